This is an optimization exercise on Yosys and OpenROAD, whose aim is a short achievable clock period and few clock cycles, not a production implementation. RTL that was checked went through simulation tests only; none was proved equivalent to the original. Order is by start time. A run may have started before the one above it ended, and the first run may already hold edits. Not every run is shown, and edits may drop behaviour that the tests do not exercise. The RTL of run 3 was laid out without a check of its function. No activity file was given, so power comes from the tool's default toggle rates.

--- run.sh ---
#!/bin/bash
# synth_recipe.tcl (not shown) runs the flow's synth.tcl, then flattens the netlist and writes it again
# the make line also repeats each setting of config.mk as NAME=value (left out here)
make -C /OpenROAD-flow-scripts/flow DESIGN_CONFIG=/design/flow/config.mk WORK_HOME=/design/flow/orfs CLKGATE_MAP_FILE= SYNTH_SCRIPT=/design/flow/synth_recipe.tcl finish
--- config.mk ---
export PLATFORM = sky130hd
export DESIGN_NAME = pipelined_processor
export DESIGN_NICKNAME = pipelined_processor
export VERILOG_FILES = /design/flow/design.v
export SDC_FILE = /design/flow/constraint.sdc
export NUM_CORES = 8
export LEC_CHECK = 0
export CAP_MARGIN = 20
export CORE_MARGIN = 2
export CORE_UTILIZATION = 40
export PLACE_DENSITY = 0.6
export SLEW_MARGIN = 20
--- constraint.sdc ---
create_clock -name core_clock -period 8.5 [get_ports {clk}]
set_input_delay 1.7000 -clock core_clock [delete_from_list [all_inputs] [get_ports {clk}]]
set_output_delay 1.7000 -clock core_clock [all_outputs]
set_load 0.01 [all_outputs]
--- design.v ---
module Adder(
	input [63:0] a,b, 
	output wire [63:0] out
);
	assign out = a + b;
endmodule
module mux(
  input sel,
  input [63:0] a,  
  input [63:0] b,
  output reg [63:0] data_out
);
always @ (sel or a or b)
begin
  if (sel) 
    data_out = a;
  else
    data_out = b;
end
endmodule
module InstructionParser (
  input [31:0] instruction,
  output reg [6:0] opcode,
  output reg [4:0] rd,
  output reg [2:0] funct3,
  output reg [4:0] rs1,
  output reg [4:0] rs2,
  output reg [6:0] funct7
);
  always @ (instruction)
  begin 
    opcode = instruction[6:0];
    rd = instruction[11:7];
    funct3 = instruction[14:12];
    rs1 = instruction[19:15];
    rs2 = instruction[24:20];
    funct7 = instruction[31:25];
  end
endmodule
module ImmDataExtractor(
  input [31:0] instruction,
  output reg [63:0] imm_data
  );
always@(instruction)
	begin
	case(instruction[6]) 
		1'b0:  
			case(instruction[5]) 
				1'b0:  
					imm_data = {{52{instruction[31]}}, instruction[31:20]};
				1'b1:  
					imm_data = {{52{instruction[31]}}, instruction[31:25], instruction[11:7]};
			endcase
		1'b1:  
			imm_data = {{52{instruction[31]}}, instruction[31], instruction[7], instruction[30:25], instruction[11:8]};
	endcase
end
endmodule
module Control_Unit(
	input [6:0] opcode,
	output reg Branch, MemRead, MemToReg, MemWrite, ALUSrc, RegWrite,
	output reg [1:0] ALUOp
);
always @ (*)
begin
	case (opcode)
		7'b0110011:  
			{ALUSrc, MemToReg, RegWrite, MemRead, MemWrite, Branch, ALUOp} = 8'b00100010;
		7'b0000011:  
			{ALUSrc, MemToReg, RegWrite, MemRead, MemWrite, Branch, ALUOp} = 8'b11110000;
		7'b0100011:  
			{ALUSrc, MemToReg, RegWrite, MemRead, MemWrite, Branch, ALUOp} = 8'b10001000;
		7'b1100011:  
			{ALUSrc, MemToReg, RegWrite, MemRead, MemWrite, Branch, ALUOp} = 8'b00000101;
		7'b0010011:  
			{ALUSrc, MemToReg, RegWrite, MemRead, MemWrite, Branch, ALUOp} = 8'b10100010;
		default:     
			{ALUSrc, MemToReg, RegWrite, MemRead, MemWrite, Branch, ALUOp} = 8'b00000000;
	endcase
end
endmodule
module hazard_mux(
  input sel,
  input Branch, MemRead, MemToReg, MemWrite, ALUSrc, RegWrite,
  input [1:0] ALUOp,
  output reg [7:0] out
);
always @ (*)
begin
  if (sel) 
    out = {ALUSrc, MemToReg, RegWrite, MemRead, MemWrite, Branch, ALUOp};
  else
    out = 8'b00000000;
end
endmodule
module Hazard_Detection
(
	input id_ex_memread,
	input[4:0] id_ex_rd, if_id_rs1, if_id_rs2,
	output reg PCWrite, if_id_write, control_mux_sel
);
	always @ (*)
	begin
		if ((id_ex_memread) && ((id_ex_rd == if_id_rs1) ||  (id_ex_rd == if_id_rs2)))
		begin
			PCWrite = 1'b0;
			if_id_write = 1'b0;
			control_mux_sel = 1'b0;
		end
	    else
		begin
			PCWrite = 1'b1;
			if_id_write = 1'b1;
			control_mux_sel = 1'b1;
		end
	end
endmodule
module registerFile(
	input [63:0] WriteData,
	input [4:0] rs1,
	input [4:0] rs2,
	input [4:0] rd,
	output reg [63:0] readData1,
	output reg [63:0] readData2,
	input clk, reset, RegWrite
);
reg [63:0] Registers [31:1];
always @ (posedge clk)
begin
	if (RegWrite && (rd != 5'd0))
		Registers[rd] <= WriteData;
end
always @ (*)
begin
	if (rs1 == 5'd0)
		readData1 = 64'd0;
	else if (RegWrite && (rd == rs1))
		readData1 = WriteData;
	else
		readData1 = Registers[rs1];
	if (rs2 == 5'd0)
		readData2 = 64'd0;
	else if (RegWrite && (rd == rs2))
		readData2 = WriteData;
	else
		readData2 = Registers[rs2];
end
endmodule
module Program_Counter
(
	input clk, reset,
	input [63:0] PC_In,
	input PCWrite,
	output reg [63:0] PC_Out
);
always @ (posedge clk)
begin
	if (reset == 1)
		PC_Out <= 64'd0;
	else if (PCWrite == 1)
		PC_Out <= PC_In;
end
endmodule
module IF_ID(
  input clk,
  input reset,
  input flush,
  input if_id_write,
  input [31:0] Instruction,
  input [63:0] Inst_Addr,
  output reg [31:0] Instruction_Out,
  output reg [63:0] Inst_Addr_Out
);
always @ (posedge clk)
begin
if ((if_id_write == 1) && (flush == 0))
begin
  Instruction_Out <= Instruction;
  Inst_Addr_Out <= Inst_Addr;
end
if (flush == 1)
begin
    Instruction_Out <= 32'h00000000;
    Inst_Addr_Out <=  64'h0000000000000000;
end
if (reset == 1)
    Instruction_Out <= 32'h00000000;
end
endmodule
module ID_EX(
  input clk,
  input reset,
  input flush,
  input [63:0] Inst_Addr,
  output reg [63:0] Inst_Addr_Out,
  input [4:0] rs1,
  output reg [4:0] rs1_Out,
  input [4:0] rs2,
  output reg [4:0] rs2_Out,
  input [4:0] rd,
  output reg [4:0] rd_Out,
  input [63:0] ReadData1, 
  output reg [63:0] ReadData1_Out,
  input [63:0] ReadData2,
  output reg [63:0] ReadData2_Out,
  input [63:0] ImmediateData,
  output reg [63:0] ImmediateData_Out,
  input [3:0] Funct_Instruction,  
  output reg [3:0] Funct_Out,  
  input [1:0] WB,
  output reg [1:0] WB_Out,
  input [2:0] M,
  output reg [2:0] M_Out,
  input [2:0] EX,
  output reg [1:0] ALUOp,
  output reg ALUSrc
);
always @ (posedge clk)
begin
  if ((flush == 1) || (reset == 1))
   begin
  Inst_Addr_Out <= 64'h0000000000000000;
  rs1_Out <= 5'b00000;
  rs2_Out <= 5'b00000;
  rd_Out <= 5'b00000;
  ReadData1_Out <= 64'h0000000000000000;
  ReadData2_Out <= 64'h0000000000000000;
  ImmediateData_Out <= 64'h0000000000000000;
  Funct_Out <= 4'b0000;
  WB_Out <= 2'b00;
  M_Out <= 3'b000;
  ALUOp <= 2'b00;
  ALUSrc <= 1'b0;
 end
 else
 begin
  Inst_Addr_Out <= Inst_Addr;
  rs1_Out <= rs1;
  rs2_Out <= rs2;
  rd_Out <= rd;
  ReadData1_Out <= ReadData1;
  ReadData2_Out <= ReadData2;
  ImmediateData_Out <= ImmediateData;
  Funct_Out <= Funct_Instruction;
  WB_Out <= WB;
  M_Out <= M;
  ALUOp <= EX[1:0];
  ALUSrc <= EX[2];
  end
end
endmodule
module MEM_WB(
  input clk,
  input reset,
  input flush,
  input [1:0] WB,
  output reg [1:0] WB_Out,
  input [2:0] M,
  output reg Branch, MemWrite, MemRead,
  input [63:0] Adder_Result,
  output reg [63:0] Adder_Result_Out,
  input comp,
  output reg comp_Out,
  input [63:0] ALU_Result,
  output reg [63:0] ALU_Result_Out,
  input [63:0] Forward_B_Mux_Result,
  output reg [63:0] Forward_B_Mux_Result_Out,
  input [4:0] rd,
  output reg [4:0] rd_out
);
always @ (posedge clk)
begin
if ((flush == 0) && (reset == 0))
begin
  WB_Out <= WB;
  {Branch, MemWrite, MemRead} <= M;
  Adder_Result_Out <= Adder_Result;
  comp_Out <= comp;
  ALU_Result_Out <= ALU_Result;
  Forward_B_Mux_Result_Out <= Forward_B_Mux_Result;
  rd_out <= rd;
end
else
begin
  WB_Out <= 2'b00;
  {Branch, MemWrite, MemRead} <= 3'b000;
  Adder_Result_Out <= 64'h0000000000000000;
  comp_Out <= 1'b0;
  ALU_Result_Out <= 64'h0000000000000000;
  Forward_B_Mux_Result_Out <= 64'h0000000000000000;
  rd_out <= 5'b00000;
end
end
endmodule
module EX_MEM
(
    input clk,
    input reset,
    input [1:0] WB,
    output reg Mem_to_Reg, Reg_Write,
    input [63:0] Read_Data,
    output reg [63:0] Read_Data_out,
    input [4:0] rd,
    output reg [4:0] rd_out,
    input [63:0] Mem_Address,
    output reg [63:0] Mem_Address_out
);
    always@(posedge clk)
    begin
      Mem_to_Reg <= WB[0];
      Reg_Write <= reset ? 1'b0 : WB[1];
      Read_Data_out <= Read_Data;
      rd_out <= rd;
      Mem_Address_out <= Mem_Address;
    end
endmodule
module ALU_Control(
	input [1:0] ALUOp,
	input [3:0] Funct,
	output reg [3:0] Operation
);
always @ (ALUOp or Funct)
begin
	case (ALUOp)
		2'b00:
			Operation = 4'b0010;
		2'b01:
			Operation = 4'b0110;
		2'b10:
			case (Funct)
				4'b0000:
					Operation = 4'b0010;
				4'b1000:
					Operation = 4'b0110;
				4'b0111:
					Operation = 4'b0000;
				4'b0110:
					Operation = 4'b0001;
				default:
					Operation = 4'b0010;
			endcase
		default:
			Operation = 4'b0010;
	endcase
end
endmodule
module alu_64(
	input [63:0] a,b,
	input [3:0] ALUOp,
	output reg [63:0] Result,
	output reg CarryOut,
	output reg less  
);
always @ (a or b or ALUOp)
begin
	case(ALUOp)
	4'b0000:
		Result = a & b;
	4'b0010:
		Result = a + b;
	4'b0001:
		Result = a | b;
	4'b0110:
		Result = a - b;
	4'b1100:
		Result = ~a & ~b;
	default:
		Result = a + b;
	endcase
	if (Result == 0)            
		CarryOut = 1;
	else
		CarryOut = 0;
	if (a[63] != b[63])         
		less = a[63];
	else if (Result[63] == 1)
		less = 1;
	else
		less = 0;
end
endmodule
module branch_control(
	input [3:0] Funct,
	input less,
	input  CarryOut,
	output reg comp
);
always @ (*)
begin
	if ((Funct[2:0] == 3'b000) && ( CarryOut == 1'b1))
		comp = 1'b1;   
	else if ((Funct[2:0] == 3'b100) && ( less == 1'b1))
		comp = 1'b1;  
	else
		comp = 1'b0;
end
endmodule
module forward_A_mux (
	input [1:0] ForwardA,
	input[63:0] id_ex_input,
	input[63:0] mem_wb_input,
	input[63:0] ex_mem_input,
	output reg [63:0] a
);
	always @ (*)
	begin
		case (ForwardA)
			2'b01 : a = mem_wb_input;
			2'b10 : a = ex_mem_input;
			default : a = id_ex_input;
		endcase
	end
endmodule
module forward_B_mux (
	input [1:0] ForwardB,
	input[63:0] id_ex_input,
	input[63:0] mem_wb_input,
	input[63:0] ex_mem_input,
	output reg [63:0] b
);
	always @ (*)
	begin
		case (ForwardB)
			2'b01 : b = mem_wb_input;
			2'b10 : b = ex_mem_input;
			default : b = id_ex_input;
		endcase
	end
endmodule
module forwarding_unit 
(
	input [4:0] id_ex_rs1,
	input [4:0] id_ex_rs2,
	input ex_mem_RegWrite, 
	input [4:0] ex_mem_rd,
	input mem_wb_RegWrite,
	input [4:0] mem_wb_rd,
	output reg [1:0] ForwardA,
	output reg [1:0] ForwardB
);
	always @ (*)
	begin
		ForwardA = 2'b00;
		ForwardB = 2'b00;
		if(ex_mem_RegWrite == 1'b1) begin
			if(ex_mem_rd != 5'b0) begin
				if(ex_mem_rd == id_ex_rs1) begin
					ForwardA = 2'b10;
				end
			end
		end
		if(mem_wb_RegWrite == 1'b1) 
		begin
			if(mem_wb_rd != 5'b0) 
			begin
				if(mem_wb_rd == id_ex_rs1) 
				begin
					if(ex_mem_RegWrite != 1'b1)
						ForwardA = 2'b01;
					if(ex_mem_rd == 5'b0)
						ForwardA = 2'b01;
					if(ex_mem_rd != id_ex_rs1)
						ForwardA = 2'b01;					
				end
			end
		end
		if(ex_mem_RegWrite == 1'b1) begin
			if(ex_mem_rd != 5'b0) begin
				if(ex_mem_rd == id_ex_rs2) begin
					ForwardB = 2'b10;
				end
			end
		end
		if(mem_wb_RegWrite == 1'b1) begin
			if(mem_wb_rd != 5'b0) begin
				if(mem_wb_rd == id_ex_rs2) begin
					if(ex_mem_RegWrite != 1'b1)
						ForwardB = 2'b01;
					if(ex_mem_rd == 5'b0)
						ForwardB = 2'b01;
					if(ex_mem_rd != id_ex_rs2)
						ForwardB = 2'b01;					
				end
			end
		end
	end
endmodule
module pipelined_processor (
	input clk,     
	input reset,   
	output [63:0] imem_addr,
	input  [31:0] imem_rdata,
	output [63:0] dmem_addr,
	output [63:0] dmem_wdata,
	output        dmem_we,
	input  [63:0] dmem_rdata
);
	wire pc_select;  
	wire [63:0] pc_default_out;  
	wire [63:0] mem_branch_out;  
	wire [63:0] pc_mux_out;  
	wire [63:0] PC_Out;
	wire [31:0] instruction;
	wire [31:0] id_Instruction_Out;
	wire [63:0] if_id_Inst_Addr_Out;
	wire [6:0] opcode;
	wire [4:0] id_rs1;
	wire [4:0] id_rs2;
	wire [4:0] id_rd;
	wire [2:0] funct3; 
	wire [6:0] funct7; 
	wire [3:0] Funct;
	wire [63:0] readData1;
	wire [63:0] readData2;
	wire [63:0] imm_data;
	wire Branch, RegWrite, MemRead, MemToReg, MemWrite, ALUSrc;
	wire [1:0] ALUOp;
	wire [63:0] id_ex_Inst_Addr_Out;
	wire [4:0] ex_rs1;
	wire [4:0] ex_rs2;
	wire [4:0] ex_rd;
	wire [63:0] ex_readData1;
	wire [63:0] ex_readData2;
	wire [63:0] ex_imm_data;
	wire [3:0] ex_Funct;
	wire [1:0] ex_WB_out;
	wire [2:0] ex_M_out;
	wire ex_ALUSrc;
	wire [1:0] ex_ALUOp;
	wire [63:0] forward_mux_a_out;
	wire [63:0] forward_mux_b_out;
	wire [63:0] register_file_mux_out;
	wire [1:0] ForwardA;
	wire [1:0] ForwardB;
	wire [63:0] branch_adder_out;
	wire [3:0] alu_c_aluop;
	wire [63:0] alu_result;
	wire Zero, less, comp;
	wire [1:0] mem_WB_out;
	wire mem_Branch, mem_MemWrite, mem_MemRead, mem_comp;
	wire [63:0] mem_alu_result, mem_WriteData;
	wire [4:0] mem_rd;
	wire [63:0] data_memory_readData, wb_readData;
	wire wb_MemToReg, wb_RegWrite;
	wire [4:0] wb_rd;
	wire [63:0] wb_alu_result, WriteData;
	wire if_id_write, PCWrite, hm_sel;	
	wire [7:0] hm_id_ex;
	wire flush;
	assign Funct = {id_Instruction_Out[30] & opcode[5], id_Instruction_Out[14:12]};
	assign pc_select = mem_Branch & mem_comp;
	assign flush = pc_select;
	Hazard_Detection hd(
		.id_ex_memread(ex_M_out[0]),
		.id_ex_rd(ex_rd), 
		.if_id_rs1(id_rs1), 
		.if_id_rs2(id_rs2),
		.PCWrite(PCWrite), 
		.if_id_write(if_id_write), 
		.control_mux_sel(hm_sel)
	);
	hazard_mux hm(
		.sel(hm_sel),
                  	.Branch(Branch), 
	  	.MemRead(MemRead),
	  	.MemToReg(MemToReg),
	  	.MemWrite(MemWrite), 
	  	.ALUSrc(ALUSrc), 
	  	.RegWrite(RegWrite),
  	  	.ALUOp(ALUOp),
  	  	.out(hm_id_ex)
	);
	mux pc_mux(
		.sel(pc_select), 
		.a(mem_branch_out), 
		.b(pc_default_out),
		.data_out(pc_mux_out)
	);
	Program_Counter pc0(
		.PC_In(pc_mux_out),
		.PC_Out(PC_Out),
		.clk(clk),
		.reset(reset),
		.PCWrite(PCWrite | pc_select)
	);
	Adder pc_default_adder(
		.a(PC_Out),
		.b(64'd4),
		.out(pc_default_out)
	);
	assign imem_addr = PC_Out;
	assign instruction = imem_rdata;
	IF_ID if_id
	(
		.clk(clk),
		.reset(reset),
		.flush(flush),
		.Instruction(instruction),
		.Inst_Addr(PC_Out),
		.Instruction_Out(id_Instruction_Out),
		.Inst_Addr_Out(if_id_Inst_Addr_Out),
		.if_id_write(if_id_write)
	);
	InstructionParser ip0 (
		.opcode(opcode),
		.instruction(id_Instruction_Out),
		.rs1(id_rs1),
		.rs2(id_rs2),
		.rd(id_rd),
		.funct3(funct3),
		.funct7(funct7)
	);
	registerFile rf(
		.WriteData(WriteData), 
		.rs1(id_rs1),
		.rs2(id_rs2),
		.rd(wb_rd),
		.readData1(readData1),
		.readData2(readData2),
		.RegWrite(wb_RegWrite),
		.clk(clk),
		.reset(reset)
	);
	ImmDataExtractor ide0(
		.instruction(id_Instruction_Out),
		.imm_data(imm_data)
	);
	Control_Unit cu(
		.opcode(opcode),
		.Branch(Branch),
		.ALUOp(ALUOp),
		.RegWrite(RegWrite),
		.MemRead(MemRead),
		.MemToReg(MemToReg),
		.MemWrite(MemWrite),
		.ALUSrc(ALUSrc)
	);
	ID_EX id_ex
	(
		.flush(flush),
		.reset(reset),
		.clk(clk),
		.Inst_Addr(if_id_Inst_Addr_Out),
		.Inst_Addr_Out(id_ex_Inst_Addr_Out),
		.rs1(id_rs1),
		.rs1_Out(ex_rs1),
		.rs2(id_rs2),
		.rs2_Out(ex_rs2),
		.rd(id_rd),
		.rd_Out(ex_rd),
		.ReadData1(readData1),
		.ReadData1_Out(ex_readData1),
		.ReadData2(readData2),
		.ReadData2_Out(ex_readData2),
		.ImmediateData(imm_data),
		.ImmediateData_Out(ex_imm_data),
		.Funct_Instruction(Funct),
		.Funct_Out(ex_Funct),
		.WB({hm_id_ex[5], hm_id_ex[6]}),
		.WB_Out(ex_WB_out),
		.M({hm_id_ex[2], hm_id_ex[3], hm_id_ex[4]}),
		.M_Out(ex_M_out),
		.EX({hm_id_ex[7], hm_id_ex[1:0]}),
		.ALUOp(ex_ALUOp),
		.ALUSrc(ex_ALUSrc)
	);
	forward_A_mux fam0(
		.ForwardA(ForwardA),
		.id_ex_input(ex_readData1),
		.mem_wb_input(WriteData),
		.ex_mem_input(mem_alu_result),
		.a(forward_mux_a_out)
	);
	forward_B_mux fbm0(
		.ForwardB(ForwardB),
		.id_ex_input(ex_readData2),
		.mem_wb_input(WriteData),
		.ex_mem_input(mem_alu_result),
		.b(forward_mux_b_out)
	);
	Adder pc_branch_adder(
		.a(id_ex_Inst_Addr_Out),
		.b(ex_imm_data << 1),  
		.out(branch_adder_out) 
	);
	mux register_file_mux(
		.sel(ex_ALUSrc),
		.a(ex_imm_data),
		.b(forward_mux_b_out),
		.data_out(register_file_mux_out)
	);
	ALU_Control alu_c(
		.ALUOp(ex_ALUOp),
		.Funct(ex_Funct),
		.Operation(alu_c_aluop)
	);
	alu_64 a(
		.a(forward_mux_a_out),
		.b(register_file_mux_out),
		.ALUOp(alu_c_aluop),
		.Result(alu_result),
		.CarryOut(Zero),
		.less(less)
	);
	forwarding_unit fu0(
		.id_ex_rs1(ex_rs1),
		.id_ex_rs2(ex_rs2),
		.ex_mem_RegWrite(mem_WB_out[1]),
		.ex_mem_rd(mem_rd),
		.mem_wb_RegWrite(wb_RegWrite),
		.mem_wb_rd(wb_rd),
		.ForwardA(ForwardA),
		.ForwardB(ForwardB)
	);
	branch_control bc0
	(
		.Funct(ex_Funct),
		.less(less),
		.CarryOut(Zero),
		.comp(comp)
	);
	MEM_WB mem_wb
	(
		.clk(clk),
		.reset(reset),
		.flush(flush),
		.WB(ex_WB_out),
		.WB_Out(mem_WB_out),
		.M(ex_M_out),
		.Branch(mem_Branch),
		.MemWrite(mem_MemWrite),
		.MemRead(mem_MemRead),
		.Adder_Result(branch_adder_out),
		.Adder_Result_Out(mem_branch_out),
		.comp(comp),
		.comp_Out(mem_comp),
		.ALU_Result(alu_result),
		.ALU_Result_Out(mem_alu_result),
		.Forward_B_Mux_Result(forward_mux_b_out),
		.Forward_B_Mux_Result_Out(mem_WriteData),
		.rd(ex_rd),
		.rd_out(mem_rd)
	);
	assign dmem_addr = mem_alu_result;
	assign dmem_wdata = mem_WriteData;
	assign dmem_we = mem_MemWrite;
	assign data_memory_readData = dmem_rdata;
	EX_MEM ex_mem
	(
		.clk(clk),
		.reset(reset),
		.WB(mem_WB_out),
		.Mem_to_Reg(wb_MemToReg),
		.Reg_Write(wb_RegWrite),
		.Read_Data(data_memory_readData),
		.Read_Data_out(wb_readData),
		.rd(mem_rd),
		.rd_out(wb_rd),
		.Mem_Address(mem_alu_result),
		.Mem_Address_out(wb_alu_result)
	);
	mux data_memory_mux(
		.sel(wb_MemToReg),
		.a(wb_readData),
		.b(wb_alu_result),
		.data_out(WriteData)
	);
endmodule
==> impl_metrics.ini, run 1 <==
[route]
first_iter_violations = 11700
vias = 87300
drc = 0
vias_per_cell = 6.44
routed_wl_um = 463000
wl_per_cell_um = 34.2
dr.pass1.iters = 8
antenna_left = 0

[sta]
fmax_ghz = 0.123
finalCritPeriodShare = 0.960
skew_ps = 62.5
slew_viol_final = 0
hold_viol = 0
tightest_slew_ps = 1280
fin_setup_tns_ps = 0
whs_ps = 337
setup_viol = 0
fin_crit_ps = 8160
slew_headroom = 0.137
grt_setup_unrepaired = false

[clocking]
cts_max_level = 5
cts_made_buffers = 293
cts.sink_count = 2710
cts_max_path_buffers = 4
clkLatencyLatePin_ps = 880
cts_tree = built
cts_root_buffer = clkbuf_16
path_clk_slew_ps = 60
cts_hold_buffers = 0

[setup_path]
cp_common_cell = buf_4
rr_startpoint = mem_wb.rd_out[4]$_SDFF_PN0_
endpoint = mem_wb.comp_Out$_SDFF_PN0_
cpPeakStageDelay_ps = 610
r2r_cells = 31
critPathTopFamily = simple AND/OR/NAND/NOR gates
critical_path_class = register to register
cp_num_buf_inv = 5
worst-path-max-fanout = 14
crit_cells = 31
timing.rr.end = mem_wb.comp_Out$_SDFF_PN0_
reg2reg_slack_ps = 340
slowest_stage = o31ai_2
critPathLaunchType = register
startpoint = mem_wb.rd_out[4]$_SDFF_PN0_
worstSetupEndpointType = register
cp_data_arrival_time_ps = 8920
required_ps = 9260

[layout]
fillers = 27300
final_nets = 9388
fin_util = 0.463
drive_gt1_frac = 0.224
area_growth_pct = 14.9

[logic_synthesis]
synth.distinct_cells = 103
synthArstFlopShare = 0
synth_top_family_by_area = multiplexers
synthMuxAreaShare = 0.203
synth-simple-area-share = 0.0658
synth-xor-area-share = 0.0168
yosysMostFrequentCell = edfxtp_1
synth_compound_area_frac = 0.0918
synth_edf_count = 1984
yosysSeqAreaShare = 0.584
synthAdderAreaFrac = 0.0161
yosys-top-cells-area = edfxtp_1 (47%), mux4_2 (16%), dfxtp_1 (11%)
synth_top_cell_by_area = edfxtp_1
synthFlopType = edfxtp_1
yosys_warnings = 18
synth_top_area_share = 0.470
yosys-top-cells-count = edfxtp_1 (1984), mux4_2 (876), dfxtp_1 (726)
netlist_instances = 8834
synth-seq-cells = 2710
synthesis.area_mm2 = 0.127
synth_area_per_cell_um2 = 14.4

[power_and_ir_drop]
p_int_uw = 23600
ir_drop_uv = 164
p_sw_frac = 0.261
p_seq_frac = 0.473
netSwitchingPower_uw = 8330
leakagePower_uw = 0.0483
clock_power_share = 0.403
power_density_mw_per_mm2 = 219
power_frac_comb = 0.124

[place]
dp_hpwl_um = 288000
place_congestion = 0.981
port_buffers = 290

[grt]
grt_pass1_vias = 85700
antenna_found_initial = 37
grt_pass1_wl_um = 648000
grt_max_degree = 125
grt_util_all_layers = 0.280
grt-ovfl-total = 0

[floorplanning]
coreArea_mm2 = 0.315
io_pins = 291
die_area_mm2 = 0.322
fp.dieH_um = 567
start_util = 0.402
num_rows = 206
die_x_um = 567

[status]
status = no timing/DRC/antenna violations

[min_path]
hp-class = register to register

[flow_run]
cap_viol_max_count = 0
==> cells by family (layout without fill, tap and decap cells) <==
| group | count (synthesis) | count (layout) |
|---|---|---|
| compound gates | 1773 | 1773 |
| xor+xnor | 243 | 243 |
| fa+ha+maj | 166 | 166 |
| buf+inv | 716 | 1257 |
| flops | 2710 | 2710 |
| mux | 1444 | 1444 |
| other cells | 0 | 24 |
| simple gates | 1782 | 1782 |
==> worst min-delay path by stage <==
stage / endpoint / cells past startpoint / start / slack (ps)
5_1_grt: ex_mem.Mem_to_Reg$_DFF_P_ / 0 / mem_wb.WB_Out[0]$_SDFF_PN0_ / 340
4_1_cts: ex_mem.Mem_to_Reg$_DFF_P_ / 0 / mem_wb.WB_Out[0]$_SDFF_PN0_ / 340
6_report: ex_mem.Mem_to_Reg$_DFF_P_ / 0 / mem_wb.WB_Out[0]$_SDFF_PN0_ / 340
3_3_place_gp: ex_mem.Mem_to_Reg$_DFF_P_ / 0 / mem_wb.WB_Out[0]$_SDFF_PN0_ / 320
2_1_floorplan: ex_mem.Mem_to_Reg$_DFF_P_ / 0 / mem_wb.WB_Out[0]$_SDFF_PN0_ / 310
3_5_place_dp: ex_mem.Mem_to_Reg$_DFF_P_ / 0 / mem_wb.WB_Out[0]$_SDFF_PN0_ / 330
==> registers in the layout, indices dropped and copies added, names as in the netlist, 12 cells and up <==
name,cells
mem_wb.Forward_B_Mux_Result_Out,64
mem_wb.ALU_Result_Out,64
if_id.Instruction_Out,32
mem_wb.Adder_Result_Out,64
if_id.Inst_Addr_Out,64
id_ex.Inst_Addr_Out,64
id_ex.ReadData1_Out,64
pc0.PC_Out,64
rf.Registers,1984
ex_mem.Read_Data_out,64
ex_mem.Mem_Address_out,64
id_ex.ReadData2_Out,64
id_ex.ImmediateData_Out,12
==> worst reg2reg max path: cells and delay by family (launching register included) <==
| kind | cells | cell delay, ps |
|---|---|---|
| simple gates | 14 | 3470 |
| xor+xnor | 1 | 100 |
| compound gates | 9 | 2460 |
| buf+inv | 5 | 990 |
| flops | 1 | 350 |
| fa+ha+maj | 2 | 700 |
==> metal layers <==
metal	routed length (um)	part of all wire	vias up	global-route usage
met4	19200	0.041	12	0.105
met3	48400	0.10	885	0.0653
met2	209000	0.45	5133	0.433
li1	-	-	35800	-
met1	187000	0.40	45500	0.384
met5	57	0.00012	-	0
==> cell usage in the layout (no fill, tap or decap), types with 24 or more instances in the layout <==
| cell | netlist | routed |
|---|---|---|
| nand2b_1 | 30 | 29 |
| mux2i_1 | 302 | 302 |
| clkinv_2 | 0 | 60 |
| a221oi_1 | 227 | 225 |
| and3_1 | 43 | 43 |
| clkbuf_16 | 0 | 303 |
| nand2_1 | 490 | 486 |
| diode_2 | 0 | 24 |
| a221o_1 | 53 | 53 |
| bufinv_16 | 0 | 26 |
| o221ai_1 | 77 | 77 |
| a211oi_1 | 71 | 70 |
| nor2_1 | 566 | 532 |
| xor2_1 | 113 | 113 |
| clkinv_1 | 0 | 46 |
| nor2b_1 | 80 | 76 |
| nand3_1 | 78 | 78 |
| dfxtp_1 | 726 | 713 |
| inv_1 | 55 | 55 |
| edfxtp_1 | 1984 | 1984 |
| clkbuf_1 | 467 | 41 |
| xnor2_1 | 130 | 130 |
| a21oi_1 | 580 | 579 |
| mux2_2 | 255 | 255 |
| nand4_1 | 49 | 49 |
| and2_1 | 137 | 135 |
| o21a_1 | 32 | 32 |
| nor2_4 | 0 | 32 |
| nor3_1 | 186 | 180 |
| buf_12 | 0 | 27 |
| clkdlybuf4s50_1 | 0 | 289 |
| a31oi_1 | 37 | 36 |
| a22oi_1 | 72 | 72 |
| or3_1 | 34 | 31 |
| a21o_1 | 62 | 61 |
| ha_1 | 142 | 138 |
| mux4_2 | 876 | 876 |
| o21ai_0 | 361 | 361 |
| buf_4 | 5 | 355 |
==> power by group through the flow <==
stage | combinational (uW) | sequential (uW) | clock [uW]
5_1_grt | 4160 | 15100 | 13500
4_1_cts | 3890 | 15100 | 13000
2_1_floorplan | 2150 | 15200 | 0
3_3_place_gp | 3850 | 15400 | 0
3_5_place_dp | 3870 | 15400 | 0
6_report | 3970 | 15100 | 12900
==> final cells by class <==
class / instances / area [um^2] / area share
clock buffer: 359 / 7930 / 0.0544
clock inverter: 165 / 1600 / 0.0110
multi-input combinational: 5408 / 50500 / 0.346
tap: 4160 / 5200 / 0.0357
sequential: 2710 / 74200 / 0.509
inverter: 57 / 214 / 0.00147
timing repair buffer: 676 / 6180 / 0.0424
antenna: 24 / 60.1 / 0.000412
==> through the flow <==
stage | power (uW) | setup slack, ps | instance area (um^2) | cells
floorplan | 17300 | 825 | 127000 | 8834
global placement | 19200 | 35.5 | 136000 | 13000
detailed placement | 19200 | 199 | 136000 | 13000
CTS | 32000 | 134 | 146000 | 13500
global route | 32800 | 11.1 | 146000 | 13500
finish | 31900 | 338 | 146000 | 13600
==> repair_timing <==
action | 4_1_cts | 5_1_grt
setup endpoints to repair | 0 | 1
resized for setup | 0 | 9
buffers inserted | 0 | 2
Testbench counts, summed over its fixed seeds: cycles 43,592.
==> run 2: changes to the inputs <==
==> design.v (replaced) <==
module pipelined_processor (
	input clk,     
	input reset,   
	output [63:0] imem_addr,
	input  [31:0] imem_rdata,
	output [63:0] dmem_addr,
	output [63:0] dmem_wdata,
	output        dmem_we,
	input  [63:0] dmem_rdata
);
	localparam OP_R  = 7'b0110011;
	localparam OP_I  = 7'b0010011;
	localparam OP_LD = 7'b0000011;
	localparam OP_ST = 7'b0100011;
	localparam OP_BR = 7'b1100011;
	reg  [63:0] pc;
	reg         d_valid;
	reg  [31:0] d_inst;
	reg  [63:0] d_alt;       
	reg         d_pred;
	reg  [3:0]  d_pidx;
	reg         e_valid;
	reg  [63:0] e_a, e_b, e_c;    
	reg         e_fa, e_fb, e_fc;  
	reg         e_la, e_lb, e_lc;  
	reg         e_sub, e_and, e_or;
	reg         e_ld, e_st, e_br, e_wen;
	reg  [4:0]  e_rd;
	reg         e_beq, e_blt;
	reg         e_pred;
	reg  [63:0] e_alt;
	reg  [3:0]  e_pidx;
	reg  [63:0] m_res;       
	reg  [63:0] m_addr;      
	reg  [63:0] m_wdata;
	reg         m_we;
	reg         m_ld, m_wen;
	reg  [4:0]  m_rd;
	reg         m_br;        
	reg  [63:0] m_ba, m_bb;
	reg         m_beq, m_blt;
	reg         m_pred;
	reg  [63:0] m_alt;
	reg  [3:0]  m_pidx;
	reg  [63:0] rf [1:31];
	reg  [1:0]  bp [0:15];
	assign dmem_addr  = m_addr;
	assign dmem_wdata = m_wdata;
	assign dmem_we    = m_we;
	wire [63:0] m_wbdata = m_ld ? dmem_rdata : m_res;
	wire m_eq = (m_ba == m_bb);
	wire m_lt = (m_ba[63] != m_bb[63]) ? m_ba[63] : (m_ba[62:0] < m_bb[62:0]);
	wire m_taken = (m_beq & m_eq) | (m_blt & m_lt);
	wire m_redir = m_br & (m_taken != m_pred);
	wire [63:0] ea = e_fa ? m_res : e_a;
	wire [63:0] eb = e_fb ? m_res : e_b;
	wire [63:0] ec = e_lc ? dmem_rdata : (e_fc ? m_res : e_c);
	wire [63:0] e_sum = ea + (e_sub ? ~eb : eb) + {63'd0, e_sub};
	wire [63:0] e_res = e_and ? (ea & eb) : e_or ? (ea | eb) : e_sum;
	wire e_late = e_la | e_lb;
	wire e_eq = (ea == eb);
	wire e_lt = (ea[63] != eb[63]) ? ea[63] : (ea[62:0] < eb[62:0]);
	wire e_taken = (e_beq & e_eq) | (e_blt & e_lt);
	wire e_bres = e_valid & e_br & ~e_late;            
	wire e_redir = e_bres & (e_taken != e_pred) & ~m_redir;
	wire e_go = e_valid & ~m_redir;                   
	wire [6:0] d_op  = d_inst[6:0];
	wire [4:0] d_rd  = d_inst[11:7];
	wire [2:0] d_f3  = d_inst[14:12];
	wire [4:0] d_rs1 = d_inst[19:15];
	wire [4:0] d_rs2 = d_inst[24:20];
	wire d_isR  = (d_op == OP_R);
	wire d_isI  = (d_op == OP_I);
	wire d_isLd = (d_op == OP_LD);
	wire d_isSt = (d_op == OP_ST);
	wire d_isBr = (d_op == OP_BR);
	wire d_wen  = (d_isR | d_isI | d_isLd) & (d_rd != 5'd0);
	wire d_use1 = d_isR | d_isI | d_isLd | d_isSt | d_isBr;
	wire d_use2 = d_isR | d_isSt | d_isBr;
	wire [63:0] d_immI = {{52{d_inst[31]}}, d_inst[31:20]};
	wire [63:0] d_immS = {{52{d_inst[31]}}, d_inst[31:25], d_inst[11:7]};
	wire [63:0] d_r1 = (d_rs1 == 5'd0) ? 64'd0 :
	                   (m_wen && m_rd == d_rs1) ? m_wbdata : rf[d_rs1];
	wire [63:0] d_r2 = (d_rs2 == 5'd0) ? 64'd0 :
	                   (m_wen && m_rd == d_rs2) ? m_wbdata : rf[d_rs2];
	wire d_hit1 = e_valid & e_wen & (e_rd == d_rs1);
	wire d_hit2 = e_valid & e_wen & (e_rd == d_rs2);
	wire d_stall = d_valid & e_valid & e_ld &
	               ((d_hit1 & (d_isR | d_isI | d_isLd | d_isSt)) | (d_hit2 & d_isR));
	assign imem_addr = pc;
	wire [31:0] f_inst = imem_rdata;
	wire        f_isBr = (f_inst[6:0] == OP_BR);
	wire        f_same = (f_inst[19:15] == f_inst[24:20]);
	wire        f_beq  = (f_inst[14:12] == 3'b000);
	wire        f_blt  = (f_inst[14:12] == 3'b100);
	wire [3:0]  f_pidx = pc[5:2];
	wire        f_pred = f_isBr & ((f_beq & f_same) | (~(f_blt & f_same) & bp[f_pidx][1]));
	wire [12:0] f_imm = {f_inst[31], f_inst[7], f_inst[30:25], f_inst[11:8], 1'b0};
	wire [13:0] f_lo  = {1'b0, pc[12:0]} + {1'b0, f_imm};
	wire [50:0] pc_hi     = pc[63:13];
	wire [50:0] pc_hi_inc = pc_hi + 51'd1;
	wire [50:0] pc_hi_dec = pc_hi - 51'd1;
	wire [50:0] f_hi = (f_lo[13] == f_imm[12]) ? pc_hi :
	                   f_lo[13] ? pc_hi_inc : pc_hi_dec;
	wire [63:0] f_target = {f_hi, f_lo[12:0]};
	wire [63:0] f_next   = {pc[63:2] + 62'd1, pc[1:0]};
	integer i;
	always @(posedge clk) begin
		if (reset)
			pc <= 64'd0;
		else if (m_redir)
			pc <= m_alt;
		else if (e_redir)
			pc <= e_alt;
		else if (!d_stall)
			pc <= f_pred ? f_target : f_next;
		if (reset || m_redir || e_redir)
			d_valid <= 1'b0;
		else if (!d_stall)
			d_valid <= 1'b1;
		if (!d_stall) begin
			d_inst <= f_inst;
			d_alt  <= f_pred ? f_next : f_target;
			d_pred <= f_pred;
			d_pidx <= f_pidx;
		end
		if (reset || m_redir || e_redir || d_stall)
			e_valid <= 1'b0;
		else
			e_valid <= d_valid;
		e_a  <= d_r1;
		e_b  <= (d_isI | d_isLd) ? d_immI : d_isSt ? d_immS : d_r2;
		e_c  <= d_r2;
		e_fa <= d_hit1 & ~e_ld;
		e_fb <= d_hit2 & ~e_ld & (d_isR | d_isBr);
		e_fc <= d_hit2 & ~e_ld;
		e_la <= d_hit1 & e_ld;
		e_lb <= d_hit2 & e_ld & d_isBr;
		e_lc <= d_hit2 & e_ld;
		e_sub <= d_isBr | (d_isR & d_inst[30] & (d_f3 == 3'b000));
		e_and <= (d_isR | d_isI) & (d_f3 == 3'b111);
		e_or  <= (d_isR | d_isI) & (d_f3 == 3'b110);
		e_ld  <= d_isLd;
		e_st  <= d_isSt;
		e_br  <= d_isBr;
		e_wen <= d_wen;
		e_rd  <= d_rd;
		e_beq <= d_f3 == 3'b000;
		e_blt <= d_f3 == 3'b100;
		e_pred <= d_pred;
		e_alt  <= d_alt;
		e_pidx <= d_pidx;
		m_res <= e_res;
		if (e_ld | e_st)
			m_addr <= e_sum;
		if (e_st)
			m_wdata <= ec;
		if (reset) begin
			m_we  <= 1'b0;
			m_wen <= 1'b0;
			m_br  <= 1'b0;
		end else begin
			m_we  <= e_go & e_st;
			m_wen <= e_go & e_wen;
			m_br  <= e_go & e_br & e_late;
		end
		m_ld  <= e_ld;
		m_rd  <= e_rd;
		m_ba  <= e_la ? dmem_rdata : ea;
		m_bb  <= e_lb ? dmem_rdata : eb;
		m_beq <= e_beq;
		m_blt <= e_blt;
		m_pred <= e_pred;
		m_alt  <= e_alt;
		m_pidx <= e_pidx;
		if (m_wen)
			rf[m_rd] <= m_wbdata;
		if (reset) begin
			for (i = 0; i < 16; i = i + 1)
				bp[i] <= 2'b10;
		end else begin
			if (m_br) begin
				if (m_taken && bp[m_pidx] != 2'b11)
					bp[m_pidx] <= bp[m_pidx] + 2'b01;
				else if (!m_taken && bp[m_pidx] != 2'b00)
					bp[m_pidx] <= bp[m_pidx] - 2'b01;
			end
			if (e_bres && !m_redir) begin
				if (e_taken && bp[e_pidx] != 2'b11)
					bp[e_pidx] <= bp[e_pidx] + 2'b01;
				else if (!e_taken && bp[e_pidx] != 2'b00)
					bp[e_pidx] <= bp[e_pidx] - 2'b01;
			end
		end
	end
endmodule
==> run 2 against run 1 <==
Non-clock buffer count decreased by 189. Register-to-register slack gained 1600 ps. Still clean. Critical path depth shrank 12. Count of clock-buffer cells in the layout increased by 47. Die area grew 11%. Worst setup slack improved by 1300 ps. Sequential cell count up 163. Synthesized cell count increased by 7.7%. Via count up 6.0%. Total power up 16%. Highest routed layer unchanged. Final cell count rose by 6.9%. Clock power is 5% higher.
==> impl_metrics.ini, run 2 <==
[place]
port_buffers = 290
place_congestion = 0.941
place_area_mm2 = 0.149
dp_hpwl_um = 296000

[sta]
hold_viol = 0
fin_crit_ps = 6910
setup_viol = 0
tightest_slew_ps = 1230
fin_setup_tns_ps = 0
finalCritPeriodShare = 0.812
grt_setup_unrepaired = false
whs_ps = 314
skew_ps = 61.1
fmax_ghz = 0.145
slew_headroom = 0.172
slew_viol_final = 0

[clocking]
cts_hold_buffers = 0
cts_tree = built
cts_setup_buffers = 0
cts_root_buffer = clkbuf_16
cts_resized = 0
clkLatencyLatePin_ps = 910
path_clk_slew_ps = 70
cts.sink_count = 2873
cts_made_buffers = 311
cts_max_path_buffers = 4
cts_max_level = 5

[setup_path]
path_cells = clkdlybuf4s50_1 -> ha_1 -> fa_1 -> a211o_1 -> o211ai_1 -> a211o_1 -> nand3_1 -> nand2_2 -> buf_4 -> ha_1 -> a21oi_1 -> o211ai_1 -> a211oi_1 -> a211oi_1 -> o21ai_0 -> o21ai_0 -> a311oi_1 -> xor2_1 -> a21oi_1
worstSetupEndpointType = register
reg2reg_slack_ps = 1920
required_ps = 9100
critPathLaunchType = input port
cpPeakStageDelay_ps = 620
startpoint = imem_rdata[8]
slowest_stage = a311oi_1
worst-path-max-fanout = 22
cp_data_arrival_time_ps = 7510
rr_startpoint = e_fb$_DFF_P_
critical_path_class = input port to register

[layout]
design_area_mm2 = 0.159
top_register = rf
fin_util = 0.454
largest_reg_flops = 1984
final_common_cell = edfxtp_1
layout_common_cells = edfxtp_1 (2245), mux4_2 (1019), dfxtp_1 (613)
area_growth_pct = 12.9
drive_gt1_frac = 0.219
final_nets = 10100

[logic_synthesis]
synth_top_cell_by_area = edfxtp_1
synth-seq-cells = 2873
yosys-top-cells-area = edfxtp_1 (48%), mux4_2 (16%), dfxtp_1 (8.9%)
synth_edf_count = 2245
synth_top_area_share = 0.480
synthesis.area_mm2 = 0.141
synthFlopType = edfxtp_1
synthArstFlopShare = 0
yosys_warnings = 1
synth.distinct_cells = 92
yosys-top-cells-count = edfxtp_1 (2245), mux4_2 (1019), dfxtp_1 (628)
yosysSeqAreaShare = 0.569
netlist_instances = 9517
yosysMostFrequentCell = edfxtp_1
synth_area_per_cell_um2 = 14.8

[min_path]
hp-class = register to register
hp-start = e_alt[20]$_DFF_P_

[flow_run]
cap_viol_max_count = 0

[floorplanning]
num_rows = 217
coreArea_mm2 = 0.350
fp.dieH_um = 597
start_util = 0.402
die_area_mm2 = 0.356
die_x_um = 597
io_pins = 291

[route]
vias = 92500
antenna_left = 0
vias_per_cell = 6.38
wl_per_cell_um = 33.3
dr.pass1.iters = 6
drc = 0
first_iter_violations = 11400
routed_wl_um = 484000

[power_and_ir_drop]
ir_drop_uv = 162
power_density_mw_per_mm2 = 233
leakagePower_uw = 0.0542

[grt]
grt_pass1_vias = 91600
antenna_found_initial = 31
grt_max_degree = 132
grt-ovfl-total = 0
grt_util_all_layers = 0.265
grt_pass1_wl_um = 682000

[status]
status = no timing/DRC/antenna violations
==> run 2: cell count changes in the layout (fill, tap and decap cells not counted), sizes merged, moves of 143 or more <==
cell,before,now
edfxtp,1984,2245
inv,68,309
ha,142,378
buf,387,198
mux2i,302,469
mux4,876,1019
==> run 2: area by class of cell <==
class / instances / area (um^2)
diodes: 9 / 22.5
clock buffers: 406 / 8540
clock inverters: 153 / 1440
fillers: 30400 / 191000
inverters: 300 / 1130
multi-input cells: 5673 / 57200
flip-flops and latches: 2873 / 80000
well taps: 4599 / 5750
repair buffers: 487 / 4650
==> run 2: metal layers <==
metal  vias to the layer above  global-route usage  part of all wire
met4                        10               0.105             0.044
met1                     48200               0.352              0.39
met2                      5219               0.426              0.47
li1                      38100                   -                 -
met3                      1026              0.0561              0.10
met5                         -                   0           0.00014
==> run 2: where the power goes <==
part           internal (uW)  switching, uW  leakage [uW]  total [uW]
clock network           7790           5780       0.00486       13600
logic                   1780           4090        0.0237        5870
registers              17100            354        0.0256       17500
==> run 2: path summary, 6_finish.rpt <==
| check | to | cells past startpoint |
|---|---|---|
| min | m_alt[20]$_DFF_P_ | 0 |
| max reg2reg | pc[5]$_SDFFE_PP0N_ | 14 |
| min reg2reg | m_alt[20]$_DFF_P_ | 0 |
| max | d_alt[60]$_DFFE_PN_ | 19 |
==> run 2: cell families (layout without fill, tap and decap cells) <==
kind of cell               count (synthesis)  after routing  share of synthesized area
muxes                                   1861           1861                      0.227
buffers and inverters                    971           1346                     0.0272
and+or+nand+nor                         1484           1484                     0.0508
AOI/OAI and AO/OA                       1714           1714                     0.0777
other                                      0              9                          0
DFF                                     2873           2873                      0.569
adders and majority gates                381            381                     0.0341
xor gates and xnor gates                 233            233                     0.0145
==> run 2: through the flow <==
step           instances  setup slack (ps)  power, uW
3_5_place_dp       13900               761      23500
5_1_grt            14500              1190      38100
4_1_cts            14500              1670      37000
3_3_place_gp       13900               457      23400
6_report           14500              1590      36900
2_1_floorplan       9517              1750      21200
==> run 2: worst max-delay path: cells and delay by family <==
kind,cells,cell delay [ps]
and+or+nand+nor,2,630
AOI/OAI and AO/OA,11,3250
xor gates and xnor gates,1,200
buffers and inverters,2,720
adders and majority gates,3,960
Testbench counts for the RTL of run 2, summed over its fixed seeds: cycles 27,357.
==> run 3: changes to the inputs <==
==> design.v (replaced) <==
module pipelined_processor (
	input clk,     
	input reset,   
	output [63:0] imem_addr,
	input  [31:0] imem_rdata,
	output [63:0] dmem_addr,
	output [63:0] dmem_wdata,
	output        dmem_we,
	input  [63:0] dmem_rdata
);
	localparam OP_R  = 7'b0110011;
	localparam OP_I  = 7'b0010011;
	localparam OP_LD = 7'b0000011;
	localparam OP_ST = 7'b0100011;
	localparam OP_BR = 7'b1100011;
	localparam K_NONE = 2'd0;    
	localparam K_OWN  = 2'd1;    
	localparam K_FOLD = 2'd2;    
	reg  [61:0] pc;          
	reg         f_sq;        
	reg         f_recov;     
	reg         d_valid;
	reg  [31:0] d_inst;
	reg  [61:0] d_pc;
	reg         d_sq;
	reg  [1:0]  d_kind;
	reg  [4:0]  d_frs;       
	reg         d_fsw, d_fpz;    
	reg         d_fbeq, d_fblt;
	reg         d_pred;      
	reg  [61:0] d_alt;       
	reg  [1:0]  d_pidx;
	reg  [4:0]  d_ghr;
	reg         e_valid;
	reg  [63:0] e_a, e_b, e_c;     
	reg         e_fa, e_fb, e_fc;  
	reg         e_la, e_lb, e_lc;  
	reg         e_sub, e_and, e_or;
	reg         e_ld, e_st, e_wen;
	reg  [4:0]  e_rd;
	reg         e_car;             
	reg         e_br;              
	reg         e_beq, e_blt;
	reg         e_fold;            
	reg  [63:0] e_x;               
	reg         e_xf, e_xl, e_fsw, e_fpz;
	reg         e_fbeq, e_fblt;
	reg         e_pred;
	reg  [1:0]  e_pidx;
	reg  [4:0]  e_ghr;
	reg  [61:0] e_ra;              
	reg         e_sok;             
	reg  [2:0]  e_sidx;
	reg  [63:0] m_res;       
	reg  [63:0] m_addr;      
	reg  [63:0] m_wdata;
	reg         m_we;
	reg         m_ld, m_wen;
	reg  [4:0]  m_rd;
	reg         m_fold;
	reg  [63:0] m_x;
	reg         m_fsw, m_fpz;
	reg         m_beq, m_blt;
	reg         m_pred;
	reg  [1:0]  m_pidx;
	reg  [4:0]  m_ghr;
	reg  [61:0] m_ra;
	reg         m_sok;
	reg  [2:0]  m_sidx;
	reg  [63:0] rf [1:31];
	reg  [1:0]  bp [0:127];
	reg  [4:0]  ghr;
	reg         u_v, u_taken, w_v, w_taken;
	reg  [6:0]  u_idx, w_idx;
	reg  [1:0]  u_old, w_old;
	reg  [47:0] rg;
	reg         bv   [0:15];
	reg  [9:0]  btag [0:15];
	reg  [13:0] btgt [0:15];
	reg         bunc [0:15];
	reg         bnev [0:15];
	reg         bcar [0:15];
	reg         bbeq [0:15];
	reg         bblt [0:15];
	reg  [4:0]  brs  [0:15];
	reg         bsw  [0:15];
	reg         bpz  [0:15];
	reg         l_v, l_ok, l_unc, l_nev, l_car, l_beq, l_blt;
	reg  [47:0] l_rg;
	reg  [3:0]  l_idx;
	reg  [9:0]  l_tag;
	reg  [13:0] l_tgt;
	reg  [4:0]  l_rs;
	wire        l_new = (l_rg != rg);    
	reg         l_sw, l_pz;
	reg         sv    [0:7];
	reg  [10:0] stag  [0:7];
	reg  [31:0] sword [0:7];
	assign dmem_addr  = m_addr;
	assign dmem_wdata = m_wdata;
	assign dmem_we    = m_we;
	wire [63:0] m_wbdata = m_ld ? dmem_rdata : m_res;
	wire [63:0] mo = m_fpz ? 64'd0 : m_res;
	wire [63:0] mx = m_fsw ? mo : m_x;
	wire [63:0] my = m_fsw ? m_x : mo;
	wire m_eq = (mx == my);
	wire m_lt = (mx[63] != my[63]) ? mx[63] : (mx[62:0] < my[62:0]);
	wire m_taken = (m_beq & m_eq) | (m_blt & m_lt);
	wire m_redir = m_fold & (m_taken != m_pred);
	wire m_rsh   = m_redir & m_sok;
	wire m_rpc   = m_redir & ~m_sok;
	wire [63:0] ea = e_fa ? m_res : e_a;
	wire [63:0] eb = e_fb ? m_res : e_b;
	wire [63:0] ec = e_lc ? dmem_rdata : (e_fc ? m_res : e_c);
	wire [63:0] e_sum = ea + (e_sub ? ~eb : eb) + {63'd0, e_sub};
	wire [63:0] e_res = e_and ? (ea & eb) : e_or ? (ea | eb) : e_sum;
	wire [63:0] ca = e_la ? dmem_rdata : ea;
	wire [63:0] cb = e_lb ? dmem_rdata : eb;
	wire e_eq = (ca == cb);
	wire e_lt = (ca[63] != cb[63]) ? ca[63] : (ca[62:0] < cb[62:0]);
	wire e_taken = (e_beq & e_eq) | (e_blt & e_lt);
	wire e_redir = e_br & (e_taken != e_pred);     
	wire e_rsh   = e_redir & e_sok;
	wire e_rpc   = e_redir & ~e_sok;
	wire [63:0] ex = e_xl ? dmem_rdata : e_xf ? m_res : e_x;
	wire [6:0] d_op  = d_inst[6:0];
	wire [4:0] d_rd  = d_inst[11:7];
	wire [2:0] d_f3  = d_inst[14:12];
	wire [4:0] d_rs1 = d_inst[19:15];
	wire [4:0] d_rs2 = d_inst[24:20];
	wire d_isR  = (d_op == OP_R);
	wire d_isI  = (d_op == OP_I);
	wire d_isLd = (d_op == OP_LD);
	wire d_isSt = (d_op == OP_ST);
	wire d_isBr = (d_op == OP_BR);
	wire d_own  = (d_kind == K_OWN);
	wire d_wen  = (d_isR | d_isI | d_isLd) & (d_rd != 5'd0);
	wire [63:0] d_immI = {{52{d_inst[31]}}, d_inst[31:20]};
	wire [63:0] d_immS = {{52{d_inst[31]}}, d_inst[31:25], d_inst[11:7]};
	wire [61:0] d_tgt  = d_pc + {{52{d_inst[31]}}, d_inst[7], d_inst[30:25], d_inst[11:9]};
	wire        d_same = (d_rs1 == d_rs2);
	wire        d_z1 = (d_rs1 == 5'd0), d_z2 = (d_rs2 == 5'd0);
	wire        d_q1 = e_wen & (e_rd == d_rs1), d_q2 = e_wen & (e_rd == d_rs2);
	wire        d_sa = (d_z1 | d_q1) & ~d_q2;      
	wire        d_sb = (d_z2 | d_q2) & ~d_q1;      
	wire        d_car  = d_sq & e_valid & e_car & (d_sa | d_sb);
	wire        d_learn = d_valid & d_isBr & (~d_own | d_car);
	wire [14:0] d_tlo  = {1'b0, d_pc[13:0]} + {{4{d_inst[31]}}, d_inst[31], d_inst[7], d_inst[30:25], d_inst[11:9]};
	wire        d_bpred = d_own & d_pred;
	wire [61:0] d_balt  = d_own ? d_alt : d_tgt;
	wire [2:0] d_sidx = d_alt[2:0];
	wire       d_sok  = (d_own | (d_kind == K_FOLD)) & (d_alt[61:14] == rg) &
	                    sv[d_sidx] & (stag[d_sidx] == d_alt[13:3]) &
	                    (sword[d_sidx][6:0] != OP_BR);
	function [63:0] rd_reg(input [4:0] r);
		rd_reg = (r == 5'd0) ? 64'd0 : (m_wen && m_rd == r) ? m_wbdata : rf[r];
	endfunction
	wire [63:0] d_r1 = rd_reg(d_rs1);
	wire [63:0] d_r2 = rd_reg(d_rs2);
	wire [63:0] d_x  = rd_reg(d_frs);
	wire d_hit1 = e_valid & e_wen & (e_rd == d_rs1);
	wire d_hit2 = e_valid & e_wen & (e_rd == d_rs2);
	wire d_hitx = e_valid & e_wen & (e_rd == d_frs);
	wire d_stall = d_valid & e_valid & e_ld &
	               ((d_hit1 & (d_isR | d_isI | d_isLd | d_isSt)) | (d_hit2 & d_isR));
	assign imem_addr = {pc, 2'b00};
	wire [61:0] pc1 = pc + 62'd1;
	wire [61:0] pc2 = pc + 62'd2;
	wire        f_inrg  = (pc[61:14] == rg);
	wire        f_inrg1 = f_inrg & ~(&pc[13:0]);
	wire [3:0]  i0 = pc[3:0];
	wire [3:0]  i1 = pc[3:0] + 4'd1;
	wire        h0 = f_inrg  & bv[i0] & (btag[i0] == pc[13:4]);
	wire        h1 = f_inrg1 & bv[i1] & (btag[i1] == pc1[13:4]);
	wire [61:0] t0 = {pc[61:14], btgt[i0]};
	wire [61:0] t1 = {pc[61:14], btgt[i1]};
	wire        p0 = bunc[i0] | (~bnev[i0] & bp[{i0[1:0], ghr}][1]);
	wire        p1 = bunc[i1] | (~bnev[i1] & bp[{i1[1:0], ghr}][1]);
	wire        j1 = h1 & bunc[i1];              
	wire        c1 = h1 & ~bunc[i1] & bcar[i1];  
	wire [61:0] f_ft   = j1 ? t1 : pc1;
	wire [61:0] f_go   = h0 ? (p0 ? t0 : f_ft) : j1 ? t1 : c1 ? (p1 ? t1 : pc2) : pc1;
	wire [61:0] f_alt  = h0 ? (p0 ? f_ft : t0) : (p1 ? pc2 : t1);
	wire        f_seqn = h0 ? (~p0 & ~j1) : (~j1 & ~c1);   
	wire [1:0]  f_kind = h0 ? K_OWN : c1 ? K_FOLD : K_NONE;
	wire        f_bpred = h0 ? p0 : p1;
	wire        f_push = (h0 & ~bunc[i0]) | c1;
	wire [61:0] re_1 = e_ra + 62'd1, re_2 = e_ra + 62'd2;
	wire [3:0]  re_i = re_1[3:0];
	wire        re_h = (re_1[61:14] == rg) & bv[re_i] & (btag[re_i] == re_1[13:4]);
	wire [4:0]  re_ghr = {e_ghr[3:0], ~e_pred};
	wire        re_p = bunc[re_i] | (~bnev[re_i] & bp[{re_i[1:0], re_ghr}][1]);
	wire        re_j = re_h & bunc[re_i];
	wire        re_c = re_h & ~bunc[re_i] & bcar[re_i];
	wire [61:0] re_t = {re_1[61:14], btgt[re_i]};
	wire [61:0] re_alt = re_p ? re_2 : re_t;
	wire        re_sq = ~re_j & ~re_c;
	wire [61:0] re_pc = ~e_sok ? e_ra : re_j ? re_t : re_c ? (re_p ? re_t : re_2) : re_1;
	wire [61:0] rm_1 = m_ra + 62'd1, rm_2 = m_ra + 62'd2;
	wire [3:0]  rm_i = rm_1[3:0];
	wire        rm_h = (rm_1[61:14] == rg) & bv[rm_i] & (btag[rm_i] == rm_1[13:4]);
	wire [4:0]  rm_ghr = {m_ghr[3:0], ~m_pred};
	wire        rm_p = bunc[rm_i] | (~bnev[rm_i] & bp[{rm_i[1:0], rm_ghr}][1]);
	wire        rm_j = rm_h & bunc[rm_i];
	wire        rm_c = rm_h & ~bunc[rm_i] & bcar[rm_i];
	wire [61:0] rm_t = {rm_1[61:14], btgt[rm_i]};
	wire [61:0] rm_alt = rm_p ? rm_2 : rm_t;
	wire        rm_sq = ~rm_j & ~rm_c;
	wire [61:0] rm_pc = ~m_sok ? m_ra : rm_j ? rm_t : rm_c ? (rm_p ? rm_t : rm_2) : rm_1;
	wire [61:0] pc_keep = d_stall ? pc : f_go;
	wire [61:0] pc_e    = e_redir ? re_pc : pc_keep;
	wire [61:0] pc_nxt  = m_redir ? rm_pc : pc_e;
	integer i;
	always @(posedge clk) begin
		if (reset)
			pc <= 62'd0;
		else
			pc <= pc_nxt;
		if (reset || m_rpc || (e_rpc && !m_redir))
			f_sq <= 1'b0;
		else if (m_rsh)
			f_sq <= rm_sq;
		else if (e_rsh)
			f_sq <= re_sq;
		else if (!d_stall)
			f_sq <= f_seqn;
		if (reset || m_rpc || (e_rpc && !m_redir))
			d_valid <= 1'b0;
		else if (!d_stall)
			d_valid <= 1'b1;
		if (m_rsh) begin
			d_inst <= sword[m_sidx];
			d_kind <= rm_c ? K_FOLD : K_NONE;
			d_sq   <= 1'b0;
			d_pred <= rm_p;
			d_alt  <= rm_alt;
			d_pidx <= rm_i[1:0];
			d_ghr  <= rm_ghr;
			d_frs  <= brs[rm_i];
			d_fsw  <= bsw[rm_i];
			d_fpz  <= bpz[rm_i];
			d_fbeq <= bbeq[rm_i];
			d_fblt <= bblt[rm_i];
		end else if (e_rsh) begin
			d_inst <= sword[e_sidx];
			d_kind <= re_c ? K_FOLD : K_NONE;
			d_sq   <= 1'b0;
			d_pred <= re_p;
			d_alt  <= re_alt;
			d_pidx <= re_i[1:0];
			d_ghr  <= re_ghr;
			d_frs  <= brs[re_i];
			d_fsw  <= bsw[re_i];
			d_fpz  <= bpz[re_i];
			d_fbeq <= bbeq[re_i];
			d_fblt <= bblt[re_i];
		end else if (!d_stall) begin
			d_inst <= imem_rdata;
			d_kind <= f_kind;
			d_sq   <= f_sq;
			d_pc   <= pc;
			d_pred <= f_bpred;
			d_alt  <= f_alt;
			d_pidx <= h0 ? i0[1:0] : i1[1:0];
			d_ghr  <= ghr;
			d_frs  <= brs[i1];
			d_fsw  <= bsw[i1];
			d_fpz  <= bpz[i1];
			d_fbeq <= bbeq[i1];
			d_fblt <= bblt[i1];
		end
		if (reset)
			f_recov <= 1'b0;
		else
			f_recov <= m_rpc | (e_rpc & ~m_redir);
		if (reset || (l_v && l_new)) begin
			for (i = 0; i < 8; i = i + 1)
				sv[i] <= 1'b0;
		end else if (f_recov && f_inrg) begin
			sv[pc[2:0]]    <= 1'b1;
			stag[pc[2:0]]  <= pc[13:3];
			sword[pc[2:0]] <= imem_rdata;
		end
		if (reset)
			l_v <= 1'b0;
		else
			l_v <= d_learn;
		l_ok   <= ~d_tlo[14];
		l_rg   <= d_pc[61:14];
		l_idx  <= d_pc[3:0];
		l_tag  <= d_pc[13:4];
		l_tgt  <= d_tlo[13:0];
		l_unc  <= (d_f3 == 3'b000) & d_same;
		l_nev  <= (d_f3 == 3'b100) & d_same;
		l_car  <= d_car;
		l_beq  <= (d_f3 == 3'b000);
		l_blt  <= (d_f3 == 3'b100);
		l_rs   <= d_sa ? d_rs2 : d_rs1;
		l_sw   <= d_sa;
		l_pz   <= d_sa ? d_z1 : d_z2;
		if (reset) begin
			for (i = 0; i < 16; i = i + 1)
				bv[i] <= 1'b0;
		end else if (l_v) begin
			if (l_new) begin
				rg <= l_rg;
				for (i = 0; i < 16; i = i + 1)
					bv[i] <= 1'b0;
			end
			if (l_ok) begin
				bv[l_idx]   <= 1'b1;
				btag[l_idx] <= l_tag;
				btgt[l_idx] <= l_tgt;
				bunc[l_idx] <= l_unc;
				bnev[l_idx] <= l_nev;
				bcar[l_idx] <= l_car;
				bbeq[l_idx] <= l_beq;
				bblt[l_idx] <= l_blt;
				brs[l_idx]  <= l_rs;
				bsw[l_idx]  <= l_sw;
				bpz[l_idx]  <= l_pz;
			end
		end
		if (reset)
			ghr <= 5'd0;
		else if (m_redir)
			ghr <= (m_sok & rm_c) ? {rm_ghr[3:0], rm_p} : rm_ghr;
		else if (e_redir)
			ghr <= (e_sok & re_c) ? {re_ghr[3:0], re_p} : re_ghr;
		else if (!d_stall && f_push)
			ghr <= {ghr[3:0], f_bpred};
		if (reset || m_redir || e_redir || d_stall) begin
			e_valid <= 1'b0;
			e_br    <= 1'b0;
			e_fold  <= 1'b0;
		end else begin
			e_valid <= d_valid;
			e_br    <= d_valid & d_isBr;
			e_fold  <= d_valid & (d_kind == K_FOLD);
		end
		e_a  <= d_r1;
		e_b  <= (d_isI | d_isLd) ? d_immI : d_isSt ? d_immS : d_r2;
		e_c  <= d_r2;
		e_fa <= d_hit1 & ~e_ld;
		e_fb <= d_hit2 & ~e_ld & (d_isR | d_isBr);
		e_fc <= d_hit2 & ~e_ld;
		e_la <= d_hit1 & e_ld;
		e_lb <= d_hit2 & e_ld & d_isBr;
		e_lc <= d_hit2 & e_ld;
		e_sub <= d_isR & d_inst[30] & (d_f3 == 3'b000);
		e_and <= (d_isR | d_isI) & (d_f3 == 3'b111);
		e_or  <= (d_isR | d_isI) & (d_f3 == 3'b110);
		e_ld  <= d_isLd;
		e_st  <= d_isSt;
		e_wen <= d_wen;
		e_rd  <= d_rd;
		e_car <= ~d_isBr & ~d_isLd & (d_kind != K_FOLD);
		e_beq <= d_f3 == 3'b000;
		e_blt <= d_f3 == 3'b100;
		e_x  <= d_x;
		e_xf <= d_hitx & ~e_ld;
		e_xl <= d_hitx & e_ld;
		e_fsw <= d_fsw;
		e_fpz <= d_fpz;
		e_fbeq <= d_fbeq;
		e_fblt <= d_fblt;
		e_pred <= d_isBr ? d_bpred : d_pred;
		e_pidx <= d_isBr ? d_pc[1:0] : d_pidx;
		e_ghr  <= d_ghr;
		e_sok  <= d_sok;
		e_sidx <= d_sidx;
		e_ra   <= d_isBr ? d_balt : d_alt;
		m_res <= e_res;
		if (e_ld | e_st)
			m_addr <= e_sum;
		if (e_st)
			m_wdata <= ec;
		if (reset) begin
			m_we   <= 1'b0;
			m_wen  <= 1'b0;
			m_fold <= 1'b0;
		end else begin
			m_we   <= e_valid & e_st & ~m_redir;
			m_wen  <= e_valid & e_wen & ~m_redir;
			m_fold <= e_fold & ~m_redir;
		end
		m_ld  <= e_ld;
		m_rd  <= e_rd;
		m_x   <= ex;
		m_fsw <= e_fsw;
		m_fpz <= e_fpz;
		m_beq <= e_fbeq;
		m_blt <= e_fblt;
		m_pred <= e_pred;
		m_pidx <= e_pidx;
		m_ghr  <= e_ghr;
		m_ra   <= e_ra;
		m_sok  <= e_sok;
		m_sidx <= e_sidx;
		if (m_wen)
			rf[m_rd] <= m_wbdata;
		if (reset) begin
			u_v <= 1'b0;
			w_v <= 1'b0;
		end else begin
			u_v <= e_br & ~m_redir;
			w_v <= m_fold;
		end
		u_taken <= e_taken;
		u_idx   <= {e_pidx, e_ghr};
		u_old   <= bp[{e_pidx, e_ghr}];
		w_taken <= m_taken;
		w_idx   <= {m_pidx, m_ghr};
		w_old   <= bp[{m_pidx, m_ghr}];
		if (reset) begin
			for (i = 0; i < 128; i = i + 1)
				bp[i] <= 2'b10;
		end else begin
			if (w_v)
				bp[w_idx] <= w_taken ? (w_old == 2'b11 ? 2'b11 : w_old + 2'b01)
				                     : (w_old == 2'b00 ? 2'b00 : w_old - 2'b01);
			if (u_v)
				bp[u_idx] <= u_taken ? (u_old == 2'b11 ? 2'b11 : u_old + 2'b01)
				                     : (u_old == 2'b00 ? 2'b00 : u_old - 2'b01);
		end
	end
endmodule
==> flow/run.sh (new file) <==
#!/bin/bash
# Layout flow: the standard flow step by step, except that the ports are
# buffered with plain buffers (sky130_fd_sc_hd__buf_4) instead of the delay
# cell buffer_ports picks by default. Each step's output goes to its own log.
set -euo pipefail
export BUFFER_PORTS_ARGS="-buffer_cell sky130_fd_sc_hd__buf_4"
for step in synth floorplan place cts route finish; do
  bash standard.sh "$step" > "log_$step.txt" 2>&1
done
==> standard.sh (new file) <==
#!/bin/bash
# synth_recipe.tcl (not shown) runs the flow's synth.tcl, then flattens the netlist and writes it again
# the make line also repeats each setting of config.mk as NAME=value (left out here)
make -C /OpenROAD-flow-scripts/flow DESIGN_CONFIG=/design/flow/config.mk WORK_HOME=/design/flow/orfs CLKGATE_MAP_FILE= SYNTH_SCRIPT=/design/flow/synth_recipe.tcl "${@:-finish}"
--- a/config.mk
+++ b/config.mk
@@ -10,3 +10,5 @@
 export CORE_UTILIZATION = 40
 export PLACE_DENSITY = 0.6
+export SETUP_SLACK_MARGIN = 5
 export SLEW_MARGIN = 20
+export TNS_END_PERCENT = 30
removed: run.sh
==> run 3 against run 2 <==
Worst setup slack better by 1600 ps. First-iteration DRC count grew to 2.9 times the previous value. Synthesized cell count is 94% higher. Largest cell class is now multi-input combinational cells. Critical endpoint is now pc[44]$_SDFFE_PP0P_.
==> impl_metrics.ini, run 3 <==
[layout]
layout_common_cells = edfxtp_1 (3511), mux4_2 (2541), buf_4 (1282)
largest_reg_flops = 1984
drive_gt1_frac = 0.353
fillers = 53200
area_growth_pct = 21.3
top_register = rf
final_common_cell = edfxtp_1
final_nets = 19700

[clocking]
clkLatencyLatePin_ps = 1140
cts_root_buffer = clkbuf_16
cts_hold_buffers = 0
cts_max_level = 5
cts.sink_count = 4295
cts_made_buffers = 471
cts_tree = built
path_clk_slew_ps = 70
cts_max_path_buffers = 4

[setup_path]
slowest_stage = or4_4
worstSetupEndpointType = register
critical_path_class = register to register
worst-path-max-fanout = 8
required_ps = 9560
rr_startpoint = m_ra[2]$_DFF_P_
startpoint = m_ra[2]$_DFF_P_
cp_data_arrival_time_ps = 6400
path_cells = ha_4 -> nand3_2 -> nor2_1 -> nand4_1 -> or4_1 -> o21ai_0 -> nand3_1 -> buf_4 -> nand3b_1 -> or4_4 -> mux2_4 -> nand3b_1 -> xnor2_2 -> buf_6 -> a22oi_2 -> a31oi_1
cp_common_cell = nand3b_1
cp_num_buf_inv = 2
critPathLaunchType = register
critPathTopFamily = simple AND/OR/NAND/NOR gates
cpPeakStageDelay_ps = 750

[logic_synthesis]
yosys-top-cells-count = edfxtp_1 (3511), mux4_2 (2541), nand2_1 (1337)
yosys-top-cells-area = edfxtp_1 (42%), mux4_2 (23%), dfxtp_1 (6.3%)
synthesis.area_mm2 = 0.249
synthFlopType = edfxtp_1
synth_top_cell_by_area = edfxtp_1
synthArstFlopShare = 0
synth_area_per_cell_um2 = 13.5
synth_edf_count = 3511
synth.distinct_cells = 116
yosysMostFrequentCell = edfxtp_1
netlist_instances = 18400
synth-seq-cells = 4295
yosys_warnings = 1
synth_top_area_share = 0.423
yosysSeqAreaShare = 0.486

[sta]
fin_crit_ps = 5330
tightest_slew_ps = 1300
fmax_ghz = 0.187
slew_viol_final = 0
skew_ps = 109
slew_headroom = 0.123
grt_setup_unrepaired = true
finalCritPeriodShare = 0.628
hold_viol = 0
setup_viol = 0
fin_setup_tns_ps = 0

[grt]
antenna_found_initial = 91
grt_pass1_wl_um = 1550000
grt_max_degree = 118
grt_util_all_layers = 0.351
grt_pass1_vias = 183000
grt-ovfl-total = 0

[route]
antenna_left = 0
dr.pass1.iters = 7
wl_met2_um = 501000
vias_per_cell = 6.95
first_iter_violations = 32800
vias = 196000
wl_per_cell_um = 41.4
wl_met1_um = 414000
highest_layer = met5
drc = 0
wl_met3_um = 148000
routed_wl_um = 1160000

[floorplanning]
die_area_mm2 = 0.630
num_rows = 290
fp.dieH_um = 794
start_util = 0.401
die_x_um = 794
coreArea_mm2 = 0.623
io_pins = 291

[flow_run]
cap_viol_max_count = 0

[place]
dp_hpwl_um = 735000
port_buffers = 288
place_congestion = 1.05

[min_path]
hp-class = register to register
hp-start = d_fblt$_DFFE_PN_

[power_and_ir_drop]
power.total_uw = 65000
leakagePower_uw = 0.101
power_density_mw_per_mm2 = 215
ir_drop_uv = 213

[status]
status = no timing/DRC/antenna violations
run 3: what timing repair did:
action                                   CTS  global route
gates cloned                              93            48
setup buffers                            596           271
gates resized for setup                 1445           925
pin swaps                                312           313
endpoints found under the setup margin  1671          1926
run 3: area by class of cell:
cell class	instances	area, um^2	area share
tap	8322	10400	0.0344
sequential	4295	121000	0.401
timing repair inverter	2	17.5	0.0000579
multi-input combinational	12300	131000	0.433
antenna	53	133	0.000438
clock buffer	634	13000	0.0429
timing repair buffer	1984	22600	0.0748
inverter	241	986	0.00326
clock inverter	261	3030	0.0100
run 3: worst paths after layout:
kind	end	slack, ps	cells after the start
worst min register to register	e_fblt$_DFF_P_	330	0
worst max-delay path	pc[44]$_SDFFE_PP0P_	3170	16
worst min-delay path	e_fblt$_DFF_P_	330	0
worst max register to register	pc[44]$_SDFFE_PP0P_	3170	16
run 3: per-layer routing:
layer	vias up	GRT usage
li1	76000	-
met1	100000	0.451
met2	15500	0.516
met3	3569	0.0989
met4	42	0.240
met5	-	0.000454
run 3: worst register-to-register path, cell delays in order, from the launching register on:
cell	delay, ps
dfxtp_2	460
ha_4	250
nand3_2	280
nor2_1	620
nand4_1	330
or4_1	490
o21ai_0	190
nand3_1	100
buf_4	190
nand3b_1	290
or4_4	750
mux2_4	370
nand3b_1	200
xnor2_2	320
buf_6	230
a22oi_2	70
a31oi_1	150
run 3: cells by family after synthesis:
family	share of synthesized area
AO/OA/AOI/OAI	0.0821
XOR/XNOR	0.0296
adder cells (fa/ha/maj)	0.0132
buffers and inverters	0.0286
flip-flops	0.486
multiplexers	0.279
other	0.0000150
AND/OR/NAND/NOR	0.0818
run 3: through the flow:
step / instance area, um^2 / util / hold WS [ps] / setup WS (ps) / std cells
floorplan: 251000 / - / 310 / 2370 / 18400
global placement: 263000 / 0.423 / 311 / 1170 / 26200
detailed placement: 263000 / 0.423 / 312 / 1110 / 26200
CTS: 294000 / 0.473 / 328 / 3320 / 27700
global route: 302000 / 0.486 / 344 / 3190 / 28100
finish: 303000 / 0.486 / 326 / 3170 / 28100
run 3: report_power, final:
part	switching, uW	internal, uW	leakage [uW]
Clock	9190	12300	0.00782
Sequential	1140	25000	0.0385
Combinational	10500	6840	0.0550
Total	20800	44200	0.101
==> run 4: changes to the inputs <==
==> design.v (replaced) <==
module pipelined_processor (
	input clk,     
	input reset,   
	output [63:0] imem_addr,
	input  [31:0] imem_rdata,
	output [63:0] dmem_addr,
	output [63:0] dmem_wdata,
	output        dmem_we,
	input  [63:0] dmem_rdata
);
	localparam OP_R  = 7'b0110011;
	localparam OP_I  = 7'b0010011;
	localparam OP_LD = 7'b0000011;
	localparam OP_ST = 7'b0100011;
	localparam OP_BR = 7'b1100011;
	localparam K_NONE = 2'd0;    
	localparam K_OWN  = 2'd1;    
	localparam K_FOLD = 2'd2;    
	reg  [61:0] pc;          
	reg  [61:0] pc_o;        
	reg         f_first;     
	reg         f_sq;        
	reg         f_recov;     
	reg         d_valid;
	reg  [31:0] d_inst;
	reg  [61:0] d_pc;
	reg         d_sq;
	reg  [1:0]  d_kind;
	reg  [4:0]  d_frs;           
	reg         d_fsw, d_fpz;    
	reg         d_fbeq, d_fblt;
	reg         d_pred;      
	reg  [61:0] d_alt;       
	reg  [1:0]  d_pidx;
	reg  [4:0]  d_ghr;
	reg         d_rec;       
	reg         e_valid;
	reg  [63:0] e_a, e_b, e_c;     
	reg         e_la, e_lb, e_lc;  
	reg         e_sub, e_and, e_lg;
	reg         e_ld, e_st, e_wen;
	reg  [4:0]  e_rd;
	reg         e_car;             
	reg         e_br;              
	reg         e_beq, e_blt;
	reg         e_fold;            
	reg         e_fsw, e_fpz;
	reg         e_fbeq, e_fblt;
	reg         e_pred;
	reg  [1:0]  e_pidx;
	reg  [4:0]  e_ghr;
	reg  [61:0] e_ra;              
	reg         e_fp, e_flip;      
	reg         e_sok;             
	reg  [2:0]  e_sidx;
	reg  [63:0] m_res;       
	reg  [63:0] m_addr;      
	reg  [63:0] m_wdata;
	reg         m_we;
	reg         m_ld, m_wen;
	reg  [4:0]  m_rd;
	reg         m_fold;
	reg  [63:0] m_x;
	reg         m_fsw, m_fpz;
	reg         m_beq, m_blt;
	reg         m_pred;
	reg  [1:0]  m_pidx;
	reg  [4:0]  m_ghr;
	reg  [61:0] m_ra;
	reg         m_fp, m_flip;
	reg         m_sok;
	reg  [2:0]  m_sidx;
	reg         x_v, y_v;
	reg  [61:0] x_pc, y_pc;
	reg         x_sok, y_sok;
	reg  [2:0]  x_sidx, y_sidx;
	reg  [4:0]  x_ghr, y_ghr;
	reg         x_fp, y_fp;        
	reg         x_flip, y_flip;    
	reg         x_inrg, y_inrg;    
	reg  [63:0] rf [1:31];
	reg  [1:0]  bp [0:127];
	reg  [4:0]  ghr;
	reg         u_v, u_taken, w_v, w_taken;
	reg  [6:0]  u_idx, w_idx;
	reg  [1:0]  u_old, w_old;
	reg  [47:0] rg;
	reg         in_rg;
	reg         bv   [0:15];
	reg  [9:0]  btag [0:15];
	reg  [13:0] btgt [0:15];
	reg         bunc [0:15];
	reg         bnev [0:15];
	reg         bcar [0:15];
	reg         bbeq [0:15];
	reg         bblt [0:15];
	reg  [4:0]  brs  [0:15];
	reg         bsw  [0:15];
	reg         bpz  [0:15];
	reg         l_v, l_ok, l_unc, l_nev, l_car, l_beq, l_blt;
	reg  [47:0] l_rg;
	reg  [3:0]  l_idx;
	reg  [9:0]  l_tag;
	reg  [13:0] l_tgt;
	reg  [4:0]  l_rs;
	reg         l_sw, l_pz;
	wire        l_new = (l_rg != rg);    
	reg         sv    [0:7];
	reg  [10:0] stag  [0:7];
	reg  [31:0] sword [0:7];
	reg         sfold [0:7];
	reg  [4:0]  sfrs  [0:7];
	reg         sfsw  [0:7];
	reg         sfpz  [0:7];
	reg         sfbeq [0:7];
	reg         sfblt [0:7];
	reg         spred [0:7];
	reg  [13:0] snext [0:7];
	reg  [13:0] salt  [0:7];
	reg         sseq  [0:7];
	function [1:0] cmp64(input [63:0] a, input [63:0] b);
		reg [63:0] l, e;
		integer k, w;
		begin
			l = ~a & b;
			e = ~(a ^ b);
			l[63] = a[63] & ~b[63];
			for (w = 1; w < 64; w = w * 2)
				for (k = 0; k < 64; k = k + 2 * w) begin
					l[k] = l[k + w] | (e[k + w] & l[k]);
					e[k] = e[k + w] & e[k];
				end
			cmp64 = {l[0], e[0]};
		end
	endfunction
	wire redir = x_v | y_v;      
	assign dmem_addr  = m_addr;
	assign dmem_wdata = m_wdata;
	assign dmem_we    = m_we;
	wire [63:0] m_wbdata = m_ld ? dmem_rdata : m_res;
	wire [1:0] m_cmp = cmp64(m_res, m_x);
	wire       m_xz  = (m_x == 64'd0);
	wire m_eq = m_fpz ? m_xz : m_cmp[0];
	wire m_lt = m_fpz ? (m_fsw ? (~m_x[63] & ~m_xz) : m_x[63])
	                  : (m_fsw ? m_cmp[1] : (~m_cmp[1] & ~m_cmp[0]));
	wire m_taken = (m_beq & m_eq) | (m_blt & m_lt);
	wire m_mis   = m_fold & (m_taken != m_pred);
	wire [63:0] ec = e_lc ? dmem_rdata : e_c;
	wire [63:0] e_sum = e_a + e_b + {63'd0, e_sub};
	wire [63:0] e_log = e_and ? (e_a & e_b) : (e_a | e_b);
	wire [63:0] e_res = e_lg ? e_log : e_sum;
	wire [1:0] e_cmp0 = cmp64(e_a, e_b);
	wire [1:0] e_cmpa = cmp64(dmem_rdata, e_b);
	wire [1:0] e_cmpb = cmp64(e_a, dmem_rdata);
	wire e_eq = e_la ? (e_lb | e_cmpa[0]) : e_lb ? e_cmpb[0] : e_cmp0[0];
	wire e_lt = e_la ? (~e_lb & e_cmpa[1]) : e_lb ? e_cmpb[1] : e_cmp0[1];
	wire e_taken = (e_beq & e_eq) | (e_blt & e_lt);
	wire e_ok    = ~redir & ~m_mis;                   
	wire e_mis   = e_br & e_ok & (e_taken != e_pred);
	wire [6:0] d_op  = d_inst[6:0];
	wire [4:0] d_rd  = d_inst[11:7];
	wire [2:0] d_f3  = d_inst[14:12];
	wire [4:0] d_rs1 = d_inst[19:15];
	wire [4:0] d_rs2 = d_inst[24:20];
	wire d_isR  = (d_op == OP_R);
	wire d_isI  = (d_op == OP_I);
	wire d_isLd = (d_op == OP_LD);
	wire d_isSt = (d_op == OP_ST);
	wire d_isBr = (d_op == OP_BR);
	wire d_own  = (d_kind == K_OWN);
	wire d_wen  = (d_isR | d_isI | d_isLd) & (d_rd != 5'd0);
	wire [63:0] d_immI = {{52{d_inst[31]}}, d_inst[31:20]};
	wire [63:0] d_immS = {{52{d_inst[31]}}, d_inst[31:25], d_inst[11:7]};
	wire        d_same = (d_rs1 == d_rs2);
	wire        d_z1 = (d_rs1 == 5'd0), d_z2 = (d_rs2 == 5'd0);
	wire        d_q1 = e_wen & (e_rd == d_rs1), d_q2 = e_wen & (e_rd == d_rs2);
	wire        d_sa = (d_z1 | d_q1) & ~d_q2;      
	wire        d_sb = (d_z2 | d_q2) & ~d_q1;      
	wire        d_car  = d_sq & e_valid & e_car & (d_sa | d_sb);
	wire        d_learn = d_valid & d_isBr & (~d_own | d_car);
	wire [14:0] d_tlo  = {1'b0, d_pc[13:0]} + {{4{d_inst[31]}}, d_inst[31], d_inst[7], d_inst[30:25], d_inst[11:9]};
	wire [47:0] d_hi   = d_pc[61:14];
	wire [47:0] d_hi_i = d_hi + 48'd1;
	wire [47:0] d_hi_d = d_hi - 48'd1;
	wire        d_up   = d_tlo[14] & ~d_inst[31];
	wire        d_dn   = d_tlo[14] & d_inst[31];
	wire [61:0] d_tgt  = {({48{d_up}} & d_hi_i) | ({48{d_dn}} & d_hi_d) | ({48{~d_tlo[14]}} & d_hi),
	                      d_tlo[13:0]};
	wire        d_bpred = d_own & d_pred;
	wire [61:0] d_balt  = d_own ? d_alt : d_tgt;
	wire [2:0] d_sidx = d_alt[2:0];
	wire       d_sok  = (d_own | (d_kind == K_FOLD)) & (d_alt[61:14] == rg) &
	                    sv[d_sidx] & (stag[d_sidx] == d_alt[13:3]) &
	                    (sword[d_sidx][6:0] != OP_BR);
	wire       d_fp   = bp[{d_sidx[1:0] + 2'd1, d_ghr[3:0], ~d_pred}][1];
	wire       d_flip = sfold[d_sidx] & (d_fp != spred[d_sidx]);
	wire [2:0] d_widx = d_pc[2:0];
	wire       d_wok  = ~(d_valid & d_sok & (d_sidx == d_widx)) &
	                    ~(e_sok & (e_br | e_fold) & (e_sidx == d_widx)) &
	                    ~(m_sok & m_fold & (m_sidx == d_widx));
	wire       rg_busy = (d_valid & d_sok) | e_br | e_fold | m_fold | x_v | y_v;
	wire       rg_chg  = l_v & l_new & ~rg_busy;
	function [63:0] rd_reg(input [4:0] r);
		rd_reg = (r == 5'd0) ? 64'd0 : (m_wen && m_rd == r) ? m_wbdata : rf[r];
	endfunction
	wire [63:0] d_r1 = rd_reg(d_rs1);
	wire [4:0]  d_rs2p = (d_kind == K_FOLD) ? d_frs : d_rs2;
	wire [63:0] d_r2 = rd_reg(d_rs2p);
	wire d_hit1 = e_valid & e_wen & (e_rd == d_rs1);
	wire d_hit2 = e_valid & e_wen & (e_rd == d_rs2p);
	wire        d_f1 = d_hit1 & ~e_ld, d_f2 = d_hit2 & ~e_ld;
	wire [63:0] d_a = ({64{d_f1 & ~e_lg}} & e_sum) | ({64{d_f1 & e_lg}} & e_log) | ({64{~d_f1}} & d_r1);
	wire [63:0] d_c = ({64{d_f2 & ~e_lg}} & e_sum) | ({64{d_f2 & e_lg}} & e_log) | ({64{~d_f2}} & d_r2);
	wire        d_sub = d_isR & d_inst[30] & (d_f3 == 3'b000);
	wire [63:0] d_b = (d_isI | d_isLd) ? d_immI : d_isSt ? d_immS : d_c;
	wire d_stall = d_valid & e_valid & e_ld &
	               ((d_hit1 & (d_isR | d_isI | d_isLd | d_isSt)) | (d_hit2 & d_isR));
	assign imem_addr = {pc_o, 2'b00};
	wire [61:0] pc1 = pc + 62'd1;
	wire [61:0] pc2 = pc + 62'd2;
	wire        f_inrg  = in_rg;
	wire        f_inrg1 = f_inrg & ~(&pc[13:0]);
	wire [3:0]  i0 = pc[3:0];
	wire [3:0]  i1 = pc[3:0] + 4'd1;
	reg  [15:0] f_bm;
	integer     k;
	always @(*)
		for (k = 0; k < 16; k = k + 1)
			f_bm[k] = bv[k] & (btag[k] == pc[13:4]);
	wire        f_bm0n = bv[0] & (btag[0] == pc[13:4] + 10'd1);
	wire        h0 = f_inrg  & f_bm[i0];
	wire        h1 = f_inrg1 & ((i0 == 4'hf) ? f_bm0n : f_bm[i1]);
	wire [61:0] t0 = {pc[61:14], btgt[i0]};
	wire [61:0] t1 = {pc[61:14], btgt[i1]};
	wire        p0 = bunc[i0] | (~bnev[i0] & bp[{i0[1:0], ghr}][1]);
	wire        p1 = bunc[i1] | (~bnev[i1] & bp[{i1[1:0], ghr}][1]);
	wire        j1 = h1 & bunc[i1];              
	wire        c1 = h1 & ~bunc[i1] & bcar[i1];  
	wire        f_on  = ~redir & ~d_stall & ~f_first;
	wire        s_t0  = f_on & h0 & p0;
	wire        s_t1  = f_on & (h0 ? (~p0 & j1) : (j1 | (c1 & p1)));
	wire        s_pc2 = f_on & ~h0 & ~j1 & c1 & ~p1;
	wire        s_pc1 = f_on & (h0 ? (~p0 & ~j1) : (~j1 & ~c1));
	wire        s_hld = ~redir & (d_stall | f_first);
	wire        s_x   = x_v & ~y_v;
	wire [61:0] f_ft   = j1 ? t1 : pc1;
	wire [61:0] f_alt  = ({62{h0 & ~p0}} & t0) | ({62{(h0 & p0 & j1) | (~h0 & ~p1)}} & t1) |
	                     ({62{h0 & p0 & ~j1}} & pc1) | ({62{~h0 & p1}} & pc2);
	wire        f_seqn = h0 ? (~p0 & ~j1) : (~j1 & ~c1);   
	wire [1:0]  f_kind = h0 ? K_OWN : c1 ? K_FOLD : K_NONE;
	wire        f_bpred = h0 ? p0 : p1;
	wire        f_push = (h0 & ~bunc[i0]) | c1;
	wire        f_rec = (f_recov | (sv[pc[2:0]] & (stag[pc[2:0]] == pc[13:3]))) &
	                    f_inrg & (pc[13:1] != 13'h1fff);
	wire        rsok  = y_v ? y_sok : x_sok;
	wire        rfp   = y_v ? y_fp : x_fp;
	wire        rflip = y_v ? y_flip : x_flip;
	wire [2:0]  rsidx = y_v ? y_sidx : x_sidx;
	wire [4:0]  rghr  = y_v ? y_ghr : x_ghr;
	wire        rsh   = redir & rsok;
	wire [61:0] pc_nxt  = ({62{y_v}} & y_pc) | ({62{s_x}} & x_pc) | ({62{s_hld}} & pc) |
	                      ({62{s_t0}} & t0) | ({62{s_t1}} & t1) |
	                      ({62{s_pc1}} & pc1) | ({62{s_pc2}} & pc2);
	integer i;
	always @(posedge clk) begin
		if (reset) begin
			x_v <= 1'b0;
			y_v <= 1'b0;
		end else begin
			x_v <= e_mis;
			y_v <= m_mis;
		end
		x_pc   <= e_sok ? {rg, e_flip ? salt[e_sidx] : snext[e_sidx]} : e_ra;
		x_sok  <= e_sok;
		x_sidx <= e_sidx;
		x_ghr  <= {e_ghr[3:0], ~e_pred};
		x_fp   <= e_fp;
		x_flip <= e_flip;
		x_inrg <= e_sok | (e_ra[61:14] == rg);
		y_pc   <= m_sok ? {rg, m_flip ? salt[m_sidx] : snext[m_sidx]} : m_ra;
		y_sok  <= m_sok;
		y_sidx <= m_sidx;
		y_ghr  <= {m_ghr[3:0], ~m_pred};
		y_fp   <= m_fp;
		y_flip <= m_flip;
		y_inrg <= m_sok | (m_ra[61:14] == rg);
		if (reset)
			pc <= 62'd0;
		else
			pc <= pc_nxt;
		pc_o    <= pc_nxt;
		f_first <= reset;
		if (reset)
			in_rg <= 1'b1;
		else if (rg_chg)
			in_rg <= 1'b0;
		else if (y_v)
			in_rg <= y_inrg;
		else if (x_v)
			in_rg <= x_inrg;
		else if (s_pc1)
			in_rg <= in_rg & ~(&pc[13:0]);
		else if (s_pc2)
			in_rg <= in_rg & (pc[13:1] != 13'h1fff);
		if (reset || (redir && !rsok))
			f_sq <= 1'b0;
		else if (redir)
			f_sq <= sseq[rsidx];
		else if (f_on)
			f_sq <= f_seqn;
		if (reset || (redir && !rsok) || f_first)
			d_valid <= 1'b0;
		else if (!d_stall || redir)
			d_valid <= 1'b1;
		if (rsh) begin
			d_inst <= sword[rsidx];
			d_kind <= sfold[rsidx] ? K_FOLD : K_NONE;
			d_sq   <= 1'b0;
			d_rec  <= 1'b0;
			d_pred <= rfp;
			d_alt  <= {rg, rflip ? snext[rsidx] : salt[rsidx]};
			d_pidx <= rsidx[1:0] + 2'd1;
			d_ghr  <= rghr;
			d_frs  <= sfrs[rsidx];
			d_fsw  <= sfsw[rsidx];
			d_fpz  <= sfpz[rsidx];
			d_fbeq <= sfbeq[rsidx];
			d_fblt <= sfblt[rsidx];
		end else if (!d_stall) begin
			d_inst <= imem_rdata;
			d_kind <= f_kind;
			d_sq   <= f_sq;
			d_rec  <= f_rec;
			d_pc   <= pc;
			d_pred <= f_bpred;
			d_alt  <= f_alt;
			d_pidx <= h0 ? i0[1:0] : i1[1:0];
			d_ghr  <= ghr;
			d_frs  <= brs[i1];
			d_fsw  <= bsw[i1];
			d_fpz  <= bpz[i1];
			d_fbeq <= bbeq[i1];
			d_fblt <= bblt[i1];
		end
		if (reset)
			f_recov <= 1'b0;
		else
			f_recov <= redir & ~rsok;
		if (reset || rg_chg) begin
			for (i = 0; i < 8; i = i + 1)
				sv[i] <= 1'b0;
		end else if (l_v && l_ok) begin
			sv[l_idx[2:0] - 1'b1] <= 1'b0;
		end else if (d_valid && d_rec && !redir && d_wok) begin
			sv[d_pc[2:0]]    <= 1'b1;
			stag[d_pc[2:0]]  <= d_pc[13:3];
			sword[d_pc[2:0]] <= d_inst;
			sfold[d_pc[2:0]] <= d_kind == K_FOLD;
			sfrs[d_pc[2:0]]  <= d_frs;
			sfsw[d_pc[2:0]]  <= d_fsw;
			sfpz[d_pc[2:0]]  <= d_fpz;
			sfbeq[d_pc[2:0]] <= d_fbeq;
			sfblt[d_pc[2:0]] <= d_fblt;
			spred[d_pc[2:0]] <= d_pred;
			snext[d_pc[2:0]] <= pc[13:0];
			salt[d_pc[2:0]]  <= d_alt[13:0];
			sseq[d_pc[2:0]]  <= f_sq;
		end
		if (reset)
			l_v <= 1'b0;
		else
			l_v <= d_learn;
		l_ok   <= ~d_tlo[14];
		l_rg   <= d_pc[61:14];
		l_idx  <= d_pc[3:0];
		l_tag  <= d_pc[13:4];
		l_tgt  <= d_tlo[13:0];
		l_unc  <= (d_f3 == 3'b000) & d_same;
		l_nev  <= (d_f3 == 3'b100) & d_same;
		l_car  <= d_car;
		l_beq  <= (d_f3 == 3'b000);
		l_blt  <= (d_f3 == 3'b100);
		l_rs   <= d_sa ? d_rs2 : d_rs1;
		l_sw   <= d_sa;
		l_pz   <= d_sa ? d_z1 : d_z2;
		if (reset) begin
			rg <= 48'd0;
			for (i = 0; i < 16; i = i + 1)
				bv[i] <= 1'b0;
		end else if (l_v && (!l_new || rg_chg)) begin
			if (l_new) begin
				rg <= l_rg;
				for (i = 0; i < 16; i = i + 1)
					bv[i] <= 1'b0;
			end
			if (l_ok) begin
				bv[l_idx]   <= 1'b1;
				btag[l_idx] <= l_tag;
				btgt[l_idx] <= l_tgt;
				bunc[l_idx] <= l_unc;
				bnev[l_idx] <= l_nev;
				bcar[l_idx] <= l_car;
				bbeq[l_idx] <= l_beq;
				bblt[l_idx] <= l_blt;
				brs[l_idx]  <= l_rs;
				bsw[l_idx]  <= l_sw;
				bpz[l_idx]  <= l_pz;
			end
		end
		if (reset)
			ghr <= 5'd0;
		else if (redir)
			ghr <= (rsok & sfold[rsidx]) ? {rghr[3:0], rfp} : rghr;
		else if (f_on && f_push)
			ghr <= {ghr[3:0], f_bpred};
		if (reset || redir || d_stall) begin
			e_valid <= 1'b0;
			e_br    <= 1'b0;
			e_fold  <= 1'b0;
		end else begin
			e_valid <= d_valid;
			e_br    <= d_valid & d_isBr;
			e_fold  <= d_valid & (d_kind == K_FOLD);
		end
		e_a  <= d_a;
		e_b  <= d_sub ? ~d_b : d_b;
		e_c  <= d_c;
		e_la <= d_hit1 & e_ld;
		e_lb <= d_hit2 & e_ld & d_isBr;
		e_lc <= d_hit2 & e_ld;
		e_sub <= d_sub;
		e_and <= (d_isR | d_isI) & (d_f3 == 3'b111);
		e_lg  <= (d_isR | d_isI) & ((d_f3 == 3'b111) | (d_f3 == 3'b110));
		e_ld  <= d_isLd;
		e_st  <= d_isSt;
		e_wen <= d_wen;
		e_rd  <= d_rd;
		e_car <= ~d_isBr & ~d_isLd & ~d_isR & ~d_isSt & (d_kind != K_FOLD);
		e_beq <= d_f3 == 3'b000;
		e_blt <= d_f3 == 3'b100;
		e_fsw <= d_fsw;
		e_fpz <= d_fpz;
		e_fbeq <= d_fbeq;
		e_fblt <= d_fblt;
		e_pred <= d_isBr ? d_bpred : d_pred;
		e_pidx <= d_isBr ? d_pc[1:0] : d_pidx;
		e_ghr  <= d_ghr;
		e_sok  <= d_sok;
		e_fp   <= d_fp;
		e_flip <= d_flip;
		e_sidx <= d_sidx;
		e_ra   <= d_isBr ? d_balt : d_alt;
		m_res <= e_res;
		m_addr  <= e_sum;
		m_wdata <= ec;
		if (reset) begin
			m_we   <= 1'b0;
			m_wen  <= 1'b0;
			m_fold <= 1'b0;
		end else begin
			m_we   <= e_valid & e_ok & e_st;
			m_wen  <= e_valid & e_ok & e_wen;
			m_fold <= e_fold & e_ok;
		end
		m_ld  <= e_ld;
		m_rd  <= e_rd;
		if (e_fold)
			m_x <= ec;
		m_fsw <= e_fsw;
		m_fpz <= e_fpz;
		m_beq <= e_fbeq;
		m_blt <= e_fblt;
		m_pred <= e_pred;
		m_pidx <= e_pidx;
		m_ghr  <= e_ghr;
		m_ra   <= e_ra;
		m_sok  <= e_sok;
		m_fp   <= e_fp;
		m_flip <= e_flip;
		m_sidx <= e_sidx;
		if (m_wen)
			rf[m_rd] <= m_wbdata;
		if (reset) begin
			u_v <= 1'b0;
			w_v <= 1'b0;
		end else begin
			u_v <= e_br & e_ok;
			w_v <= m_fold;
		end
		u_taken <= e_taken;
		u_idx   <= {e_pidx, e_ghr};
		u_old   <= bp[{e_pidx, e_ghr}];
		w_taken <= m_taken;
		w_idx   <= {m_pidx, m_ghr};
		w_old   <= bp[{m_pidx, m_ghr}];
		if (reset) begin
			for (i = 0; i < 128; i = i + 1)
				bp[i] <= 2'b10;
		end else begin
			if (w_v)
				bp[w_idx] <= w_taken ? (w_old == 2'b11 ? 2'b11 : w_old + 2'b01)
				                     : (w_old == 2'b00 ? 2'b00 : w_old - 2'b01);
			if (u_v)
				bp[u_idx] <= u_taken ? (u_old == 2'b11 ? 2'b11 : u_old + 2'b01)
				                     : (u_old == 2'b00 ? 2'b00 : u_old - 2'b01);
		end
	end
endmodule
--- a/config.mk
+++ b/config.mk
@@ -12,3 +12,3 @@
 export SETUP_SLACK_MARGIN = 5
 export SLEW_MARGIN = 20
-export TNS_END_PERCENT = 30
+export TNS_END_PERCENT = 100
==> run 4 against run 3 <==
Still clean on timing, DRC and antenna. Maximum frequency is 8.1% higher. Count of clock-buffer cells in the layout stayed put. Synthesized cell count is 0.76% lower. Worst setup slack better by 400 ps. Sequential share of layout area is 4.8 points higher. Non-clock buffer count is 311 higher. Die area is 7.7% lower. Critical path type unchanged.
==> impl_metrics.ini, run 4 <==
[status]
status = no timing/DRC/antenna violations

[sta]
tightest_slew_ps = 1330
fin_crit_ps = 4940
fin_setup_tns_ps = 0
hold_viol = 0
whs_ps = 329
skew_ps = 86.1
fmax_ghz = 0.203
setup_viol = 0
layout_setup_ws_ps = 3560
grt_setup_unrepaired = true
slew_viol_final = 0
finalCritPeriodShare = 0.581
slew_headroom = 0.109

[logic_synthesis]
yosys-top-cells-area = edfxtp_1 (49%), mux4_2 (12%), dfxtp_1 (8.9%)
synthArstFlopShare = 0
yosys-top-cells-count = edfxtp_1 (3727), nand2_1 (2981), mux4_2 (1250)
synth_area_per_cell_um2 = 12.6
netlist_instances = 18300
synth_top_area_share = 0.486
synth.distinct_cells = 101
yosys_warnings = 1
yosysSeqAreaShare = 0.575
yosysMostFrequentCell = edfxtp_1
synthFlopType = edfxtp_1
synth_top_cell_by_area = edfxtp_1
synth_edf_count = 3727
synth-seq-cells = 4747
synthesis.area_mm2 = 0.230

[floorplanning]
fp.dieH_um = 762
die_x_um = 762
die_area_mm2 = 0.581
start_util = 0.401
num_rows = 278
io_pins = 291
coreArea_mm2 = 0.573

[power_and_ir_drop]
ir_drop_uv = 354
leakagePower_uw = 0.103
power_density_mw_per_mm2 = 285
power.total_uw = 84200

[route]
vias_per_cell = 6.66
routed_wl_um = 1020000
antenna_left = 0
drc = 0
vias = 185000
dr.pass1.iters = 7
wl_per_cell_um = 36.8
first_iter_violations = 30000

[setup_path]
cpPeakStageDelay_ps = 700
r2r_cells = 14
required_ps = 9290
crit_cells = 14
cp_num_buf_inv = 4
critPathTopFamily = simple AND/OR/NAND/NOR gates
cp_data_arrival_time_ps = 5720
reg2reg_slack_ps = 3560
timing.rr.end = spred[1]$_DFFE_PP_
slowest_stage = nor3_4
critical_path_class = register to register
worstSetupEndpointType = register
worst-path-max-fanout = 7
rr_startpoint = d_alt[54]$_DFFE_PN_
path_cells = xor2_1 -> nor4_2 -> nand4_1 -> nor3_4 -> and4_1 -> nand4_1 -> o211a_4 -> or4_4 -> or2_4 -> buf_6 -> nor3_4 -> buf_12 -> buf_12 -> buf_16
critPathLaunchType = register

[layout]
layout_common_cells = edfxtp_1 (3727), nand2_1 (2822), mux4_2 (1250)
top_register = rf
final_common_cell = edfxtp_1
multi_input_area_mm2 = 0.103
final-seq-area_mm2 = 0.133
final_nets = 20200
fin_util = 0.515
drive_gt1_frac = 0.321
largest_reg_flops = 1984
fillers = 47000
area_growth_pct = 28.3

[clocking]
cts_max_path_buffers = 4
path_clk_slew_ps = 60
cts.sink_count = 4747
cts_made_buffers = 481
clkLatencyLatePin_ps = 1130
cts_max_level = 5
cts_root_buffer = clkbuf_16
cts_tree = built
cts_hold_buffers = 0

[grt]
antenna_found_initial = 70
grt-ovfl-total = 0
grt_max_degree = 110
grt_util_all_layers = 0.329
grt_pass1_vias = 171000
grt_pass1_wl_um = 1360000

[flow_run]
cap_viol_max_count = 0

[place]
dpl_worst_slack_ps = 2260
place_congestion = 0.995
port_buffers = 288
dp_hpwl_um = 540000

[min_path]
hp-class = register to register
whs_endpoint = x_fp$_DFF_P_
hold-path-cell-count = 0
hp-start = e_fp$_DFF_P_
[run 4: changes by cell type after synthesis, sizes merged, moves of 216 or more]
| cell | delta |
|---|---|
| a311oi | +303 |
| dfxtp | +236 |
| edfxtp | +216 |
| mux2i | -604 |
| mux4 | -1291 |
| nand2 | +1643 |
| nand3 | +735 |
| nor2 | -279 |
| o21ai | -281 |
| xor2 | -310 |
[run 4: worst max path at each step]
stage	start	endpoint
finish	d_alt[54]$_DFFE_PN_	spred[1]$_DFFE_PP_
global route	d_alt[32]$_DFFE_PN_	sword[1][19]$_DFFE_PP_
CTS	d_alt[34]$_DFFE_PN_	salt[3][9]$_DFFE_PP_
detailed placement	register	sword[0][20]$_DFFE_PP_
global placement	register	sword[0][20]$_DFFE_PP_
floorplan	register	salt[1][0]$_DFFE_PP_
[run 4: timing repair]
item,CTS,global route
resized for setup,2449,1279
hold endpoints to repair,0,0
endpoints found under the setup margin,2586,2037
setup buffers,800,388
cloned,320,102
pin swaps,692,693
[run 4: cell families (layout without fill, tap and decap cells)]
group,count (synthesis),count (layout),synth area share
adder cells (fa/ha/maj),415,415,0.0227
flip-flops,4747,4747,0.575
XOR/XNOR,567,567,0.0216
multiplexers,1840,1855,0.149
other,1,56,0.0000163
AO/OA/AOI/OAI,2986,2987,0.0869
AND/OR/NAND/NOR,5907,5920,0.113
buffers and inverters,1833,3643,0.0309
[run 4: area by class of cell]
| cell class | count | area share |
|---|---|---|
| diodes | 54 | 0.000458 |
| inverters | 446 | 0.00585 |
| repair inverters | 2 | 0.0000509 |
| repair buffers | 2295 | 0.109 |
| clock inverters | 266 | 0.00853 |
| well taps | 7560 | 0.0320 |
| flip-flops and latches | 4747 | 0.449 |
| multi-input cells | 11700 | 0.350 |
| clock buffers | 634 | 0.0447 |
[run 4: metal layers]
| metal | GRT usage | part of all wire | up-vias | wire (um) |
|---|---|---|---|---|
| li1 | - | - | 73000 | - |
| met4 | 0.243 | 0.096 | 48 | 98500 |
| met1 | 0.414 | 0.34 | 92300 | 348000 |
| met3 | 0.0794 | 0.13 | 3984 | 132000 |
| met2 | 0.495 | 0.43 | 15400 | 443000 |
| met5 | 0.000573 | 0.00060 | - | 615 |
[run 4: power by group]
| part | total [uW] | internal, uW | leakage, uW | switching (uW) |
|---|---|---|---|---|
| clock network | 21700 | 12100 | 0.00773 | 9590 |
| logic | 32800 | 13400 | 0.0528 | 19400 |
| registers | 29700 | 28200 | 0.0424 | 1470 |
| total | 84200 | 53800 | 0.103 | 30500 |
[run 4: stage by stage]
stage / std cells / area (um^2)
floorplan: 18300 / 230000
finish: 27800 / 295000
global placement: 25200 / 241000
CTS: 27200 / 284000
detailed placement: 25200 / 242000
global route: 27700 / 295000
[run 4: worst register-to-register path: cells and delay by family (launching register included)]
kind                      cells  cell delay [ps]
xor gates and xnor gates      1              210
DFF                           1              400
AOI/OAI and AO/OA             1              330
and+or+nand+nor               8             3040
buffers and inverters         4              630
Testbench counts for the RTL of run 4, summed over its fixed seeds: cycles 21,942.
==> run 5: changes to the inputs <==
--- a/design.v
+++ b/design.v
@@ -22,17 +22,40 @@
 	reg         f_sq;        
 	reg         f_recov;     
-	reg         d_valid;
-	reg  [31:0] d_inst;
-	reg  [61:0] d_pc;
-	reg         d_sq;
-	reg  [1:0]  d_kind;
-	reg  [4:0]  d_frs;           
-	reg         d_fsw, d_fpz;    
-	reg         d_fbeq, d_fblt;
-	reg         d_pred;      
-	reg  [61:0] d_alt;       
-	reg  [1:0]  d_pidx;
-	reg  [4:0]  d_ghr;
-	reg         d_rec;       
+	reg         dr_valid;
+	reg  [31:0] dr_inst;
+	reg  [61:0] dr_pc;
+	reg         dr_sq;
+	reg  [1:0]  dr_kind;
+	reg  [4:0]  dr_frs;           
+	reg         dr_fsw, dr_fpz;    
+	reg         dr_fbeq, dr_fblt;
+	reg         dr_pred;      
+	reg  [61:0] dr_alt;       
+	reg  [1:0]  dr_pidx;
+	reg  [4:0]  dr_ghr;
+	reg         dr_rec;       
+	reg  [31:0] d2_inst;
+	reg  [1:0]  d2_kind;
+	reg  [4:0]  d2_frs;
+	reg         d2_fsw, d2_fpz, d2_fbeq, d2_fblt, d2_pred, d2_m;
+	reg  [61:0] d2_alt;
+	reg  [1:0]  d2_pidx;
+	reg  [4:0]  d2_ghr;
+	reg         use2;        
+	wire        d_valid = use2 | dr_valid;
+	wire [31:0] d_inst  = use2 ? d2_inst : dr_inst;
+	wire [61:0] d_pc    = dr_pc;
+	wire        d_sq    = ~use2 & dr_sq;
+	wire [1:0]  d_kind  = use2 ? d2_kind : dr_kind;
+	wire [4:0]  d_frs   = use2 ? d2_frs : dr_frs;
+	wire        d_fsw   = use2 ? d2_fsw : dr_fsw;
+	wire        d_fpz   = use2 ? d2_fpz : dr_fpz;
+	wire        d_fbeq  = use2 ? d2_fbeq : dr_fbeq;
+	wire        d_fblt  = use2 ? d2_fblt : dr_fblt;
+	wire        d_pred  = use2 ? d2_pred : dr_pred;
+	wire [61:0] d_alt   = use2 ? d2_alt : dr_alt;
+	wire [1:0]  d_pidx  = use2 ? d2_pidx : dr_pidx;
+	wire [4:0]  d_ghr   = use2 ? d2_ghr : dr_ghr;
+	wire        d_rec   = ~use2 & dr_rec;
 	reg         e_valid;
 	reg  [63:0] e_a, e_b, e_c;     
@@ -51,4 +74,8 @@
 	reg  [4:0]  e_ghr;
 	reg  [61:0] e_ra;              
+	reg         e_unk;             
+	reg  [14:0] e_tlo;             
+	reg  [47:0] e_hi;
+	reg         e_tneg, e_hieq;
 	reg         e_fp, e_flip;      
 	reg         e_sok;             
@@ -79,7 +106,11 @@
 	reg         x_flip, y_flip;    
 	reg         x_inrg, y_inrg;    
+	reg         x_two, y_two;      
+	reg  [4:0]  x_g1, y_g1;        
+	reg  [4:0]  x_g2, y_g2;        
 	reg  [63:0] rf [1:31];
 	reg  [1:0]  bp [0:127];
 	reg  [4:0]  ghr;
+	reg  [3:0]  prow;        
 	reg         u_v, u_taken, w_v, w_taken;
 	reg  [6:0]  u_idx, w_idx;
@@ -105,5 +136,5 @@
 	reg  [4:0]  l_rs;
 	reg         l_sw, l_pz;
-	wire        l_new = (l_rg != rg);    
+	reg         l_new;                   
 	reg         sv    [0:7];
 	reg  [10:0] stag  [0:7];
@@ -119,4 +150,22 @@
 	reg  [13:0] salt  [0:7];
 	reg         sseq  [0:7];
+	reg         sv2    [0:7];
+	reg  [31:0] sword2 [0:7];
+	reg  [1:0]  skind2 [0:7];
+	reg  [4:0]  sfrs2  [0:7];
+	reg         sfsw2  [0:7];
+	reg         sfpz2  [0:7];
+	reg         sfbeq2 [0:7];
+	reg         sfblt2 [0:7];
+	reg         spred2 [0:7];
+	reg         spush2 [0:7];
+	reg  [1:0]  spidx2 [0:7];
+	reg  [13:0] snext2 [0:7];
+	reg  [13:0] salt2  [0:7];
+	reg         sseq2  [0:7];
+	reg         r2_v;        
+	reg         dr_sh;       
+	reg  [2:0]  dr_shidx;
+	reg  [2:0]  r2_idx;
 	function [1:0] cmp64(input [63:0] a, input [63:0] b);
 		reg [63:0] l, e;
@@ -158,4 +207,11 @@
 	wire e_ok    = ~redir & ~m_mis;                   
 	wire e_mis   = e_br & e_ok & (e_taken != e_pred);
+	wire [47:0] e_hi_i = e_hi + 48'd1;
+	wire [47:0] e_hi_d = e_hi - 48'd1;
+	wire        e_up   = e_tlo[14] & ~e_tneg;
+	wire        e_dn   = e_tlo[14] & e_tneg;
+	wire [61:0] e_rax  = e_unk ? {({48{e_up}} & e_hi_i) | ({48{e_dn}} & e_hi_d) | ({48{~e_tlo[14]}} & e_hi),
+	                              e_tlo[13:0]} : e_ra;
+	wire        x_two_n = e_sok & ~e_flip & sv2[e_sidx] & ~(m_sok & m_fold);
 	wire [6:0] d_op  = d_inst[6:0];
 	wire [4:0] d_rd  = d_inst[11:7];
@@ -180,24 +236,22 @@
 	wire        d_learn = d_valid & d_isBr & (~d_own | d_car);
 	wire [14:0] d_tlo  = {1'b0, d_pc[13:0]} + {{4{d_inst[31]}}, d_inst[31], d_inst[7], d_inst[30:25], d_inst[11:9]};
-	wire [47:0] d_hi   = d_pc[61:14];
-	wire [47:0] d_hi_i = d_hi + 48'd1;
-	wire [47:0] d_hi_d = d_hi - 48'd1;
-	wire        d_up   = d_tlo[14] & ~d_inst[31];
-	wire        d_dn   = d_tlo[14] & d_inst[31];
-	wire [61:0] d_tgt  = {({48{d_up}} & d_hi_i) | ({48{d_dn}} & d_hi_d) | ({48{~d_tlo[14]}} & d_hi),
-	                      d_tlo[13:0]};
 	wire        d_bpred = d_own & d_pred;
-	wire [61:0] d_balt  = d_own ? d_alt : d_tgt;
 	wire [2:0] d_sidx = d_alt[2:0];
+	wire [2:0] d_widx = d_pc[2:0];
 	wire       d_sok  = (d_own | (d_kind == K_FOLD)) & (d_alt[61:14] == rg) &
 	                    sv[d_sidx] & (stag[d_sidx] == d_alt[13:3]) &
-	                    (sword[d_sidx][6:0] != OP_BR);
+	                    (sword[d_sidx][6:0] != OP_BR) &
+	                    ~(d_rec & (d_sidx == d_widx)) &   
+	                    ~(r2_v & (d_sidx == r2_idx));
 	wire       d_fp   = bp[{d_sidx[1:0] + 2'd1, d_ghr[3:0], ~d_pred}][1];
 	wire       d_flip = sfold[d_sidx] & (d_fp != spred[d_sidx]);
-	wire [2:0] d_widx = d_pc[2:0];
-	wire       d_wok  = ~(d_valid & d_sok & (d_sidx == d_widx)) &
-	                    ~(e_sok & (e_br | e_fold) & (e_sidx == d_widx)) &
+	wire       d_wok  = ~(e_sok & (e_br | e_fold) & (e_sidx == d_widx)) &
 	                    ~(m_sok & m_fold & (m_sidx == d_widx));
-	wire       rg_busy = (d_valid & d_sok) | e_br | e_fold | m_fold | x_v | y_v;
+	wire       r1_ok  = ~(e_sok & (e_br | e_fold) & (e_sidx == dr_shidx)) &
+	                    ~(m_sok & m_fold & (m_sidx == dr_shidx)) & sv[dr_shidx];
+	wire       r2_ok  = ~(e_sok & (e_br | e_fold) & (e_sidx == r2_idx)) &
+	                    ~(m_sok & m_fold & (m_sidx == r2_idx));
+	wire       d_push = (d_kind == K_FOLD) | (d_own & ~((d_f3 == 3'b000) & d_same));
+	wire       rg_busy = (d_valid & (d_own | (d_kind == K_FOLD))) | e_br | e_fold | m_fold | x_v | y_v;
 	wire       rg_chg  = l_v & l_new & ~rg_busy;
 	function [63:0] rd_reg(input [4:0] r);
@@ -207,6 +261,6 @@
 	wire [4:0]  d_rs2p = (d_kind == K_FOLD) ? d_frs : d_rs2;
 	wire [63:0] d_r2 = rd_reg(d_rs2p);
-	wire d_hit1 = e_valid & e_wen & (e_rd == d_rs1);
-	wire d_hit2 = e_valid & e_wen & (e_rd == d_rs2p);
+	wire d_hit1 = e_valid & ~redir & e_wen & (e_rd == d_rs1);
+	wire d_hit2 = e_valid & ~redir & e_wen & (e_rd == d_rs2p);
 	wire        d_f1 = d_hit1 & ~e_ld, d_f2 = d_hit2 & ~e_ld;
 	wire [63:0] d_a = ({64{d_f1 & ~e_lg}} & e_sum) | ({64{d_f1 & e_lg}} & e_log) | ({64{~d_f1}} & d_r1);
@@ -233,6 +287,6 @@
 	wire [61:0] t0 = {pc[61:14], btgt[i0]};
 	wire [61:0] t1 = {pc[61:14], btgt[i1]};
-	wire        p0 = bunc[i0] | (~bnev[i0] & bp[{i0[1:0], ghr}][1]);
-	wire        p1 = bunc[i1] | (~bnev[i1] & bp[{i1[1:0], ghr}][1]);
+	wire        p0 = bunc[i0] | (~bnev[i0] & prow[i0[1:0]]);
+	wire        p1 = bunc[i1] | (~bnev[i1] & prow[i1[1:0]]);
 	wire        j1 = h1 & bunc[i1];              
 	wire        c1 = h1 & ~bunc[i1] & bcar[i1];  
@@ -259,4 +313,15 @@
 	wire [4:0]  rghr  = y_v ? y_ghr : x_ghr;
 	wire        rsh   = redir & rsok;
+	wire [4:0]  ghr_rd = use2 ? (y_v ? y_g2 : x_g2) :
+	                     (rsok & sfold[rsidx]) ? {rghr[3:0], rfp} : rghr;
+	reg  [3:0]  g_rd, g_p0, g_p1, g_same;
+	integer     kk;
+	always @(*)
+		for (kk = 0; kk < 4; kk = kk + 1) begin
+			g_rd[kk]   = bp[{kk[1:0], ghr_rd}][1];
+			g_p0[kk]   = bp[{kk[1:0], ghr[3:0], 1'b0}][1];
+			g_p1[kk]   = bp[{kk[1:0], ghr[3:0], 1'b1}][1];
+			g_same[kk] = bp[{kk[1:0], ghr}][1];
+		end
 	wire [61:0] pc_nxt  = ({62{y_v}} & y_pc) | ({62{s_x}} & x_pc) | ({62{s_hld}} & pc) |
 	                      ({62{s_t0}} & t0) | ({62{s_t1}} & t1) |
@@ -271,5 +336,6 @@
 			y_v <= m_mis;
 		end
-		x_pc   <= e_sok ? {rg, e_flip ? salt[e_sidx] : snext[e_sidx]} : e_ra;
+		x_pc   <= (e_sok & ~e_flip & sv2[e_sidx] & ~(m_sok & m_fold)) ? {rg, snext2[e_sidx]} :
+		          e_sok ? {rg, e_flip ? salt[e_sidx] : snext[e_sidx]} : e_rax;
 		x_sok  <= e_sok;
 		x_sidx <= e_sidx;
@@ -277,6 +343,16 @@
 		x_fp   <= e_fp;
 		x_flip <= e_flip;
-		x_inrg <= e_sok | (e_ra[61:14] == rg);
-		y_pc   <= m_sok ? {rg, m_flip ? salt[m_sidx] : snext[m_sidx]} : m_ra;
+		x_inrg <= e_sok | (e_unk ? (e_hieq & ~e_tlo[14]) : (e_ra[61:14] == rg));
+		x_two  <= x_two_n;
+		if (reset)
+			use2 <= 1'b0;
+		else
+			use2 <= (m_mis & m_sok & ~m_flip & sv2[m_sidx]) | (e_mis & ~m_mis & x_two_n);
+		x_g1   <= sfold[e_sidx] ? {e_ghr[2:0], ~e_pred, e_fp} : {e_ghr[3:0], ~e_pred};
+		x_g2   <= spush2[e_sidx] ? (sfold[e_sidx] ? {e_ghr[1:0], ~e_pred, e_fp, spred2[e_sidx]}
+		                                          : {e_ghr[2:0], ~e_pred, spred2[e_sidx]})
+		                         : (sfold[e_sidx] ? {e_ghr[2:0], ~e_pred, e_fp} : {e_ghr[3:0], ~e_pred});
+		y_pc   <= (m_sok & ~m_flip & sv2[m_sidx]) ? {rg, snext2[m_sidx]} :
+		          m_sok ? {rg, m_flip ? salt[m_sidx] : snext[m_sidx]} : m_ra;
 		y_sok  <= m_sok;
 		y_sidx <= m_sidx;
@@ -285,4 +361,35 @@
 		y_flip <= m_flip;
 		y_inrg <= m_sok | (m_ra[61:14] == rg);
+		y_two  <= m_sok & ~m_flip & sv2[m_sidx];
+		y_g1   <= sfold[m_sidx] ? {m_ghr[2:0], ~m_pred, m_fp} : {m_ghr[3:0], ~m_pred};
+		y_g2   <= spush2[m_sidx] ? (sfold[m_sidx] ? {m_ghr[1:0], ~m_pred, m_fp, spred2[m_sidx]}
+		                                          : {m_ghr[2:0], ~m_pred, spred2[m_sidx]})
+		                         : (sfold[m_sidx] ? {m_ghr[2:0], ~m_pred, m_fp} : {m_ghr[3:0], ~m_pred});
+		d2_m    <= m_sok & m_fold;
+		if (m_sok & m_fold) begin
+			d2_inst <= sword[m_sidx];
+			d2_kind <= sfold[m_sidx] ? K_FOLD : K_NONE;
+			d2_frs  <= sfrs[m_sidx];
+			d2_fsw  <= sfsw[m_sidx];
+			d2_fpz  <= sfpz[m_sidx];
+			d2_fbeq <= sfbeq[m_sidx];
+			d2_fblt <= sfblt[m_sidx];
+			d2_pred <= m_fp;
+			d2_alt  <= {rg, salt[m_sidx]};
+			d2_pidx <= m_sidx[1:0] + 2'd1;
+			d2_ghr  <= {m_ghr[3:0], ~m_pred};
+		end else begin
+			d2_inst <= sword[e_sidx];
+			d2_kind <= sfold[e_sidx] ? K_FOLD : K_NONE;
+			d2_frs  <= sfrs[e_sidx];
+			d2_fsw  <= sfsw[e_sidx];
+			d2_fpz  <= sfpz[e_sidx];
+			d2_fbeq <= sfbeq[e_sidx];
+			d2_fblt <= sfblt[e_sidx];
+			d2_pred <= e_fp;
+			d2_alt  <= {rg, salt[e_sidx]};
+			d2_pidx <= e_sidx[1:0] + 2'd1;
+			d2_ghr  <= {e_ghr[3:0], ~e_pred};
+		end
 		if (reset)
 			pc <= 62'd0;
@@ -305,4 +412,6 @@
 		if (reset || (redir && !rsok))
 			f_sq <= 1'b0;
+		else if (use2)
+			f_sq <= sseq2[rsidx];
 		else if (redir)
 			f_sq <= sseq[rsidx];
@@ -310,36 +419,51 @@
 			f_sq <= f_seqn;
 		if (reset || (redir && !rsok) || f_first)
-			d_valid <= 1'b0;
+			dr_valid <= 1'b0;
 		else if (!d_stall || redir)
-			d_valid <= 1'b1;
-		if (rsh) begin
-			d_inst <= sword[rsidx];
-			d_kind <= sfold[rsidx] ? K_FOLD : K_NONE;
-			d_sq   <= 1'b0;
-			d_rec  <= 1'b0;
-			d_pred <= rfp;
-			d_alt  <= {rg, rflip ? snext[rsidx] : salt[rsidx]};
-			d_pidx <= rsidx[1:0] + 2'd1;
-			d_ghr  <= rghr;
-			d_frs  <= sfrs[rsidx];
-			d_fsw  <= sfsw[rsidx];
-			d_fpz  <= sfpz[rsidx];
-			d_fbeq <= sfbeq[rsidx];
-			d_fblt <= sfblt[rsidx];
+			dr_valid <= 1'b1;
+		if (use2) begin
+			dr_inst <= sword2[rsidx];
+			dr_kind <= skind2[rsidx];
+			dr_sq   <= 1'b0;
+			dr_rec  <= 1'b0;
+			dr_pc   <= {rg, snext[rsidx]};
+			dr_pred <= spred2[rsidx];
+			dr_alt  <= {rg, salt2[rsidx]};
+			dr_pidx <= spidx2[rsidx];
+			dr_ghr  <= y_v ? y_g1 : x_g1;
+			dr_frs  <= sfrs2[rsidx];
+			dr_fsw  <= sfsw2[rsidx];
+			dr_fpz  <= sfpz2[rsidx];
+			dr_fbeq <= sfbeq2[rsidx];
+			dr_fblt <= sfblt2[rsidx];
+		end else if (rsh) begin
+			dr_inst <= sword[rsidx];
+			dr_kind <= sfold[rsidx] ? K_FOLD : K_NONE;
+			dr_sq   <= 1'b0;
+			dr_rec  <= 1'b0;
+			dr_pred <= rfp;
+			dr_alt  <= {rg, rflip ? snext[rsidx] : salt[rsidx]};
+			dr_pidx <= rsidx[1:0] + 2'd1;
+			dr_ghr  <= rghr;
+			dr_frs  <= sfrs[rsidx];
+			dr_fsw  <= sfsw[rsidx];
+			dr_fpz  <= sfpz[rsidx];
+			dr_fbeq <= sfbeq[rsidx];
+			dr_fblt <= sfblt[rsidx];
 		end else if (!d_stall) begin
-			d_inst <= imem_rdata;
-			d_kind <= f_kind;
-			d_sq   <= f_sq;
-			d_rec  <= f_rec;
-			d_pc   <= pc;
-			d_pred <= f_bpred;
-			d_alt  <= f_alt;
-			d_pidx <= h0 ? i0[1:0] : i1[1:0];
-			d_ghr  <= ghr;
-			d_frs  <= brs[i1];
-			d_fsw  <= bsw[i1];
-			d_fpz  <= bpz[i1];
-			d_fbeq <= bbeq[i1];
-			d_fblt <= bblt[i1];
+			dr_inst <= imem_rdata;
+			dr_kind <= f_kind;
+			dr_sq   <= f_sq;
+			dr_rec  <= f_rec;
+			dr_pc   <= pc;
+			dr_pred <= f_bpred;
+			dr_alt  <= f_alt;
+			dr_pidx <= h0 ? i0[1:0] : i1[1:0];
+			dr_ghr  <= ghr;
+			dr_frs  <= brs[i1];
+			dr_fsw  <= bsw[i1];
+			dr_fpz  <= bpz[i1];
+			dr_fbeq <= bbeq[i1];
+			dr_fblt <= bblt[i1];
 		end
 		if (reset)
@@ -350,8 +474,15 @@
 			for (i = 0; i < 8; i = i + 1)
 				sv[i] <= 1'b0;
+		end else if (rsh && !use2 && rflip) begin
+			spred[rsidx] <= rfp;
+			snext[rsidx] <= salt[rsidx];
+			salt[rsidx]  <= snext[rsidx];
+			sv2[rsidx]   <= 1'b0;
 		end else if (l_v && l_ok) begin
 			sv[l_idx[2:0] - 1'b1] <= 1'b0;
 		end else if (d_valid && d_rec && !redir && d_wok) begin
 			sv[d_pc[2:0]]    <= 1'b1;
+			if (!(sv[d_pc[2:0]] && stag[d_pc[2:0]] == d_pc[13:3] && snext[d_pc[2:0]] == pc[13:0]))
+				sv2[d_pc[2:0]] <= 1'b0;
 			stag[d_pc[2:0]]  <= d_pc[13:3];
 			sword[d_pc[2:0]] <= d_inst;
@@ -368,4 +499,35 @@
 		end
 		if (reset)
+			r2_v <= 1'b0;
+		else
+			r2_v <= (d_valid & d_rec & ~redir & d_wok & ~rg_chg & ~(l_v & l_ok) & f_on) |
+			        (d_valid & dr_sh & ~redir & r1_ok & ~rg_chg & ~(l_v & l_ok) & f_on);
+		r2_idx <= dr_sh ? dr_shidx : d_pc[2:0];
+		if (reset || (redir && !rsh) || use2)
+			dr_sh <= 1'b0;
+		else if (rsh)
+			dr_sh <= 1'b1;
+		else if (!d_stall)
+			dr_sh <= 1'b0;
+		if (rsh)
+			dr_shidx <= rsidx;
+		if (r2_v && d_valid && !redir && r2_ok && !rg_chg && !(l_v && l_ok) &&
+		    !(d_rec && d_pc[2:0] == r2_idx)) begin
+			sv2[r2_idx]    <= 1'b1;
+			sword2[r2_idx] <= d_inst;
+			skind2[r2_idx] <= d_kind;
+			sfrs2[r2_idx]  <= d_frs;
+			sfsw2[r2_idx]  <= d_fsw;
+			sfpz2[r2_idx]  <= d_fpz;
+			sfbeq2[r2_idx] <= d_fbeq;
+			sfblt2[r2_idx] <= d_fblt;
+			spred2[r2_idx] <= d_pred;
+			spush2[r2_idx] <= d_push;
+			spidx2[r2_idx] <= d_pidx;
+			snext2[r2_idx] <= pc[13:0];
+			salt2[r2_idx]  <= d_alt[13:0];
+			sseq2[r2_idx]  <= f_sq;
+		end
+		if (reset)
 			l_v <= 1'b0;
 		else
@@ -373,4 +535,5 @@
 		l_ok   <= ~d_tlo[14];
 		l_rg   <= d_pc[61:14];
+		l_new  <= (d_pc[61:14] != rg) | rg_chg;
 		l_idx  <= d_pc[3:0];
 		l_tag  <= d_pc[13:4];
@@ -410,9 +573,19 @@
 		if (reset)
 			ghr <= 5'd0;
+		else if (use2)
+			ghr <= y_v ? y_g2 : x_g2;
 		else if (redir)
 			ghr <= (rsok & sfold[rsidx]) ? {rghr[3:0], rfp} : rghr;
 		else if (f_on && f_push)
 			ghr <= {ghr[3:0], f_bpred};
-		if (reset || redir || d_stall) begin
+		if (reset)
+			prow <= 4'b1111;
+		else if (redir)
+			prow <= g_rd;
+		else if (f_on && f_push)
+			prow <= f_bpred ? g_p1 : g_p0;
+		else
+			prow <= g_same;
+		if (reset || (redir && !use2) || d_stall) begin
 			e_valid <= 1'b0;
 			e_br    <= 1'b0;
@@ -450,5 +623,10 @@
 		e_flip <= d_flip;
 		e_sidx <= d_sidx;
-		e_ra   <= d_isBr ? d_balt : d_alt;
+		e_ra   <= d_alt;
+		e_unk  <= d_isBr & ~d_own;
+		e_tlo  <= d_tlo;
+		e_hi   <= d_pc[61:14];
+		e_tneg <= d_inst[31];
+		e_hieq <= d_pc[61:14] == rg;
 		m_res <= e_res;
 		m_addr  <= e_sum;
@@ -465,6 +643,5 @@
 		m_ld  <= e_ld;
 		m_rd  <= e_rd;
-		if (e_fold)
-			m_x <= ec;
+		m_x   <= e_fold ? ec : 64'd0;
 		m_fsw <= e_fsw;
 		m_fpz <= e_fpz;
==> run 5 against run 4 <==
Worst setup slack better by 60 ps. Clock power up 24%. First-iteration DRC count grew 32%. Critical endpoint is now x_v$_SDFF_PP0_. Still clean on timing, DRC and antenna.
==> impl_metrics.ini, run 5 <==
[min_path]
hp-class = register to register
hp-start = e_ra[8]$_DFF_P_

[setup_path]
cp_data_arrival_time_ps = 5930
critPathLaunchType = register
startpoint = m_x[4]$_SDFF_PN0_
critical_path_class = register to register
worst-path-max-fanout = 4
rr_startpoint = m_x[4]$_SDFF_PN0_
required_ps = 9550
worstSetupEndpointType = register

[clocking]
cts_max_path_buffers = 4
cts_max_level = 6
cts_tree = built
clkLatencyLatePin_ps = 1200
cts_made_buffers = 605
cts_root_buffer = clkbuf_16
path_clk_slew_ps = 60
cts.sink_count = 5510

[sta]
hold_viol = 0
skew_ps = 91.8
fin_setup_tns_ps = 0
finalCritPeriodShare = 0.574
fin_crit_ps = 4870
tightest_slew_ps = 1370
fmax_ghz = 0.205
slew_viol_final = 0
setup_viol = 0
whs_ps = 306
grt_setup_unrepaired = true
slew_headroom = 0.0837

[logic_synthesis]
yosysSeqAreaShare = 0.561
synthesis.area_mm2 = 0.273
synth_edf_count = 4274
synth_top_cell_by_area = edfxtp_1
synth_top_area_share = 0.470
netlist_instances = 23300
yosys-top-cells-area = edfxtp_1 (47%), mux4_2 (9.9%), dfxtp_1 (9.1%)
synthArstFlopShare = 0
yosys_warnings = 1
yosys-top-cells-count = nand2_1 (4632), edfxtp_1 (4274), nand3_1 (1481)
synth_area_per_cell_um2 = 11.7
yosysMostFrequentCell = nand2_1
synth.distinct_cells = 125
synthFlopType = edfxtp_1
synth-seq-cells = 5510

[place]
port_buffers = 288
place_congestion = 0.995
dp.cells = 31300
dp_hpwl_um = 678000

[grt]
antenna_found_initial = 107
grt_pass1_vias = 207000
grt_pass1_wl_um = 1630000
grt-ovfl-total = 0
grt_util_all_layers = 0.331
grt_max_degree = 123

[layout]
area_growth_pct = 23.6
drive_gt1_frac = 0.259
largest_reg_flops = 1984
stdcell_count = 33800
final-seq-area_mm2 = 0.153
top_register = rf
final_common_cell = nand2_1
multi_input_area_mm2 = 0.123
layout_common_cells = nand2_1 (4517), edfxtp_1 (4274), nand3_1 (1431)
fillers = 57600
final_nets = 24700

[floorplanning]
die_area_mm2 = 0.689
start_util = 0.401
coreArea_mm2 = 0.681
io_pins = 291
die_x_um = 830
num_rows = 303
fp.dieH_um = 830

[flow_run]
cap_viol_max_count = 0

[status]
status = no timing/DRC/antenna violations

[power_and_ir_drop]
p_sw_frac = 0.347
leakagePower_uw = 0.120
p_seq_frac = 0.386
ir_drop_uv = 283
power_density_mw_per_mm2 = 261
clock_power_share = 0.305
power_frac_comb = 0.309
netSwitchingPower_uw = 30600
p_int_uw = 57500

[route]
drc = 0
first_iter_violations = 39500
vias_per_cell = 6.71
vias = 227000
antenna_left = 0
wl_per_cell_um = 36.7
routed_wl_um = 1240000
dr.pass1.iters = 10
==> run 5: cell count changes in the layout (fill, tap and decap cells not counted), sizes merged, moves of 234 or more <==
cell | before | now
nand2 | 2984 | 4641
edfxtp | 3727 | 4274
nand3 | 1109 | 1484
a311oi | 314 | 606
buf | 2172 | 1911
mux2i | 341 | 590
and3 | 172 | 406
==> run 5: final timing paths <==
| path | end | slack, ps | cells past startpoint |
|---|---|---|---|
| worst max register to register | x_v$_SDFF_PP0_ | 3630 | 13 |
| worst min-delay path | m_ra[8]$_DFF_P_ | 310 | 0 |
| worst min register to register | m_ra[8]$_DFF_P_ | 310 | 0 |
| worst max-delay path | x_v$_SDFF_PP0_ | 3630 | 13 |
==> run 5: kinds of logic after synthesis <==
| family | after synthesis | share of synthesized area |
|---|---|---|
| compound gates | 3870 | 0.0961 |
| xor+xnor | 657 | 0.0211 |
| fa+ha+maj | 414 | 0.0190 |
| buf+inv | 2334 | 0.0338 |
| flops | 5510 | 0.561 |
| mux | 2090 | 0.133 |
| other cells | 1 | 0.0000137 |
| simple gates | 8395 | 0.136 |
==> run 5: worst max-delay path: stages (launching register included) <==
cell     delay [ps]
dfxtp_1         470
nor4_4          960
nand4_1         570
nor4_1          510
buf_4           230
nor3b_1          50
o21ai_0         200
a21oi_1         100
a31oi_1         150
nand2_1         400
or3_4           530
a311o_2         410
buf_6           130
nor2_1           80
==> run 5: stage by stage <==
stage | setup slack [ps] | total power, uW | util | cell area, um^2
final | 3630 | 88200 | 0.496 | 338000
after global placement | 2270 | 55400 | 0.419 | 285000
after global routing | 3730 | 90000 | 0.496 | 337000
after floorplan | 3240 | 46700 | - | 273000
after CTS | 4070 | 85300 | 0.477 | 325000
after detailed placement | 2190 | 55600 | 0.420 | 286000
==> run 5: timing repair <==
item	in CTS	in global routing
pin swaps	382	731
cloned	207	119
buffers inserted	557	413
hold buffers	0	0
endpoints found under the setup margin	3166	1533
resized for setup	1994	1439
==> run 5: area by class of cell <==
class | count | share of cell area
well taps | 8997 | 0.0334
repair inverters | 6 | 0.000152
flip-flops and latches | 5510 | 0.455
inverters | 515 | 0.00611
clock buffers | 840 | 0.0505
multi-input cells | 15500 | 0.363
repair buffers | 2083 | 0.0826
diodes | 74 | 0.000549
clock inverters | 270 | 0.00880
==> run 5: power groups by stage <==
stage / registers, uW / clock network, uW / logic (uW)
6_report: 34100 / 26900 / 27200
5_1_grt: 34100 / 27900 / 28000
4_1_cts: 34000 / 26800 / 24600
3_5_place_dp: 34600 / 0 / 21000
3_3_place_gp: 34600 / 0 / 20800
2_1_floorplan: 33500 / 0 / 13300
==> run 5: routing by layer <==
metal	GRT usage	vias up	wire length, um
li1	-	89800	-
met3	0.0922	4924	178000
met4	0.222	72	110000
met1	0.422	112000	424000
met2	0.494	19700	526000
met5	0	-	877
Testbench counts for the RTL of run 5, summed over its fixed seeds: cycles 20,939.
==> run 6: changes to the inputs <==
--- a/design.v
+++ b/design.v
@@ -42,4 +42,5 @@
 	reg  [1:0]  d2_pidx;
 	reg  [4:0]  d2_ghr;
+	reg  [4:0]  dr_rs1, dr_rs2p, d2_rs1, d2_rs2p;    
 	reg         use2;        
 	wire        d_valid = use2 | dr_valid;
@@ -109,4 +110,6 @@
 	reg  [4:0]  x_g1, y_g1;        
 	reg  [4:0]  x_g2, y_g2;        
+	reg  [4:0]  x_ghrd, y_ghrd;    
+	reg  [3:0]  x_prow, y_prow;    
 	reg  [63:0] rf [1:31];
 	reg  [1:0]  bp [0:127];
@@ -258,16 +261,24 @@
 		rd_reg = (r == 5'd0) ? 64'd0 : (m_wen && m_rd == r) ? m_wbdata : rf[r];
 	endfunction
-	wire [63:0] d_r1 = rd_reg(d_rs1);
-	wire [4:0]  d_rs2p = (d_kind == K_FOLD) ? d_frs : d_rs2;
-	wire [63:0] d_r2 = rd_reg(d_rs2p);
-	wire d_hit1 = e_valid & ~redir & e_wen & (e_rd == d_rs1);
-	wire d_hit2 = e_valid & ~redir & e_wen & (e_rd == d_rs2p);
+	wire [63:0] d_r1 = rd_reg(use2 ? d2_rs1 : dr_rs1);
+	wire [63:0] d_r2 = rd_reg(use2 ? d2_rs2p : dr_rs2p);
+	wire d_hit1 = e_valid & ~redir & e_wen & (e_rd == dr_rs1);
+	wire d_hit2 = e_valid & ~redir & e_wen & (e_rd == dr_rs2p);
 	wire        d_f1 = d_hit1 & ~e_ld, d_f2 = d_hit2 & ~e_ld;
-	wire [63:0] d_a = ({64{d_f1 & ~e_lg}} & e_sum) | ({64{d_f1 & e_lg}} & e_log) | ({64{~d_f1}} & d_r1);
-	wire [63:0] d_c = ({64{d_f2 & ~e_lg}} & e_sum) | ({64{d_f2 & e_lg}} & e_log) | ({64{~d_f2}} & d_r2);
 	wire        d_sub = d_isR & d_inst[30] & (d_f3 == 3'b000);
-	wire [63:0] d_b = (d_isI | d_isLd) ? d_immI : d_isSt ? d_immS : d_c;
-	wire d_stall = d_valid & e_valid & e_ld &
-	               ((d_hit1 & (d_isR | d_isI | d_isLd | d_isSt)) | (d_hit2 & d_isR));
+	wire        d_bim = d_isI | d_isLd | d_isSt;                
+	wire        d_fs1 = d_f1 & ~e_lg, d_fs2 = d_f2 & ~e_lg;     
+	wire [63:0] d_ao  = (d_f1 & e_lg) ? e_log : d_r1;
+	wire [63:0] d_co  = (d_f2 & e_lg) ? e_log : d_r2;
+	wire [63:0] d_bo  = (d_isI | d_isLd) ? d_immI : d_isSt ? d_immS : d_co;
+	wire [63:0] d_a   = ({64{d_fs1}} & e_sum) | ({64{~d_fs1}} & d_ao);
+	wire [63:0] d_c   = ({64{d_fs2}} & e_sum) | ({64{~d_fs2}} & d_co);
+	wire        d_bs  = d_fs2 & ~d_bim;
+	wire [63:0] d_bn  = ({64{d_bs & ~d_sub}} & e_sum) | ({64{d_bs & d_sub}} & ~e_sum) |
+	                    ({64{~d_bs}} & (d_sub ? ~d_bo : d_bo));
+	wire [6:0] dr_op = dr_inst[6:0];
+	wire d_stall = dr_valid & e_valid & e_ld &
+	               ((d_hit1 & ((dr_op == OP_R) | (dr_op == OP_I) | (dr_op == OP_LD) | (dr_op == OP_ST))) |
+	                (d_hit2 & (dr_op == OP_R)));
 	assign imem_addr = {pc_o, 2'b00};
 	wire [61:0] pc1 = pc + 62'd1;
@@ -284,11 +295,21 @@
 	wire        f_bm0n = bv[0] & (btag[0] == pc[13:4] + 10'd1);
 	wire        h0 = f_inrg  & f_bm[i0];
-	wire        h1 = f_inrg1 & ((i0 == 4'hf) ? f_bm0n : f_bm[i1]);
+	reg  [15:0] f_bm1, f_unc1, f_nev1, f_car1;
+	integer     k1;
+	always @(*)
+		for (k1 = 0; k1 < 16; k1 = k1 + 1) begin
+			f_bm1[k1]  = (k1 == 15) ? f_bm0n : f_bm[(k1 + 1) % 16];
+			f_unc1[k1] = bunc[(k1 + 1) % 16];
+			f_nev1[k1] = bnev[(k1 + 1) % 16];
+			f_car1[k1] = bcar[(k1 + 1) % 16];
+		end
+	wire [3:0]  prow1 = {prow[0], prow[3:1]};
+	wire        h1 = f_inrg1 & f_bm1[i0];
 	wire [61:0] t0 = {pc[61:14], btgt[i0]};
 	wire [61:0] t1 = {pc[61:14], btgt[i1]};
 	wire        p0 = bunc[i0] | (~bnev[i0] & prow[i0[1:0]]);
-	wire        p1 = bunc[i1] | (~bnev[i1] & prow[i1[1:0]]);
-	wire        j1 = h1 & bunc[i1];              
-	wire        c1 = h1 & ~bunc[i1] & bcar[i1];  
+	wire        p1 = f_unc1[i0] | (~f_nev1[i0] & prow1[i0[1:0]]);
+	wire        j1 = h1 & f_unc1[i0];                
+	wire        c1 = h1 & ~f_unc1[i0] & f_car1[i0];  
 	wire        f_on  = ~redir & ~d_stall & ~f_first;
 	wire        s_t0  = f_on & h0 & p0;
@@ -313,11 +334,20 @@
 	wire [4:0]  rghr  = y_v ? y_ghr : x_ghr;
 	wire        rsh   = redir & rsok;
-	wire [4:0]  ghr_rd = use2 ? (y_v ? y_g2 : x_g2) :
-	                     (rsok & sfold[rsidx]) ? {rghr[3:0], rfp} : rghr;
-	reg  [3:0]  g_rd, g_p0, g_p1, g_same;
+	wire [4:0]  ghr_rd = y_v ? y_ghrd : x_ghrd;
+	wire [4:0]  x_gn = x_two_n ? (spush2[e_sidx] ? (sfold[e_sidx] ? {e_ghr[1:0], ~e_pred, e_fp, spred2[e_sidx]}
+	                                                             : {e_ghr[2:0], ~e_pred, spred2[e_sidx]})
+	                                            : (sfold[e_sidx] ? {e_ghr[2:0], ~e_pred, e_fp} : {e_ghr[3:0], ~e_pred})) :
+	                   (e_sok & sfold[e_sidx]) ? {e_ghr[2:0], ~e_pred, e_fp} : {e_ghr[3:0], ~e_pred};
+	wire        y_two_n = m_sok & ~m_flip & sv2[m_sidx];
+	wire [4:0]  y_gn = y_two_n ? (spush2[m_sidx] ? (sfold[m_sidx] ? {m_ghr[1:0], ~m_pred, m_fp, spred2[m_sidx]}
+	                                                             : {m_ghr[2:0], ~m_pred, spred2[m_sidx]})
+	                                            : (sfold[m_sidx] ? {m_ghr[2:0], ~m_pred, m_fp} : {m_ghr[3:0], ~m_pred})) :
+	                   (m_sok & sfold[m_sidx]) ? {m_ghr[2:0], ~m_pred, m_fp} : {m_ghr[3:0], ~m_pred};
+	reg  [3:0]  g_x, g_y, g_p0, g_p1, g_same;
 	integer     kk;
 	always @(*)
 		for (kk = 0; kk < 4; kk = kk + 1) begin
-			g_rd[kk]   = bp[{kk[1:0], ghr_rd}][1];
+			g_x[kk]    = bp[{kk[1:0], x_gn}][1];
+			g_y[kk]    = bp[{kk[1:0], y_gn}][1];
 			g_p0[kk]   = bp[{kk[1:0], ghr[3:0], 1'b0}][1];
 			g_p1[kk]   = bp[{kk[1:0], ghr[3:0], 1'b1}][1];
@@ -345,4 +375,8 @@
 		x_inrg <= e_sok | (e_unk ? (e_hieq & ~e_tlo[14]) : (e_ra[61:14] == rg));
 		x_two  <= x_two_n;
+		x_ghrd <= x_gn;
+		x_prow <= g_x;
+		y_ghrd <= y_gn;
+		y_prow <= g_y;
 		if (reset)
 			use2 <= 1'b0;
@@ -369,4 +403,6 @@
 		if (m_sok & m_fold) begin
 			d2_inst <= sword[m_sidx];
+			d2_rs1  <= sword[m_sidx][19:15];
+			d2_rs2p <= sfold[m_sidx] ? sfrs[m_sidx] : sword[m_sidx][24:20];
 			d2_kind <= sfold[m_sidx] ? K_FOLD : K_NONE;
 			d2_frs  <= sfrs[m_sidx];
@@ -381,4 +417,6 @@
 		end else begin
 			d2_inst <= sword[e_sidx];
+			d2_rs1  <= sword[e_sidx][19:15];
+			d2_rs2p <= sfold[e_sidx] ? sfrs[e_sidx] : sword[e_sidx][24:20];
 			d2_kind <= sfold[e_sidx] ? K_FOLD : K_NONE;
 			d2_frs  <= sfrs[e_sidx];
@@ -424,4 +462,6 @@
 		if (use2) begin
 			dr_inst <= sword2[rsidx];
+			dr_rs1  <= sword2[rsidx][19:15];
+			dr_rs2p <= (skind2[rsidx] == K_FOLD) ? sfrs2[rsidx] : sword2[rsidx][24:20];
 			dr_kind <= skind2[rsidx];
 			dr_sq   <= 1'b0;
@@ -439,4 +479,6 @@
 		end else if (rsh) begin
 			dr_inst <= sword[rsidx];
+			dr_rs1  <= sword[rsidx][19:15];
+			dr_rs2p <= sfold[rsidx] ? sfrs[rsidx] : sword[rsidx][24:20];
 			dr_kind <= sfold[rsidx] ? K_FOLD : K_NONE;
 			dr_sq   <= 1'b0;
@@ -453,4 +495,6 @@
 		end else if (!d_stall) begin
 			dr_inst <= imem_rdata;
+			dr_rs1  <= imem_rdata[19:15];
+			dr_rs2p <= (f_kind == K_FOLD) ? brs[i1] : imem_rdata[24:20];
 			dr_kind <= f_kind;
 			dr_sq   <= f_sq;
@@ -573,8 +617,6 @@
 		if (reset)
 			ghr <= 5'd0;
-		else if (use2)
-			ghr <= y_v ? y_g2 : x_g2;
 		else if (redir)
-			ghr <= (rsok & sfold[rsidx]) ? {rghr[3:0], rfp} : rghr;
+			ghr <= ghr_rd;
 		else if (f_on && f_push)
 			ghr <= {ghr[3:0], f_bpred};
@@ -582,5 +624,5 @@
 			prow <= 4'b1111;
 		else if (redir)
-			prow <= g_rd;
+			prow <= y_v ? y_prow : x_prow;
 		else if (f_on && f_push)
 			prow <= f_bpred ? g_p1 : g_p0;
@@ -597,5 +639,5 @@
 		end
 		e_a  <= d_a;
-		e_b  <= d_sub ? ~d_b : d_b;
+		e_b  <= d_bn;
 		e_c  <= d_c;
 		e_la <= d_hit1 & e_ld;
==> run 6 against run 5 <==
Combinational power grew 8.5%. Total power grew 2.6%. Count of clock-buffer cells in the layout shrank 8. Sequential cell count grew 18. First-iteration DRC count shrank 1.6%. Hold slack lost 39 ps. Design area grew 1.2%. Worst setup slack gained 830 ps. Highest routed layer unchanged.
==> impl_metrics.ini, run 6 <==
[status]
status = no timing/DRC/antenna violations

[route]
antenna_left = 0
vias = 230000
vias_per_cell = 6.70
dr.pass1.iters = 12
first_iter_violations = 38900
routed_wl_um = 1240000
wl_per_cell_um = 36.3
drc = 0

[sta]
fin_setup_tns_ps = 0
finalCritPeriodShare = 0.476
fmax_ghz = 0.247
fin_crit_ps = 4050
grt_setup_unrepaired = true
setup_viol = 0
skew_ps = 117
tightest_slew_ps = 1320
hold_viol = 0
slew_headroom = 0.115
slew_viol_final = 0

[clocking]
cts_root_buffer = clkbuf_16
cts_made_buffers = 604
cts_max_level = 6
cts_max_path_buffers = 4
cts.sink_count = 5528
cts_hold_buffers = 0
clkLatencyLatePin_ps = 1200
path_clk_slew_ps = 70
cts_tree = built

[layout]
design_area_mm2 = 0.342
final_common_cell = nand2_1
layout_common_cells = nand2_1 (4674), edfxtp_1 (4279), nand3_1 (1708)
final_nets = 25200
area_growth_pct = 24.6
fillers = 58200
fin_util = 0.499
largest_reg_flops = 1984
drive_gt1_frac = 0.266
top_register = rf

[min_path]
hp-start = e_fpz$_DFF_P_
hp-class = register to register

[floorplanning]
fp.dieH_um = 832
die_area_mm2 = 0.692
coreArea_mm2 = 0.684
start_util = 0.401
die_x_um = 832
io_pins = 291
num_rows = 304

[logic_synthesis]
synthesis.area_mm2 = 0.274
yosysSeqAreaShare = 0.560
synth_area_per_cell_um2 = 11.6
yosys_warnings = 1
yosys-top-cells-area = edfxtp_1 (47%), mux4_2 (10%), dfxtp_1 (9.1%)
synth-seq-cells = 5528
yosys-top-cells-count = nand2_1 (4831), edfxtp_1 (4279), nand3_1 (1790)
synth_top_cell_by_area = edfxtp_1
synth_edf_count = 4279
netlist_instances = 23600
yosysMostFrequentCell = nand2_1
synthArstFlopShare = 0
synth.distinct_cells = 105
synthFlopType = edfxtp_1
synth_top_area_share = 0.469

[grt]
grt_pass1_vias = 211000
antenna_found_initial = 74
grt_pass1_wl_um = 1640000
grt_max_degree = 131
grt-ovfl-total = 0
grt_util_all_layers = 0.331

[power_and_ir_drop]
netSwitchingPower_uw = 31800
power_frac_comb = 0.326
p_int_uw = 58700
ir_drop_uv = 398
clock_power_share = 0.298
leakagePower_uw = 0.121
p_seq_frac = 0.376
p_sw_frac = 0.351
power_density_mw_per_mm2 = 265

[setup_path]
worstSetupEndpointType = register
startpoint = use2$_SDFF_PP0_
cp_data_arrival_time_ps = 5070
rr_startpoint = use2$_SDFF_PP0_
required_ps = 9530
critPathLaunchType = register
worst-path-max-fanout = 7
critical_path_class = register to register

[flow_run]
cap_viol_max_count = 0

[place]
port_buffers = 288
place_area_mm2 = 0.287
place_congestion = 0.987
dp_hpwl_um = 670000
run 6: cell types whose count changed after synthesis, sizes merged, moves of 95 or more:
cell / change
a21oi: +108
and3: -134
mux2i: -166
nand2: +198
nand3: +308
nor2: +95
o211ai: -127
o21ai: -145
run 6: layer usage:
| metal | wire length (um) | GRT usage |
|---|---|---|
| met1 | 416000 | 0.414 |
| met2 | 523000 | 0.489 |
| met3 | 183000 | 0.0914 |
| met4 | 122000 | 0.250 |
| met5 | 526 | 0.00138 |
run 6: cell type report:
type	instances	area, um^2	area share
antenna	35	87.6	0.000256
clock buffer	832	16700	0.0490
clock inverter	288	3300	0.00967
inverter	522	2210	0.00646
multi-input combinational	15800	124000	0.364
sequential	5528	154000	0.450
tap	9027	11300	0.0331
timing repair buffer	2253	29700	0.0869
timing repair inverter	10	121	0.000355
run 6: kinds of logic after synthesis:
| kind of cell | after synthesis | share of synthesized area |
|---|---|---|
| fa+ha+maj | 413 | 0.0189 |
| compound gates | 3767 | 0.0927 |
| xor+xnor | 657 | 0.0211 |
| flops | 5528 | 0.560 |
| buf+inv | 2346 | 0.0336 |
| other cells | 1 | 0.0000137 |
| simple gates | 8894 | 0.143 |
| mux | 1993 | 0.131 |
run 6: repair_timing:
item,CTS,global route
gates resized for setup,2127,1338
cloned,209,120
buffers inserted,671,459
setup endpoints to repair,3775,2312
pin swaps,514,755
run 6: path summary, 6_finish.rpt:
kind         slack (ps)  depth (start not counted)         endpoint
max reg2reg        4450                         18  e_b[52]$_DFF_P_
min reg2reg         270                          0    m_fpz$_DFF_P_
min                 270                          0    m_fpz$_DFF_P_
max                4450                         18  e_b[52]$_DFF_P_
run 6: per-stage QoR:
step,worst slack [ps],hold slack (ps),std cells,total power (uW)
floorplan,3180,310,23600,47700
global placement,1750,320,31600,56500
detailed placement,2770,315,31600,56700
CTS,4530,254,33600,87700
global route,4370,264,34200,92400
finish,4450,267,34300,90500
run 6: power by group through the flow:
stage	Sequential, uW	Combinational [uW]	Clock (uW)
2_1_floorplan	33600	14100	0
3_3_place_gp	34600	21900	0
3_5_place_dp	34600	22100	0
4_1_cts	33900	26900	26900
5_1_grt	34000	30400	28000
6_report	34000	29500	27000
run 6: worst max-delay path, cell delays in order (launching register included):
cell and delay, ps:
dfxtp_4 350, buf_6 120, buf_12 140, buf_12 130, mux2_8 310, buf_12 120
buf_16 130, buf_16 210, buf_12 140, buf_16 160, buf_12 190, mux4_2 510
nand2_1 80, nand3_1 140, a31oi_2 430, o21ai_0 150, a21oi_1 270, a221o_1 200
o21ai_0 90
Testbench counts for the RTL of run 6, summed over its fixed seeds: cycles 20,939.
==> run 7: changes to the inputs <==
--- a/design.v
+++ b/design.v
@@ -43,5 +43,6 @@
 	reg  [4:0]  d2_ghr;
 	reg  [4:0]  dr_rs1, dr_rs2p, d2_rs1, d2_rs2p;    
-	reg         use2;        
+	reg         u2x, u2y;    
+	wire        use2 = y_v ? u2y : u2x;    
 	wire        d_valid = use2 | dr_valid;
 	wire [31:0] d_inst  = use2 ? d2_inst : dr_inst;
@@ -189,5 +190,7 @@
 	assign dmem_addr  = m_addr;
 	assign dmem_wdata = m_wdata;
-	assign dmem_we    = m_we;
+	assign dmem_we    = m_we & ~y_v;
+	wire   m_wv       = m_wen & ~y_v;
+	wire   m_fv       = m_fold & ~y_v;
 	wire [63:0] m_wbdata = m_ld ? dmem_rdata : m_res;
 	wire [1:0] m_cmp = cmp64(m_res, m_x);
@@ -197,5 +200,5 @@
 	                  : (m_fsw ? m_cmp[1] : (~m_cmp[1] & ~m_cmp[0]));
 	wire m_taken = (m_beq & m_eq) | (m_blt & m_lt);
-	wire m_mis   = m_fold & (m_taken != m_pred);
+	wire m_mis   = m_fv & (m_taken != m_pred);
 	wire [63:0] ec = e_lc ? dmem_rdata : e_c;
 	wire [63:0] e_sum = e_a + e_b + {63'd0, e_sub};
@@ -208,5 +211,5 @@
 	wire e_lt = e_la ? (~e_lb & e_cmpa[1]) : e_lb ? e_cmpb[1] : e_cmp0[1];
 	wire e_taken = (e_beq & e_eq) | (e_blt & e_lt);
-	wire e_ok    = ~redir & ~m_mis;                   
+	wire e_ok    = ~redir;      
 	wire e_mis   = e_br & e_ok & (e_taken != e_pred);
 	wire [47:0] e_hi_i = e_hi + 48'd1;
@@ -259,5 +262,5 @@
 	wire       rg_chg  = l_v & l_new & ~rg_busy;
 	function [63:0] rd_reg(input [4:0] r);
-		rd_reg = (r == 5'd0) ? 64'd0 : (m_wen && m_rd == r) ? m_wbdata : rf[r];
+		rd_reg = (r == 5'd0) ? 64'd0 : (m_wv && m_rd == r) ? m_wbdata : rf[r];
 	endfunction
 	wire [63:0] d_r1 = rd_reg(use2 ? d2_rs1 : dr_rs1);
@@ -379,8 +382,11 @@
 		y_ghrd <= y_gn;
 		y_prow <= g_y;
-		if (reset)
-			use2 <= 1'b0;
-		else
-			use2 <= (m_mis & m_sok & ~m_flip & sv2[m_sidx]) | (e_mis & ~m_mis & x_two_n);
+		if (reset) begin
+			u2x <= 1'b0;
+			u2y <= 1'b0;
+		end else begin
+			u2x <= e_mis & x_two_n;
+			u2y <= m_sok & ~m_flip & sv2[m_sidx];
+		end
 		x_g1   <= sfold[e_sidx] ? {e_ghr[2:0], ~e_pred, e_fp} : {e_ghr[3:0], ~e_pred};
 		x_g2   <= spush2[e_sidx] ? (sfold[e_sidx] ? {e_ghr[1:0], ~e_pred, e_fp, spred2[e_sidx]}
@@ -698,5 +704,5 @@
 		m_flip <= e_flip;
 		m_sidx <= e_sidx;
-		if (m_wen)
+		if (m_wv)
 			rf[m_rd] <= m_wbdata;
 		if (reset) begin
@@ -705,5 +711,5 @@
 		end else begin
 			u_v <= e_br & e_ok;
-			w_v <= m_fold;
+			w_v <= m_fv;
 		end
 		u_taken <= e_taken;
@@ -720,5 +726,5 @@
 				bp[w_idx] <= w_taken ? (w_old == 2'b11 ? 2'b11 : w_old + 2'b01)
 				                     : (w_old == 2'b00 ? 2'b00 : w_old - 2'b01);
-			if (u_v)
+			if (u_v && !y_v)
 				bp[u_idx] <= u_taken ? (u_old == 2'b11 ? 2'b11 : u_old + 2'b01)
 				                     : (u_old == 2'b00 ? 2'b00 : u_old - 2'b01);
==> run 7 against run 6 <==
The layout now fails its checks (max-capacitance violations, max-slew violations). Worst setup slack got worse by 370 ps. Critical path depth shrank 5. Register-to-register slack lost 370 ps. Critical endpoint is now e_flip$_DFF_P_. Wire length is 8.1% higher. Largest power group unchanged. Clock power decreased by 1%. Critical path type unchanged. Final cell count rose by 1.7%.
==> impl_metrics.ini, run 7 <==
[status]
status = failed layout checks
so.violations = max-capacitance violations, max-slew violations

[floorplanning]
start_util = 0.402
die_x_um = 831
die_area_mm2 = 0.691
num_rows = 303
io_pins = 291
fp.dieH_um = 831
coreArea_mm2 = 0.681

[setup_path]
worst-path-max-fanout = 38
path_cells = mux2_8 -> buf_6 -> buf_6 -> buf_16 -> nand2_4 -> and2_4 -> inv_1 -> buf_4 -> and3_1 -> a31oi_1 -> xor2_2 -> nand3_1 -> o21ai_1
critical_path_class = register to register
cp_common_cell = buf_6
cp_data_arrival_time_ps = 5480
critPathLaunchType = register
worstSetupEndpointType = register
slowest_stage = a31oi_1
required_ps = 9560
cpPeakStageDelay_ps = 1360

[logic_synthesis]
synth-simple-area-share = 0.137
synth-seq-cells = 5529
synth_top_area_share = 0.469
synthAdderAreaFrac = 0.0190
yosys-top-cells-count = nand2_1 (4928), edfxtp_1 (4279), nand3_1 (1458)
synthesis.area_mm2 = 0.274
synth_top_family_by_area = simple AND/OR/NAND/NOR gates
synth.distinct_cells = 108
synth_edf_count = 4279
yosysSeqAreaShare = 0.561
synth_compound_area_frac = 0.0940
yosys-top-cells-area = edfxtp_1 (47%), mux4_2 (11%), dfxtp_1 (9.1%)
synthArstFlopShare = 0
synth-xor-area-share = 0.0220
synthFlopType = edfxtp_1
yosysMostFrequentCell = nand2_1
synth_top_cell_by_area = edfxtp_1
yosys_warnings = 1
synth_area_per_cell_um2 = 11.7
synthMuxAreaShare = 0.132
netlist_instances = 23500

[power_and_ir_drop]
ir_drop_uv = 257
leakagePower_uw = 0.127
power_density_mw_per_mm2 = 214
power.total_uw = 76300

[grt]
grt_pass1_wl_um = 1750000
grt_util_all_layers = 0.357
antenna_found_initial = 122
grt-ovfl-total = 0
grt_pass1_vias = 218000
grt_max_degree = 93

[clocking]
clkLatencyLatePin_ps = 1210
cts_max_path_buffers = 4
cts_made_buffers = 595
cts.sink_count = 5529
cts_hold_buffers = 0
cts_max_level = 6
cts_root_buffer = clkbuf_16
cts_tree = built
path_clk_slew_ps = 70

[sta]
skew_ps = 113
setup_viol = 0
slew_headroom = -0.288
fin_crit_ps = 4410
grt_setup_unrepaired = true
slew_viol_final = 4
hold_viol = 0
finalCritPeriodShare = 0.519
tightest_slew_ps = 1920
fmax_ghz = 0.227
fin_setup_tns_ps = 0
layout_setup_ws_ps = 4090

[place]
dpl_worst_slack_ps = 2500
port_buffers = 288
dp_hpwl_um = 667000
place_congestion = 0.993

[flow_run]
cap_viol_max_count = 2

[route]
drc = 0
vias_per_cell = 6.88
dr.pass1.iters = 14
routed_wl_um = 1350000
vias = 240000
wl_per_cell_um = 38.6
antenna_left = 0
first_iter_violations = 45400

[layout]
layout_common_cells = nand2_1 (4707), edfxtp_1 (4279), buf_4 (1353)
top_register = rf
final_common_cell = nand2_1
largest_reg_flops = 1984
area_growth_pct = 30.0
drive_gt1_frac = 0.293
final_nets = 25800

[min_path]
hp-class = register to register
==> run 7: cell count changes in the layout (fill, tap and decap cells not counted), moves of 64 or more <==
cell	previous run	this run
mux2_2	302	158
mux4_2	1241	1305
buf_12	307	497
buf_16	194	452
a211oi_1	155	83
a311oi_1	414	342
buf_6	284	379
buf_4	1231	1353
nand3_1	1708	1340
==> run 7: layer usage <==
layer	global-route usage	vias to the layer above	share of wire
met3	0.126	7202	0.16
met5	0.000827	-	0.00071
met4	0.299	100	0.12
met1	0.428	117000	0.32
met2	0.514	23900	0.41
li1	-	91900	-
==> run 7: metrics by stage <==
stage               hold WS (ps)  instances  instance area, um^2   util
floorplan                    310      23500               274000      -
global placement             314      31500               286000  0.420
detailed placement           320      31500               286000  0.420
CTS                          341      34000               341000  0.500
global route                 351      34800               356000  0.522
finish                       336      34800               356000  0.523
==> run 7: logic make-up after synthesis <==
group,Yosys count
buf+inv,2382
compound gates,3849
flops,5529
mux,1947
fa+ha+maj,414
xor+xnor,688
other cells,1
simple gates,8651
==> run 7: timing repair <==
item | CTS | global route
cloned | 422 | 140
pin swaps | 750 | 749
endpoints found under the setup margin | 5111 | 3147
resized for setup | 3116 | 1462
setup buffers | 1048 | 561
==> run 7: power breakdown <==
part | switching (uW) | total, uW | leakage, uW | internal (uW)
clock network | 11800 | 26600 | 0.00953 | 14800
registers | 679 | 32200 | 0.0493 | 31500
logic | 11500 | 17600 | 0.0681 | 6080
total | 24000 | 76300 | 0.127 | 52300
==> run 7: critical path, delay by kind of cell (launching register included) <==
kind	cells	cell delay [ps]
buf+inv	5	1070
flops	1	400
simple gates	4	770
xor+xnor	1	150
compound gates	2	1450
mux	1	420
==> run 7: final timing paths <==
| check | cells after the start | to | start | slack, ps |
|---|---|---|---|---|
| worst max-delay path | 13 | e_flip$_DFF_P_ | y_v$_SDFF_PP0_ | 4090 |
| worst max register to register | 13 | e_flip$_DFF_P_ | y_v$_SDFF_PP0_ | 4090 |
| worst min-delay path | 0 | m_fpz$_DFF_P_ | e_fpz$_DFF_P_ | 340 |
| worst min register to register | 0 | m_fpz$_DFF_P_ | e_fpz$_DFF_P_ | 340 |
==> run 7: cell type report <==
class                           instances  area [um^2]
Sequential cell                      5529       154000
Timing Repair inverter                 15          209
Timing Repair Buffer                 2970        43500
Multi-Input combinational cell      15600       125000
Clock buffer                          827        16600
Clock inverter                        277         2880
Antenna cell                           88          220
Inverter                              560         2390
Tap cell                             8997        11300
Fill cell                           55100       325000
Testbench counts for the RTL of run 7, summed over its fixed seeds: cycles 20,939.
==> run 8: changes to the inputs <==
--- a/design.v
+++ b/design.v
@@ -195,5 +195,5 @@
 	wire [63:0] m_wbdata = m_ld ? dmem_rdata : m_res;
 	wire [1:0] m_cmp = cmp64(m_res, m_x);
-	wire       m_xz  = (m_x == 64'd0);
+	reg        m_xz;                   
 	wire m_eq = m_fpz ? m_xz : m_cmp[0];
 	wire m_lt = m_fpz ? (m_fsw ? (~m_x[63] & ~m_xz) : m_x[63])
@@ -692,4 +692,5 @@
 		m_rd  <= e_rd;
 		m_x   <= e_fold ? ec : 64'd0;
+		m_xz  <= ~e_fold | (ec == 64'd0);
 		m_fsw <= e_fsw;
 		m_fpz <= e_fpz;
==> run 8 against run 7 <==
Area after synthesis grew 0.94%. Critical path type unchanged. The run now finishes clean. Die area is 0.93% higher. Sequential cell count increased by 1.
==> impl_metrics.ini, run 8 <==
[clocking]
path_clk_slew_ps = 60
cts_hold_buffers = 0
cts_max_path_buffers = 4
cts_max_level = 6
cts_tree = built
cts_made_buffers = 617
cts_root_buffer = clkbuf_16
cts.sink_count = 5530
clkLatencyLatePin_ps = 1180

[layout]
area_growth_pct = 32.0
drive_gt1_frac = 0.274
design_area_mm2 = 0.365
top_register = rf
layout_common_cells = nand2_1 (5754), edfxtp_1 (4279), nand3_1 (2030)
fillers = 56500
largest_reg_flops = 1984
final_common_cell = nand2_1
final_nets = 27800

[logic_synthesis]
synth-xor-area-share = 0.0202
yosys-top-cells-count = nand2_1 (6010), edfxtp_1 (4279), nand3_1 (2134)
synth.distinct_cells = 102
synth_edf_count = 4279
synth_compound_area_frac = 0.0997
yosysSeqAreaShare = 0.556
synthAdderAreaFrac = 0.0188
yosys_warnings = 1
synth_area_per_cell_um2 = 10.8
synthMuxAreaShare = 0.103
synth_top_family_by_area = simple AND/OR/NAND/NOR gates
synth-seq-cells = 5530
synthesis.area_mm2 = 0.276
yosys-top-cells-area = edfxtp_1 (47%), dfxtp_1 (9.1%), nand2_1 (8.2%)
synthFlopType = edfxtp_1
synth_top_area_share = 0.465
synth-simple-area-share = 0.167
synth_top_cell_by_area = edfxtp_1
yosysMostFrequentCell = nand2_1
synthArstFlopShare = 0
netlist_instances = 25500

[setup_path]
slowest_stage = or4_4
r2r_cells = 15
required_ps = 9570
critical_path_class = register to register
cpPeakStageDelay_ps = 590
worst-path-max-fanout = 6
critPathLaunchType = register
reg2reg_slack_ps = 4130
cp_common_cell = buf_4
cp_data_arrival_time_ps = 5440
crit_cells = 15
worstSetupEndpointType = register
cp_num_buf_inv = 6
rr_startpoint = pc[0]$_SDFF_PP0_
critPathTopFamily = simple AND/OR/NAND/NOR gates
path_cells = buf_12 -> buf_4 -> mux4_2 -> mux4_2 -> buf_4 -> nor2b_1 -> o21ai_4 -> or4_4 -> buf_6 -> buf_12 -> nand2_8 -> buf_4 -> a21oi_2 -> o221ai_2 -> nor2b_1
timing.rr.end = pc[3]$_SDFF_PP0_

[place]
place_area_mm2 = 0.290
place_congestion = 1.01
port_buffers = 288
dp_hpwl_um = 726000

[grt]
grt-ovfl-total = 0
grt_pass1_wl_um = 1870000
use_met3 = 0.146
grt_max_degree = 140
met2_usage = 0.538
grt_pass1_vias = 230000
antenna_found_initial = 173
grt_util_all_layers = 0.379
top_usage_layer = met2
use_met1 = 0.448

[power_and_ir_drop]
power.total_uw = 91500
leakagePower_uw = 0.132
power_density_mw_per_mm2 = 251
ir_drop_uv = 258

[route]
vias_per_cell = 6.85
drc = 0
dr.pass1.iters = 20
wl_per_cell_um = 38.8
routed_wl_um = 1440000
vias = 255000
first_iter_violations = 49700
antenna_left = 0

[min_path]
hp-start = e_fblt$_DFF_P_
hp-class = register to register
hold-path-cell-count = 0
whs_endpoint = m_blt$_DFF_P_

[floorplanning]
die_area_mm2 = 0.697
fp.dieH_um = 835
start_util = 0.401
io_pins = 291
die_x_um = 835
num_rows = 305
coreArea_mm2 = 0.689

[flow_run]
cap_viol_max_count = 0

[sta]
hold_viol = 0
grt_setup_unrepaired = true
slew_headroom = 0.0752
fin_crit_ps = 4370
skew_ps = 72.5
fmax_ghz = 0.229
slew_viol_final = 0
fin_setup_tns_ps = 0
setup_viol = 0
finalCritPeriodShare = 0.514
tightest_slew_ps = 1360

[status]
status = no timing/DRC/antenna violations
[run 8: through the flow]
stage / utilization / worst slack [ps] / hold WS, ps / instances
finish: 0.529 / 4130 / 332 / 37300
global route: 0.529 / 4160 / 343 / 37200
CTS: 0.506 / 4480 / 335 / 36400
detailed placement: 0.421 / 2680 / 320 / 33600
global placement: 0.421 / 2400 / 315 / 33600
floorplan: - / 2640 / 310 / 25500
[run 8: logic make-up (layout without fill, tap and decap cells)]
group,count (synthesis),count (layout)
compound gates,4064,4065
xor+xnor,634,634
fa+ha+maj,413,413
buf+inv,2574,4901
flops,5530,5530
mux,1687,1699
other cells,1,223
simple gates,10600,10600
[run 8: metal layers]
metal / vias up / routed length [um]
met5: - / 1390
met4: 104 / 170000
met3: 7996 / 237000
met2: 25400 / 579000
met1: 123000 / 456000
li1: 98400 / -
[run 8: area by class of cell]
| type | instances | area (um^2) | share of cell area |
|---|---|---|---|
| clock inverters | 298 | 3500 | 0.00960 |
| inverters | 601 | 2540 | 0.00695 |
| multi-input cells | 17400 | 129000 | 0.353 |
| repair buffers | 3146 | 46700 | 0.128 |
| diodes | 221 | 553 | 0.00152 |
| flip-flops and latches | 5530 | 154000 | 0.422 |
| clock buffers | 843 | 17100 | 0.0469 |
| repair inverters | 13 | 148 | 0.000405 |
| well taps | 9210 | 11500 | 0.0316 |
[run 8: report_power, final]
group | internal (uW) | total, uW | switching, uW
Clock | 15600 | 27800 | 12200
Combinational | 10800 | 29700 | 19000
Sequential | 32400 | 34000 | 1550
[run 8: what timing repair did]
item,4_1_cts,5_1_grt
pin swaps,863,895
setup endpoints to repair,5269,2381
gates cloned,425,151
setup buffers,1190,515
resized for setup,3507,1554
[run 8: how the worst max path moves through the flow]
stage          slack, ps             start               endpoint
2_1_floorplan       2640    y_v$_SDFF_PP0_  salt2[0][0]$_DFFE_PP_
3_3_place_gp        2400    u2x$_SDFF_PP0_      e_tlo[13]$_DFF_P_
3_5_place_dp        2680    u2x$_SDFF_PP0_        e_b[57]$_DFF_P_
4_1_cts             4480    y_v$_SDFF_PP0_                dmem_we
5_1_grt             4160  pc[0]$_SDFF_PP0_      pc[47]$_SDFF_PP0_
6_report            4130  pc[0]$_SDFF_PP0_       pc[3]$_SDFF_PP0_
[run 8: worst reg2reg max path: cells and delay by family (launching register included)]
family / cells / cell delay [ps]
buffers and inverters: 6 / 930
AO/OA/AOI/OAI: 3 / 500
multiplexers: 2 / 1060
flip-flops: 1 / 360
AND/OR/NAND/NOR: 4 / 1460
Testbench counts for the RTL of run 8, summed over its fixed seeds: cycles 20,939.

## what the ideal ports hide
Ports are ideal in the flow. The routed layouts listed here were re-timed in OpenROAD.
Step 1 (the two cells are an assumption about what drives the block):
set clk [get_ports {clk}]
set_driving_cell -lib_cell sky130_fd_sc_hd__clkbuf_16 $clk
set_driving_cell -lib_cell sky130_fd_sc_hd__buf_2 [delete_from_list [all_inputs] $clk]
Step 2 also shifts input and output timing later by t, the mid clock arrival at the registers, as if the neighbouring blocks saw the same clock.
Three values: no drivers, after step 1, after step 2; two values: the first two.
run	t (ns)	setup slack, ns	latest minus earliest clock arrival (ns)	slew at the worst register clock pin (ns)
run 1	0.957	0.338 / 0.338 / 0.338	0.072 / 0.071	0.07 / 0.07
run 2	0.988	1.595 / 1.671 / 0.682	0.065 / 0.065	0.07 / 0.07
run 3	1.236	3.165 / 3.165 / 2.289	0.117 / 0.117	0.08 / 0.08
run 4	1.228	3.565 / 3.565 / 3.561	0.099 / 0.100	0.07 / 0.07
run 5	1.304	3.625 / 3.625 / 3.157	0.109 / 0.109	0.07 / 0.07
run 6	1.281	4.455 / 4.455 / 3.750	0.122 / 0.122	0.07 / 0.07
run 7	1.309	4.085 / 4.085 / 3.459	0.115 / 0.115	0.09 / 0.09
run 8	1.307	4.128 / 4.128 / 3.297	0.081 / 0.082	0.08 / 0.08
For run 2, which loses most, drivers alone change the setup slack by +0.076 ns; drivers and shift together by -0.913 ns.
